This is an optimization exercise on Yosys and OpenROAD, whose aim is small area, not a production implementation. At most, simulation tests tie the RTL to the original design; equivalence was not proved. The runs stand in the order in which they began. Some may have run side by side, so a run need not build on the results above it, and the first need not be the original design. Not every run is shown, and edits may drop behaviour that the tests do not exercise. Function not checked in runs 1 and 9 to 12: the RTL went through the layout flow alone. Power and IR drop assume default switching activity.

## design.v

```verilog
module CRC32_D8(
  input  [31:0]     i_crc     ,
  input  [7 :0]     i_data    ,
  output [31:0]     o_crc
);
    wire [7 :0] d = {i_data[0],i_data[1],i_data[2],i_data[3],i_data[4],i_data[5],i_data[6],i_data[7]};
    wire [31:0] c = i_crc;
    wire [31:0] newcrc;
    assign o_crc = newcrc;
    assign newcrc[0] = d[6] ^ d[0] ^ c[24] ^ c[30];
    assign newcrc[1] = d[7] ^ d[6] ^ d[1] ^ d[0] ^ c[24] ^ c[25] ^ c[30] ^ c[31];
    assign newcrc[2] = d[7] ^ d[6] ^ d[2] ^ d[1] ^ d[0] ^ c[24] ^ c[25] ^ c[26] ^ c[30] ^ c[31];
    assign newcrc[3] = d[7] ^ d[3] ^ d[2] ^ d[1] ^ c[25] ^ c[26] ^ c[27] ^ c[31];
    assign newcrc[4] = d[6] ^ d[4] ^ d[3] ^ d[2] ^ d[0] ^ c[24] ^ c[26] ^ c[27] ^ c[28] ^ c[30];
    assign newcrc[5] = d[7] ^ d[6] ^ d[5] ^ d[4] ^ d[3] ^ d[1] ^ d[0] ^ c[24] ^ c[25] ^ c[27] ^ c[28] ^ c[29] ^ c[30] ^ c[31];
    assign newcrc[6] = d[7] ^ d[6] ^ d[5] ^ d[4] ^ d[2] ^ d[1] ^ c[25] ^ c[26] ^ c[28] ^ c[29] ^ c[30] ^ c[31];
    assign newcrc[7] = d[7] ^ d[5] ^ d[3] ^ d[2] ^ d[0] ^ c[24] ^ c[26] ^ c[27] ^ c[29] ^ c[31];
    assign newcrc[8] = d[4] ^ d[3] ^ d[1] ^ d[0] ^ c[0] ^ c[24] ^ c[25] ^ c[27] ^ c[28];
    assign newcrc[9] = d[5] ^ d[4] ^ d[2] ^ d[1] ^ c[1] ^ c[25] ^ c[26] ^ c[28] ^ c[29];
    assign newcrc[10] = d[5] ^ d[3] ^ d[2] ^ d[0] ^ c[2] ^ c[24] ^ c[26] ^ c[27] ^ c[29];
    assign newcrc[11] = d[4] ^ d[3] ^ d[1] ^ d[0] ^ c[3] ^ c[24] ^ c[25] ^ c[27] ^ c[28];
    assign newcrc[12] = d[6] ^ d[5] ^ d[4] ^ d[2] ^ d[1] ^ d[0] ^ c[4] ^ c[24] ^ c[25] ^ c[26] ^ c[28] ^ c[29] ^ c[30];
    assign newcrc[13] = d[7] ^ d[6] ^ d[5] ^ d[3] ^ d[2] ^ d[1] ^ c[5] ^ c[25] ^ c[26] ^ c[27] ^ c[29] ^ c[30] ^ c[31];
    assign newcrc[14] = d[7] ^ d[6] ^ d[4] ^ d[3] ^ d[2] ^ c[6] ^ c[26] ^ c[27] ^ c[28] ^ c[30] ^ c[31];
    assign newcrc[15] = d[7] ^ d[5] ^ d[4] ^ d[3] ^ c[7] ^ c[27] ^ c[28] ^ c[29] ^ c[31];
    assign newcrc[16] = d[5] ^ d[4] ^ d[0] ^ c[8] ^ c[24] ^ c[28] ^ c[29];
    assign newcrc[17] = d[6] ^ d[5] ^ d[1] ^ c[9] ^ c[25] ^ c[29] ^ c[30];
    assign newcrc[18] = d[7] ^ d[6] ^ d[2] ^ c[10] ^ c[26] ^ c[30] ^ c[31];
    assign newcrc[19] = d[7] ^ d[3] ^ c[11] ^ c[27] ^ c[31];
    assign newcrc[20] = d[4] ^ c[12] ^ c[28];
    assign newcrc[21] = d[5] ^ c[13] ^ c[29];
    assign newcrc[22] = d[0] ^ c[14] ^ c[24];
    assign newcrc[23] = d[6] ^ d[1] ^ d[0] ^ c[15] ^ c[24] ^ c[25] ^ c[30];
    assign newcrc[24] = d[7] ^ d[2] ^ d[1] ^ c[16] ^ c[25] ^ c[26] ^ c[31];
    assign newcrc[25] = d[3] ^ d[2] ^ c[17] ^ c[26] ^ c[27];
    assign newcrc[26] = d[6] ^ d[4] ^ d[3] ^ d[0] ^ c[18] ^ c[24] ^ c[27] ^ c[28] ^ c[30];
    assign newcrc[27] = d[7] ^ d[5] ^ d[4] ^ d[1] ^ c[19] ^ c[25] ^ c[28] ^ c[29] ^ c[31];
    assign newcrc[28] = d[6] ^ d[5] ^ d[2] ^ c[20] ^ c[26] ^ c[29] ^ c[30];
    assign newcrc[29] = d[7] ^ d[6] ^ d[3] ^ c[21] ^ c[27] ^ c[30] ^ c[31];
    assign newcrc[30] = d[7] ^ d[4] ^ c[22] ^ c[28] ^ c[31];
    assign newcrc[31] = d[5] ^ c[23] ^ c[29];
endmodule
module udp_rx_stack(
    input               i_clk               ,
    input               i_rst               ,
    input [31:0]        i_local_ip          ,
    input               i_local_ip_valid    ,
    input [15:0]        i_local_port        ,
    input               i_local_port_valid  ,
    input [7:0]         i_GMII_data         ,
    input               i_GMII_valid        ,
    output [47:0]       o_rec_src_mac       ,
    output              o_rec_src_valid     ,
    output              o_crc_error         ,
    output              o_crc_valid         ,
    output [7:0]        o_udp_data          ,
    output [15:0]       o_udp_len           ,
    output              o_udp_last          ,
    output              o_udp_valid         ,
    output [15:0]       o_icmp_seq          ,
    output              o_icmp_reply        ,
    output [47:0]       o_arp_mac           ,
    output [31:0]       o_arp_ip            ,
    output              o_arp_valid         ,
    output              o_arp_reply
);
reg [7:0]   s0, s1, s2, s3, s4, s5, s6, s7, s8, s9, s10;
always @(posedge i_clk) begin
    s0 <= i_GMII_data;
    s1 <= s0; s2 <= s1; s3 <= s2; s4 <= s3; s5 <= s4;
    s6 <= s5; s7 <= s6; s8 <= s7; s9 <= s8; s10 <= s9;
end
reg         v0, v1;
always @(posedge i_clk or posedge i_rst) begin
    if (i_rst) begin
        v0 <= 1'b0;
        v1 <= 1'b0;
    end else begin
        v0 <= i_GMII_valid;
        v1 <= v0;
    end
end
wire        neg = v1 & ~v0;          
reg [4:0]   rc;
wire        s0_55 = s0 == 8'h55;
wire        s0_d5 = s0 == 8'hD5;
always @(posedge i_clk or posedge i_rst) begin
    if (i_rst)
        rc <= 5'd0;
    else if (v0) begin
        if (!(rc == 5'd6 && s0_55) && rc != 5'd25)
            rc <= rc + 5'd1;
    end else if (rc >= 5'd20 && rc <= 5'd24)
        rc <= rc + 5'd1;
    else
        rc <= 5'd0;
end
reg         hdr_ok;                  
always @(posedge i_clk or posedge i_rst) begin
    if (i_rst)
        hdr_ok <= 1'b1;
    else if (!v0)
        hdr_ok <= 1'b1;
    else if (rc <= 5'd6 && !(s0_55 || (rc == 5'd6 && s0_d5)))
        hdr_ok <= 1'b0;
end
reg         lo08, is_ip, is_arp;
always @(posedge i_clk or posedge i_rst) begin
    if (i_rst) begin
        lo08   <= 1'b0;
        is_ip  <= 1'b0;
        is_arp <= 1'b0;
    end else if (v0 && (rc == 5'd19 || rc == 5'd20)) begin
        lo08   <= s0 == 8'h08;
        is_ip  <= lo08 && s0 == 8'h00;
        is_arp <= lo08 && s0 == 8'h06;
    end
end
reg [47:0]  src_mac;
always @(posedge i_clk)
    if (v0 && rc >= 5'd13 && rc <= 5'd18)
        src_mac <= {src_mac[39:0], s0};
reg         src_valid;
always @(posedge i_clk or posedge i_rst) begin
    if (i_rst)
        src_valid <= 1'b0;
    else if (v0 && rc == 5'd19)
        src_valid <= 1'b1;
end
wire        post_last = neg & hdr_ok;
reg         post_valid;
always @(posedge i_clk or posedge i_rst) begin
    if (i_rst)
        post_valid <= 1'b0;
    else if (neg)
        post_valid <= 1'b0;
    else if (rc == 5'd25 && hdr_ok)
        post_valid <= 1'b1;
end
wire        d5at6 = v0 && rc == 5'd6 && s0_d5;
reg         crc_arm, crc_stuck, crc_chk;
always @(posedge i_clk or posedge i_rst) begin
    if (i_rst) begin
        crc_arm   <= 1'b0;
        crc_stuck <= 1'b0;
        crc_chk   <= 1'b0;
    end else begin
        crc_chk <= neg && (crc_stuck || (crc_arm && rc >= 5'd12));
        if (neg) begin
            crc_stuck <= crc_arm && rc <= 5'd10;
            crc_arm   <= 1'b0;
        end else if (d5at6)
            crc_arm   <= 1'b1;
    end
end
reg  [31:0] crc;
wire [31:0] crc_next;
CRC32_D8 CRC32_D8_u0(.i_crc(crc), .i_data(s1), .o_crc(crc_next));
always @(posedge i_clk)
    crc <= (d5at6 && !crc_stuck) ? 32'h30F1A90F : crc_next;
reg         ro_crc_valid, ro_crc_error;
always @(posedge i_clk or posedge i_rst) begin
    if (i_rst) begin
        ro_crc_valid <= 1'b0;
        ro_crc_error <= 1'b0;
    end else begin
        ro_crc_valid <= crc_chk;
        ro_crc_error <= crc_chk && crc != 32'hC704DD7B;
    end
end
reg         i0v, i0l, i1v, i1l, a0v;
always @(posedge i_clk or posedge i_rst) begin
    if (i_rst) begin
        i0v <= 1'b0; i0l <= 1'b0; i1v <= 1'b0; i1l <= 1'b0; a0v <= 1'b0;
    end else begin
        i0v <= post_valid & is_ip;
        i0l <= post_valid & is_ip & post_last;
        i1v <= i0v;
        i1l <= i0l;
        a0v <= post_valid & is_arp;
    end
end
reg [4:0]   ic;
always @(posedge i_clk or posedge i_rst) begin
    if (i_rst)
        ic <= 5'd0;
    else if (i0v | a0v) begin
        if (ic != 5'd21)
            ic <= ic + 5'd1;
    end else
        ic <= 5'd0;
end
reg [31:0]  local_ip;
always @(posedge i_clk or posedge i_rst) begin
    if (i_rst)
        local_ip <= {8'd192, 8'd168, 8'd1, 8'd1};
    else if (i_local_ip_valid)
        local_ip <= i_local_ip;
end
reg [15:0]  ip_len;
always @(posedge i_clk)
    if (i0v && (ic == 5'd2 || ic == 5'd3))
        ip_len <= {ip_len[7:0], s6};
reg         t17, t1;
always @(posedge i_clk)
    if (i0v && ic == 5'd9) begin
        t17 <= s6 == 8'd17;
        t1  <= s6 == 8'd1;
    end
wire        ip_hit = i1v && ic == 5'd20 && {s10, s9, s8, s7} == local_ip;
reg         ipv_udp, ipv_icmp, ip_udp_last;
always @(posedge i_clk or posedge i_rst) begin
    if (i_rst) begin
        ipv_udp     <= 1'b0;
        ipv_icmp    <= 1'b0;
        ip_udp_last <= 1'b0;
    end else begin
        if (i1l)
            ipv_udp <= 1'b0;
        else if (ip_hit && t17)
            ipv_udp <= 1'b1;
        if (i1l)
            ipv_icmp <= 1'b0;
        else if (ip_hit && t1)
            ipv_icmp <= 1'b1;
        ip_udp_last <= i1v && t17 && i0l;
    end
end
reg [15:0]  local_port;
always @(posedge i_clk or posedge i_rst) begin
    if (i_rst)
        local_port <= 16'h8080;
    else if (i_local_port_valid)
        local_port <= i_local_port;
end
reg         uv, ul;
always @(posedge i_clk or posedge i_rst) begin
    if (i_rst) begin
        uv <= 1'b0;
        ul <= 1'b0;
    end else begin
        uv <= ipv_udp;
        ul <= ipv_udp & ip_udp_last;
    end
end
reg [7:0]   u0;
always @(posedge i_clk)
    if (ipv_udp)
        u0 <= s7;
reg [10:0]  uc;
always @(posedge i_clk or posedge i_rst) begin
    if (i_rst)
        uc <= 11'd0;
    else if (uv)
        uc <= uc + 11'd1;
    else
        uc <= 11'd0;
end
reg [15:0]  port;
always @(posedge i_clk)
    if (uv && (uc == 11'd2 || uc == 11'd3))
        port <= {port[7:0], u0};
reg  [15:0] udp_len;
wire [15:0] udp_len_next = uv ? ip_len - 16'd28 : udp_len;
always @(posedge i_clk or posedge i_rst) begin
    if (i_rst)
        udp_len <= 16'hFFF8;
    else
        udp_len <= udp_len_next;
end
reg         ro_udp_valid, ro_udp_last;
always @(posedge i_clk or posedge i_rst) begin
    if (i_rst) begin
        ro_udp_valid <= 1'b0;
        ro_udp_last  <= 1'b0;
    end else begin
        if (ul)
            ro_udp_valid <= 1'b0;
        else if (uc == 11'd7 && uv && port == local_port)
            ro_udp_valid <= 1'b1;
        ro_udp_last <= {5'd0, uc} == udp_len_next + 16'd6;
    end
end
reg         cv;
reg [3:0]   cc;
reg         type8, ro_icmp_reply;
always @(posedge i_clk or posedge i_rst) begin
    if (i_rst) begin
        cv <= 1'b0;
        cc <= 4'd0;
        ro_icmp_reply <= 1'b0;
    end else begin
        cv <= ipv_icmp;
        if (cv) begin
            if (cc != 4'd8)
                cc <= cc + 4'd1;
        end else
            cc <= 4'd0;
        ro_icmp_reply <= cv && cc == 4'd7 && type8;
    end
end
always @(posedge i_clk)
    if (cv && cc == 4'd0)
        type8 <= s8 == 8'd8;
reg         op12, op1;
always @(posedge i_clk)
    if (a0v && ic == 5'd7) begin
        op12 <= s7 == 8'd0 && (s6 == 8'd1 || s6 == 8'd2);
        op1  <= s7 == 8'd0 && s6 == 8'd1;
    end
reg [47:0]  arp_mac;
reg [31:0]  arp_ip;
reg         ro_arp_valid, ro_arp_reply;
always @(posedge i_clk or posedge i_rst) begin
    if (i_rst) begin
        arp_mac      <= 48'd0;
        arp_ip       <= 32'd0;
        ro_arp_valid <= 1'b0;
        ro_arp_reply <= 1'b0;
    end else begin
        if (a0v && op12 && ic >= 5'd8 && ic <= 5'd13)
            arp_mac <= {arp_mac[39:0], s6};
        if (a0v && op12 && ic >= 5'd14 && ic <= 5'd17)
            arp_ip <= {arp_ip[23:0], s6};
        ro_arp_valid <= a0v && ic == 5'd17;
        ro_arp_reply <= a0v && ic == 5'd18 && op1;
    end
end
assign o_rec_src_mac   = src_mac;
assign o_rec_src_valid = src_valid;
assign o_crc_error     = ro_crc_error;
assign o_crc_valid     = ro_crc_valid;
assign o_udp_data      = u0;
assign o_udp_len       = udp_len;
assign o_udp_last      = ro_udp_last;
assign o_udp_valid     = ro_udp_valid;
assign o_icmp_seq      = {s10, s9};
assign o_icmp_reply    = ro_icmp_reply;
assign o_arp_mac       = arp_mac;
assign o_arp_ip        = arp_ip;
assign o_arp_valid     = ro_arp_valid;
assign o_arp_reply     = ro_arp_reply;
endmodule
```

## run.sh

```bash
#!/bin/bash
# synth_recipe.tcl (not shown) runs the flow's synth.tcl, then flattens the netlist and writes it again
# the make line also repeats each setting of config.mk as NAME=value (left out here)
make -C /OpenROAD-flow-scripts/flow DESIGN_CONFIG=/design/flow/config.mk WORK_HOME=/design/flow/orfs CLKGATE_MAP_FILE= SYNTH_SCRIPT=/design/flow/synth_recipe.tcl finish
```

## config.mk

```make
export PLATFORM = sky130hd
export DESIGN_NAME = udp_rx_stack
export DESIGN_NICKNAME = udp_rx_stack
export VERILOG_FILES = /design/flow/design.v
export SDC_FILE = /design/flow/constraint.sdc
export NUM_CORES = 4
export LEC_CHECK = 0
export CAP_MARGIN = 20
export CORE_MARGIN = 2
export CORE_UTILIZATION = 40
export SLEW_MARGIN = 20
```

## constraint.sdc

```tcl
create_clock -name core_clock -period 8.0 [get_ports {i_clk}]
set_input_delay 1.6000 -clock core_clock [delete_from_list [all_inputs] [get_ports {i_clk}]]
set_output_delay 1.6000 -clock core_clock [all_outputs]
set_load 0.01 [all_outputs]
```

==> notes.md, run 1 <==
The amount of wire on met2 after detailed routing is between 15,000 and 20,000 µm. The number of hold-repair buffers added at the cts stage is 0. Counting every instance in the synthesized netlist gives approximately 1,100.

At the placement stage, the worst setup path has a slack of ~4600 ps. For this run, the leading register cell type out of synthesis is sky130_fd_sc_hd__dfrtp_1. The cell sitting at the root of the clock tree is a sky130_fd_sc_hd__clkbuf_16. The global-route congestion overflow total came out at 0. The worst setup path is launched from a register.

The pin slew with the least headroom to its limit is 962.0 ps. The hold violation total from the final report came out at 0. The tool flagged a number of max-cap violations equal to 0.

The share of the synthesized netlist area taken by xor and xnor gates is 8.594%. Clock skew on the completed layout was measured at about 19 ps. The number of antenna violations at the first check in global routing came out at 0. The area share of the leading cell type in the synthesized netlist came out at between 20 and 30%. The worst hold path begins at s3[2].

The final weighted congestion of routability-driven global placement came out at around 0.8. The switching portion of total power is about 27%. Input and output buffers added on the ports amount to 236.

The unique cell type count in the Yosys netlist is 68. The post-synthesis to final-layout area growth came out at 29.74%. The synthesized netlist devotes 3.405% of its cell area to compound gates.

The multiplexer fraction of the synthesized cell area is 10.03%. The instance area after placement is 18,270 µm². The worst register-to-register path begins at uv. After synthesis, the largest family of logic cells by area is multiplexers.

The via count of the first global-routing pass is 9,139. The final wirelength is 33,240 µm. The static leakage power came out at approximately 8.0 nW. Overall power consumption after layout is estimated at around 5.6 mW. The met1 wire length is around 14,000 µm. After synthesis, the cell types taking the most area are sky130_fd_sc_hd__dfrtp_1, sky130_fd_sc_hd__edfxtp_1, sky130_fd_sc_hd__dfxtp_1. The count of routing violations after the opening detailed-route iteration is roughly 380. The area of all placed cells without fillers came out at just under 20,000 µm².

The placed cell count is between 1,500 and 2,000. The total negative slack is 0 ps. The number of remaining DRC errors is 0. In the synthesized netlist the async set-or-reset flop fraction comes to between 40% and 50%. The die footprint came out at about 40,000 µm².

The initialized floorplan defines between 70 and 80 standard-cell rows. TritonCTS built the clock tree. The leading area contributor after synthesis is sky130_fd_sc_hd__dfrtp_1. The global-route total usage across every layer is between 15 and 20%.

The post-DP HPWL came out at 23,260 µm. The core utilization of the finished layout came out at a little over half. The longest clock path from root to sink contains 3 buffers. STA classifies the critical path endpoint as a register. The share of synthesized cell area in and, or, nand and nor gates is between 8 and 9%. The slowest stage of the critical path belongs to the cell sky130_fd_sc_hd__a2111oi_0. The worst path needs 3377 ps of the cycle, external delays included. In this run the power density over the cells is between 200 and 300 nW/µm².

The run finished with no timing, DRC or antenna violations. In this run the cell area of the synthesized design comes to between 15,000 and 20,000 µm². The die is around 200 µm wide. The share of the yosys chip area belonging to registers is approximately two thirds. The first global-routing pass estimated 51,540 µm of wire. The pin count of the biggest net entering global routing is slightly above 100. Traced cell by cell, the critical path runs through buf_4 -> mux2_2 -> ha_1 -> a2111oi_0 -> o21a_1 -> nand2_1 -> or3_1 -> a22oi_1 -> o2111ai_1 -> a221oi_2. The remaining max-slew budget at the tightest pin came out at 35.65%. The number of slew-limit violations in the final report came out at 0.

Per report_power, the sequential group accounts for roughly 43% of the total. The internal power of the cells totals 4.071 mW. The maximum operating frequency is 296.1 MHz.

The classification of the worst setup path is reg2reg. For this design, the sink count on the clock tree is between 400 and 500. For this block, the via count after detailed routing is 8,997. The net switching component of the power came out at 1.487 mW. The number of standard cells in the layout, taps in and fillers out is approximately 1,900. The buffer count from post-CTS setup fixing came out at 0. The routed length on met3 is between 1000 and 1500 µm. Post-CTS repair changed the size of 0 cells.

STA puts the critical path data arrival time at 3840 ps. The largest vdd supply drop came out at about 0.33 mV. The count of nets after finishing is 1,427. The number of iterations in the first detailed-routing pass is 6. The detailed-route wire length per cell came out at between 15 and 20 µm. The count of endpoints failing setup in the final report is 0. The count of flip-flops with a built-in enable after synthesis is 93. The clock insertion delay at the later pin of the skew report is approximately 570 ps. The post-route worst hold slack came out at 320.3 ps. The floorplan step set the die height to 199.5 µm. Leaving out fill and tap cells, the most frequent cells in the layout are sky130_fd_sc_hd__clkdlybuf4s50_1, sky130_fd_sc_hd__dfrtp_1, sky130_fd_sc_hd__mux2_2.

A synthesized cell averages between 10 and 15 µm². Setup repair after global routing left no endpoint under its margin. The maximum fanout count along the critical path came out at 42. The yosys synthesis warning count came out at 1.

The adder-cell area share of the yosys netlist came out at between 1 and 1.5%. The number of flip-flops and latches in the synthesized netlist came out at just over 400. The relative contribution of combinational cells to total power is 18.6%. The H-tree depth is 2.

TritonCTS created between 40 and 50 clock buffers. Data on the critical path is required at its endpoint by approximately 8500 ps. The post-synth net total is ~1,200.

The ratio of cells with drive above 1 in the final layout came out at about a fifth. The least setup slack across all paths after layout came out at about 4600 ps. The area of the core region came out at approximately 38,000 µm². The count of nets left with antenna violations after detail routing came out at 0. For this run, the slowest stage of the critical path takes ~440 ps. The CTS clock-pin slew for the worst setup and hold paths came out at roughly 60 ps. The final critical-path share of the clock period is between 40% and 50%. The critical path starts at uv. Dividing the detail-routed via count by the number of cells gives between 4 and 5.

The share of total power dissipated in the clock network is a little under two fifths. The number of top-level design ports came out at 237. The path class of the tightest hold or removal check is reg2reg. The highest metal layer with signal wires is met4. Leaving out fill and tap cells, the most frequent cell in the layout is sky130_fd_sc_hd__clkdlybuf4s50_1.

The initial utilization of the core area, before any placement, comes to between 40% and 50%. The count of inserted antenna diode cells came out at 0.
-- cell families after synthesis --
kind of cell	Yosys count
adders and majority gates	13
buffers and inverters	56
DFF	411
and+or+nand+nor	255
AOI/OAI and AO/OA	72
muxes	137
xor gates and xnor gates	150
-- Yosys cell counts (3+ instances only) --
library cell                 n
sky130_fd_sc_hd__or4_1       5
sky130_fd_sc_hd__nor3b_1     3
sky130_fd_sc_hd__o41ai_1     4
sky130_fd_sc_hd__nand3_1    18
sky130_fd_sc_hd__inv_1      22
sky130_fd_sc_hd__clkbuf_1   22
sky130_fd_sc_hd__buf_2       4
sky130_fd_sc_hd__dfrtp_1   175
sky130_fd_sc_hd__xor2_1     52
sky130_fd_sc_hd__mux2_2    130
sky130_fd_sc_hd__dfxtp_1   120
sky130_fd_sc_hd__nand4b_1    7
sky130_fd_sc_hd__nor4b_1     3
sky130_fd_sc_hd__nand2b_1    5
sky130_fd_sc_hd__and2_1     18
sky130_fd_sc_hd__a21o_1      3
sky130_fd_sc_hd__nand4_1    16
sky130_fd_sc_hd__mux2i_1     7
sky130_fd_sc_hd__buf_1       7
sky130_fd_sc_hd__nor3_1     11
sky130_fd_sc_hd__a21oi_1    15
sky130_fd_sc_hd__nor4_1     13
sky130_fd_sc_hd__dfstp_2    23
sky130_fd_sc_hd__and3_1      7
sky130_fd_sc_hd__and4b_1     3
sky130_fd_sc_hd__o21ai_0    15
sky130_fd_sc_hd__or3_1       7
sky130_fd_sc_hd__o31ai_1     3
sky130_fd_sc_hd__xnor2_1    98
sky130_fd_sc_hd__a31oi_1     3
sky130_fd_sc_hd__nor2b_1    10
sky130_fd_sc_hd__nand2_1    44
sky130_fd_sc_hd__ha_1       13
sky130_fd_sc_hd__nor2_1     71
sky130_fd_sc_hd__edfxtp_1   93
-- critical path: cells and delay by family, from the launching register on --
family,cells,cell delay (ps)
compound gates,5,1360
fa+ha+maj,1,220
buf+inv,1,380
flops,1,320
mux,1,400
simple gates,2,590
-- layer usage --
metal,vias to the layer above,global-route usage (%)
met5,-,0
met4,0,6.968
met3,63,3.190
met2,171,28.03
met1,4419,21.43
li1,4344,-
-- flip-flops by register name, indices dropped and copies added, names as in the netlist, 11 cells and up --
name / cells
local_port: 16
udp_len: 16
ip_len: 16
arp_ip: 32
port: 16
crc: 32
local_ip: 32
arp_mac: 48
uc: 11
src_mac: 48
-- power by group through the flow --
| stage | registers (mW) | logic (mW) | clock network [mW] |
|---|---|---|---|
| 2_1_floorplan | 2.42 | 0.834 | 0 |
| 4_1_cts | 2.41 | 1.05 | 2.18 |
| 6_report | 2.41 | 1.04 | 2.12 |
| 3_5_place_dp | 2.45 | 1.04 | 0 |
| 3_3_place_gp | 2.45 | 1.02 | 0 |
| 5_1_grt | 2.43 | 1.15 | 2.27 |
-- area by class of cell --
type                       count  area [µm²]
clock buffer                  58        1297
clock inverter                26       266.5
fill                        3272       17830
inverter                      23       93.84
multi-input combinational    627        4928
sequential                   411       10180
tap                          511       639.4
timing repair buffer         245        2430
-- path summary, 6_finish.rpt --
check	to	slack, ps	cells past startpoint
worst min register to register	s4[2]	320	0
worst max register to register	ro_udp_last	4620	10
max in group asynchronous	arp_mac[10]	5250	3
min in group asynchronous	arp_mac[47]	1570	2
worst min-delay path	s4[2]	320	0
worst max-delay path	ro_udp_last	4620	10
==> run 2, diff against run 1 <==
--- a/design.v
+++ b/design.v
@@ -140,3 +140,5 @@
 wire        d5at6 = v0 && rc == 5'd6 && s0_d5;
-reg         crc_arm, crc_stuck, crc_chk;
+wire        crc_full  = crc_arm && rc >= 5'd12;
+wire        crc_quirk = crc_arm && rc <= 5'd10;
+reg         crc_arm, crc_stuck, crc_hold, crc_chk, crc_chk0;
 always @(posedge i_clk or posedge i_rst) begin
@@ -145,7 +147,11 @@
         crc_stuck <= 1'b0;
+        crc_hold  <= 1'b0;
         crc_chk   <= 1'b0;
+        crc_chk0  <= 1'b0;
     end else begin
-        crc_chk <= neg && (crc_stuck || (crc_arm && rc >= 5'd12));
+        crc_chk  <= neg && (crc_stuck || crc_hold || crc_full);
+        crc_chk0 <= neg && crc_hold && !crc_full;
         if (neg) begin
-            crc_stuck <= crc_arm && rc <= 5'd10;
+            crc_hold  <= crc_quirk && (crc_stuck || crc_hold) && rc == 5'd10;
+            crc_stuck <= crc_quirk && !((crc_stuck || crc_hold) && rc == 5'd10);
             crc_arm   <= 1'b0;
@@ -167,3 +173,4 @@
         ro_crc_valid <= crc_chk;
-        ro_crc_error <= crc_chk && crc != 32'hC704DD7B;
+        ro_crc_error <= crc_chk && (crc_chk0 ? {s2, s3, s4, s5} != 32'd0
+                                             : crc != 32'hC704DD7B);
     end
==> notes.md, run 2 <==
The flow ran to the end and the layout has no timing, DRC or antenna violations. In the layout the commonest cells are sky130_fd_sc_hd__clkdlybuf4s50_1, sky130_fd_sc_hd__dfrtp_1, sky130_fd_sc_hd__mux2_2. The via count came out at ~9,100. The area of combinational cells with multiple inputs came out at between 5000 and 6000 µm². The cell count after synthesis is 1,110. Setup violations remaining at the end of the flow were counted as 0. The total negative slack came out at 0 ps. The hold violation total from the final report is 0.

The worst setup path is launched from an input port. Counting distinct cell types in the post-synthesis netlist gives roughly 60. In this run the most critical hold path is launched from s5[2]. The tree built by TritonCTS fans out to between 400 and 500 sinks. Relative to the synthesized area, the layout overhead comes to 28.95%.

The completed layout was analyzed and its total power is 5.513 mW. The CTS clock-pin slew for the worst setup and hold paths is around 60 ps. The final critical-path share of the clock period came out at about two fifths. The number of antenna violations at the first check in global routing is 0. The final weighted congestion of routability-driven global placement is just under 0.8. The largest vdd supply drop is between 0.3 and 0.4 mV. The leading area contributor after synthesis is sky130_fd_sc_hd__dfrtp_1. The region available for standard cell placement spans roughly 38,000 µm². Counting tap cells, the placed design contains a total of approximately 1,800 instances. The least setup slack across all paths after layout is approximately 4800 ps. The data arrival at the endpoint of the critical path is about 3800 ps. The maximum fanout count along the critical path is 127.

The yosys synthesis warning count came out at 1. The library cell used most frequently in the layout, excluding fill and tap cells, is sky130_fd_sc_hd__clkdlybuf4s50_1. The number of top-level design ports is between 200 and 250. The die is between 200 and 250 µm tall. The number of iterations in the first detailed-routing pass came out at 4.

The global-route total usage across every layer is between 10% and 20%. For this block, the routed nets add up to about 34,000 µm of wire. The mean area per synthesized cell is ~14 µm².

The dominant register cell in the synthesized netlist is sky130_fd_sc_hd__dfrtp_1. The post-placement worst setup slack is 4078 ps. The endpoint class of the critical path is an async pin.

The buffer count from post-CTS setup fixing came out at 0. The number of slew-limit violations in the final report came out at 0. The via count of the first global-routing pass came to between 9,000 and 10,000. The post-DP HPWL came out at 23,340 µm. The number of flip-flops and latches in the synthesized netlist came out at ~410. On the final layout, the worst clock skew is between 20 and 30 ps. For this run, the post-layout net count is around 1,400. The number of filler instances in the final layout came out at 3,281. The detailed-route vias per instance came out at 4.763. After clock tree synthesis, the flow added hold-fix buffers numbering 0. The maximum operating frequency is around 300 MHz. Sorting the synthesized cells by how often they occur yields sky130_fd_sc_hd__dfrtp_1, sky130_fd_sc_hd__mux2_2, sky130_fd_sc_hd__dfxtp_1. At the end of the flow the core is filled with cells to between 50% and 60%. The power per cell area came out at 276.8 nW/µm².

After synthesis, flip-flops and latches occupy 66.23% of the total area. The cell area that synthesis handed to floorplanning was about 15,000 µm². The ratio of cells with drive above 1 in the final layout came out at between 15 and 20%. The maximum buffer depth of the clock tree came out at 3.

The register area is slightly above 10,000 µm². The origin of the critical flop-to-flop path is uv. For the pin with the worst max-slew slack, the measured transition is 1103 ps. The wire length of the first global-routing pass is ~53,000 µm. The count of inserted antenna diode cells came out at 0.

The worst pin sits at a relative slew slack of between 20% and 30%. The number of placement rows came out at 71. The H-tree depth came out at 2.

The static leakage power came out at slightly below 8 nW. The number of gates given a new drive strength after cts is 0. The area share of the leading cell type in the synthesized netlist came out at 28.68%. Data on the critical path is required at its endpoint by roughly 8500 ps. The starting density of the core is just over 40%. The most numerous cell in the Yosys netlist is sky130_fd_sc_hd__dfrtp_1. The clock insertion delay at the later pin of the skew report is approximately 570 ps. The number of remaining DRC errors is 0. The largest registers in the layout are arp_mac (48), src_mac (48). TritonCTS built the clock tree.

TritonCTS created 44 clock buffers. The die width came out at ~200 µm. The count of flip-flops with a built-in enable after synthesis is 93. The launching instance or port of the critical path is i_rst. Dividing the detail-routed wire length by the instance count gives around 18 µm. The count of port buffers added during placement is around 240. The count of nets left with antenna violations after detail routing came out at 0. Setup repair after global routing left no endpoint under its margin.

The clock period minus worst slack is between 3000 and 4000 ps. The classification of the worst setup path is in2async. The share of synthesized registers carrying an async set or reset is 48.43%. The die footprint is around 40,000 µm². Hold is met by about 350 ps. By area the synthesized netlist is led by sky130_fd_sc_hd__dfrtp_1, sky130_fd_sc_hd__edfxtp_1, sky130_fd_sc_hd__dfxtp_1. The instance area after placement came out at roughly 18,000 µm².

After the first detailed-routing iteration, the DRC count stood at between 300 and 400. The area of all placed cells without fillers came out at 19,910 µm². Entering global routing, the biggest net connects between 100 and 150 pins. The root buffer cell is sky130_fd_sc_hd__clkbuf_16. The number of max-capacitance violations reported came out at 0. The worst hold path belongs to the class reg2reg.

Counting every net in the synthesized netlist gives ~1,200. The global-route congestion overflow total is 0. After the flow finishes, the layout carries non-filler instances totaling around 1,900.
run 2: routing by layer:
metal  routed length [µm]  GRT usage (%)
met1                15070          21.80
met2                16330          28.10
met3                 1092          3.084
met4                 1028          6.693
met5                    0              0
run 2: layout make-up:
| cell class | count | area share (%) |
|---|---|---|
| sequential | 413 | 51.36 |
| clock inverter | 20 | 0.9299 |
| clock buffer | 62 | 6.547 |
| multi-input combinational | 646 | 25.45 |
| inverter | 19 | 0.3958 |
| tap | 511 | 3.211 |
| timing repair buffer | 242 | 12.11 |
run 2: report_power, final:
part	switching [mW]	internal, mW	leakage (nW)
clock network	0.822	1.24	0.739
registers	0.105	2.32	4.47
logic	0.521	0.511	2.69
run 2: kinds of logic after synthesis:
family | count (synthesis) | share of synthesized area (%)
simple gates | 273 | 9.374
flops | 413 | 66.23
mux | 138 | 10.01
xor+xnor | 156 | 8.847
compound gates | 66 | 3.216
fa+ha+maj | 13 | 1.053
buf+inv | 51 | 1.264
run 2: path summary, 6_finish.rpt:
kind                           endpoint  slack [ps]  cells past startpoint
hold / removal                    s6[2]         350                      0
hold reg to reg                   s6[2]         350                      0
setup / recovery                   lo08        4770                      3
max in group core_clock    o_udp_len[3]        4770                      1
setup reg to reg            ro_udp_last        4990                      9
min in group asynchronous            ul        1610                      2
run 2: critical path, cell delays in order:
cell	delay [ps]
sky130_fd_sc_hd__clkdlybuf4s50_1	490
sky130_fd_sc_hd__inv_8	610
sky130_fd_sc_hd__buf_4	890
==> run 3, diff against run 2 <==
==> flow/run.sh (new file) <==
#!/bin/bash
set -euo pipefail
cd "$(dirname "$0")/.."
export BUFFER_PORTS_ARGS="-buffer_cell sky130_fd_sc_hd__buf_1"
export CTS_ARGS="-sink_clustering_enable -repair_clock_nets -dont_use_dummy_load"
bash standard.sh finish > flow_make.log 2>&1
==> standard.sh (new file) <==
#!/bin/bash
# synth_recipe.tcl (not shown) runs the flow's synth.tcl, then flattens the netlist and writes it again
# the make line also repeats each setting of config.mk as NAME=value (left out here)
make -C /OpenROAD-flow-scripts/flow DESIGN_CONFIG=/design/flow/config.mk WORK_HOME=/design/flow/orfs CLKGATE_MAP_FILE= SYNTH_SCRIPT=/design/flow/synth_recipe.tcl "${@:-finish}"
--- a/config.mk
+++ b/config.mk
@@ -7,2 +7,3 @@
 export LEC_CHECK = 0
+export ABC_AREA = 1
 export CAP_MARGIN = 20
removed: run.sh
==> notes.md, run 3 <==
The run finished with no timing, DRC or antenna violations. The maximum operating frequency is approximately 350 MHz. The maximum fanout count along the critical path is 3. The area of the core region is approximately 40,000 µm². After synthesis, the cell types taking the most area are sky130_fd_sc_hd__dfrtp_1, sky130_fd_sc_hd__edfxtp_1, sky130_fd_sc_hd__dfxtp_1. The share of synthesized cell area in and, or, nand and nor gates is between 10% and 20%.

The number of hold-repair buffers added at the cts stage came out at 0. The area share of the leading cell type in the synthesized netlist came out at between 20% and 30%. The yosys synthesis warning count is 1. The combinational family with the most area after synthesis is simple AND/OR/NAND/NOR gates. The clock period minus worst slack came out at 2889 ps.

The number of top-level design ports is between 200 and 250. The count of inserted antenna diode cells is 0. The unique cell type count in the Yosys netlist is 44. The data arrival at the endpoint of the critical path is around 1300 ps. The post-DP HPWL is between 20,000 and 30,000 µm. The detailed-route wire length per cell is roughly 16 µm. Synthesis produced a netlist whose cell count is ~1,600. STA classifies the critical path endpoint as an output port. For this run, the total global-route usage over all layers was measured as roughly 17%. The setup check on the worst reg-to-reg path leaves a slack of around 5300 ps. After synthesis, the most frequently instantiated cells are sky130_fd_sc_hd__nand2_1, sky130_fd_sc_hd__dfrtp_1, sky130_fd_sc_hd__inv_1. The hold violation total from the final report is 0. The global-route congestion overflow total is 0. The worst pin sits at a relative slew slack of a little over a third.

The die height is approximately 210 µm. The post-route netlist has around 8.4% of its cells at a drive strength greater than 1. The worst setup path is launched from a register. Prior to clock tree synthesis, the placed netlist has a worst setup slack of 4452 ps. The share of the synthesized netlist area taken by xor and xnor gates is about 8.2%. The multiplexer fraction of the synthesized cell area is ~2.9%. The number of iterations in the first detailed-routing pass is 5.

The switching portion of total power is 28.43%. The synthesized area came out at about 16,000 µm². Summing the areas of all compound-gate instances in the mapped netlist gives a little under 6% of the synthesized area. Port buffering added about 240 buffers. The delay of the slowest critical-path stage is between 500 and 600 ps. The maximum buffer depth of the clock tree is 3.

The internal cell power came out at 3.796 mW. Among all stages on the critical path, the largest delay is contributed by sky130_fd_sc_hd__dfstp_2. The count of nets left with antenna violations after detail routing is 0.

The signal on the critical path passes through buf_1. The die footprint is 42,780 µm². After synthesis, the mean cell area works out to about 10 µm². The die width came out at roughly 210 µm. The wire length of the first global-routing pass is slightly below 60,000 µm. The detailed-route vias per instance came out at 4.794.

For this run, the share of the core covered by cells in the final layout is between 40% and 50%. The root buffer cell chosen for the clock tree is sky130_fd_sc_hd__clkbuf_16. The CTS clock-pin slew for the worst setup and hold paths is around 60 ps. The adder-cell area share of the yosys netlist is less than 1%. The via count of the first global-routing pass came out at between 10,000 and 15,000. Counting both buffers and inverters, the worst setup path holds a total of 1. Of all cell types, the one taking the most synthesized area is sky130_fd_sc_hd__dfrtp_1. The number of remaining DRC errors came out at 0. The CTS buffer count is 45. The required arrival time at the worst endpoint is between 6000 and 7000 ps. The number of max-capacitance violations reported is 0.

At the pin with the least slew margin, the transition time is 960.0 ps. Across the VDD grid, the largest voltage drop is between 0.2 and 0.25 mV. The total clock sinks came out at 413. The final route contains 11,257 vias. The post-synthesis to final-layout area growth came out at 15.61%. The static leakage power came out at slightly above 8 nW.

The count of routing violations after the opening detailed-route iteration came out at between 600 and 700. Setup total negative slack on the finished layout was measured at 0 ps. The count of flip-flops with a built-in enable after synthesis came out at between 90 and 100. The CTS tree is built. The number of antenna violations at the first check in global routing is 0. The largest registers in the layout are arp_mac (48), src_mac (48). After detailed routing, the total wire length is approximately 37,000 µm. The pin count of the biggest net entering global routing came out at ~130. The count of nets after finishing came out at 1,892. The number of slew-limit violations in the final report came out at 0. The final critical path takes up around 36% of the cycle. The largest clock skew in the final design is 31.41 ps. The share of synthesized registers carrying an async set or reset came out at 48.43%. The setup path with the least slack is of type reg2out. After synthesis the netlist holds a flip-flop and latch count of 413. The dominant register cell in the synthesized netlist is sky130_fd_sc_hd__dfrtp_1. The library cell used most frequently in the layout, excluding fill and tap cells, is sky130_fd_sc_hd__nand2_1.

The number of filler instances in the final layout came out at ~4,000. The relative contribution of combinational cells to total power came out at 21.1%. The category of cells accounting for the largest share of critical-path delay is flip-flops.

The sequential group share of total power is 46.3%. Gates resized during post-CTS repair numbered 0. The least setup slack across all paths after layout is between 5000 and 6000 ps. The area of combinational cells with multiple inputs came out at about 5400 µm². The count of endpoints failing setup in the final report is 0.

The starting density of the core came out at 40.40%. The number of nets in the synthesized netlist is 1,645. Yosys instantiated no cell more often than sky130_fd_sc_hd__nand2_1. The area of all placed cells without fillers came out at 19,030 µm². Setup repair after global routing left no endpoint under its margin. The buffer count from post-CTS setup fixing came out at 0.

Leaving out fill and tap cells, the most frequent cells in the layout are sky130_fd_sc_hd__nand2_1, sky130_fd_sc_hd__buf_1, sky130_fd_sc_hd__dfrtp_1. Of the total power, the clock network draws 32.7%. The number of placement rows came out at 74. The H-tree depth came out at 2.

The power per cell area came out at roughly 280 nW/µm². The register area came out at 10,230 µm². The instance area after placement is approximately 18,000 µm². The congestion estimate from routability-driven global placement came to about 0.88.

The analysis attributes to net switching a power of roughly 1.5 mW. The share of the yosys chip area belonging to registers is roughly 62%. The clock insertion delay at the later pin of the skew report is approximately 560 ps. The path class of the tightest hold or removal check is reg2reg.
## run 3: cell count changes after synthesis, sizes merged, moves of 17 or more
| cell | delta |
|---|---|
| a21oi | +38 |
| nand2 | +216 |
| nor2 | +46 |
| or2 | +17 |
| o21ai | +96 |
| inv | +149 |
| mux2 | -90 |
| xnor2 | -39 |
| nand3 | +51 |
| xor2 | +35 |
## run 3: path summary, 6_finish.rpt
check / start / to / cells after the start
hold / removal: s4[4] / s5[4] / 0
min in group asynchronous: i_rst / uc[5] / 2
hold reg to reg: s4[4] / s5[4] / 0
setup reg to reg: uv / ro_udp_last / 17
max in group asynchronous: i_rst / udp_len[4] / 4
setup / recovery: udp_len[5] / o_udp_len[5] / 1
## run 3: cell families (layout without fill, tap and decap cells)
family | count (synthesis) | after routing
flops | 413 | 413
compound gates | 181 | 181
buf+inv | 213 | 458
fa+ha+maj | 13 | 13
xor+xnor | 152 | 152
mux | 42 | 42
simple gates | 557 | 557
## run 3: layout make-up
cell class	count	share of cell area, %
sequential	413	53.76
multi-input combinational	945	28.34
clock buffer	45	5.919
timing repair buffer	245	5.123
tap	532	3.499
inverter	168	3.354
## run 3: metal layers
layer | vias to the layer above | wire [µm] | global-route usage, %
met1 | 5340 | 16190 | 22.70
met5 | - | 0 | 0
met4 | 0 | 982 | 6.206
met2 | 241 | 17730 | 28.51
met3 | 76 | 1722 | 2.857
li1 | 5600 | - | -
## run 3: power by group through the flow
stage               Combinational, mW  Sequential (mW)  Clock, mW
global placement                 1.08             2.49          0
global route                     1.27             2.47       1.87
detailed placement               1.11             2.49          0
CTS                              1.12             2.46       1.79
floorplan                       0.970             2.41          0
finish                           1.12             2.45       1.73
## run 3: metrics by stage
step	power [mW]	std cells	hold slack, ps
after detailed placement	3.602	2301	338.9
after floorplan	3.379	1571	325.8
after global placement	3.578	2301	336.2
after CTS	5.366	2346	325.3
after global routing	5.613	2348	344.9
final	5.304	2348	327.3
==> run 4, diff against run 3 <==
--- a/design.v
+++ b/design.v
@@ -177,11 +177,9 @@
 end
-reg         i0v, i0l, i1v, i1l, a0v;
+reg         i0v, i1v, a0v;
 always @(posedge i_clk or posedge i_rst) begin
     if (i_rst) begin
-        i0v <= 1'b0; i0l <= 1'b0; i1v <= 1'b0; i1l <= 1'b0; a0v <= 1'b0;
+        i0v <= 1'b0; i1v <= 1'b0; a0v <= 1'b0;
     end else begin
         i0v <= post_valid & is_ip;
-        i0l <= post_valid & is_ip & post_last;
         i1v <= i0v;
-        i1l <= i0l;
         a0v <= post_valid & is_arp;
@@ -189,2 +187,3 @@
 end
+wire        i_end = i1v & ~i0v;      
 reg [4:0]   ic;
@@ -206,3 +205,3 @@
 end
-reg [15:0]  ip_len;
+reg [15:0]  ip_len;                  
 always @(posedge i_clk)
@@ -210,3 +209,3 @@
         ip_len <= {ip_len[7:0], s6};
-reg         t17, t1;
+reg         t17, t1;                 
 always @(posedge i_clk)
@@ -216,20 +215,11 @@
     end
-wire        ip_hit = i1v && ic == 5'd20 && {s10, s9, s8, s7} == local_ip;
-reg         ipv_udp, ipv_icmp, ip_udp_last;
+wire        ip_hit = i1v && ic == 5'd20 && (t17 || t1) && {s10, s9, s8, s7} == local_ip;
+reg         ipv;
 always @(posedge i_clk or posedge i_rst) begin
-    if (i_rst) begin
-        ipv_udp     <= 1'b0;
-        ipv_icmp    <= 1'b0;
-        ip_udp_last <= 1'b0;
-    end else begin
-        if (i1l)
-            ipv_udp <= 1'b0;
-        else if (ip_hit && t17)
-            ipv_udp <= 1'b1;
-        if (i1l)
-            ipv_icmp <= 1'b0;
-        else if (ip_hit && t1)
-            ipv_icmp <= 1'b1;
-        ip_udp_last <= i1v && t17 && i0l;
-    end
+    if (i_rst)
+        ipv <= 1'b0;
+    else if (i_end)
+        ipv <= 1'b0;
+    else if (ip_hit)
+        ipv <= 1'b1;
 end
@@ -242,36 +232,36 @@
 end
-reg         uv, ul;
+reg         xv, xvd;
+reg [10:0]  xc;
 always @(posedge i_clk or posedge i_rst) begin
     if (i_rst) begin
-        uv <= 1'b0;
-        ul <= 1'b0;
+        xv  <= 1'b0;
+        xvd <= 1'b0;
+        xc  <= 11'd22;
     end else begin
-        uv <= ipv_udp;
-        ul <= ipv_udp & ip_udp_last;
+        xv  <= ipv;
+        xvd <= xv;
+        xc  <= xv ? xc + 11'd1 : 11'd22;
     end
 end
-reg [7:0]   u0;
+wire        uv     = xv & t17;
+wire        cv     = xv & t1;
+wire        u_in   = (xv | xvd) & t17;   
+reg [7:0]   u0;                      
 always @(posedge i_clk)
-    if (ipv_udp)
+    if (ipv && t17)
         u0 <= s7;
-reg [10:0]  uc;
-always @(posedge i_clk or posedge i_rst) begin
-    if (i_rst)
-        uc <= 11'd0;
-    else if (uv)
-        uc <= uc + 11'd1;
-    else
-        uc <= 11'd0;
-end
 reg [15:0]  port;
 always @(posedge i_clk)
-    if (uv && (uc == 11'd2 || uc == 11'd3))
+    if (uv && (xc == 11'd24 || xc == 11'd25))
         port <= {port[7:0], u0};
-reg  [15:0] udp_len;
-wire [15:0] udp_len_next = uv ? ip_len - 16'd28 : udp_len;
+reg         len2, u_len;
 always @(posedge i_clk or posedge i_rst) begin
-    if (i_rst)
-        udp_len <= 16'hFFF8;
-    else
-        udp_len <= udp_len_next;
+    if (i_rst) begin
+        len2  <= 1'b0;
+        u_len <= 1'b0;
+    end else begin
+        if (uv)
+            len2 <= ip_len == 16'd22;
+        u_len <= u_in;
+    end
 end
@@ -283,30 +273,19 @@
     end else begin
-        if (ul)
+        if (uv && !ipv)
             ro_udp_valid <= 1'b0;
-        else if (uc == 11'd7 && uv && port == local_port)
+        else if (uv && xc == 11'd29 && port == local_port)
             ro_udp_valid <= 1'b1;
-        ro_udp_last <= {5'd0, uc} == udp_len_next + 16'd6;
+        ro_udp_last <= u_in ? {5'd0, xc} == ip_len : len2;
     end
 end
-reg         cv;
-reg [3:0]   cc;
 reg         type8, ro_icmp_reply;
+always @(posedge i_clk)
+    if (cv && xc == 11'd22)
+        type8 <= s8 == 8'd8;
 always @(posedge i_clk or posedge i_rst) begin
-    if (i_rst) begin
-        cv <= 1'b0;
-        cc <= 4'd0;
+    if (i_rst)
         ro_icmp_reply <= 1'b0;
-    end else begin
-        cv <= ipv_icmp;
-        if (cv) begin
-            if (cc != 4'd8)
-                cc <= cc + 4'd1;
-        end else
-            cc <= 4'd0;
-        ro_icmp_reply <= cv && cc == 4'd7 && type8;
-    end
+    else
+        ro_icmp_reply <= cv && xc == 11'd29 && type8;
 end
-always @(posedge i_clk)
-    if (cv && cc == 4'd0)
-        type8 <= s8 == 8'd8;
 reg         op12, op1;
@@ -340,3 +319,3 @@
 assign o_udp_data      = u0;
-assign o_udp_len       = udp_len;
+assign o_udp_len       = u_len ? ip_len - 16'd28 : 16'hFFFA;
 assign o_udp_last      = ro_udp_last;
==> flow/run.sh (replaced) <==
#!/bin/bash
set -euo pipefail
cd "$(dirname "$0")/.."
export BUFFER_PORTS_ARGS="-buffer_cell sky130_fd_sc_hd__buf_1"
export CTS_ARGS="-sink_clustering_enable -repair_clock_nets -dont_use_dummy_load -buf_list sky130_fd_sc_hd__clkbuf_8"
bash standard.sh finish > flow_make.log 2>&1
--- a/config.mk
+++ b/config.mk
@@ -7,3 +7,2 @@
 export LEC_CHECK = 0
-export ABC_AREA = 1
 export CAP_MARGIN = 20
==> notes.md, run 4 <==
The run finished with no timing, DRC or antenna violations. The clock insertion delay at the later pin of the skew report is approximately 570 ps. The largest registers in the layout are arp_mac (48), src_mac (48). The detailed-route wire length per cell came out at around 17 µm. The number of remaining DRC errors is 0. Leaving out fill and tap cells, the most frequent cell in the layout is sky130_fd_sc_hd__buf_1. On the final layout, the worst clock skew is 60.25 ps. By area the synthesized netlist is led by sky130_fd_sc_hd__dfrtp_1, sky130_fd_sc_hd__edfxtp_1, sky130_fd_sc_hd__dfxtp_1. The number of flip-flops and latches in the synthesized netlist came out at 390. The count of routing violations after the opening detailed-route iteration is between 300 and 400. The overall power after layout came out at between 4 and 5 mW. At the worst endpoint, the required time is about 6400 ps.

The count of endpoints failing setup in the final report came out at 0. The clock passes through at most 3 buffers. The synthesized design spends more area on one cell type than any other, namely sky130_fd_sc_hd__dfrtp_1. The via count of the first global-routing pass came to a little under 9,000. The final critical-path share of the clock period came out at between 50% and 60%. In the post-route analysis, the smallest setup slack over all paths is 3707 ps. The count of port buffers added during placement came out at roughly 240.

The buffer and inverter count on the worst path came out at 1. After synthesis, the largest area contributor takes up ~28% of total cell area. In this run, synthesis inferred between 90 and 100 flip-flops with an integrated enable. The H-tree generated during clock tree synthesis spans 3 levels.

The final layout contains routed wiring with a total length of 30,190 µm. The instance area after placement is 15,880 µm². The post-synthesis to final-layout area growth is 16.32%. The CTS clock-pin slew for the worst setup and hold paths came out at approximately 50 ps. The area of all placed cells without fillers is between 15,000 and 20,000 µm². Before antenna repair, the detailed router went through 4 iterations. Max-cap violations in this run came to 0. The die width is approximately 190 µm.

The largest vdd supply drop came out at ~0.35 mV. The slowest cell on the critical path is sky130_fd_sc_hd__or4_4. The ratio of cells with drive above 1 in the final layout is between 10% and 20%. The final weighted congestion of routability-driven global placement is 0.8006. The number of slew-limit violations in the final report is 0. For this run, the post-layout net count is 1,373. The library cells used most frequently in the layout, excluding fill and tap cells, are sky130_fd_sc_hd__buf_1, sky130_fd_sc_hd__dfrtp_1, sky130_fd_sc_hd__mux2_2.

The unique cell type count in the Yosys netlist is 59. The number of antenna violations at the first check in global routing came out at 0. After synthesis the cells add up to between 10,000 and 15,000 µm². Headroom to the max-slew limit came out at a little under a third. The first global-routing pass estimated about 49,000 µm of wire. The number of hold-repair buffers added at the cts stage came out at 0. The number of gates given a new drive strength after cts came out at 0. The data arrival at the endpoint of the critical path came out at about 2700 ps. The min-delay analysis places its worst path in the category reg2reg. Broken down by cell family, the worst path's largest delay share belongs to simple AND/OR/NAND/NOR gates. CTS placed an instance of sky130_fd_sc_hd__clkbuf_8 at the clock tree root. The global-route congestion overflow total came out at 0. The post-placement worst setup slack is ~4300 ps. The via count is between 8,000 and 9,000.

The clock period minus worst slack is roughly 4300 ps. The classification of the worst setup path is reg2out. The CTS tree is built. The cell count after synthesis came out at just over 1,000. In the synthesized netlist, the cells that appear most often are sky130_fd_sc_hd__dfrtp_1, sky130_fd_sc_hd__mux2_2, sky130_fd_sc_hd__dfxtp_1.

The pin slew with the least headroom to its limit came out at 1043 ps. The buffer count from post-CTS setup fixing came out at 0. The power per cell area is ~280 nW/µm². For this run, the total global-route usage over all layers was measured as ~16%. The count of nets left with antenna violations after detail routing is 0. Static timing analysis puts the maximum clock frequency at around 230 MHz. The signal on the critical path passes through or4_4 -> or3_4 -> nor4b_4 -> xnor2_1 -> nand2_1 -> buf_1.

The total negative slack came out at 0 ps. The analysis attributes to cell leakage a power of ~6.7 nW. The worst setup path is launched from a register. The CTS buffer count is 68. Measured along the y axis, the die boundary spans 194.2 µm. The number of top-level design ports is around 240. Once detailed placement completed, the half-perimeter wirelength came to roughly 21,000 µm. For this run, the leading register cell type out of synthesis is sky130_fd_sc_hd__dfrtp_1. The area of the core region came out at ~36,000 µm².

The post-route worst hold slack is between 300 and 400 ps. The number of placement rows is 69. The total clock sinks came out at between 300 and 400.

Setup repair after global routing left no endpoint under its margin. STA classifies the critical path endpoint as an output port. The mean area per synthesized cell came out at 14.19 µm². For this run, the slowest stage of the critical path takes about 600 ps. The most numerous cell in the Yosys netlist is sky130_fd_sc_hd__dfrtp_1. The maximum fanout count along the critical path is 7. For this run, the number of Yosys warnings is 1. Dividing the detail-routed via count by the number of cells gives between 4 and 5. The starting density of the core is 40.66%. The share of synthesized registers carrying an async set or reset came out at 45.38%.

Entering global routing, the biggest net connects approximately 110 pins. The number of nets handed over by synthesis was roughly 1,100. The share of the yosys chip area belonging to registers came out at approximately 67%. The hold violation total from the final report came out at 0.

The die covers 37,690 µm².
run 4: final cells by class:
type / count / area (µm²)
antenna: 1 / 2.502
clock buffer: 68 / 935.9
fill: 3286 / 18750
inverter: 13 / 53.80
multi-input combinational: 585 / 4690
sequential: 390 / 9641
tap: 461 / 576.8
timing repair buffer: 241 / 924.6
run 4: per-layer routing:
layer  up-vias  routed length [µm]  GRT usage, %
met2       170               15190         27.64
met3        60                1214         4.035
met4         0                 748         5.920
met5         -                   0             0
li1       4088                   -             -
met1      4146               13030         20.38
run 4: report_power, final:
group / switching, mW / internal (mW)
registers: 0.111 / 2.20
logic: 0.510 / 0.525
clock network: 0.682 / 0.748
total: 1.30 / 3.47
run 4: logic make-up after synthesis:
group                      after synthesis  share of synthesized area [%]
AOI/OAI and AO/OA                       45                          2.085
muxes                                  128                          9.966
buffers and inverters                   44                          1.211
and+or+nand+nor                        249                          9.300
adders and majority gates               13                          1.125
DFF                                    390                          66.66
xor gates and xnor gates               150                          9.655
run 4: worst reg2reg max path, cell delays in order, from the launching register on:
cell                      delay (ps)
sky130_fd_sc_hd__dfrtp_1         490
sky130_fd_sc_hd__nor3b_1         340
sky130_fd_sc_hd__o21ai_0         230
sky130_fd_sc_hd__a21oi_4         860
sky130_fd_sc_hd__mux2_2          450
run 4: worst paths after layout:
check	depth (start not counted)	slack, ps	to	start
min in group asynchronous	2	1220	arp_mac[33]	i_rst
worst min-delay path	0	330	s3[6]	s2[6]
worst max-delay path	6	3710	o_udp_len[15]	ip_len[5]
worst min register to register	0	330	s3[6]	s2[6]
worst max register to register	4	5510	arp_ip[27]	ic[2]
max in group asynchronous	3	5200	len2	i_rst
run 4: per-stage QoR:
step | cells | util, %
after floorplan | 1019 | -
after detailed placement | 1690 | 44.64
after global placement | 1689 | 44.62
final | 1759 | 47.30
after CTS | 1758 | 47.27
after global routing | 1758 | 47.29
==> run 5, diff against run 4 <==
==> flow/run.sh (replaced) <==
#!/bin/bash
set -euo pipefail
cd "$(dirname "$0")/.."
export BUFFER_PORTS_ARGS="-buffer_cell sky130_fd_sc_hd__buf_1"
export CTS_ARGS="-sink_clustering_enable -repair_clock_nets -dont_use_dummy_load -buf_list sky130_fd_sc_hd__clkbuf_4"
bash standard.sh finish > flow_make.log 2>&1
==> notes.md, run 5 <==
The global-route total usage across every layer is between 15 and 20%. The share of the yosys chip area belonging to registers came out at around two thirds. Once detail routing completed, the nets flagged for antenna violations numbered 0. For this design the ratio of total power to cell area is between 200 and 300 nW/µm².

The largest vdd supply drop came out at 0.3542 mV. For hold timing, the worst endpoint is s6[3]. The count of flip-flops with a built-in enable after synthesis is 93.

Buffers added to address setup during post-CTS repair amount to 0. For this run, design rule violations remaining after detail routing come to 0. The most numerous cell in the Yosys netlist is sky130_fd_sc_hd__dfrtp_1. At the later pin of the worst-skew pair, clock insertion delay measures 730 ps. The starting density of the core is between 40 and 50%.

The register area is approximately 9600 µm². The number of gates given a new drive strength after cts came out at 0. The area of the core region is roughly 36,000 µm². The wire length of the first global-routing pass came out at approximately 49,000 µm.

The count of nets after finishing is ~1,400. The met2 layer usage reported by global route came out at 27.96%. By count the netlist is led by sky130_fd_sc_hd__dfrtp_1, sky130_fd_sc_hd__mux2_2, sky130_fd_sc_hd__dfxtp_1. The hold violation total from the final report came out at 0. Setup slack closes at roughly 3600 ps. The CTS buffer count is slightly above 100. The dominant register cell in the synthesized netlist is sky130_fd_sc_hd__dfrtp_1. The total negative slack is 0 ps.

The post-placement worst setup slack is 4271 ps. The clock period minus worst slack came out at 4411 ps. The slowest cell on the critical path is sky130_fd_sc_hd__or4_4.

After legalization and detailed placement, the total HPWL measured approximately 21,000 µm. The routing usage on met1 is around 20%. The buffer and inverter count on the worst path is 1. The number of max-capacitance violations reported came out at 0. The count of routing violations after the opening detailed-route iteration came out at 316. Summed over all cells, the static leakage comes to ~6.7 nW.

The largest clock skew in the final design is between 50 and 60 ps. At the worst endpoint, the arrival time is 2810 ps. The leading area contributor after synthesis is sky130_fd_sc_hd__dfrtp_1. For this run, global-route usage on met3 was measured as 4.627%.

The number of top-level design ports came out at ~240. The post-synthesis to final-layout area growth is 15.13%. The required arrival time at the worst endpoint is roughly 6400 ps. Each instance of the synthesized netlist takes up on average roughly 14 µm². The run finished with no timing, DRC or antenna violations. The yosys synthesis warning count came out at 1. The delay of the slowest critical-path stage is about 600 ps. The number of hold-repair buffers added at the cts stage came out at 0. The largest registers in the layout are arp_mac (48), src_mac (48). The slack of the worst reg-to-reg path is around 5500 ps.

Of all nets on the critical path, the largest fanout is 7. The area share of the leading cell type in the synthesized netlist is around 28%. Leaving out fill and tap cells, the most frequent cell in the layout is sky130_fd_sc_hd__buf_1. The final wirelength came out at 30,340 µm. The endpoint identified for the worst register-to-register timing path is arp_ip[27].

The clock tree synthesis step divided the H-tree into 3 levels. From bottom edge to top edge, the die measures just under 200 µm. Walking the worst path, the cells encountered are or4_4 -> or3_4 -> nor4b_4 -> xnor2_1 -> nand2_1 -> buf_1. The number of antenna violations at the first check in global routing is 2. Before antenna repair, the detailed router went through 4 iterations.

The remaining max-slew budget at the tightest pin is a little under a third. The via count is 8,679. In the synthesized netlist, the number of instances is between 1,000 and 1,500. The launch point of the worst hold path is s5[3]. The count of endpoints failing setup in the final report is 0. The post-synth net total is about 1,100. The maximum operating frequency came out at about 230 MHz. The count of port buffers added during placement is ~240. The detailed-route vias per instance came out at roughly 4.8. Clock tree synthesis found a total of 390 sinks. The die footprint is around 38,000 µm².

The critical path is of the reg2out type. The most utilized layer in the global route result is met2. The root buffer cell chosen for the clock tree is sky130_fd_sc_hd__clkbuf_4. The share of synthesized registers carrying an async set or reset is 45.38%. The number of placement rows came out at 69. The number of slew-limit violations in the final report came to 0. Synthesis instantiated 59 different standard cells from the library.

The maximum buffer depth of the clock tree came out at 3. The area of combinational cells with multiple inputs is between 4000 and 5000 µm². The global-route congestion overflow total is 0. The worst hold path passes through 0 cells. The cell family contributing the most delay on the critical path is simple AND/OR/NAND/NOR gates.

The pin slew with the least headroom to its limit is roughly 1000 ps. The number of flip-flops and latches in the synthesized netlist is ~400. Entering global routing, the biggest net connects approximately 110 pins. The worst setup path is launched from a register. The startpoint identified for the worst register-to-register timing path is ic[2]. The die is between 150 and 200 µm wide.

The number of filler instances in the final layout is around 3,300. After clock tree synthesis, the clock-pin slew on the worst setup and hold paths is approximately 50 ps. The tightest min-delay check is of the reg2reg type.

The via count of the first global-routing pass came out at ~9,100. The ratio of cells with drive above 1 in the final layout is between 20% and 30%. The endpoint class of the critical path is an output port. For the worst flop-to-flop path, the logic depth is 4. The congestion estimate from routability-driven global placement came to about 0.80. In this run the cell area of the synthesized design comes to about 14,000 µm².

The final critical-path share of the clock period came out at 55.14%. The overall power after layout is about 4.6 mW. TritonCTS built the clock tree. In the post-synthesis netlist, the biggest area contributors are sky130_fd_sc_hd__dfrtp_1, sky130_fd_sc_hd__edfxtp_1, sky130_fd_sc_hd__dfxtp_1. The detailed-route wire length per cell is 16.91 µm. Setup repair after global routing left no endpoint under its margin.

Leaving out fill and tap cells, the most frequent cells in the layout are sky130_fd_sc_hd__buf_1, sky130_fd_sc_hd__dfrtp_1, sky130_fd_sc_hd__mux2_2.
[run 5: stage by stage]
stage	cells	utilization [%]	cell area [µm²]	hold WS (ps)
final	1794	46.81	16650	335.0
after global routing	1794	46.81	16650	330.4
after CTS	1791	46.77	16640	311.2
after detailed placement	1690	44.64	15880	330.7
after global placement	1689	44.62	15870	335.3
after floorplan	1019	-	14460	322.7
[run 5: power by group]
| part | leakage (nW) | switching (mW) | internal [mW] |
|---|---|---|---|
| registers | 4.18 | 0.111 | 2.20 |
| logic | 2.08 | 0.511 | 0.525 |
| clock network | 0.465 | 0.670 | 0.569 |
| total | 6.73 | 1.29 | 3.29 |
[run 5: final cells by class]
class	count	share of cell area [%]
Antenna cell	3	0.04509
Clock buffer	101	4.554
Inverter	13	0.3231
Multi-Input combinational cell	585	28.16
Sequential cell	390	57.90
Tap cell	461	3.464
Timing Repair Buffer	241	5.553
[run 5: cells by family after synthesis]
group	Yosys count	synth area share (%)
buf+inv	44	1.211
simple gates	249	9.300
fa+ha+maj	13	1.125
mux	128	9.966
xor+xnor	150	9.655
flops	390	66.66
compound gates	45	2.085
[run 5: worst max-delay path by stage]
stage,startpoint,endpoint,slack (ps),depth (start not counted)
after global routing,ip_len[5],o_udp_len[14],3270,6
final,ip_len[5],o_udp_len[15],3590,6
after detailed placement,ip_len[5],o_udp_len[15],4270,6
after floorplan,i_rst,a0v,1620,1
after global placement,ip_len[5],o_udp_len[15],4290,6
after CTS,ip_len[5],o_udp_len[15],3480,6
[run 5: metal layers]
| layer | up-vias | wire, µm |
|---|---|---|
| met4 | 0 | 638 |
| met3 | 65 | 1459 |
| met5 | - | 0 |
| met1 | 4235 | 12830 |
| li1 | 4182 | - |
| met2 | 197 | 15410 |
[run 5: worst register-to-register path, cell delays in order (launching register included)]
cell and delay (ps):
sky130_fd_sc_hd__dfrtp_1 490, sky130_fd_sc_hd__nor3b_1 350, sky130_fd_sc_hd__o21ai_0 230, sky130_fd_sc_hd__a21oi_4 840
sky130_fd_sc_hd__mux2_2 460
==> run 6, diff against run 5 <==
==> flow/run.sh (replaced) <==
#!/bin/bash
set -euo pipefail
cd "$(dirname "$0")/.."
export BUFFER_PORTS_ARGS="-buffer_cell sky130_fd_sc_hd__buf_1"
export CTS_ARGS="-sink_clustering_enable -repair_clock_nets -dont_use_dummy_load -buf_list sky130_fd_sc_hd__clkbuf_8 -sink_clustering_size 16 -sink_clustering_max_diameter 60"
bash standard.sh finish > flow_make.log 2>&1
==> notes.md, run 6 <==
After routing, the total negative slack on setup checks comes to 0 ps. The number of remaining DRC errors is 0. The via count is 8,280. After detailed routing, the average wire length per cell comes to 17.20 µm. In the post-synthesis netlist, the cell with the most instances is sky130_fd_sc_hd__dfrtp_1. The die covers about 38,000 µm². The largest vdd supply drop is ~0.35 mV. The worst hold path terminates at s5[2]. The final critical-path share of the clock period is roughly 53%. The cell count after synthesis came out at between 1,000 and 1,500. STA puts the critical path data arrival time at roughly 2600 ps.

The via count of the first global-routing pass came out at 8,495. The number of flip-flops and latches in the synthesized netlist came out at about 400. In this run the clock root is driven by a sky130_fd_sc_hd__clkbuf_8. The total clock sinks is 390. In the synthesized netlist the async set-or-reset flop fraction comes to approximately 45%. The number of cell instances on the worst register-to-register path came out at 4. Leaving out fill and tap cells, the most frequent cell in the layout is sky130_fd_sc_hd__buf_1. The worst register-to-register path ends at arp_ip[10]. Walking the worst path, the cells encountered are or4_4 -> or3_4 -> nor4b_4 -> xnor2_1 -> nand2_1 -> buf_1. The CTS clock-pin slew for the worst setup and hold paths came out at 90 ps. The maximum operating frequency is around 240 MHz. The worst hold path passes through 0 cells. The final wirelength came out at approximately 30,000 µm. In the layout the commonest cells are sky130_fd_sc_hd__buf_1, sky130_fd_sc_hd__dfrtp_1, sky130_fd_sc_hd__mux2_2.

The number of antenna violations at the first check in global routing came to 0. The starting density of the core came out at about two fifths. The wire length of the first global-routing pass is roughly 48,000 µm.

STA classifies the critical path endpoint as an output port. TritonCTS built the clock tree. The number of placement rows came out at between 60 and 70. The commonest cells after synthesis are sky130_fd_sc_hd__dfrtp_1, sky130_fd_sc_hd__mux2_2, sky130_fd_sc_hd__dfxtp_1. The number of setup buffers added after CTS is 0. The die width is 194.2 µm. After synthesis, the netlist uses between 50 and 60 different library cells. The largest registers in the layout are arp_mac (48), src_mac (48). On the final layout, the worst clock skew is ~81 ps. In this run the most critical hold path is launched from s4[2].

The origin of the critical flop-to-flop path is ic[2]. Summing the sequential cell areas from Yosys gives 66.66% of the chip area. The count of endpoints failing setup in the final report came out at 0. The post-synthesis to final-layout area growth came out at 13.17%. The number of iterations in the first detailed-routing pass is 4.

Gates resized during post-CTS repair numbered 0. The static leakage power came out at 6.512 nW. The maximum fanout count along the critical path is 7. In this run the tightest slew margin relative to its limit is a little under a third.

The number of slew-limit violations in the final report came out at 0. The area share of the leading cell type in the synthesized netlist is about 28%. The post-DP HPWL is about 21,000 µm. Cells with a size suffix above 1 make up 16.30% of the layout.

The count of nets after finishing is approximately 1,300. The hold violation total from the final report was 0. Setup repair after global routing left no endpoint under its margin.

The core utilization of the finished layout came out at between 40% and 50%. The synthesized design spends more area on one cell type than any other, namely sky130_fd_sc_hd__dfrtp_1. The category of the worst setup path launch point is a register. The flow ran to the end and the layout has no timing, DRC or antenna violations.

The die height is 194.2 µm. The global-route total usage across every layer is about 16%. The clock insertion delay at the later pin of the skew report is ~550 ps. 0 antenna diodes ended up in the layout. The delay of the slowest critical-path stage is approximately 600 ps. The CTS buffer count came out at 35. The synthesized area is about 14,000 µm². The synthesized design contains 93 enable-type register cells. The worst setup path is of the reg2out kind. The count of nets left with antenna violations after detail routing came out at 0.

The count of port buffers added during placement came out at about 240. The clock period minus worst slack came out at roughly 4200 ps. The type of the tightest min-delay check is reg2reg. After layout, the design draws a total of about 4.3 mW. The yosys synthesis warning count came out at 1. The slack of the worst reg-to-reg path came out at roughly 5500 ps. The pin count of the biggest net entering global routing is between 100 and 150.

The mean area per synthesized cell is 14.19 µm². The global-route congestion overflow total is 0. The maximum buffer depth of the clock tree came out at 3. The detailed-route vias per instance is around 4.8. At the end of routability-driven placement, the weighted congestion stood at 0.8006. 237 I/O pins were placed. The tool flagged a number of max-cap violations equal to 0. The slowest stage of the critical path belongs to the cell sky130_fd_sc_hd__or4_4.

At the pin with the least slew margin, the transition time is ~1000 ps. In the synthesized netlist the dominant register cell turns out to be sky130_fd_sc_hd__dfrtp_1. The area of the core region came out at 35,570 µm². The number of hold-repair buffers added at the cts stage is 0. The count of routing violations after the opening detailed-route iteration is between 200 and 300.

The required arrival time at the worst endpoint came out at around 6400 ps. By area the synthesized netlist is led by sky130_fd_sc_hd__dfrtp_1, sky130_fd_sc_hd__edfxtp_1, sky130_fd_sc_hd__dfxtp_1. The H-tree depth is 2. The number of nets in the synthesized netlist is 1,093. The power per cell area is ~260 nW/µm².
==> run 6: cell counts after synthesis <==
Identical to the previous run, type by type.
==> run 6: cell type report <==
| class | count | area, µm² |
|---|---|---|
| Timing Repair Buffer | 241 | 924.6 |
| Inverter | 13 | 53.80 |
| Tap cell | 461 | 576.8 |
| Fill cell | 3322 | 19200 |
| Sequential cell | 390 | 9641 |
| Multi-Input combinational cell | 585 | 4690 |
| Clock buffer | 35 | 481.7 |
==> run 6: cells by family after synthesis <==
kind of cell | share of synthesized area (%)
AO/OA/AOI/OAI | 2.085
AND/OR/NAND/NOR | 9.300
adder cells (fa/ha/maj) | 1.125
buffers and inverters | 1.211
XOR/XNOR | 9.655
flip-flops | 66.66
multiplexers | 9.966
==> run 6: metrics by stage <==
step | hold slack (ps) | setup WS [ps] | instance area [µm²] | cells
2_1_floorplan | 322.7 | 1620 | 14460 | 1019
3_3_place_gp | 335.3 | 4290 | 15870 | 1689
3_5_place_dp | 330.7 | 4271 | 15880 | 1690
4_1_cts | 350.4 | 3702 | 16360 | 1725
5_1_grt | 359.2 | 3503 | 16370 | 1725
6_report | 349.7 | 3764 | 16370 | 1725
==> run 6: power breakdown <==
group / switching (mW) / total, mW / internal [mW]
sequential: 0.111 / 2.31 / 2.20
clock: 0.593 / 0.986 / 0.393
combinational: 0.508 / 1.03 / 0.525
total: 1.21 / 4.33 / 3.11
==> run 6: worst max path at each step <==
stage               startpoint             to  slack (ps)  cells past startpoint
finish               ip_len[5]  o_udp_len[15]        3760                      6
global route         ip_len[5]  o_udp_len[14]        3500                      6
CTS                  ip_len[5]  o_udp_len[15]        3700                      6
detailed placement   ip_len[5]  o_udp_len[15]        4270                      6
global placement     ip_len[5]  o_udp_len[15]        4290                      6
floorplan                i_rst            a0v        1620                      1
==> run 6: layer usage <==
| layer | global-route usage [%] | wire length (µm) |
|---|---|---|
| met1 | 20.58 | 13040 |
| met2 | 27.61 | 15200 |
| met3 | 2.505 | 960 |
| met4 | 3.872 | 473 |
| met5 | 0 | 0 |
==> run 6: critical path: cells and delay by family, from the launching register on <==
| family | cells | cell delay [ps] |
|---|---|---|
| buffers and inverters | 1 | 140 |
| xor gates and xnor gates | 1 | 140 |
| DFF | 1 | 500 |
| and+or+nand+nor | 4 | 1360 |
==> run 7, diff against run 6 <==
==> flow/run.sh (replaced) <==
#!/bin/bash
set -euo pipefail
cd "$(dirname "$0")/.."
export BUFFER_PORTS_ARGS="-buffer_cell sky130_fd_sc_hd__buf_1"
export CTS_ARGS="-sink_clustering_enable -repair_clock_nets -dont_use_dummy_load -buf_list sky130_fd_sc_hd__clkbuf_4 -sink_clustering_size 10 -sink_clustering_max_diameter 50"
bash standard.sh finish > flow_make.log 2>&1
==> notes.md, run 7 <==
The flow ran to the end and the layout has no timing, DRC or antenna violations. The data arrival at the endpoint of the critical path came out at roughly 2900 ps. Walking the worst path, the cells encountered are or4_4 -> or3_4 -> nor4b_4 -> xnor2_1 -> nand2_1 -> buf_1. The global-route total usage across every layer is around 16%. The detailed-route wire length per cell is between 15 and 20 µm. The count of port buffers added during placement is between 200 and 250. The maximum buffer depth of the clock tree is 3. The buffer count from post-CTS setup fixing is 0. The ratio of cells with drive above 1 in the final layout came out at about 17%. After synthesis, the share of flip-flops with an asynchronous set or reset is between 40% and 50%. The pin count of the biggest net entering global routing came out at 107. The clock period minus worst slack came out at approximately 4500 ps. The number of max-capacitance violations reported is 0.

The first detailed-routing pass ran for 4 iterations. For this design, the slowest cell found on the critical path is sky130_fd_sc_hd__or4_4. For this run, the number of Yosys warnings is 1. The number of filler instances in the final layout is ~3,300.

After clock tree synthesis, the clock-pin slew on the worst setup and hold paths is 110 ps. The most numerous cell in the Yosys netlist is sky130_fd_sc_hd__dfrtp_1. Ranked by total cell area, the synthesized netlist is headed by sky130_fd_sc_hd__dfrtp_1, sky130_fd_sc_hd__edfxtp_1, sky130_fd_sc_hd__dfxtp_1. The largest registers in the layout are arp_mac (48), src_mac (48). The number of placement rows is 69. The number of antenna violations at the first check in global routing was 1. Of all nets on the critical path, the largest fanout is 7. The die height came out at a little under 200 µm. Setup repair after global routing left no endpoint under its margin. The synthesized design contains between 90 and 100 enable-type register cells.

In this run the tightest slew margin relative to its limit is between 20% and 30%. The area share of the leading cell type in the synthesized netlist is 28.38%. The wire length of the first global-routing pass is 48,420 µm.

The worst path uses 55.74% of the clock period. The tree built by TritonCTS fans out to 390 sinks. The buffer and inverter count on the worst path came out at 1. The slack of the worst reg-to-reg path is 5490 ps. The classification of the worst setup path is reg2out. The most used flip-flop cell after synthesis is sky130_fd_sc_hd__dfrtp_1. The number of gates given a new drive strength after cts is 0. For this design, the CTS-stage hold fixing added 0 buffers. Wires add up to ~30,000 µm. The count of nets left with antenna violations after detail routing came out at 0. The die width is ~190 µm. The mean area per synthesized cell is 14.19 µm². The worst setup path is launched from a register.

The total negative slack is 0 ps. The delay of the slowest critical-path stage came out at roughly 600 ps. Detailed routing inserted a total of 8,385 vias. Data on the critical path is required at its endpoint by around 6400 ps. The count of endpoints failing setup in the final report is 0. The maximum operating frequency came out at about 220 MHz. The final weighted congestion of routability-driven global placement is approximately 0.8.

The share of the yosys chip area belonging to registers is 66.66%. The unique cell type count in the Yosys netlist came out at 59. The category of cells accounting for the largest share of critical-path delay is simple AND/OR/NAND/NOR gates. The number of flip-flops and latches in the synthesized netlist is 390.

For this run, design rule violations remaining after detail routing come to 0. The pin slew with the least headroom to its limit came out at 1050 ps. The least setup slack across all paths after layout came out at roughly 3500 ps. The post-DP HPWL came out at around 21,000 µm. Across the VDD grid, the largest voltage drop is about 0.36 mV. The CTS buffer count is 49.

The global-route congestion overflow total came out at 0. TritonCTS built the clock tree. The via count of the first global-routing pass came out at ~8,600.

The die footprint is roughly 38,000 µm². CTS placed an instance of sky130_fd_sc_hd__clkbuf_4 at the clock tree root. Synthesis produced a netlist with a net count of between 1,000 and 1,500.

The count of nets after finishing came out at around 1,400. The synthesized area came out at 14,460 µm². The min-delay analysis places its worst path in the category reg2reg. The endpoint class of the critical path is an output port.

From synthesis to final layout, the design area changed by 12.40%. In the layout the commonest cells are sky130_fd_sc_hd__buf_1, sky130_fd_sc_hd__dfrtp_1, sky130_fd_sc_hd__mux2_2. At the later pin of the worst-skew pair, clock insertion delay measures 770 ps. For this configuration, the core starts out at a cell density of between 40 and 50%. On the final layout, the worst clock skew is around 110 ps.

The count of routing violations after the opening detailed-route iteration is around 340. Ranked by instance count, the synthesized netlist is headed by sky130_fd_sc_hd__dfrtp_1, sky130_fd_sc_hd__mux2_2, sky130_fd_sc_hd__dfxtp_1. The clock tree synthesis step divided the H-tree into 2 levels. The biggest area contributor in the post-synthesis netlist is sky130_fd_sc_hd__dfrtp_1.

The number of top-level design ports came out at approximately 240. The number of slew-limit violations in the final report is 0. The power per cell area is roughly 260 nW/µm².

The area of the core region is approximately 36,000 µm². The cell count after synthesis is between 1,000 and 1,500. The detailed-route vias per instance came out at between 4 and 5. The static leakage power is 6.486 nW.

The hold violation total from the final report came out at 0. Leaving out fill and tap cells, the most frequent cell in the layout is sky130_fd_sc_hd__buf_1. Before CTS, the worst setup slack after placement is approximately 4300 ps.
==> run 7: changes by cell type in the layout (fill, tap and decap cells not counted), sizes merged <==
cell,change
clkbuf,+14
diode,+1
==> run 7: area by class of cell <==
class	instances	area [µm²]	area share, %
flip-flops and latches	390	9641	59.31
multi-input cells	585	4690	28.85
well taps	461	576.8	3.548
inverters	13	53.80	0.3310
repair buffers	241	924.6	5.688
clock buffers	49	367.9	2.263
diodes	1	2.502	0.01539
==> run 7: layer usage <==
layer  global-route usage, %  up-vias  routed length (µm)  share of wire (%)
met5                       0        -                   0                  0
met3                   3.792       54                1320                4.4
met1                   20.38     4125               12970                 43
met2                   27.60      145               15060                 50
met4                   5.079        0                 659                2.2
li1                        -     4061                   -                  -
==> run 7: path summary, 6_finish.rpt <==
kind / startpoint / endpoint / cells after the start
max in group asynchronous: i_rst / arp_mac[44] / 3
min in group asynchronous: i_rst / arp_mac[33] / 2
worst min register to register: s9[6] / s10[6] / 0
worst min-delay path: s9[6] / s10[6] / 0
worst max register to register: ic[2] / arp_ip[29] / 4
worst max-delay path: ip_len[5] / o_udp_len[15] / 6
==> run 7: where the power goes <==
group | internal [mW] | switching (mW) | total, mW
sequential | 2.20 | 0.111 | 2.31
clock | 0.281 | 0.603 | 0.885
combinational | 0.525 | 0.508 | 1.03
total | 3.00 | 1.22 | 4.22
==> run 7: cell families (layout without fill, tap and decap cells) <==
kind of cell	count (synthesis)	after routing	synth area share, %
and+or+nand+nor	249	249	9.300
adders and majority gates	13	13	1.125
DFF	390	390	66.66
muxes	128	128	9.966
buffers and inverters	44	303	1.211
AOI/OAI and AO/OA	45	45	2.085
xor gates and xnor gates	150	150	9.655
other	0	1	0
==> run 7: stage by stage <==
stage / cell area [µm²] / hold WS (ps) / cells / power, mW / util (%)
5_1_grt: 16260 / 360.4 / 1740 / 4.515 / 45.70
6_report: 16260 / 341.7 / 1740 / 4.224 / 45.70
4_1_cts: 16250 / 346.4 / 1739 / 4.305 / 45.68
3_3_place_gp: 15870 / 335.3 / 1689 / 3.384 / 44.62
2_1_floorplan: 14460 / 322.7 / 1019 / 3.198 / -
3_5_place_dp: 15880 / 330.7 / 1690 / 3.392 / 44.64
==> run 7: worst reg2reg max path: stages, from the launching register on <==
cell and delay, ps:
sky130_fd_sc_hd__dfrtp_1 510, sky130_fd_sc_hd__nor3b_1 340, sky130_fd_sc_hd__o21ai_0 230, sky130_fd_sc_hd__a21oi_4 860
sky130_fd_sc_hd__mux2_2 440
==> run 8, diff against run 7 <==
--- a/config.mk
+++ b/config.mk
@@ -9,3 +9,3 @@
 export CORE_MARGIN = 2
-export CORE_UTILIZATION = 40
+export CORE_UTILIZATION = 65
 export SLEW_MARGIN = 20
==> notes.md, run 8 <==
The largest vdd supply drop came out at roughly 0.4 mV. The flow ran to the end and the layout has no timing, DRC or antenna violations. The highest metal layer with signal wires is met4. The largest registers in the layout are arp_mac (48), src_mac (48). The ratio of cells with drive above 1 in the final layout came out at approximately 17%.

The number of antenna violations at the first check in global routing came out at 1. Setup repair after global routing left no endpoint under its margin. The critical path starts at ip_len[5]. Summing all placed instances gives a cell area of 15,650 µm². In the synthesized netlist the dominant register cell turns out to be sky130_fd_sc_hd__dfrtp_1.

The hold violation total from the final report came out at 0. OpenSTA, run right after detailed placement, puts the worst setup slack at between 4000 and 5000 ps. The CTS clock-pin slew for the worst setup and hold paths came out at ~110 ps.

The slack of the worst reg-to-reg path came out at roughly 5500 ps. The count of routing violations after the opening detailed-route iteration came out at 448. The number of gates given a new drive strength after cts came out at 0.

The global-route total usage across every layer came out at between 20% and 30%. Yosys attributes the largest share of cell area to sky130_fd_sc_hd__dfrtp_1, sky130_fd_sc_hd__edfxtp_1, sky130_fd_sc_hd__dfxtp_1. Routability-driven placement finished with a final weighted congestion of between 0.8 and 0.9. The most common cell after layout, fill and taps aside is sky130_fd_sc_hd__buf_1. The yosys synthesis warning count came out at 1. The type of the tightest min-delay check is reg2reg. In this run, post-CTS hold repair placed 0 buffers. The routed length on met3 came out at 1330 µm.

The number of remaining DRC errors is 0. The total negative slack came out at 0 ps. At the pin with the least slew margin, the transition time is just under 1000 ps. Compared with the post-synthesis result, the final layout area differs by 10.64%. The number of slew-limit violations in the final report came to 0.

By startpoint and endpoint, the worst setup path is classified as reg2out. Yosys instantiated no cell more often than sky130_fd_sc_hd__dfrtp_1. The area share of the leading cell type in the synthesized netlist came out at 28.38%.

The clock insertion delay at the later pin of the skew report came out at ~660 ps. CTS saw roughly 400 sinks. The mean area per synthesized cell is ~14 µm². The static leakage power came out at approximately 6.5 nW.

The cell sitting at the root of the clock tree is a sky130_fd_sc_hd__clkbuf_4. The power per cell area came out at around 260 nW/µm². The remaining max-slew budget at the tightest pin is 34.91%.

The via count of the first global-routing pass is about 8,600. The die covers between 20,000 and 25,000 µm². The amount of wire on met2 after detailed routing is between 10,000 and 15,000 µm.

In the layout the commonest cells are sky130_fd_sc_hd__buf_1, sky130_fd_sc_hd__dfrtp_1, sky130_fd_sc_hd__mux2_2. The first global-routing pass estimated between 40,000 and 50,000 µm of wire. In this run, synthesis inferred 93 flip-flops with an integrated enable. The maximum buffer depth of the clock tree came out at 3. In this run the post-CTS setup repair buffer count came out at 0. The count of nets after finishing is ~1,300. The number of different library cells used by synthesis comes to 59.

The register area is just under 10,000 µm². Cells fill around three quarters of the core in the end. The largest clock skew in the final design is between 30 and 40 ps. The final wirelength is around 27,000 µm.

The post-DP HPWL is roughly 19,000 µm. At the worst endpoint, the required time is around 6400 ps. Summed over all layers, the global routing overflow is 0. Dividing the detail-routed wire length by the instance count gives approximately 18 µm.

The area of the core region is ~22,000 µm². For this block, wires on met1 add up to roughly 11,000 µm. The post-synth net total is roughly 1,100.

The maximum fanout count along the critical path is 7. Entering global routing, the biggest net connects 111 pins. The synthesized area came out at 14,460 µm². Summed over all instances, the cell type with the most area after synthesis is sky130_fd_sc_hd__dfrtp_1. The count of endpoints failing setup in the final report came out at 0.

STA classifies the critical path startpoint as a register. The least setup slack across all paths after layout is 3561 ps. The number of filler instances in the final layout came out at approximately 1,600.

After routing the design area is 16,000 µm². The number of flip-flops and latches in the synthesized netlist is just under 400. The data arrival at the endpoint of the critical path is 2840 ps. For the worst flop-to-flop path, the logic depth is 4. Max-cap violations in this run came to 0.

The number of placement rows is 54. The H-tree depth is 2. The die height is approximately 150 µm. The CTS tree is built. The share of the yosys chip area belonging to registers is between 60% and 70%. The count of port buffers added during placement is around 240. In this run the worst setup path terminates at o_udp_len[14].

The detailed-route vias per instance came out at between 5 and 6. The die width is 153.2 µm. The number of iterations in the first detailed-routing pass came out at 5. The endpoint class of the critical path is an output port.

The cell count after synthesis came out at 1,019. The smallest clock period supported by the final layout is computed as between 4000 and 5000 ps. The final critical-path share of the clock period came out at around 55%. The via count is 8,501.

The maximum operating frequency is around 230 MHz. The starting density of the core came out at between 60% and 70%. The worst register-to-register path ends at arp_ip[23]. The count of nets left with antenna violations after detail routing is 0. Counting flops with an async set or reset pin after synthesis yields a share of between 40% and 50%. The number of top-level design ports came out at 237.

The area of combinational cells with multiple inputs came out at about 4700 µm². The post-route worst hold slack is between 300 and 400 ps. The origin of the critical flop-to-flop path is ic[2]. By count the netlist is led by sky130_fd_sc_hd__dfrtp_1, sky130_fd_sc_hd__mux2_2, sky130_fd_sc_hd__dfxtp_1.

Buffers inserted during clock tree synthesis total 44.
[run 8: critical path, cell delays in order (launching register included)]
cell                       delay [ps]
sky130_fd_sc_hd__edfxtp_1         520
sky130_fd_sc_hd__or4_4            600
sky130_fd_sc_hd__or3_1            410
sky130_fd_sc_hd__nor2_1           230
sky130_fd_sc_hd__a21oi_1          110
sky130_fd_sc_hd__o21ai_0          160
sky130_fd_sc_hd__buf_1            160
[run 8: power by group]
part | internal (mW) | switching, mW | leakage [nW]
sequential | 2.20 | 0.114 | 4.18
clock | 0.254 | 0.567 | 0.202
combinational | 0.525 | 0.511 | 2.07
total | 2.98 | 1.19 | 6.46
[run 8: layout make-up]
cell class	count	share of cell area [%]
tap	280	2.189
clock buffer	44	2.064
inverter	13	0.3362
timing repair buffer	241	5.771
antenna	3	0.04692
multi-input combinational	585	29.35
sequential	390	60.25
[run 8: how the worst min path moves through the flow]
stage,start,end,slack [ps],cells after the start
after floorplan,s4[5],s5[5],320,0
after global placement,s4[5],s5[5],330,0
after detailed placement,s5[6],s6[6],330,0
after CTS,s4[6],s5[6],350,0
after global routing,s4[3],s5[3],350,0
final,s3[0],s4[0],340,0
[run 8: kinds of logic (layout without fill, tap and decap cells)]
group,count (synthesis),in the layout,synth area share [%]
AOI/OAI and AO/OA,45,45,2.085
other,0,3,0
buffers and inverters,44,298,1.211
muxes,128,128,9.966
adders and majority gates,13,13,1.125
xor gates and xnor gates,150,150,9.655
and+or+nand+nor,249,249,9.300
DFF,390,390,66.66
[run 8: layer usage]
metal / track usage (%) / vias to the layer above
li1: - / 4059
met1: 31.26 / 4188
met2: 40.45 / 203
met3: 4.253 / 51
met4: 7.496 / 0
met5: 0 / -
[run 8: through the flow]
stage | instances | total power [mW]
5_1_grt | 1554 | 4.415
3_3_place_gp | 1509 | 3.371
3_5_place_dp | 1509 | 3.395
2_1_floorplan | 1019 | 3.198
6_report | 1556 | 4.167
4_1_cts | 1553 | 4.209
==> run 9, diff against run 8 <==
--- a/design.v
+++ b/design.v
@@ -5,38 +5,60 @@
 );
-    wire [7 :0] d = {i_data[0],i_data[1],i_data[2],i_data[3],i_data[4],i_data[5],i_data[6],i_data[7]};
     wire [31:0] c = i_crc;
-    wire [31:0] newcrc;
-    assign o_crc = newcrc;
-    assign newcrc[0] = d[6] ^ d[0] ^ c[24] ^ c[30];
-    assign newcrc[1] = d[7] ^ d[6] ^ d[1] ^ d[0] ^ c[24] ^ c[25] ^ c[30] ^ c[31];
-    assign newcrc[2] = d[7] ^ d[6] ^ d[2] ^ d[1] ^ d[0] ^ c[24] ^ c[25] ^ c[26] ^ c[30] ^ c[31];
-    assign newcrc[3] = d[7] ^ d[3] ^ d[2] ^ d[1] ^ c[25] ^ c[26] ^ c[27] ^ c[31];
-    assign newcrc[4] = d[6] ^ d[4] ^ d[3] ^ d[2] ^ d[0] ^ c[24] ^ c[26] ^ c[27] ^ c[28] ^ c[30];
-    assign newcrc[5] = d[7] ^ d[6] ^ d[5] ^ d[4] ^ d[3] ^ d[1] ^ d[0] ^ c[24] ^ c[25] ^ c[27] ^ c[28] ^ c[29] ^ c[30] ^ c[31];
-    assign newcrc[6] = d[7] ^ d[6] ^ d[5] ^ d[4] ^ d[2] ^ d[1] ^ c[25] ^ c[26] ^ c[28] ^ c[29] ^ c[30] ^ c[31];
-    assign newcrc[7] = d[7] ^ d[5] ^ d[3] ^ d[2] ^ d[0] ^ c[24] ^ c[26] ^ c[27] ^ c[29] ^ c[31];
-    assign newcrc[8] = d[4] ^ d[3] ^ d[1] ^ d[0] ^ c[0] ^ c[24] ^ c[25] ^ c[27] ^ c[28];
-    assign newcrc[9] = d[5] ^ d[4] ^ d[2] ^ d[1] ^ c[1] ^ c[25] ^ c[26] ^ c[28] ^ c[29];
-    assign newcrc[10] = d[5] ^ d[3] ^ d[2] ^ d[0] ^ c[2] ^ c[24] ^ c[26] ^ c[27] ^ c[29];
-    assign newcrc[11] = d[4] ^ d[3] ^ d[1] ^ d[0] ^ c[3] ^ c[24] ^ c[25] ^ c[27] ^ c[28];
-    assign newcrc[12] = d[6] ^ d[5] ^ d[4] ^ d[2] ^ d[1] ^ d[0] ^ c[4] ^ c[24] ^ c[25] ^ c[26] ^ c[28] ^ c[29] ^ c[30];
-    assign newcrc[13] = d[7] ^ d[6] ^ d[5] ^ d[3] ^ d[2] ^ d[1] ^ c[5] ^ c[25] ^ c[26] ^ c[27] ^ c[29] ^ c[30] ^ c[31];
-    assign newcrc[14] = d[7] ^ d[6] ^ d[4] ^ d[3] ^ d[2] ^ c[6] ^ c[26] ^ c[27] ^ c[28] ^ c[30] ^ c[31];
-    assign newcrc[15] = d[7] ^ d[5] ^ d[4] ^ d[3] ^ c[7] ^ c[27] ^ c[28] ^ c[29] ^ c[31];
-    assign newcrc[16] = d[5] ^ d[4] ^ d[0] ^ c[8] ^ c[24] ^ c[28] ^ c[29];
-    assign newcrc[17] = d[6] ^ d[5] ^ d[1] ^ c[9] ^ c[25] ^ c[29] ^ c[30];
-    assign newcrc[18] = d[7] ^ d[6] ^ d[2] ^ c[10] ^ c[26] ^ c[30] ^ c[31];
-    assign newcrc[19] = d[7] ^ d[3] ^ c[11] ^ c[27] ^ c[31];
-    assign newcrc[20] = d[4] ^ c[12] ^ c[28];
-    assign newcrc[21] = d[5] ^ c[13] ^ c[29];
-    assign newcrc[22] = d[0] ^ c[14] ^ c[24];
-    assign newcrc[23] = d[6] ^ d[1] ^ d[0] ^ c[15] ^ c[24] ^ c[25] ^ c[30];
-    assign newcrc[24] = d[7] ^ d[2] ^ d[1] ^ c[16] ^ c[25] ^ c[26] ^ c[31];
-    assign newcrc[25] = d[3] ^ d[2] ^ c[17] ^ c[26] ^ c[27];
-    assign newcrc[26] = d[6] ^ d[4] ^ d[3] ^ d[0] ^ c[18] ^ c[24] ^ c[27] ^ c[28] ^ c[30];
-    assign newcrc[27] = d[7] ^ d[5] ^ d[4] ^ d[1] ^ c[19] ^ c[25] ^ c[28] ^ c[29] ^ c[31];
-    assign newcrc[28] = d[6] ^ d[5] ^ d[2] ^ c[20] ^ c[26] ^ c[29] ^ c[30];
-    assign newcrc[29] = d[7] ^ d[6] ^ d[3] ^ c[21] ^ c[27] ^ c[30] ^ c[31];
-    assign newcrc[30] = d[7] ^ d[4] ^ c[22] ^ c[28] ^ c[31];
-    assign newcrc[31] = d[5] ^ c[23] ^ c[29];
+    wire [7:0]  f;               
+    assign f[0] = i_data[7] ^ c[24];
+    assign f[1] = i_data[6] ^ c[25];
+    assign f[2] = i_data[5] ^ c[26];
+    assign f[3] = i_data[4] ^ c[27];
+    assign f[4] = i_data[3] ^ c[28];
+    assign f[5] = i_data[2] ^ c[29];
+    assign f[6] = i_data[1] ^ c[30];
+    assign f[7] = i_data[0] ^ c[31];
+    wire t0 = f[2] ^ f[7];
+    wire t1 = f[0] ^ f[6];
+    wire t2 = f[4] ^ f[5];
+    wire t3 = f[1] ^ t2;
+    wire t4 = f[3] ^ f[4];
+    wire t5 = f[1] ^ t0;
+    wire t6 = f[3] ^ f[7];
+    wire t7 = f[6] ^ t0;
+    wire t8 = f[3] ^ f[5];
+    wire t9 = f[2] ^ t3;
+    wire t10 = f[1] ^ t1;
+    wire t11 = f[0] ^ t4;
+    wire t12 = f[0] ^ t8;
+    wire t13 = f[1] ^ t11;
+    wire t14 = f[5] ^ f[6];
+    wire t15 = t1 ^ t4;
+    assign o_crc[0] = t1;
+    assign o_crc[1] = f[7] ^ t10;
+    assign o_crc[2] = t1 ^ t5;
+    assign o_crc[3] = f[3] ^ t5;
+    assign o_crc[4] = f[2] ^ t15;
+    assign o_crc[5] = t1 ^ t3 ^ t6;
+    assign o_crc[6] = t3 ^ t7;
+    assign o_crc[7] = t0 ^ t12;
+    assign o_crc[8] = c[0] ^ t13;
+    assign o_crc[9] = c[1] ^ t9;
+    assign o_crc[10] = c[2] ^ f[2] ^ t12;
+    assign o_crc[11] = c[3] ^ t13;
+    assign o_crc[12] = c[4] ^ t1 ^ t9;
+    assign o_crc[13] = c[5] ^ f[6] ^ t5 ^ t8;
+    assign o_crc[14] = c[6] ^ t4 ^ t7;
+    assign o_crc[15] = c[7] ^ t2 ^ t6;
+    assign o_crc[16] = c[8] ^ f[0] ^ t2;
+    assign o_crc[17] = c[9] ^ f[1] ^ t14;
+    assign o_crc[18] = c[10] ^ t7;
+    assign o_crc[19] = c[11] ^ t6;
+    assign o_crc[20] = c[12] ^ f[4];
+    assign o_crc[21] = c[13] ^ f[5];
+    assign o_crc[22] = c[14] ^ f[0];
+    assign o_crc[23] = c[15] ^ t10;
+    assign o_crc[24] = c[16] ^ t5;
+    assign o_crc[25] = c[17] ^ f[2] ^ f[3];
+    assign o_crc[26] = c[18] ^ t15;
+    assign o_crc[27] = c[19] ^ f[7] ^ t3;
+    assign o_crc[28] = c[20] ^ f[2] ^ t14;
+    assign o_crc[29] = c[21] ^ f[6] ^ t6;
+    assign o_crc[30] = c[22] ^ f[4] ^ f[7];
+    assign o_crc[31] = c[23] ^ f[5];
 endmodule
@@ -258,11 +280,9 @@
 always @(posedge i_clk or posedge i_rst) begin
-    if (i_rst) begin
+    if (i_rst)
         len2  <= 1'b0;
-        u_len <= 1'b0;
-    end else begin
-        if (uv)
-            len2 <= ip_len == 16'd22;
-        u_len <= u_in;
-    end
+    else if (uv)
+        len2 <= ip_len == 16'd22;
 end
+always @(posedge i_clk)
+    u_len <= u_in;
 reg         ro_udp_valid, ro_udp_last;
==> flow/run.sh (replaced) <==
#!/bin/bash
set -euo pipefail
cd "$(dirname "$0")/.."
export BUFFER_PORTS_ARGS="-buffer_cell sky130_fd_sc_hd__buf_1"
export CTS_ARGS="-sink_clustering_enable -repair_clock_nets -dont_use_dummy_load -buf_list sky130_fd_sc_hd__clkbuf_4 -sink_clustering_size 10 -sink_clustering_max_diameter 50 "
bash standard.sh finish > flow_make.log 2>&1
--- a/config.mk
+++ b/config.mk
@@ -9,3 +9,3 @@
 export CORE_MARGIN = 2
-export CORE_UTILIZATION = 65
+export CORE_UTILIZATION = 80
 export SLEW_MARGIN = 20
==> notes.md, run 9 <==
The global-route congestion overflow total came out at 0. Setup repair after global routing left no endpoint under its margin. Leaving out fill and tap cells, the most frequent cells in the layout are sky130_fd_sc_hd__buf_1, sky130_fd_sc_hd__dfrtp_1, sky130_fd_sc_hd__mux2_2.

The number of remaining DRC errors came out at 0. The total negative slack came out at 0 ps. The largest clock skew in the final design came out at 58.94 ps. The worst hold path was traced through 0 stages. The number of placement rows came out at 49. For this design, the CTS-stage hold fixing added 0 buffers. The H-tree depth came out at 2. The largest vdd supply drop is 0.6319 mV. The share of the synthesized netlist area taken by xor and xnor gates is approximately a tenth.

The count of nets after finishing is 1,341. The total clock sinks came out at 390. The post-DP HPWL came out at about 21,000 µm. No sink is reached through more buffers than the 3 on the longest clock path. Once detail routing completed, the nets flagged for antenna violations numbered 0. The clock insertion delay at the later pin of the skew report is about 670 ps. After synthesis the netlist holds a flip-flop and latch count of a little under 400. Entering global routing, the biggest net connects between 90 and 100 pins. In this run the critical register-to-register path is launched from ic[2]. The number of top-level design ports came out at 237.

The core utilization of the finished layout came out at 88.99%. For this block, the via count after detailed routing is 8,761. The number of slew-limit violations in the final report is 0. The buffer count from post-CTS setup fixing is 0.

The run finished with no timing, DRC or antenna violations. The final critical-path share of the clock period is between 50% and 60%. In this run the worst hold path is classified as reg2reg.

The startpoint identified for the worst hold timing path is s3[6]. The complex-gate fraction of the synthesized area came out at 2.062%. The post-synthesis to final-layout area growth is 9.938%. After synthesis, the cell types taking the most area are sky130_fd_sc_hd__dfrtp_1, sky130_fd_sc_hd__edfxtp_1, sky130_fd_sc_hd__dfxtp_1. The endpoint class of the critical path is an output port. The clock period minus worst slack came out at between 4000 and 5000 ps. The area of all placed cells without fillers came out at between 15,000 and 20,000 µm². The initial utilization of the core area, before any placement, comes to roughly 81%. The commonest cells after synthesis are sky130_fd_sc_hd__dfrtp_1, sky130_fd_sc_hd__mux2_2, sky130_fd_sc_hd__dfxtp_1. The via count of the first global-routing pass is about 9,000. The area of combinational cells with multiple inputs came out at approximately 4700 µm². The count of endpoints failing setup in the final report came out at 0.

The count of routing violations after the opening detailed-route iteration is just under 600. The CTS clock-pin slew for the worst setup and hold paths came out at 100 ps. The maximum operating frequency came out at between 200 and 250 MHz.

The adder-cell area share of the yosys netlist is 1.126%. The number of filler instances in the final layout is between 700 and 800. The share of synthesized cell area in and, or, nand and nor gates came out at under 10%. The leading area contributor after synthesis is sky130_fd_sc_hd__dfrtp_1. The pin slew with the least headroom to its limit is 1015 ps. The post-synth net total came out at between 1,000 and 1,500. In this run the worst path has a maximum fanout of 8. The area share of the leading cell type in the synthesized netlist came out at between 20 and 30%. The final weighted congestion of routability-driven global placement came out at approximately 0.89.

The instance area after placement came out at 15,530 µm². The wire length of the first global-routing pass came out at 46,200 µm. The number of antenna violations at the first check in global routing came out at 1. The category of the worst setup path launch point is a register. In the synthesized netlist, the number of instances is roughly 1,000.

The largest registers in the layout are arp_mac (48), src_mac (48). The most common cell after layout, fill and taps aside is sky130_fd_sc_hd__buf_1. The register area is just under 10,000 µm². The number of iterations in the first detailed-routing pass is 4.

For this design the ratio of total power to cell area is 262.8 nW/µm². The count of flip-flops with a built-in enable after synthesis came out at 93. Measured against the total synthesized area, the mux share comes to approximately a tenth.

The count of port buffers added during placement came out at roughly 240. The hold violation total from the final report is 0. After synthesis, the netlist uses between 60 and 70 different library cells. Excluding fillers, the count of instances in the completed layout stands at around 1,500. The yosys synthesis warning count came out at 1.

The ratio of cells with drive above 1 in the final layout came out at about 17%. At the worst endpoint, the arrival time is around 2600 ps. sky130_fd_sc_hd__dfrtp_1 is the most common cell in the netlist.

In this run the mean area of a mapped cell was approximately 14 µm². Among all flip-flop cells after synthesis, the most frequent one is sky130_fd_sc_hd__dfrtp_1. The critical path is of the reg2out type.

For this run, the total global-route usage over all layers was measured as a little under a third. The die width is 138.4 µm. The die footprint is ~19,000 µm². After detailed placement, the design holds a cell count of around 1,500.

The static leakage power is 6.445 nW. The number of cell instances on the worst register-to-register path is 4. Data on the critical path is required at its endpoint by 6400 ps. Wires add up to between 20,000 and 30,000 µm. The share of the yosys chip area belonging to registers came out at about two thirds.

The number of gates given a new drive strength after cts came out at 0. The root buffer cell is sky130_fd_sc_hd__clkbuf_4. The critical path starts at ip_len[6]. By area, the combinational part of the netlist is dominated by multiplexers. The CTS tree is built. The detailed-route wire length per cell came out at around 19 µm. The share of synthesized registers carrying an async set or reset is between 40 and 50%. The die is approximately 140 µm tall.

The CTS buffer count came out at 44. In this run the tightest slew margin relative to its limit is roughly 32%. The number of max-capacitance violations reported is 0. The synthesized area came out at 14,440 µm². The area of the core region is 17,840 µm².

The detailed-route vias per instance is just under 6.
run 9: logic make-up after synthesis:
| group | after synthesis |
|---|---|
| AOI/OAI and AO/OA | 49 |
| DFF | 390 |
| adders and majority gates | 13 |
| muxes | 130 |
| xor gates and xnor gates | 149 |
| buffers and inverters | 44 |
| and+or+nand+nor | 237 |
run 9: worst paths after layout:
check                      slack, ps       endpoint
setup / recovery                3800  o_udp_len[14]
hold / removal                   350          s4[6]
setup reg to reg                5380     arp_ip[29]
hold reg to reg                  350          s4[6]
max in group asynchronous       5640    arp_mac[39]
min in group asynchronous       1080     arp_ip[24]
run 9: critical path, cell delays in order (launching register included):
cell and delay [ps]:
sky130_fd_sc_hd__edfxtp_1 520, sky130_fd_sc_hd__or4_1 590, sky130_fd_sc_hd__nor3_2 330, sky130_fd_sc_hd__nand3_1 150
sky130_fd_sc_hd__xor2_1 170, sky130_fd_sc_hd__nand2_1 70, sky130_fd_sc_hd__buf_1 150
run 9: metal layers:
layer  part of all wire (%)  up-vias  track usage [%]
li1                       -     4033                -
met1                     39     4374            38.10
met2                     53      279            54.30
met3                    4.4       75            4.468
met4                    3.6        0            12.94
met5                      0        -                0
run 9: cell type report:
| class | count | area share (%) |
|---|---|---|
| flip-flops and latches | 390 | 60.69 |
| diodes | 1 | 0.01576 |
| repair buffers | 239 | 5.745 |
| inverters | 14 | 0.3625 |
| clock buffers | 44 | 2.081 |
| well taps | 229 | 1.805 |
| multi-input cells | 578 | 29.30 |
run 9: through the flow:
stage	worst slack (ps)	power (mW)	hold WS (ps)
2_1_floorplan	1648	3.184	322.7
3_3_place_gp	4557	3.348	335.8
3_5_place_dp	4468	3.398	331.7
4_1_cts	3769	4.194	352.3
5_1_grt	3665	4.377	352.6
6_report	3804	4.173	349.6
run 9: power by group:
group	leakage, nW	total [mW]	internal (mW)	switching, mW
Sequential	4.18	2.31	2.20	0.117
Clock	0.202	0.818	0.255	0.563
Combinational	2.06	1.04	0.511	0.531
==> run 10, diff against run 9 <==
--- a/config.mk
+++ b/config.mk
@@ -9,3 +9,3 @@
 export CORE_MARGIN = 2
-export CORE_UTILIZATION = 80
+export CORE_UTILIZATION = 65
 export SLEW_MARGIN = 20
==> notes.md, run 10 <==
The flow ran to the end and the layout has no timing, DRC or antenna violations. For this run, the detailed router's first-pass iteration total came to 4. The switching portion of total power came out at ~29%. The share of synthesized registers carrying an async set or reset is a little under half. STA puts the critical path data required time at around 6400 ps. The number of placement rows came out at 54.

The count of port buffers added during placement is between 200 and 250. The via count is around 8,500. The number of setup buffers added after CTS is 0. The category of the worst setup path launch point is a register. The largest vdd supply drop came out at approximately 0.37 mV. The buffer and inverter count on the worst path is 1. The area share of the leading cell type in the synthesized netlist is between 20% and 30%. Once the clock tree was built, the resizer swapped 0 gates to a different size.

The cell count after synthesis is about 1,000. The cell sitting at the root of the clock tree is a sky130_fd_sc_hd__clkbuf_4. For this block, the initial DRC count from the detailed router was roughly 410. The number of flip-flops and latches in the synthesized netlist is 390. The starting density of the core is about two thirds.

Grouping stages by cell kind, the critical path spends the most delay in simple AND/OR/NAND/NOR gates. The wire length of the first global-routing pass came out at about 45,000 µm. The dominant register cell in the synthesized netlist is sky130_fd_sc_hd__dfrtp_1.

Summing every instance area after synthesis gives 14,440 µm². The setup path with the least slack is of type reg2out. The number of max-capacitance violations reported is 0. The H-tree was split into 2 levels. The placed cell count is around 1,500. The post-synthesis to final-layout area growth came out at 10.43%. The leading area contributor after synthesis is sky130_fd_sc_hd__dfrtp_1. The routed length on met3 is 1007 µm.

The final critical-path share of the clock period is a little over half. The relative contribution of combinational cells to total power came out at between 20% and 30%. The power per cell area came out at roughly 260 nW/µm².

The data arrival at the endpoint of the critical path is 2590 ps. The yosys synthesis warning count came out at 1. The final weighted congestion of routability-driven global placement came out at 0.8441.

The clock network power share came out at between 10% and 20%. The net switching component of the power is 1.196 mW. The amount of wire on met2 after detailed routing is 14,190 µm. The instance area after placement is ~16,000 µm². In this run, distinct cell masters in the synthesized netlist total 62. The internal cell power came out at 2.966 mW.

The most numerous cell in the Yosys netlist is sky130_fd_sc_hd__dfrtp_1. The clock period minus worst slack is approximately 4200 ps. The CTS buffer count is 45. The number of antenna violations at the first check in global routing came out at 1. The endpoint class of the critical path is an output port. The library cell used most frequently in the layout, excluding fill and tap cells, is sky130_fd_sc_hd__buf_1. Sequential cells burn about 56% of the power.

Along the worst path, the maximum fanout reaches 7. The met1 wire length is between 10,000 and 15,000 µm. In the final layout, the registers with the most flip-flops are arp_mac (48), src_mac (48).

By area the synthesized netlist is led by sky130_fd_sc_hd__dfrtp_1, sky130_fd_sc_hd__edfxtp_1, sky130_fd_sc_hd__dfxtp_1. The post-DP HPWL came out at between 15,000 and 20,000 µm. The CTS clock-pin slew for the worst setup and hold paths came out at 90 ps. The area of all placed cells without fillers came out at approximately 16,000 µm². The count of endpoints failing setup in the final report is 0. The delay of the slowest critical-path stage is about 600 ps. In the layout the commonest cells are sky130_fd_sc_hd__buf_1, sky130_fd_sc_hd__dfrtp_1, sky130_fd_sc_hd__mux2_2. The highest metal layer with signal wires is met4. Setup repair after global routing left no endpoint under its margin. Traced cell by cell, the critical path runs through or4_1 -> nor3_2 -> nand3_1 -> xor2_1 -> nand2_1 -> buf_1. The hold violation total from the final report is 0.

For the final routed database, the setup TNS stands at 0 ps. The number of slew-limit violations in the final report came out at 0. The count of flip-flops with a built-in enable after synthesis is slightly above 90. The total clock sinks came out at ~400. Cells with a size suffix above 1 make up 16.81% of the layout. Global routing used between 20% and 30% of the available tracks. Buffers inserted to repair hold after CTS numbered 0. TritonCTS built the clock tree.

The static leakage power is 6.456 nW. The min-delay analysis places its worst path in the category reg2reg. The largest clock skew in the final design came out at approximately 58 ps. By count the netlist is led by sky130_fd_sc_hd__dfrtp_1, sky130_fd_sc_hd__mux2_2, sky130_fd_sc_hd__dfxtp_1.

Entering global routing, the biggest net connects 119 pins. Dividing the synthesized area by the synthesized cell count gives roughly 14 µm². On the critical path, the stage with the largest delay is an instance of sky130_fd_sc_hd__or4_1. At the later pin of the worst-skew pair, clock insertion delay measures 680 ps.

The number of standard cells in the layout, taps in and fillers out came out at approximately 1,500. The global-route congestion overflow total is 0. The count of nets after finishing came out at roughly 1,300. The final wirelength came out at around 28,000 µm. The pin slew with the least headroom to its limit came out at approximately 1000 ps. The maximum buffer depth of the clock tree is 3. The detail route stage leaves a number of antenna-violating nets equal to 0.

The maximum operating frequency came out at 238.8 MHz. The remaining max-slew budget at the tightest pin is around a third. The detailed-route wire length per cell is about 18 µm. The share of the yosys chip area belonging to registers came out at roughly 67%.

The detailed-route vias per instance came out at between 5 and 6. The floorplan step set the die height to 153.1 µm. The number of remaining DRC errors is 0.

The die width came out at roughly 150 µm. After floorplanning, the core was sized to cover 21,820 µm². The post-synth net total is between 1,000 and 1,500. The via count of the first global-routing pass came out at 8,581. The number of top-level design ports is between 200 and 250. The die footprint is between 20,000 and 25,000 µm².
==> run 10: cell count changes in the layout (fill, tap and decap cells not counted), sizes merged <==
| cell | before | now |
|---|---|---|
| buf | 239 | 240 |
| clkbuf | 44 | 45 |
==> run 10: cells by family (layout without fill, tap and decap cells) <==
kind of cell / count (synthesis) / after routing / share of synthesized area [%]
AO/OA/AOI/OAI: 49 / 49 / 2.062
XOR/XNOR: 149 / 149 / 9.894
adder cells (fa/ha/maj): 13 / 13 / 1.126
buffers and inverters: 44 / 299 / 1.326
flip-flops: 390 / 390 / 66.72
multiplexers: 130 / 130 / 10.13
other: 0 / 1 / 0
AND/OR/NAND/NOR: 237 / 237 / 8.742
==> run 10: layout make-up <==
type | count | area [µm²]
diodes | 1 | 2.502
inverters | 14 | 60.06
well taps | 280 | 350.3
repair buffers | 240 | 915.9
clock buffers | 45 | 337.8
multi-input cells | 578 | 4646
fillers | 1606 | 5876
flip-flops and latches | 390 | 9635
==> run 10: power groups by stage <==
stage	combinational, mW	sequential (mW)	clock, mW
after floorplan	0.863	2.32	0
after global placement	1.01	2.35	0
after detailed placement	1.02	2.35	0
after CTS	1.03	2.31	0.859
after global routing	1.16	2.33	0.931
final	1.02	2.31	0.830
==> run 10: routing by layer <==
metal,vias up,track usage (%)
met5,-,0
met4,0,8.642
met3,62,3.686
met2,195,41.48
met1,4165,30.98
li1,4043,-
==> run 10: final timing paths <==
path	cells after the start	slack (ps)	to	startpoint
min in group asynchronous	2	1070	arp_ip[24]	i_rst
worst max-delay path	6	3810	o_udp_len[14]	ip_len[7]
worst min register to register	0	350	s6[6]	s5[6]
worst max register to register	4	5450	arp_ip[11]	ic[2]
max in group asynchronous	3	5550	crc_arm	i_rst
worst min-delay path	0	350	s6[6]	s5[6]
==> run 10: metrics by stage <==
stage	utilization [%]	hold slack (ps)	worst slack (ps)	power, mW
after floorplan	-	322.7	1648	3.184
after global placement	71.48	329.3	4542	3.363
after detailed placement	71.48	332.3	4470	3.377
after CTS	73.02	352.4	3762	4.202
after global routing	73.08	359.7	3630	4.418
final	73.08	350.7	3813	4.162
==> run 10: worst reg2reg max path, cell delays in order (launching register included) <==
cell	delay [ps]
sky130_fd_sc_hd__dfrtp_1	540
sky130_fd_sc_hd__nor3b_1	390
sky130_fd_sc_hd__o21ai_0	240
sky130_fd_sc_hd__a21oi_4	830
sky130_fd_sc_hd__mux2_2	450
==> run 11, diff against run 10 <==
--- a/design.v
+++ b/design.v
@@ -210,11 +210,12 @@
 wire        i_end = i1v & ~i0v;      
-reg [4:0]   ic;
+reg [10:0]  ic;
+wire        ic_run;
 always @(posedge i_clk or posedge i_rst) begin
     if (i_rst)
-        ic <= 5'd0;
-    else if (i0v | a0v) begin
-        if (ic != 5'd21)
-            ic <= ic + 5'd1;
+        ic <= 11'd0;
+    else if (ic_run) begin
+        if (ic != 11'd2047)
+            ic <= ic + 11'd1;
     end else
-        ic <= 5'd0;
+        ic <= 11'd0;
 end
@@ -229,3 +230,3 @@
 always @(posedge i_clk)
-    if (i0v && (ic == 5'd2 || ic == 5'd3))
+    if (i0v && (ic == 11'd2 || ic == 11'd3))
         ip_len <= {ip_len[7:0], s6};
@@ -233,3 +234,3 @@
 always @(posedge i_clk)
-    if (i0v && ic == 5'd9) begin
+    if (i0v && ic == 11'd9) begin
         t17 <= s6 == 8'd17;
@@ -237,3 +238,3 @@
     end
-wire        ip_hit = i1v && ic == 5'd20 && (t17 || t1) && {s10, s9, s8, s7} == local_ip;
+wire        ip_hit = i1v && ic == 11'd20 && (t17 || t1) && {s10, s9, s8, s7} == local_ip;
 reg         ipv;
@@ -255,3 +256,2 @@
 reg         xv, xvd;
-reg [10:0]  xc;
 always @(posedge i_clk or posedge i_rst) begin
@@ -260,3 +260,2 @@
         xvd <= 1'b0;
-        xc  <= 11'd22;
     end else begin
@@ -264,5 +263,5 @@
         xvd <= xv;
-        xc  <= xv ? xc + 11'd1 : 11'd22;
     end
 end
+assign      ic_run = i0v | a0v | ipv | xv;
 wire        uv     = xv & t17;
@@ -276,3 +275,3 @@
 always @(posedge i_clk)
-    if (uv && (xc == 11'd24 || xc == 11'd25))
+    if (uv && (ic == 11'd24 || ic == 11'd25))
         port <= {port[7:0], u0};
@@ -295,5 +294,5 @@
             ro_udp_valid <= 1'b0;
-        else if (uv && xc == 11'd29 && port == local_port)
+        else if (uv && ic == 11'd29 && port == local_port)
             ro_udp_valid <= 1'b1;
-        ro_udp_last <= u_in ? {5'd0, xc} == ip_len : len2;
+        ro_udp_last <= u_in ? {5'd0, ic} == ip_len : len2;
     end
@@ -302,3 +301,3 @@
 always @(posedge i_clk)
-    if (cv && xc == 11'd22)
+    if (cv && ic == 11'd22)
         type8 <= s8 == 8'd8;
@@ -308,3 +307,3 @@
     else
-        ro_icmp_reply <= cv && xc == 11'd29 && type8;
+        ro_icmp_reply <= cv && ic == 11'd29 && type8;
 end
@@ -312,3 +311,3 @@
 always @(posedge i_clk)
-    if (a0v && ic == 5'd7) begin
+    if (a0v && ic == 11'd7) begin
         op12 <= s7 == 8'd0 && (s6 == 8'd1 || s6 == 8'd2);
@@ -326,8 +325,8 @@
     end else begin
-        if (a0v && op12 && ic >= 5'd8 && ic <= 5'd13)
+        if (a0v && op12 && ic >= 11'd8 && ic <= 11'd13)
             arp_mac <= {arp_mac[39:0], s6};
-        if (a0v && op12 && ic >= 5'd14 && ic <= 5'd17)
+        if (a0v && op12 && ic >= 11'd14 && ic <= 11'd17)
             arp_ip <= {arp_ip[23:0], s6};
-        ro_arp_valid <= a0v && ic == 5'd17;
-        ro_arp_reply <= a0v && ic == 5'd18 && op1;
+        ro_arp_valid <= a0v && ic == 11'd17;
+        ro_arp_reply <= a0v && ic == 11'd18 && op1;
     end
==> flow/run.sh (replaced) <==
#!/bin/bash
set -euo pipefail
cd "$(dirname "$0")/.."
export BUFFER_PORTS_ARGS="-buffer_cell sky130_fd_sc_hd__buf_1"
export CTS_ARGS="-sink_clustering_enable -repair_clock_nets -dont_use_dummy_load -buf_list sky130_fd_sc_hd__clkbuf_4 -sink_clustering_size 9 -sink_clustering_max_diameter 60"
bash standard.sh finish > flow_make.log 2>&1
==> notes.md, run 11 <==
The clock insertion delay at the later pin of the skew report is slightly below 700 ps. The power per cell area is roughly 260 nW/µm². Before antenna repair, the detailed router went through 5 iterations.

The count of nets after finishing is around 1,300. The library cell used most frequently in the layout, excluding fill and tap cells, is sky130_fd_sc_hd__buf_1. The detailed-route wire length per cell is approximately 18 µm. In the layout the commonest cells are sky130_fd_sc_hd__buf_1, sky130_fd_sc_hd__dfrtp_1, sky130_fd_sc_hd__dfxtp_1.

The net switching component of the power is 1.181 mW. The first global-routing pass estimated 44,410 µm of wire. The final weighted congestion of routability-driven global placement is about 0.86. The die is about 150 µm wide. The synthesized netlist devotes between 9 and 10% of its cell area to XOR and XNOR gates. The number of filler instances in the final layout is about 1,600. The clock period minus worst slack came out at a little under 5000 ps. The largest registers in the layout are arp_mac (48), src_mac (48).

On the critical path, the stage with the largest delay is an instance of sky130_fd_sc_hd__a2111oi_0. The pin count of the biggest net entering global routing is 96. The detailed router placed about 8,400 vias in this run. The buffer count from post-CTS setup fixing came out at 0. In this run, the combinational gates consume 24.2% of the power. The share of synthesized cell area in and, or, nand and nor gates is under 10%.

The global-route total usage across every layer came out at roughly a quarter. The number of antenna violations at the first check in global routing was 1. The internal cell power came out at between 2 and 3 mW. The CTS tree is built. In this run, the number of DRC markers left after iteration 0 of detailed routing was ~400. The commonest cells after synthesis are sky130_fd_sc_hd__dfrtp_1, sky130_fd_sc_hd__dfxtp_1, sky130_fd_sc_hd__mux2_2. The tree is rooted in a sky130_fd_sc_hd__clkbuf_4. The maximum fanout count along the critical path is 6. Across the routed clock network, the largest skew measured is 70.05 ps. In this design, the critical path's most frequently occurring cell is sky130_fd_sc_hd__nand2_1.

The number of standard cells in the layout, taps in and fillers out came out at 1,531. Traced cell by cell, the critical path runs through ha_1 -> a2111oi_0 -> nand2_1 -> nor4_1 -> xnor2_1 -> nand2_1 -> buf_1. The count of nets left with antenna violations after detail routing came out at 0. The pin slew with the least headroom to its limit is roughly 1100 ps. In the post-synthesis netlist, the biggest area contributors are sky130_fd_sc_hd__dfrtp_1, sky130_fd_sc_hd__edfxtp_1, sky130_fd_sc_hd__dfxtp_1.

Data on the critical path is required at its endpoint by ~6400 ps. The final wirelength is approximately 27,000 µm. The endpoint class of the critical path is an output port. The maximum buffer depth of the clock tree is 3.

The data arrival at the endpoint of the critical path is approximately 3300 ps. Timing analysis after detailed placement gives a worst setup slack of 3850 ps. The wire-length estimate of the detail-placed layout is around 19,000 µm. The mean area per synthesized cell came out at 14.36 µm². The unique cell type count in the Yosys netlist came out at 62. Cells with a size suffix above 1 make up approximately 16% of the layout. By area, the combinational part of the netlist is dominated by multiplexers.

The clock network power share came out at between 20% and 30%. The area of all placed cells without fillers came out at about 16,000 µm². The CTS buffer count came out at between 40 and 50. The remaining max-slew budget at the tightest pin is about a quarter. The number of placement rows came out at 54. The least setup slack across all paths after layout is between 3000 and 4000 ps.

The complex-gate fraction of the synthesized area came out at ~2.2%. For this run, the slowest stage of the critical path takes just over 900 ps. The yosys synthesis warning count came out at 1. Counting flops with a built-in enable in the synthesized netlist gives 93. The adder-cell area share of the yosys netlist came out at less than 1%. The final critical-path share of the clock period came out at just over 60%. The instance area after placement came out at approximately 15,000 µm². For this run, design rule violations remaining after detail routing come to 0. Adding up every negative setup slack in the final design gives 0 ps. The starting density of the core came out at between 60 and 70%. Broken down by cell family, the worst path's largest delay share belongs to compound AO/OA/AOI/OAI gates.

After clock tree synthesis, the clock-pin slew on the worst setup and hold paths is 100 ps. Setup repair after global routing left no endpoint under its margin. The count of port buffers added during placement is around 240. Setup violations remaining at the end of the flow were counted as 0. The switching portion of total power came out at roughly 29%. The number of gates given a new drive strength after cts came out at 0. The via count of the first global-routing pass is 8,312. The multiplexer fraction of the synthesized cell area is between 10% and 20%. The clock net in this run drives a total of 385 sinks. The setup path with the least slack is of type reg2out. The post-synth net total is approximately 1,100. The number of top-level design ports is between 200 and 250. The area share of the leading cell type in the synthesized netlist is 28.29%. The die height came out at approximately 150 µm. The static leakage power is between 6 and 7 nW.

The die footprint is 23,110 µm². The number of buffers and inverters on the critical path is 1. Per report_power, the sequential group accounts for a little under three fifths of the total. The post-synthesis to final-layout area growth is 10.63%. The share of the yosys chip area belonging to registers is between 60% and 70%. The detailed-route vias per instance came out at between 5 and 6. The dominant register cell in the synthesized netlist is sky130_fd_sc_hd__dfrtp_1. For this run the aggregate overflow at the end of global routing stands at 0. The largest vdd supply drop came out at ~0.4 mV. The synthesized netlist occupies a cell area of 14,240 µm².

The run finished with no timing, DRC or antenna violations. The category of the worst setup path launch point is a register. The number of flip-flops and latches in the synthesized netlist came out at 385. Once placement completed, the tool counted placed cells totaling about 1,500. The number of hold-repair buffers added at the cts stage came out at 0.

The maximum operating frequency came out at 204.2 MHz. The most numerous cell in the Yosys netlist is sky130_fd_sc_hd__dfrtp_1. The H-tree was split into 2 levels.

Synthesis handed over a netlist of between 900 and 1,000 instances. The share of synthesized registers carrying an async set or reset is about 44%. The leading area contributor after synthesis is sky130_fd_sc_hd__dfrtp_1. In this run the worst hold path is classified as reg2reg. The hold violation total from the final report is 0. Max-cap violations in this run came to 0.

The floorplan step defined a core boundary enclosing between 20,000 and 25,000 µm². The number of slew-limit violations in the final report is 0.
-- run 11: layout make-up --
class | instances | area [µm²] | area share, %
Sequential cell | 385 | 9507 | 60.33
Multi-Input combinational cell | 564 | 4548 | 28.86
Timing Repair Buffer | 242 | 943.4 | 5.987
Clock buffer | 48 | 360.3 | 2.287
Tap cell | 280 | 350.3 | 2.223
Inverter | 11 | 46.29 | 0.2938
Antenna cell | 1 | 2.502 | 0.01588
-- run 11: worst paths after layout --
| check | start | to | slack, ps | cells past startpoint |
|---|---|---|---|---|
| min reg2reg | s2[5] | s3[5] | 350 | 0 |
| min in group asynchronous | i_rst | arp_ip[24] | 1100 | 2 |
| max reg2reg | ic[1] | arp_mac[29] | 5500 | 7 |
| max | ip_len[2] | o_udp_len[14] | 3100 | 7 |
| max in group asynchronous | i_rst | ic[6] | 5520 | 4 |
| min | s2[5] | s3[5] | 350 | 0 |
-- run 11: worst register-to-register path: stages (launching register included) --
cell	delay [ps]
sky130_fd_sc_hd__dfrtp_1	530
sky130_fd_sc_hd__inv_1	180
sky130_fd_sc_hd__ha_1	270
sky130_fd_sc_hd__a21oi_1	170
sky130_fd_sc_hd__nand2_1	70
sky130_fd_sc_hd__nand4_1	120
sky130_fd_sc_hd__buf_4	590
sky130_fd_sc_hd__mux2_2	430
-- run 11: kinds of logic (layout without fill, tap and decap cells) --
kind of cell | after synthesis | count (layout)
other | 0 | 1
flip-flops | 385 | 385
buffers and inverters | 43 | 301
multiplexers | 130 | 130
adder cells (fa/ha/maj) | 9 | 9
XOR/XNOR | 146 | 146
AO/OA/AOI/OAI | 46 | 46
AND/OR/NAND/NOR | 233 | 233
-- run 11: metal layers --
metal  vias up  global-route usage (%)  share of wire (%)
li1       3995                       -                  -
met2       204                   40.41                 51
met5         -                       0                  0
met1      4134                   31.28                 42
met3        48                   4.421                4.6
met4         0                   7.922                2.6
-- run 11: power by group through the flow --
stage | logic [mW] | registers [mW] | clock network (mW)
6_report | 0.995 | 2.28 | 0.845
5_1_grt | 1.11 | 2.30 | 0.945
4_1_cts | 1.00 | 2.28 | 0.873
3_5_place_dp | 0.991 | 2.32 | 0
3_3_place_gp | 0.978 | 2.32 | 0
2_1_floorplan | 0.834 | 2.29 | 0
-- run 11: metrics by stage --
step | total power [mW] | hold slack [ps] | util (%)
global placement | 3.297 | 332.7 | 70.88
global route | 4.348 | 359.1 | 72.65
detailed placement | 3.313 | 334.5 | 70.88
floorplan | 3.124 | 322.7 | -
finish | 4.119 | 348.0 | 72.65
CTS | 4.154 | 351.9 | 72.55
==> run 12, diff against run 11 <==
==> flow/run.sh (replaced) <==
#!/bin/bash
set -euo pipefail
cd "$(dirname "$0")/.."
export BUFFER_PORTS_ARGS="-buffer_cell sky130_fd_sc_hd__buf_1"
export CTS_ARGS="-sink_clustering_enable -repair_clock_nets -dont_use_dummy_load -buf_list sky130_fd_sc_hd__clkbuf_4 -sink_clustering_size 10 -sink_clustering_max_diameter 50"
bash standard.sh finish > flow_make.log 2>&1
==> notes.md, run 12 <==
The via count came out at between 8,000 and 9,000. Leaving out fill and tap cells, the most frequent cells in the layout are sky130_fd_sc_hd__buf_1, sky130_fd_sc_hd__dfrtp_1, sky130_fd_sc_hd__dfxtp_1. The number of antenna violations at the first check in global routing came out at 1. The number of top-level design ports came out at between 200 and 250. STA classifies the critical path startpoint as a register. The die width came out at 152.0 µm. STA classifies the critical path endpoint as an output port. The die covers 23,110 µm².

The maximum fanout count along the critical path is 6. The clock period minus worst slack came out at 4889 ps. The startpoint identified for the worst register-to-register timing path is ic[1]. Data on the critical path arrives at its endpoint at approximately 3300 ps. sky130_fd_sc_hd__dfrtp_1 takes more of the synthesized area than any other cell. The run finished with no timing, DRC or antenna violations. The hold violation total from the final report came out at 0. At the pin with the least slew margin, the transition time is ~1100 ps. VDD sags by at most around 0.41 mV. The CTS clock-pin slew for the worst setup and hold paths came out at approximately 110 ps.

Across the routed clock network, the largest skew measured is roughly 70 ps. sky130_fd_sc_hd__dfrtp_1 is the most common cell in the netlist. The count of flip-flops with a built-in enable after synthesis came out at between 90 and 100. The area of the core region is 21,690 µm².

For the worst setup path, the data required time is ~6400 ps. The clock passes through at most 3 buffers. Power spread over the standard cell area amounts to roughly 260 nW/µm². In this run the static leakage power is around 6.4 nW. The die height is 152.0 µm.

The synthesized area came out at ~14,000 µm². The number of max-capacitance violations reported is 0. Counting every net in the synthesized netlist gives around 1,100. The netlist uses 62 different library cells. The largest registers in the layout are arp_mac (48), src_mac (48). The instance area after placement came out at roughly 15,000 µm². The endpoint of the worst register-to-register path is arp_mac[38]. The count of nets left with antenna violations after detail routing is 0. The most used flip-flop cell after synthesis is sky130_fd_sc_hd__dfrtp_1. The critical path is of the reg2out type.

The area share of the leading cell type in the synthesized netlist is between 20% and 30%. Setup repair after global routing left no endpoint under its margin. The startpoint identified for the worst hold timing path is s2[3]. After detailed routing, the average wire length per cell comes to around 18 µm.

The clock insertion delay at the later pin of the skew report is just under 700 ps. Across all register-to-register paths, the minimum setup slack is between 5000 and 6000 ps. For this run, asynchronously set or reset flops after synthesis account for around 44%. For this run, the top clock speed supported by timing is around 200 MHz. The CTS buffer count is 45. Summed over all failing endpoints, the final setup total negative slack is 0 ps. The finished cells cover ~16,000 µm². The number of flip-flops and latches in the synthesized netlist is between 300 and 400. Once detailed placement completed, the half-perimeter wirelength came to 19,380 µm. Setup violations remaining at the end of the flow were counted as 0. The number of remaining DRC errors is 0. By count the netlist is led by sky130_fd_sc_hd__dfrtp_1, sky130_fd_sc_hd__dfxtp_1, sky130_fd_sc_hd__mux2_2. At the end of the flow, the number of nets in the layout was 1,319. The overall power after layout came out at around 4.1 mW. The starting density of the core came out at about two thirds. In this run the number of H-tree levels came out at 2. The number of hold-repair buffers added at the cts stage came out at 0. The final weighted congestion of routability-driven global placement is about 0.86. The remaining max-slew budget at the tightest pin came out at 27.83%. The root buffer cell chosen for the clock tree is sky130_fd_sc_hd__clkbuf_4.

The detailed-route vias per instance is around 5.5. The count of routing violations after the opening detailed-route iteration came out at between 400 and 500. Counting instances, the worst hold path has a depth of 0. The total clock sinks came out at just under 400. The number of placement rows came out at 54. The wire length of the first global-routing pass came out at approximately 44,000 µm. The global-route total usage across every layer came out at between 20% and 30%. The final critical path takes up 61.12% of the cycle.

The via count of the first global-routing pass is a little over 8,000. For this run, the number of Yosys warnings is 1. The worst register-to-register path has a depth of 7. The min-delay analysis places its worst path in the category reg2reg.

The post-route worst hold slack came out at 333.6 ps. The count of port buffers added during placement came out at approximately 240. TritonCTS built the clock tree. The global-route congestion overflow total is 0. The path with the worst hold slack has its endpoint at s3[3]. By area the synthesized netlist is led by sky130_fd_sc_hd__dfrtp_1, sky130_fd_sc_hd__edfxtp_1, sky130_fd_sc_hd__dfxtp_1. The number of gates given a new drive strength after cts is 0. The ratio of cells with drive above 1 in the final layout came out at ~16%.

The share of the yosys chip area belonging to registers is 66.74%. The cell count after synthesis came out at 992. The number of slew-limit violations in the final report was 0. A synthesized cell averages ~14 µm².

The final wirelength is ~27,000 µm. Entering global routing, the biggest net connects 96 pins. The post-synthesis to final-layout area growth came out at 10.47%.

The buffer count from post-CTS setup fixing is 0. The number of iterations in the first detailed-routing pass came out at 5. The library cell used most frequently in the layout, excluding fill and tap cells, is sky130_fd_sc_hd__buf_1.
[run 12: cell counts after synthesis]
Identical to the previous run, type by type.
[run 12: how the worst max path moves through the flow]
stage	depth (start not counted)	slack (ps)	endpoint	startpoint
detailed placement	7	3850	o_udp_len[14]	ip_len[2]
finish	7	3110	o_udp_len[14]	ip_len[2]
global placement	7	4040	o_udp_len[14]	ip_len[2]
floorplan	1	1780	a0v	i_rst
global route	7	2780	o_udp_len[14]	ip_len[2]
CTS	7	3110	o_udp_len[14]	ip_len[2]
[run 12: layout make-up]
cell class | instances | area (µm²)
antenna | 1 | 2.502
clock buffer | 45 | 337.8
fill | 1555 | 5953
inverter | 11 | 46.29
multi-input combinational | 564 | 4548
sequential | 385 | 9507
tap | 280 | 350.3
timing repair buffer | 242 | 943.4
[run 12: metal layers]
metal / vias up / part of all wire (%) / track usage (%)
met5: - / 0 / 0
met4: 0 / 2.8 / 7.922
met3: 54 / 4.8 / 4.250
met2: 220 / 51 / 40.03
met1: 4089 / 42 / 31.46
li1: 3994 / - / -
[run 12: worst max-delay path: stages (launching register included)]
cell and delay [ps]:
sky130_fd_sc_hd__edfxtp_1 510, sky130_fd_sc_hd__ha_1 290, sky130_fd_sc_hd__a2111oi_0 910, sky130_fd_sc_hd__nand2_1 230
sky130_fd_sc_hd__nor4_1 320, sky130_fd_sc_hd__xnor2_1 180, sky130_fd_sc_hd__nand2_1 70, sky130_fd_sc_hd__buf_1 140
[run 12: kinds of logic after synthesis]
logic type      Yosys count  synth area share [%]
flops                   385                 66.74
simple gates            233                 8.811
xor+xnor                146                 9.276
mux                     130                 10.79
compound gates           46                 2.187
buf+inv                  43                 1.405
fa+ha+maj                 9                0.7906
[run 12: report_power, final]
part           total [mW]  switching [mW]  internal [mW]
combinational       0.990           0.499          0.491
sequential           2.28           0.107           2.17
clock               0.822           0.562          0.260
total                4.09            1.17           2.92
[run 12: per-stage QoR]
step                      setup WS [ps]  instances  utilization (%)
after floorplan                    1785        992                -
after global placement             4039       1481            70.88
after detailed placement           3850       1481            70.88
after CTS                          3112       1526            72.44
after global routing               2781       1528            72.55
final                              3111       1528            72.55
==> run 13, diff against run 12 <==
--- a/design.v
+++ b/design.v
@@ -277,2 +277,3 @@
         port <= {port[7:0], u0};
+wire        len_eq = {5'd0, ic} == ip_len;
 reg         len2, u_len;
@@ -281,4 +282,4 @@
         len2  <= 1'b0;
-    else if (uv)
-        len2 <= ip_len == 16'd22;
+    else if (uv && ic == 11'd22)      
+        len2 <= len_eq;
 end
@@ -296,3 +297,3 @@
             ro_udp_valid <= 1'b1;
-        ro_udp_last <= u_in ? {5'd0, ic} == ip_len : len2;
+        ro_udp_last <= u_in ? len_eq : len2;
     end
==> flow/run.sh (replaced) <==
#!/bin/bash
set -euo pipefail
cd "$(dirname "$0")/.."
export BUFFER_PORTS_ARGS="-buffer_cell sky130_fd_sc_hd__buf_1"
export CTS_ARGS="-sink_clustering_enable -repair_clock_nets -dont_use_dummy_load -buf_list sky130_fd_sc_hd__clkbuf_4 -sink_clustering_size 9 -sink_clustering_max_diameter 60"
bash standard.sh finish > flow_make.log 2>&1
==> notes.md, run 13 <==
The flow ran to the end and the layout has no timing, DRC or antenna violations. Once the clock tree was built, the resizer swapped 0 gates to a different size. The data arrival at the endpoint of the critical path came out at 2660 ps.

Summed over all instances, the cell type with the most area after synthesis is sky130_fd_sc_hd__dfrtp_1. Internal power comes to roughly 2.9 mW. The post-placement worst setup slack is 4445 ps. The detailed-route vias per instance is between 5 and 6. The yosys synthesis warning count came out at 1. Among all flip-flop cells after synthesis, the most frequent one is sky130_fd_sc_hd__dfrtp_1. Counting every sink on the clock net gives just under 400. The slack of the worst reg-to-reg path is 5380 ps. The delay of the slowest critical-path stage is 510 ps. The switching portion of total power came out at between 20% and 30%. The number of placement rows is 54. The number of top-level design ports is around 240. In this run the tightest slew margin relative to its limit is ~28%. The count of nets after finishing came out at between 1,000 and 1,500.

In this run, the number of DRC markers left after iteration 0 of detailed routing was slightly above 400. The number of hold-repair buffers added at the cts stage is 0. The root buffer cell is sky130_fd_sc_hd__clkbuf_4.

Setup violations remaining at the end of the flow were counted as 0. The largest registers in the layout are arp_mac (48), src_mac (48). The net switching component of the power came out at about 1.2 mW.

The core utilization of the finished layout came out at approximately 73%. The via count of the first global-routing pass came out at approximately 8,400. The buffer count from post-CTS setup fixing is 0. The CTS tree is built.

The pin slew with the least headroom to its limit is ~1100 ps. The cell depth of the worst hold path is 0. The post-DP HPWL is approximately 20,000 µm. The post-synthesis to final-layout area growth is 10.96%. The first global-routing pass estimated 44,460 µm of wire.

The number of flip-flops and latches in the synthesized netlist is 385. The worst-case IR drop observed on VDD is ~0.46 mV. For this run, the top clock speed supported by timing is 234.8 MHz. In this run the tool buffered the top-level ports with 236 buffer cells. Tracing the worst setup path back leads to its startpoint at ip_len[2]. The global-route congestion overflow total is 0.

The clock network power share is between 20% and 30%. The die footprint is 23,050 µm². The clock insertion delay at the later pin of the skew report is about 670 ps. Yosys mapped a number of flops with a built-in enable equal to between 90 and 100. The maximum fanout count along the critical path is 6.

In this run the deepest clock path goes through 3 buffers. The hold violation total from the final report is 0. The cell count after synthesis came out at between 900 and 1,000. For the worst setup path, the data required time is about 6400 ps. Leaving out fill and tap cells, the most frequent cell in the layout is sky130_fd_sc_hd__buf_1.

In this run the critical register-to-register path is captured at arp_mac[14]. Ranked by total cell area, the synthesized netlist is headed by sky130_fd_sc_hd__dfrtp_1, sky130_fd_sc_hd__edfxtp_1, sky130_fd_sc_hd__dfxtp_1. The ratio of cells with drive above 1 in the final layout came out at between 15 and 20%. The share of synthesized registers carrying an async set or reset came out at about 44%. After clock tree synthesis, the clock-pin slew on the worst setup and hold paths is about 100 ps. In this run, distinct cell masters in the synthesized netlist total 63.

The startpoint identified for the worst register-to-register timing path is ic[10]. The clock period could shrink to 4259 ps. The static leakage power came out at approximately 6.4 nW.

The H-tree was split into 2 levels. The CTS buffer count is 48. The number of antenna violations at the first check in global routing was 3. The synthesized area came out at 14,200 µm². The largest clock skew in the final design is slightly above 50 ps. The design draws 4.116 mW. The classification of the worst setup path is reg2out. The most critical setup path has its endpoint at o_udp_len[14]. Once detail routing completed, the nets flagged for antenna violations numbered 0. The final wirelength came out at 27,840 µm. The number of remaining DRC errors is 0. The share of the yosys chip area belonging to registers came out at approximately two thirds. Traced cell by cell, the critical path runs through ha_1 -> a211o_1 -> nand2b_1 -> nor4_1 -> xnor2_1 -> nand2_1 -> buf_1. After synthesis, the most frequently instantiated cells are sky130_fd_sc_hd__dfrtp_1, sky130_fd_sc_hd__dfxtp_1, sky130_fd_sc_hd__mux2_2. Registers are responsible for a little under three fifths of the overall power.

The total negative slack came out at 0 ps. The final route contains about 8,400 vias. The number of iterations in the first detailed-routing pass came out at 5. The slowest cell on the critical path is sky130_fd_sc_hd__edfxtp_1.

The global-route total usage across every layer came out at about a quarter. The tool flagged a number of max-cap violations equal to 0. The worst setup path is captured at an output port. The power per cell area came out at 261.2 nW/µm². Entering global routing, the biggest net connects between 80 and 90 pins.

Combinational logic burns a little under a quarter of the power. The area of combinational cells with multiple inputs is 4541 µm². The starting density of the core came out at ~66%. STA classifies the critical path startpoint as a register.

The tightest hold path in the finished design has a slack of between 300 and 400 ps. The library cells used most frequently in the layout, excluding fill and tap cells, are sky130_fd_sc_hd__buf_1, sky130_fd_sc_hd__dfrtp_1, sky130_fd_sc_hd__dfxtp_1. In this run the worst hold path is classified as reg2reg. The die height came out at between 150 and 200 µm.

The number of nets handed over by synthesis was 1,064. The final critical-path share of the clock period is a little over half. The number of slew-limit violations in the final report came out at 0. The area share of the leading cell type in the synthesized netlist came out at 28.36%. The most numerous cell in the Yosys netlist is sky130_fd_sc_hd__dfrtp_1. The area of the core region came out at around 22,000 µm². The least setup slack across all paths after layout came out at between 3000 and 4000 ps. In the final layout, flip-flops and latches occupy 9507 µm².

Setup repair after global routing left no endpoint under its margin. The final weighted congestion of routability-driven global placement came out at approximately 0.83. Fill cells in the final layout number between 1,500 and 2,000. The die width came out at approximately 150 µm. The number of cell instances on the worst register-to-register path came out at 6. Dividing the synthesized area by the synthesized cell count gives between 10 and 15 µm². The detailed-route wire length per cell came out at 18.09 µm.
run 13: cell count changes after synthesis, moves of 4 or more:
| cell | previous run | this run |
|---|---|---|
| sky130_fd_sc_hd__xor2_1 | 45 | 69 |
| sky130_fd_sc_hd__clkbuf_1 | 14 | 18 |
| sky130_fd_sc_hd__nand4_1 | 23 | 15 |
| sky130_fd_sc_hd__xnor2_1 | 97 | 72 |
| sky130_fd_sc_hd__nor4_1 | 20 | 29 |
run 13: critical path: cells and delay by family (launching register included):
kind,cells,cell delay [ps]
XOR/XNOR,1,160
flip-flops,1,510
adder cells (fa/ha/maj),1,290
buffers and inverters,1,150
AND/OR/NAND/NOR,3,550
AO/OA/AOI/OAI,1,360
run 13: area by class of cell:
cell class	count	area share, %
Tap cell	280	2.223
Antenna cell	3	0.04763
Clock buffer	48	2.286
Timing Repair Buffer	243	5.978
Sequential cell	385	60.32
Multi-Input combinational cell	567	28.81
Inverter	13	0.3414
run 13: worst min path at each step:
stage / from / to / slack (ps)
final: s5[2] / s6[2] / 340
after floorplan: s4[5] / s5[5] / 320
after global placement: s5[4] / s6[4] / 340
after global routing: s5[2] / s6[2] / 360
after CTS: s5[2] / s6[2] / 320
after detailed placement: s4[5] / s5[5] / 330
run 13: power groups by stage:
stage               Combinational (mW)  Clock, mW  Sequential [mW]
finish                           0.989      0.849             2.28
global route                      1.11      0.953             2.30
CTS                              0.997      0.880             2.28
detailed placement               0.992          0             2.32
global placement                 0.976          0             2.32
floorplan                        0.835          0             2.29
run 13: routing by layer:
metal	vias up	wire length, µm	share of wire (%)	track usage (%)
met1	4140	11320	41	30.71
met2	204	14570	52	41.87
met3	58	1126	4.0	3.851
met5	-	0	0	0
li1	4010	-	-	-
met4	0	828	3.0	8.189
run 13: through the flow:
stage | cells | cell area, µm²
5_1_grt | 1539 | 15760
6_report | 1539 | 15760
4_1_cts | 1536 | 15750
2_1_floorplan | 995 | 14200
3_5_place_dp | 1488 | 15390
3_3_place_gp | 1488 | 15390
run 13: cell families (layout without fill, tap and decap cells):
| logic type | after synthesis | in the layout | share of synthesized area, % |
|---|---|---|---|
| other | 0 | 3 | 0 |
| adder cells (fa/ha/maj) | 8 | 8 | 0.7047 |
| flip-flops | 385 | 385 | 66.92 |
| AND/OR/NAND/NOR | 233 | 233 | 8.509 |
| AO/OA/AOI/OAI | 51 | 51 | 2.554 |
| XOR/XNOR | 143 | 143 | 9.028 |
| multiplexers | 132 | 132 | 10.97 |
| buffers and inverters | 43 | 304 | 1.312 |
==> run 14, diff against run 13 <==
==> flow/run.sh (replaced) <==
#!/bin/bash
set -euo pipefail
cd "$(dirname "$0")/.."
export BUFFER_PORTS_ARGS="-buffer_cell sky130_fd_sc_hd__buf_1"
export CTS_ARGS="-sink_clustering_enable -repair_clock_nets -dont_use_dummy_load -buf_list {sky130_fd_sc_hd__clkbuf_4 sky130_fd_sc_hd__clkbuf_8} -sink_clustering_size 12 -sink_clustering_max_diameter 60"
bash standard.sh finish > flow_make.log 2>&1
==> notes.md, run 14 <==
Measured against its own limit, the worst slew margin works out to ~30%. The synthesized design spends more area on one cell type than any other, namely sky130_fd_sc_hd__dfrtp_1. Traced cell by cell, the critical path runs through ha_1 -> a211o_1 -> nand2b_1 -> nor4_1 -> xnor2_1 -> nand2_1 -> buf_1. The placed cell count came out at roughly 1,500. Setup violations remaining at the end of the flow were counted as 0.

The worst setup path is captured at an output port. The mean area per synthesized cell came out at between 10 and 15 µm². Once detail routing completed, the nets flagged for antenna violations numbered 0. The worst register-to-register path begins at ic[10]. The number of placement rows came out at between 50 and 60.

Based on the critical path, the design can be clocked at up to approximately 240 MHz. The post-DP HPWL is roughly 20,000 µm. The H-tree depth came out at 2. The count of routing violations after the opening detailed-route iteration is roughly 470. The die is 151.8 µm wide. The ratio of cells with drive above 1 in the final layout is between 10% and 20%. The maximum buffer depth of the clock tree came out at 3. The pin count of the biggest net entering global routing came out at between 80 and 90. The core utilization of the finished layout came out at 73.64%. Among all flip-flop cells after synthesis, the most frequent one is sky130_fd_sc_hd__dfrtp_1. The slowest cell on the critical path is sky130_fd_sc_hd__edfxtp_1.

The final wirelength is around 28,000 µm. Counting the buffers created by CTS gives 38. The wire length of the first global-routing pass is ~44,000 µm. The buffer count from post-CTS setup fixing came out at 0. The total negative slack came out at 0 ps. The number of antenna violations at the first check in global routing is 2. The CTS clock-pin slew for the worst setup and hold paths is ~80 ps.

Counting flops and latches in the post-synthesis netlist gives 385. The number of iterations in the first detailed-routing pass came out at 4. For this configuration, the core starts out at a cell density of between 60% and 70%. The detailed-route wire length per cell came out at around 18 µm.

The number of cell instances on the worst register-to-register path came out at 6. The power per cell area came out at between 200 and 300 nW/µm². The area share of the leading cell type in the synthesized netlist came out at 28.36%. For this run, the post-layout net count is about 1,300. The delay of the slowest critical-path stage came out at 500 ps.

The largest registers in the layout are arp_mac (48), src_mac (48). Leaving out fill and tap cells, the most frequent cell in the layout is sky130_fd_sc_hd__buf_1. The clock insertion delay at the later pin of the skew report is 540 ps.

The count of flip-flops with a built-in enable after synthesis is a little over 90. The largest vdd supply drop is 0.4667 mV. The number of max-capacitance violations reported came out at 0. The launching instance or port of the critical path is ip_len[2].

The total clock sinks is 385. The share of synthesized registers carrying an async set or reset is between 40% and 50%. The yosys synthesis warning count came out at 1. The die covers roughly 23,000 µm².

The number of top-level design ports came out at approximately 240. Summing every instance area after synthesis gives approximately 14,000 µm². The layout has around 1,500 filler cells. The via count of the first global-routing pass is 8,350. sky130_fd_sc_hd__dfrtp_1 is the most common cell in the netlist. The die height came out at around 150 µm. The maximum fanout count along the critical path came out at 6. Routability-driven placement finished with a final weighted congestion of 0.8326. Gates resized during post-CTS repair numbered 0.

Setup slack on the worst reg-to-reg path comes out at between 5000 and 6000 ps. For this design the static power due to leakage is 6.474 nW. The number of remaining DRC errors is 0. Sequential elements use roughly two thirds of the synthesized area. The final critical-path share of the clock period came out at around 52%. Across every metal layer, demand over resource in global routing totals between 20% and 30%. At the worst endpoint, the required time is approximately 6400 ps. The netlist uses between 60 and 70 different library cells. The count of port buffers added during placement is ~240.

The cell depth of the worst hold path came out at 0. The type of the tightest min-delay check is reg2reg. The run finished with no timing, DRC or antenna violations.

Counting instances in the post-synthesis netlist gives the leading cell types as sky130_fd_sc_hd__dfrtp_1, sky130_fd_sc_hd__dfxtp_1, sky130_fd_sc_hd__mux2_2. The number of hold-repair buffers added at the cts stage came out at 0. The classification of the worst setup path is reg2out. By area the synthesized netlist is led by sky130_fd_sc_hd__dfrtp_1, sky130_fd_sc_hd__edfxtp_1, sky130_fd_sc_hd__dfxtp_1. The post-synthesis to final-layout area growth is 12.08%. The top cell types in the final layout, fill and taps aside, are sky130_fd_sc_hd__buf_1, sky130_fd_sc_hd__dfrtp_1, sky130_fd_sc_hd__dfxtp_1. The data arrival at the endpoint of the critical path came out at roughly 2500 ps. The number of slew-limit violations in the final report came out at 0. The pin slew with the least headroom to its limit is 1052 ps. The worst path in the final design needs a cycle of just over 4000 ps, including I/O delays and setup. The endpoint of the worst register-to-register path is arp_mac[11]. The root buffer cell is sky130_fd_sc_hd__clkbuf_8. TritonCTS built the clock tree. The largest clock skew in the final design came out at about 38 ps. The number of standard cells in the layout, taps in and fillers out is between 1,500 and 2,000. The via count is approximately 8,300. The detailed-route vias per instance came out at 5.431. The number of nets handed over by synthesis was 1,064.

The hold violation total from the final report is 0. The global-route congestion overflow total is 0. Setup repair after global routing left no endpoint under its margin. Counting every instance in the synthesized netlist gives between 900 and 1,000.

The total area inside the core boundary comes to roughly 22,000 µm². Following the worst setup path forward leads to its endpoint at o_udp_len[14]. The category of the worst setup path launch point is a register.
==> run 14: changes by cell type in the layout (fill, tap and decap cells not counted) <==
cell | before | now
sky130_fd_sc_hd__diode_2 | 3 | 2
sky130_fd_sc_hd__clkbuf_8 | 0 | 38
sky130_fd_sc_hd__clkbuf_4 | 48 | 0
==> run 14: how the worst min path moves through the flow <==
stage,startpoint,to,slack [ps]
6_report,s5[7],s6[7],320
4_1_cts,s5[7],s6[7],330
2_1_floorplan,s4[5],s5[5],320
3_5_place_dp,s4[5],s5[5],330
5_1_grt,s4[3],s5[3],330
3_3_place_gp,s5[4],s6[4],340
==> run 14: layout make-up <==
type                       count  area [µm²]  share of cell area (%)
sequential                   385        9507                   59.71
multi-input combinational    567        4541                   28.52
tap                          280       350.3                   2.200
timing repair buffer         243       942.2                   5.917
clock buffer                  38       523.0                   3.285
antenna                        2       5.005                 0.03143
inverter                      13       53.80                  0.3379
==> run 14: logic make-up after synthesis <==
kind of cell	share of synthesized area [%]
buf+inv	1.312
xor+xnor	9.028
fa+ha+maj	0.7047
compound gates	2.554
flops	66.92
simple gates	8.509
mux	10.97
==> run 14: metal layers <==
layer	track usage (%)	up-vias	share of wire (%)
met2	42.02	182	53
met3	3.822	47	3.7
met5	0	-	0
met4	7.477	0	2.4
li1	-	3973	-
met1	30.95	4096	41
==> run 14: power breakdown <==
group | switching (mW) | internal [mW]
Combinational | 0.503 | 0.491
Clock | 0.582 | 0.425
Sequential | 0.109 | 2.17
==> run 14: metrics by stage <==
stage               total power [mW]  setup WS [ps]  area (µm²)  hold WS, ps
detailed placement             3.315           4445       15390        331.3
floorplan                      3.123           1785       14200        322.7
global placement               3.297           4499       15390        337.6
finish                         4.281           3867       15920        322.6
global route                   4.520           3677       15920        325.8
CTS                            4.316           3869       15910        328.0
==> run 14: worst max-delay path, delay by kind of cell (launching register included) <==
family                     cells  cell delay (ps)
AOI/OAI and AO/OA              1              360
xor gates and xnor gates       1              160
adders and majority gates      1              290
buffers and inverters          1              150
DFF                            1              500
and+or+nand+nor                3              560
==> run 15, diff against run 14 <==
--- a/design.v
+++ b/design.v
@@ -88,3 +88,3 @@
 );
-reg [7:0]   s0, s1, s2, s3, s4, s5, s6, s7, s8, s9, s10;
+reg [7:0]   s0, s1, s2, s3, s4, s5, s6, s7, s8;
 always @(posedge i_clk) begin
@@ -92,3 +92,3 @@
     s1 <= s0; s2 <= s1; s3 <= s2; s4 <= s3; s5 <= s4;
-    s6 <= s5; s7 <= s6; s8 <= s7; s9 <= s8; s10 <= s9;
+    s6 <= s5; s7 <= s6; s8 <= s7;
 end
@@ -238,3 +238,3 @@
     end
-wire        ip_hit = i1v && ic == 11'd20 && (t17 || t1) && {s10, s9, s8, s7} == local_ip;
+wire        ip_hit = i1v && ic == 11'd20 && (t17 || t1) && {pb, s8, s7} == local_ip;
 reg         ipv;
@@ -273,6 +273,8 @@
         u0 <= s7;
-reg [15:0]  port;
+reg [15:0]  pb;
 always @(posedge i_clk)
-    if (uv && (ic == 11'd24 || ic == 11'd25))
-        port <= {port[7:0], u0};
+    if ((i0v && (ic == 11'd18 || ic == 11'd19)) ||
+        (uv  && (ic == 11'd24 || ic == 11'd25)) ||
+        (cv  && (ic == 11'd28 || ic == 11'd29)))
+        pb <= {pb[7:0], s8};
 wire        len_eq = {5'd0, ic} == ip_len;
@@ -295,3 +297,3 @@
             ro_udp_valid <= 1'b0;
-        else if (uv && ic == 11'd29 && port == local_port)
+        else if (uv && ic == 11'd29 && pb == local_port)
             ro_udp_valid <= 1'b1;
@@ -342,3 +344,3 @@
 assign o_udp_valid     = ro_udp_valid;
-assign o_icmp_seq      = {s10, s9};
+assign o_icmp_seq      = pb;
 assign o_icmp_reply    = ro_icmp_reply;
==> flow/run.sh (replaced) <==
#!/bin/bash
set -euo pipefail
cd "$(dirname "$0")/.."
export BUFFER_PORTS_ARGS="-buffer_cell sky130_fd_sc_hd__buf_1"
export CTS_ARGS="-sink_clustering_enable -repair_clock_nets -dont_use_dummy_load -buf_list sky130_fd_sc_hd__clkbuf_4 -sink_clustering_size 9 -sink_clustering_max_diameter 60"
bash standard.sh finish > flow_make.log 2>&1
==> notes.md, run 15 <==
The total negative slack came out at 0 ps. Pin placement for this block handled 237 I/O pins. Setup slack closes at just under 4000 ps. The adder-cell area share of the yosys netlist is less than 1%.

STA classifies the critical path endpoint as an output port. The count of nets left with antenna violations after detail routing is 0. The maximum operating frequency came out at 246.2 MHz.

The delay of the slowest critical-path stage came out at around 490 ps. Across the run, the number of max-cap violations was 0. The placed cell count is between 1,000 and 1,500. The global-route total usage across every layer came out at about a quarter.

Yosys attributes the largest share of cell area to sky130_fd_sc_hd__dfrtp_1, sky130_fd_sc_hd__edfxtp_1, sky130_fd_sc_hd__dfxtp_1. TritonCTS built the clock tree. The count of routing violations after the opening detailed-route iteration is 323.

The final critical-path share of the clock period is around 50%. The area of all placed cells without fillers is between 15,000 and 20,000 µm². Detailed placement finished with a half-perimeter wire length of roughly 20,000 µm. The root buffer cell is sky130_fd_sc_hd__clkbuf_4. The count of port buffers added during placement is around 240.

The number of remaining DRC errors is 0. Along the worst path, the maximum fanout reaches 6. The top cell types in the final layout, fill and taps aside, are sky130_fd_sc_hd__buf_1, sky130_fd_sc_hd__dfrtp_1, sky130_fd_sc_hd__mux2_2.

By count the netlist is led by sky130_fd_sc_hd__dfrtp_1, sky130_fd_sc_hd__mux2_2, sky130_fd_sc_hd__dfxtp_1. The required arrival time at the worst endpoint is about 6400 ps. The clock period minus worst slack is slightly above 4000 ps. The clock insertion delay at the later pin of the skew report came out at ~670 ps. The total clock sinks is 369. Synthesis handed over a netlist of a little under 1,000 instances. In this run the worst setup path begins at ip_len[2]. The multiplexer fraction of the synthesized cell area is a little under an eighth. The buffer count from post-CTS setup fixing is 0.

Traced cell by cell, the critical path runs through ha_1 -> a21oi_1 -> nand2_1 -> nor3_1 -> xnor2_1 -> nand2_1 -> buf_1. Routability-driven placement finished with a final weighted congestion of 0.8304. The pin slew with the least headroom to its limit came out at 1015 ps. The share of the synthesized netlist area taken by xor and xnor gates is approximately 9.3%. The flow ran to the end and the layout has no timing, DRC or antenna violations.

The pre-antenna-repair detailed-routing pass consisted of 5 iterations. The via count came out at between 8,000 and 9,000. The maximum buffer depth of the clock tree came out at 3.

The number of hold-repair buffers added at the cts stage came out at 0. The startpoint identified for the worst hold timing path is s2[7]. In this run the cell area measured after placement is roughly 15,000 µm². The mean area per synthesized cell is 14.12 µm². The final wirelength came out at around 28,000 µm.

The number of standard cells in the layout, taps in and fillers out is ~1,500. The number of nets in the synthesized netlist is between 1,000 and 1,500. The unique cell type count in the Yosys netlist is 58.

STA classifies the critical path startpoint as a register. In the synthesized netlist the async set-or-reset flop fraction comes to roughly 46%. The slack of the worst reg-to-reg path came out at 5170 ps.

The synthesized area is 13,910 µm². The number of gates given a new drive strength after cts is 0. The area of combinational cells with multiple inputs is between 4000 and 5000 µm². The count of flip-flops with a built-in enable after synthesis is 93. The data arrival at the endpoint of the critical path came out at 2460 ps. The number of flip-flops and latches in the synthesized netlist is 369. The number of slew-limit violations in the final report is 0.

In the final routed layout, each cell accounts on average for between 15 and 20 µm. The number of antenna violations at the first check in global routing came to 1. In the routed layout, each cell is associated on average with a via count of 5.535. The worst hold path belongs to the class reg2reg. The share of synthesized cell area in and, or, nand and nor gates is 8.500%. The area of the core region came out at roughly 21,000 µm². The CTS clock-pin slew for the worst setup and hold paths is approximately 90 ps.

Leaving out fill and tap cells, the most frequent cell in the layout is sky130_fd_sc_hd__buf_1. In this run the static leakage power is 6.209 nW. Of all cell types, the one taking the most synthesized area is sky130_fd_sc_hd__dfrtp_1. Setup violations remaining at the end of the flow were counted as 0. The register area is between 9000 and 10,000 µm².

For this run, the post-layout net count is 1,314. In the final layout, the registers with the most flip-flops are arp_mac (48), src_mac (48). The post-placement worst setup slack came out at between 4000 and 5000 ps. Power spread over the standard cell area amounts to between 200 and 300 nW/µm².

The largest clock skew in the final design is 45.30 ps. The H-tree depth is 2. The die footprint is 22,590 µm². The number of placement rows came out at between 50 and 60. The ratio of cells with drive above 1 in the final layout is 16.57%. The complex-gate fraction of the synthesized area came out at approximately 2.5%. Measured along the y axis, the die boundary spans 150.3 µm.

The starting density of the core is approximately 66%. The number of filler instances in the final layout came out at around 1,500. On the critical path, the stage with the largest delay is an instance of sky130_fd_sc_hd__edfxtp_1. The wire length of the first global-routing pass is 43,970 µm. The CTS buffer count is 46.

After synthesis, the largest family of logic cells by area is multiplexers. The remaining max-slew budget at the tightest pin came out at about a third. The hold violation total from the final report is 0. Setup repair after global routing left no endpoint under its margin. The setup path with the least slack is of type reg2out. The global-route congestion overflow total came out at 0. In the post-synthesis netlist, the cell with the most instances is sky130_fd_sc_hd__dfrtp_1.

The core utilization of the finished layout is roughly 73%. The die width is around 150 µm. For this run, the number of Yosys warnings is 1. The share of the yosys chip area belonging to registers is around two thirds. The via count of the first global-routing pass came out at 8,294. The largest vdd supply drop is 0.4693 mV. The dominant register cell in the synthesized netlist is sky130_fd_sc_hd__dfrtp_1.

The area share of the leading cell type in the synthesized netlist is 28.96%. Counting stages on the worst path, the most repeated cell is sky130_fd_sc_hd__nand2_1. Entering global routing, the biggest net connects 113 pins. The startpoint identified for the worst register-to-register timing path is ic[6]. The post-synthesis to final-layout area growth came out at 10.87%.
-- run 15: cell types whose count changed after synthesis, sizes merged, moves of 5 or more --
cell,delta
a21oi,+9
dfxtp,-16
nor2,-5
nor3,+5
xnor2,+22
xor2,-22
-- run 15: path summary, 6_finish.rpt --
| check | cells past startpoint | end |
|---|---|---|
| max | 7 | o_udp_len[12] |
| min | 0 | s3[7] |
| max reg2reg | 5 | arp_ip[22] |
| min reg2reg | 0 | s3[7] |
| max in group asynchronous | 3 | arp_mac[29] |
| min in group asynchronous | 2 | arp_ip[26] |
-- run 15: final cells by class --
class                      instances  share of cell area, %
inverter                          17                 0.4624
multi-input combinational        569                  29.45
tap                              275                  2.231
sequential                       369                  59.56
antenna                            1                0.01622
timing repair buffer             242                  6.044
clock buffer                      46                  2.239
-- run 15: cell families after synthesis --
kind of cell	Yosys count
flops	369
fa+ha+maj	8
xor+xnor	143
buf+inv	47
mux	135
simple gates	229
compound gates	54
-- run 15: per-stage QoR --
step | hold slack (ps) | power (mW)
after detailed placement | 332.6 | 3.238
after floorplan | 322.7 | 3.053
after global placement | 330.6 | 3.217
after global routing | 356.8 | 4.247
final | 352.9 | 4.009
after CTS | 353.8 | 4.042
-- run 15: layer usage --
| metal | track usage (%) | vias to the layer above | share of wire (%) |
|---|---|---|---|
| li1 | - | 3959 | - |
| met1 | 32.54 | 4156 | 41 |
| met2 | 44.68 | 248 | 52 |
| met3 | 4.030 | 44 | 5.1 |
| met4 | 7.406 | 0 | 2.0 |
| met5 | 0 | - | 0 |
-- run 15: report_power, final --
part	switching, mW	internal (mW)	leakage [nW]
clock network	0.550	0.265	0.212
registers	0.116	2.09	3.98
logic	0.496	0.489	2.01
-- run 15: worst max-delay path, delay by kind of cell, from the launching register on --
family / cells / cell delay (ps)
compound gates: 1 / 310
fa+ha+maj: 1 / 270
simple gates: 3 / 450
buf+inv: 1 / 160
xor+xnor: 1 / 140
flops: 1 / 490
==> run 16, diff against run 15 <==
==> flow/run.sh (replaced) <==
#!/bin/bash
set -euo pipefail
cd "$(dirname "$0")/.."
export BUFFER_PORTS_ARGS="-buffer_cell sky130_fd_sc_hd__buf_1"
export CTS_ARGS="-sink_clustering_enable -repair_clock_nets -dont_use_dummy_load -buf_list sky130_fd_sc_hd__clkbuf_8 -sink_clustering_size 20 -sink_clustering_max_diameter 80"
bash standard.sh finish > flow_make.log 2>&1
==> notes.md, run 16 <==
The ratio of cells with drive above 1 in the final layout came out at between 10% and 20%. The H-tree depth came out at 1. The synthesized area is around 14,000 µm².

In the layout the commonest cells are sky130_fd_sc_hd__buf_1, sky130_fd_sc_hd__dfrtp_1, sky130_fd_sc_hd__mux2_2. After detailed routing, the number of vias per cell comes to 5.541. In this run the tool buffered the top-level ports with 236 buffer cells. The starting density of the core came out at about two thirds. The count of nets after finishing came out at between 1,000 and 1,500.

The worst setup path is captured at an output port. The largest vdd supply drop is roughly 0.47 mV. Measured along the y axis, the die boundary spans 150.3 µm.

Once detail routing completed, the nets flagged for antenna violations numbered 0. The power per cell area came out at 257.5 nW/µm². The number of remaining DRC errors came out at 0. The maximum operating frequency is 251.9 MHz. The final wirelength is around 28,000 µm. The area share of the leading cell type in the synthesized netlist came out at between 20% and 30%. After clock tree synthesis, the repair step resized 0 gates. The layout has roughly 1,400 filler cells. The via count of the first global-routing pass came out at roughly 8,100. The overall power after layout came out at approximately 4.0 mW.

The count of flip-flops with a built-in enable after synthesis is between 90 and 100. The largest registers in the layout are arp_mac (48), src_mac (48). The share of synthesized registers carrying an async set or reset is a little under half. The cell type with the highest occurrence count on the critical path is sky130_fd_sc_hd__nand2_1.

The root buffer cell is sky130_fd_sc_hd__clkbuf_8. The number of max-capacitance violations reported is 0. For this run, the number of Yosys warnings is 1. Setup repair after global routing left no endpoint under its margin.

In the final routed layout, each cell accounts on average for 18.78 µm. The cell count after synthesis came out at 985. The mean area per synthesized cell is roughly 14 µm². The number of iterations in the first detailed-routing pass is 5. The pin count of the biggest net entering global routing came out at ~110. The via count is a little over 8,000. The CTS tree is built. Per report_power, the combinational group accounts for 24.9% of the total. Walking the worst path, the cells encountered are ha_1 -> a21oi_1 -> nand2_1 -> nor3_1 -> xnor2_1 -> nand2_1 -> buf_1.

The global-route total usage across every layer is between 20% and 30%. The type of the tightest min-delay check is reg2reg. The wire length of the first global-routing pass came out at between 40,000 and 50,000 µm. The count of inserted antenna diode cells came out at 0. The hold violation total from the final report is 0. After clock tree synthesis, the flow added hold-fix buffers numbering 0. The run finished with no timing, DRC or antenna violations.

STA classifies the critical path startpoint as a register. The global-route congestion overflow total is 0. The pin slew with the least headroom to its limit is ~990 ps. The die is roughly 150 µm wide. With fillers left out, the area of the finished cells amounts to 15,380 µm².

The most common cell in the synthesized netlist is sky130_fd_sc_hd__dfrtp_1. The clock period minus worst slack is about 4000 ps. The post-route worst hold slack is around 350 ps. The clock insertion delay at the later pin of the skew report is 550 ps.

In the synthesized netlist, the cells that appear most often are sky130_fd_sc_hd__dfrtp_1, sky130_fd_sc_hd__mux2_2, sky130_fd_sc_hd__dfxtp_1. Counting flops and latches in the post-synthesis netlist gives 369. The first routing iteration left around 400 violations.

The required arrival time at the worst endpoint came out at roughly 6400 ps. The unique cell type count in the Yosys netlist is 58. Of all nets on the critical path, the largest fanout is 6. The net switching component of the power is between 1 and 1.5 mW. The number of placement rows came out at between 50 and 60.

The CTS clock-pin slew for the worst setup and hold paths came out at roughly 110 ps. For the final routed database, the setup TNS stands at 0 ps. The internal cell power came out at 2.832 mW. The floorplan step defined a die boundary enclosing roughly 23,000 µm². By area the synthesized netlist is led by sky130_fd_sc_hd__dfrtp_1, sky130_fd_sc_hd__edfxtp_1, sky130_fd_sc_hd__dfxtp_1. The analysis attributes to cell leakage a power of between 6 and 7 nW. The data arrival at the endpoint of the critical path is roughly 2400 ps. The total clock sinks came out at ~370. The category of cells accounting for the largest share of critical-path delay is flip-flops. The congestion estimate from routability-driven global placement came to 0.8304. The number of slew-limit violations in the final report is 0. The number of setup buffers added after CTS is 0. The largest clock skew in the final design came out at between 40 and 50 ps. Measured against its own limit, the worst slew margin works out to approximately 34%. sky130_fd_sc_hd__dfrtp_1 takes more of the synthesized area than any other cell. The most used flip-flop cell after synthesis is sky130_fd_sc_hd__dfrtp_1. Sequential cells were found to cover between 60 and 70% of the synthesized design area. The post-DP HPWL came out at between 20,000 and 25,000 µm. The number of antenna violations at the first check in global routing was 0. Summing all placed instances gives a cell area of 15,070 µm². The critical path is of the reg2out type. The CTS buffer count is 22. Leaving out fill and tap cells, the most frequent cell in the layout is sky130_fd_sc_hd__buf_1. The slowest stage of the critical path is the sky130_fd_sc_hd__edfxtp_1 cell. The clock network power share is between 15 and 20%. The area of combinational cells with multiple inputs is roughly 4500 µm². No sink is reached through more buffers than the 3 on the longest clock path. The post-synthesis to final-layout area growth is 10.55%. The delay of the slowest critical-path stage is 500 ps. 237 I/O pins were placed. The core region is 21,020 µm². The buffer and inverter count on the worst path came out at 1.

Sequential cells burn between 50% and 60% of the power. The switching portion of total power came out at between 20 and 30%. Setup violations remaining at the end of the flow were counted as 0. The post-synth net total is 1,054. In the final layout, flip-flops and latches occupy a little over 9000 µm². After layout, the worst path uses about 50% of the clock period.
run 16: cell count changes in the layout (fill, tap and decap cells not counted), sizes merged:
cell / delta
clkbuf: -24
diode: -1
run 16: stage by stage:
stage          cells  util (%)  worst slack (ps)
6_report        1494     73.16              4030
3_3_place_gp    1472     71.67              4661
4_1_cts         1494     73.11              3978
2_1_floorplan    985         -              1785
3_5_place_dp    1472     71.67              4595
5_1_grt         1494     73.16              3773
run 16: final cells by class:
class / instances / share of cell area, %
clock buffers: 22 / 1.969
multi-input cells: 569 / 29.53
flip-flops and latches: 369 / 59.73
well taps: 275 / 2.237
repair buffers: 242 / 6.061
inverters: 17 / 0.4638
run 16: worst reg2reg max path, stage by stage (launching register included):
cell	delay [ps]
sky130_fd_sc_hd__dfrtp_1	510
sky130_fd_sc_hd__or4_4	590
sky130_fd_sc_hd__nor3_4	240
sky130_fd_sc_hd__nand3_1	190
sky130_fd_sc_hd__a21oi_4	780
sky130_fd_sc_hd__mux2_2	440
run 16: path summary, 6_finish.rpt:
kind | slack, ps | start | cells after the start | endpoint
worst max-delay path | 4030 | ip_len[2] | 7 | o_udp_len[12]
worst min-delay path | 350 | s4[5] | 0 | s5[5]
worst max register to register | 5150 | ic[5] | 5 | arp_ip[20]
worst min register to register | 350 | s4[5] | 0 | s5[5]
max in group asynchronous | 5510 | i_rst | 3 | local_ip[14]
min in group asynchronous | 1200 | i_rst | 2 | arp_ip[26]
run 16: layer usage:
metal | vias to the layer above | part of all wire [%] | GRT usage [%]
met5 | - | 0 | 0
met1 | 4157 | 42 | 32.75
li1 | 3900 | - | -
met2 | 183 | 52 | 44.52
met3 | 39 | 4.0 | 3.000
met4 | 0 | 1.8 | 5.425
run 16: cell families (layout without fill, tap and decap cells):
| kind of cell | count (synthesis) | in the layout | synth area share, % |
|---|---|---|---|
| compound gates | 54 | 54 | 2.510 |
| xor+xnor | 143 | 143 | 9.255 |
| fa+ha+maj | 8 | 8 | 0.7196 |
| buf+inv | 47 | 281 | 1.538 |
| flops | 369 | 369 | 66.04 |
| mux | 135 | 135 | 11.44 |
| simple gates | 229 | 229 | 8.500 |
run 16: power groups by stage:
stage / combinational [mW] / clock [mW] / sequential (mW)
after detailed placement: 0.989 / 0 / 2.25
after global placement: 0.973 / 0 / 2.24
after floorplan: 0.842 / 0 / 2.21
after global routing: 1.10 / 0.860 / 2.23
after CTS: 0.995 / 0.790 / 2.21
final: 0.986 / 0.766 / 2.21
==> run 17, diff against run 16 <==
--- a/design.v
+++ b/design.v
@@ -277,3 +277,3 @@
         (uv  && (ic == 11'd24 || ic == 11'd25)) ||
-        (cv  && (ic == 11'd28 || ic == 11'd29)))
+        (cv  && (ic == 11'd22 || ic == 11'd28 || ic == 11'd29)))
         pb <= {pb[7:0], s8};
@@ -302,6 +302,3 @@
 end
-reg         type8, ro_icmp_reply;
-always @(posedge i_clk)
-    if (cv && ic == 11'd22)
-        type8 <= s8 == 8'd8;
+reg         ro_icmp_reply;
 always @(posedge i_clk or posedge i_rst) begin
@@ -310,3 +307,3 @@
     else
-        ro_icmp_reply <= cv && ic == 11'd29 && type8;
+        ro_icmp_reply <= cv && ic == 11'd29 && pb[15:8] == 8'd8;
 end
==> flow/run.sh (replaced) <==
#!/bin/bash
set -euo pipefail
cd "$(dirname "$0")/.."
export BUFFER_PORTS_ARGS="-buffer_cell sky130_fd_sc_hd__buf_1"
export CTS_ARGS="-sink_clustering_enable -repair_clock_nets -dont_use_dummy_load -buf_list sky130_fd_sc_hd__clkbuf_4 -sink_clustering_size 9 -sink_clustering_max_diameter 60"
bash standard.sh finish > flow_make.log 2>&1
==> notes.md, run 17 <==
The detailed-route wire length per cell is roughly 18 µm. The path with the worst hold slack has its endpoint at s1[4]. Setup violations remaining at the end of the flow were counted as 0. The share of the yosys chip area belonging to registers is roughly two thirds. The clock network burns about a fifth of the power. The CTS tree is built.

The worst setup path is captured at an output port. The net switching component of the power came out at approximately 1.1 mW. The classification of the worst setup path is reg2out. Of the total power, combinational logic draws 24.8%. The die footprint came out at about 22,000 µm². The remaining max-slew budget at the tightest pin came out at between 30% and 40%. The synthesized design contains 368 register bits.

The die height came out at 149.7 µm. The most common cell after layout, fill and taps aside is sky130_fd_sc_hd__buf_1. Summing every instance area after synthesis gives ~14,000 µm².

The startpoint identified for the worst hold timing path is s0[4]. The initial utilization of the core area, before any placement, comes to between 60% and 70%. In this run the post-CTS setup repair buffer count came out at 0. The most common cell in the synthesized netlist is sky130_fd_sc_hd__dfrtp_1. The share of synthesized registers carrying an async set or reset came out at between 40% and 50%.

The ratio of cells with drive above 1 in the final layout is about an eighth. The maximum operating frequency is around 250 MHz. For the final database, setup skew stands at about 61 ps. The data arrival at the endpoint of the critical path is 2440 ps. For this run, the leading register cell type out of synthesis is sky130_fd_sc_hd__dfrtp_1.

The first global-routing pass estimated 43,110 µm of wire. In the synthesized netlist, the cells that appear most often are sky130_fd_sc_hd__dfrtp_1, sky130_fd_sc_hd__dfxtp_1, sky130_fd_sc_hd__edfxtp_1. Adding up every negative setup slack in the final design gives 0 ps.

The number of remaining DRC errors is 0. The area of the core region is 20,960 µm². The congestion estimate from routability-driven global placement came to a little over 0.8. The mean area per synthesized cell came out at between 10 and 15 µm².

The cell count after synthesis came out at approximately 970. The detailed-route vias per instance is roughly 5.4. Counting the buffers created by CTS gives between 40 and 50. The internal cell power came out at around 2.8 mW. The yosys synthesis warning count is 1. The clock insertion delay at the later pin of the skew report is between 600 and 700 ps. The maximum fanout count along the critical path came out at 6.

Entering global routing, the biggest net connects 88 pins. The CTS clock-pin slew for the worst setup and hold paths came out at approximately 100 ps. The number of slew-limit violations in the final report came out at 0. After synthesis, the cell types taking the most area are sky130_fd_sc_hd__dfrtp_1, sky130_fd_sc_hd__edfxtp_1, sky130_fd_sc_hd__dfxtp_1.

The post-DP HPWL came out at roughly 20,000 µm. The number of max-capacitance violations reported is 0. The count of nets left with antenna violations after detail routing came out at 0. The top cell types in the final layout, fill and taps aside, are sky130_fd_sc_hd__buf_1, sky130_fd_sc_hd__dfrtp_1, sky130_fd_sc_hd__dfxtp_1. For this block, the routed nets add up to ~27,000 µm of wire. The number of placement rows is 53. The category of the worst setup path launch point is a register. The largest vdd supply drop is about 0.50 mV. The count of nets after finishing is between 1,000 and 1,500. The cell depth of the worst hold path came out at 0. The number of top-level design ports is 237. The global-route total usage across every layer came out at roughly a quarter. The number of cell instances on the worst register-to-register path came out at 7.

The sequential group share of total power is a little over half. The H-tree depth is 2. Power spread over the standard cell area amounts to ~260 nW/µm². The hold violation total from the final report is 0.

In this run the clock root is driven by a sky130_fd_sc_hd__clkbuf_4. Setup repair after global routing left no endpoint under its margin. The final critical-path share of the clock period came out at 50.52%.

The switching portion of total power is 28.77%. The origin of the critical flop-to-flop path is ic[1]. The type of the tightest min-delay check is reg2reg. The pin slew with the least headroom to its limit is ~1000 ps. In the final layout, the registers with the most flip-flops are arp_mac (48), src_mac (48). The required arrival time at the worst endpoint came out at 6400 ps.

The count of flip-flops with a built-in enable after synthesis came out at 92. The slack of the worst reg-to-reg path came out at 5310 ps. The via count came out at slightly above 8,000.

The worst register-to-register path ends at arp_ip[27]. The number of antenna violations at the first check in global routing came to 1. The synthesized netlist contains 66 unique library cells. The number of hold-repair buffers added at the cts stage is 0. The via count of the first global-routing pass is slightly above 8,000. The worst path in the final design needs a cycle of 4041 ps, including I/O delays and setup. Global routing finished with a remaining overflow of 0. The floorplan step set the die width to between 100 and 150 µm. For this design the static power due to leakage is 6.207 nW. The area share of the leading cell type in the synthesized netlist came out at between 20 and 30%. The count of routing violations after the opening detailed-route iteration came out at ~320. Relative to the synthesized area, the layout overhead comes to 11.14%. The clock passes through at most 3 buffers.

The count of port buffers added during placement is ~240. sky130_fd_sc_hd__dfrtp_1 takes more of the synthesized area than any other cell. The run finished with no timing, DRC or antenna violations.

The tree built by TritonCTS fans out to approximately 370 sinks. The core utilization of the finished layout is 73.21%. The number of gates given a new drive strength after cts came out at 0. The post-synth net total came out at roughly 1,000. The number of iterations in the first detailed-routing pass came out at 5.
[run 17: area by class of cell]
type	count	area, µm²
fill	1460	5614
timing repair buffer	242	935.9
tap	275	344.1
sequential	368	9156
clock buffer	47	352.8
inverter	12	50.05
antenna	2	5.005
multi-input combinational	561	4497
[run 17: power by group through the flow]
| stage | Combinational [mW] | Clock [mW] | Sequential [mW] |
|---|---|---|---|
| 2_1_floorplan | 0.841 | 0 | 2.20 |
| 3_3_place_gp | 0.981 | 0 | 2.23 |
| 3_5_place_dp | 0.996 | 0 | 2.23 |
| 4_1_cts | 1.00 | 0.844 | 2.19 |
| 5_1_grt | 1.12 | 0.913 | 2.21 |
| 6_report | 0.993 | 0.812 | 2.19 |
[run 17: cells by family after synthesis]
logic type	count (synthesis)	synth area share, %
buffers and inverters	40	1.260
DFF	368	66.33
and+or+nand+nor	225	8.675
muxes	132	10.75
adders and majority gates	8	0.7252
xor gates and xnor gates	146	9.817
AOI/OAI and AO/OA	50	2.439
[run 17: metal layers]
| metal | track usage [%] | share of wire (%) |
|---|---|---|
| met1 | 32.86 | 42 |
| met2 | 42.82 | 52 |
| met3 | 4.146 | 4.1 |
| met4 | 7.028 | 1.8 |
| met5 | 0 | 0 |
[run 17: how the worst max path moves through the flow]
stage | depth (start not counted) | end | startpoint | slack [ps]
after floorplan | 1 | a0v | i_rst | 1780
after global placement | 3 | arp_mac[41] | i_rst | 4560
after detailed placement | 3 | arp_mac[44] | i_rst | 4550
after CTS | 7 | o_udp_len[14] | ip_len[2] | 3920
after global routing | 7 | o_udp_len[12] | ip_len[2] | 3710
final | 7 | o_udp_len[12] | ip_len[2] | 3960
[run 17: critical path, stage by stage (launching register included)]
cell and delay (ps):
sky130_fd_sc_hd__edfxtp_1 490, sky130_fd_sc_hd__ha_1 270, sky130_fd_sc_hd__a21oi_1 330, sky130_fd_sc_hd__nand2_1 180, sky130_fd_sc_hd__nor3_1 210, sky130_fd_sc_hd__xnor2_1 140
sky130_fd_sc_hd__nand2_1 60, sky130_fd_sc_hd__buf_1 140
[run 17: per-stage QoR]
stage	std cells	instance area, µm²	setup slack, ps	total power [mW]	hold slack, ps
final	1507	15340	3959	3.995	335.4
after floorplan	969	13800	1785	3.039	322.7
after global placement	1458	14980	4557	3.210	328.3
after CTS	1505	15330	3921	4.040	339.3
after detailed placement	1458	14980	4547	3.229	336.4
after global routing	1507	15340	3709	4.244	343.3

## afterwards: timing with drivers on the ports
How much do the figures lean on ideal ports? The routed layouts below were timed once more, with nothing changed but the port constraints.
Step 1 assumes that a clkbuf_16 drives the clock port and a buf_2 every other input.
Step 2 moves the port delays by t, midway between the first and last clock arrival at a register: inputs arrive t later, outputs are due t later. That takes back most of the time a late clock gives input paths.
Slacks: no drivers / after step 1 / after step 2; pairs: no drivers / after step 1.
run	shift t [ns]	setup slack, ns	latest minus earliest clock arrival (ns)	slew at the worst register clock pin (ns)
run 1	0.611	4.623 / 4.623 / 4.623	0.020 / 0.020	0.06 / 0.06
run 2	0.605	4.766 / 4.720 / 4.188	0.029 / 0.029	0.06 / 0.06
run 3	0.599	5.111 / 5.057 / 4.808	0.036 / 0.036	0.06 / 0.06
run 4	0.592	3.707 / 3.657 / 4.249	0.062 / 0.062	0.06 / 0.06
run 5	0.750	3.589 / 3.545 / 4.295	0.059 / 0.060	0.07 / 0.07
run 6	0.553	3.764 / 3.717 / 4.270	0.082 / 0.081	0.10 / 0.10
run 7	0.769	3.541 / 3.491 / 4.261	0.116 / 0.117	0.11 / 0.11
run 8	0.686	3.561 / 3.520 / 4.207	0.032 / 0.031	0.11 / 0.11
run 9	0.688	3.804 / 3.764 / 4.452	0.065 / 0.064	0.11 / 0.11
run 10	0.697	3.813 / 3.769 / 4.466	0.061 / 0.062	0.11 / 0.11
run 11	0.683	3.103 / 3.064 / 3.747	0.076 / 0.076	0.11 / 0.11
run 12	0.685	3.111 / 3.067 / 3.752	0.086 / 0.086	0.11 / 0.11
run 13	0.686	3.741 / 3.700 / 4.386	0.063 / 0.063	0.11 / 0.11
run 14	0.568	3.867 / 3.824 / 4.391	0.041 / 0.041	0.08 / 0.08
run 15	0.691	3.939 / 3.901 / 4.592	0.050 / 0.050	0.11 / 0.11
run 16	0.565	4.030 / 3.989 / 4.554	0.050 / 0.050	0.12 / 0.12
run 17	0.663	3.959 / 3.916 / 4.580	0.068 / 0.069	0.11 / 0.11
After both steps setup and hold are still met in every run listed. The setup slack of run 2, which loses most, moves by -0.046 ns with the drivers and by -0.578 ns with both steps. The worst setup slack also covers recovery checks on asynchronous resets.
